Source: an optimization exercise on an open RTL-to-GDS flow (aim: small area). Production flows keep margins and buffers that such runs may drop.
Only simulation tests tie the RTL to the original design; equivalence was not proved.
Order is by start time. A run may have started before the one above it ended, and the first run may already hold edits.
Some runs may be left out. An edit can pass the tests and still lose a function that they never use.

==> design.v <==
module rst_synch(RST_n,clk,rst_n);
input RST_n;
input clk;
output reg rst_n;
reg dff1;
always_ff @(negedge clk, negedge RST_n)begin
	if(!RST_n) begin
		dff1 <= 0;
		rst_n <= 0;
	end
	else begin
		dff1 <= 1;
		rst_n <= dff1;	
	end
end
endmodule	
module PWM11(duty, clk, rst_n, PWM_sig);
  input [10:0] duty;
  input clk, rst_n;
  output logic PWM_sig;
  logic PWM_sig_next;
  logic [10:0] cnt;
  always_ff @(posedge clk, negedge rst_n)
    if (!rst_n) begin
      PWM_sig <= 1'b0;
      cnt <= 11'h000;
    end
    else begin
      PWM_sig <= PWM_sig_next;
      cnt <= cnt+1;
    end
  assign PWM_sig_next = (cnt<duty) ? 1'b1: 1'b0;
endmodule
module mtr_drv(lft_duty, right_duty, clk, rst_n, PWML, PWMR, DIRL, DIRR);
  input [11:0] lft_duty, right_duty;
  input clk, rst_n;
  output PWML, PWMR;
  output DIRL, DIRR;
  logic [10:0] ABS_L, ABS_R;
  assign DIRL = lft_duty[11]  ? 1'b1: 1'b0;   
  assign DIRR = right_duty[11]? 1'b1: 1'b0;   
  assign ABS_L = lft_duty[11] ? ~lft_duty[10:0]: lft_duty[10:0];   
  assign ABS_R = right_duty[11] ? ~right_duty[10:0]: right_duty[10:0];   
  PWM11 PWM11_L (.duty(ABS_L), .clk(clk), .rst_n(rst_n), .PWM_sig(PWML));
  PWM11 PWM11_R (.duty(ABS_R), .clk(clk), .rst_n(rst_n), .PWM_sig(PWMR));
endmodule
module SPI_mstr16(clk,rst_n,SS_n,SCLK,MOSI,MISO,wrt,cmd,done,rd_data);
  input clk,rst_n;
  input wrt;
  input [15:0] cmd;
  input MISO;
  output reg done;		 
  output reg SS_n;		 
  output SCLK, MOSI;
  output [15:0] rd_data;
  typedef enum reg[1:0] {IDLE, FRNT_PRCH, MAIN, BCK_PRCH} state_t;
  state_t state, nxt_state;
  reg [15:0] shft_reg;
  reg [4:0] sclk_div;
  reg MISO_smpl;
  reg [3:0] bit_cnt;
  logic set_done,initialize,rst_sclk_div,shft,smpl;
  wire SCLK_rise_nxt, SCLK_fall_nxt;
  always @(posedge clk)
    if (initialize)
	  shft_reg <= cmd;
	else if (shft)
	  shft_reg <= {shft_reg[14:0],MISO_smpl};
  assign rd_data = shft_reg;
  assign MOSI = shft_reg[15];
  always @(posedge clk)
    if (smpl)
	  MISO_smpl <= MISO;
  always @(posedge clk)
    if (rst_sclk_div)
	  sclk_div <= 5'b10111;
	else
	  sclk_div <= sclk_div + 1;
  assign SCLK = sclk_div[4];
  assign SCLK_fall_nxt = &sclk_div;
  assign SCLK_rise_nxt = ~sclk_div[4] & &sclk_div[3:0];
  always @(posedge clk)
    if (initialize)
	  bit_cnt <= 4'b0000;
	else if (shft)
	  bit_cnt <= bit_cnt + 1;
  always @(posedge clk,negedge rst_n)
    if (!rst_n)
	  done <= 1'b0;			 
	else if (set_done)
	  done <= 1'b1;
	else if (initialize)
	  done <= 1'b0;
  always @(posedge clk,negedge rst_n)
    if (!rst_n)
	  SS_n <= 1'b1;			 
	else if (set_done)
	  SS_n <= 1'b1;
	else if (initialize)
	  SS_n <= 1'b0;
  always @(posedge clk, negedge	rst_n)
    if (!rst_n)
	  state <= IDLE;
	else
	  state <= nxt_state;
  always_comb begin
    nxt_state = IDLE;
	initialize = 0;
	rst_sclk_div = 0;
	set_done = 0;
	shft = 0;
	smpl = 0;
	case (state)
	  IDLE : begin
	    if (wrt) begin
		  initialize = 1;
		  nxt_state = FRNT_PRCH;
		end	 
        rst_sclk_div = 1;			 
	  end
	  FRNT_PRCH : begin
	    if (SCLK_rise_nxt) begin
		  smpl = 1;
		  nxt_state = MAIN;
		end else
		  nxt_state = FRNT_PRCH;
	  end
	  MAIN : begin
	    smpl = SCLK_rise_nxt;
		shft = SCLK_fall_nxt;
		if (&bit_cnt & SCLK_rise_nxt)
		  nxt_state = BCK_PRCH;
		else
		  nxt_state = MAIN;
	  end
	  BCK_PRCH : begin
	    if (SCLK_fall_nxt) begin
		  rst_sclk_div = 1;			 
		  set_done = 1;
		  shft = 1;
		  nxt_state = IDLE;
		end else
		  nxt_state = BCK_PRCH;  
	  end
	endcase
  end
endmodule
module A2D_intf(clk, rst_n, strt_cnv, chnnl, MISO, cnv_cmplt, res, SS_n, SCLK, MOSI);
  input clk, rst_n;
  input strt_cnv;     
  input [2:0] chnnl;   
  input MISO;      
  output logic cnv_cmplt;
  output logic [11:0] res;   
  output SS_n;   
  output SCLK;
  output MOSI;
  logic [15:0] rd_data;   
  logic wrt, done;
  logic [15:0] cmd;
  SPI_mstr16 SPI0(.clk(clk), .rst_n(rst_n), .SS_n(SS_n), .SCLK(SCLK), .MOSI(MOSI), .MISO(MISO), .wrt(wrt), .cmd(cmd), .done(done), .rd_data(rd_data));
  assign res = ~rd_data[11:0];
  assign cmd = {2'b00, chnnl, 11'h000};
  typedef enum logic [1:0] {IDLE, CONV, WAIT, READ} state_t;
  state_t state, nxt_state;
  always_ff @(posedge clk, negedge rst_n)
    if (!rst_n)
      state <= IDLE;
    else 
      state <= nxt_state;
  logic set_cmplt;   
  always_comb begin
    nxt_state = state;
    wrt = 1'b0;
    set_cmplt = 1'b0;
    case (state)
      IDLE: 
        if (strt_cnv) begin   
          wrt = 1'b1;
          set_cmplt = 1'b0;    
          nxt_state = CONV;
        end
      CONV: 
        if (done) begin   
          set_cmplt = 1'b0;
          nxt_state = WAIT;
        end
        else begin
          set_cmplt = 1'b0;
        end
      WAIT:  
        begin
          wrt = 1'b1;
          set_cmplt = 1'b0;
          nxt_state = READ;
        end
      READ:   
        if (done) begin
          nxt_state = IDLE;
          set_cmplt = 1'b1;   
        end
        else begin
          set_cmplt = 1'b0;
        end      
      default: nxt_state = IDLE;
    endcase
  end
  always_ff @(posedge clk, negedge rst_n)
    if (!rst_n)
      cnv_cmplt <= 1'b0;
    else if (strt_cnv)   
      cnv_cmplt <= 1'b0;
    else
      cnv_cmplt <= set_cmplt;   
endmodule
module IR_intf(clk,rst_n,SS_n,SCLK,MOSI,MISO,
				IR_L0,IR_L1,IR_L2,IR_L3,
				IR_R0,IR_R1,IR_R2,IR_R3,
				IR_en,IR_vld,line_present);
	parameter FAST_SIM = 0;
	localparam LINE_THRES = 12'h040;	 
	input clk,rst_n;	 
	output logic SS_n;	 
	output logic SCLK;	 
	output logic MOSI;	 
	input MISO;		 
	output logic [11:0] IR_L0,IR_L1,IR_L2,IR_L3;	 
	output logic [11:0] IR_R0,IR_R1,IR_R2,IR_R3;	 
	output logic IR_en;		 
	output logic IR_vld;		 
	output logic line_present;	 
	typedef enum reg[3:0]{IDLE,SETTLE,CONV,STRT_CONV} state_t;
	state_t state, nxt_state;
	logic [17:0] tmr;	 
	logic nxt_round;	 
	logic settled;		 
	logic inc_chnnl;	 
	logic strt_cnv;		 
	logic cnv_cmplt;	 
	logic clr_chnnl;	 
	logic clr;		 
	logic set_IR_en;	 
	logic clr_IR_en;	 
	logic [2:0] chnnl;	 
	logic [11:0] res;	 
	logic [11:0] IR_max;	 
	generate
		if(FAST_SIM) begin
			assign nxt_round = &tmr[13:0];
			assign settled = &tmr[10:0];
		end else begin
			assign nxt_round = &tmr;
			assign settled = &tmr[11:0];
		end
	endgenerate
	always_ff @(posedge clk, negedge rst_n) begin
		if(!rst_n)
			tmr <= 18'h3FFFF;
		else if(nxt_round)  
			tmr <= 0;
		else
			tmr <= tmr + 1;
	end
	always_ff @(posedge clk, negedge rst_n)begin
		if(!rst_n)
			IR_en <= 0;
		else if(clr_IR_en)
			IR_en <= 0;
		else if(set_IR_en)
			IR_en <= 1;
	end
	A2D_intf iA2D(.clk(clk),.rst_n(rst_n),.strt_cnv(strt_cnv),
				.cnv_cmplt(cnv_cmplt),.chnnl(chnnl),.res(res),
				.SS_n(SS_n),.SCLK(SCLK),.MOSI(MOSI),.MISO(MISO));
	always_ff @(posedge clk, negedge rst_n) begin
		if(!rst_n)
			state <= IDLE;
		else
			state <= nxt_state;
	end
	always_comb begin
		inc_chnnl = 0;
		clr_chnnl = 0;
		strt_cnv = 0;
		clr = 0;	
		IR_vld = 0;
		set_IR_en = 0;
		clr_IR_en = 0;
		nxt_state = state;
		case(state)
			IDLE:	 
				if(nxt_round) begin
					clr = 1;
					clr_chnnl = 1;
					set_IR_en = 1;
					nxt_state = SETTLE;
				end
			SETTLE: 	 
				if(settled) begin
					strt_cnv = 1;
					nxt_state = CONV;
				end
			CONV:	 
				if(cnv_cmplt) begin
					if(chnnl == 7) begin
						IR_vld = 1;
						clr_IR_en = 1;
						nxt_state = IDLE;
					end else begin
						inc_chnnl = 1;
						nxt_state = STRT_CONV;
					end
				end
			STRT_CONV: begin
				strt_cnv = 1;
				nxt_state = CONV;
				end
			default: 
				nxt_state = IDLE;
		endcase
	end
	always_ff @(posedge clk) begin
		if(clr)
			IR_max <= 0;
		else if(cnv_cmplt) begin
			if(res > IR_max)
				IR_max <= res;
		end
	end	
	always_ff @(posedge clk, negedge rst_n) begin
		if(!rst_n)
			line_present <= 0;
		else if(IR_vld) begin
			if(IR_max > LINE_THRES)
				line_present <= 1;
			else
				line_present <= 0;
		end 
	end
	always_ff @(posedge clk, negedge rst_n) begin
		if(!rst_n)
			chnnl <= 0;
		else if(clr_chnnl)
			chnnl <= 0;
		else if(inc_chnnl)
			chnnl <= chnnl + 1;
	end
	always_ff @(posedge clk) begin
		if(chnnl == 3'h0)
			IR_R0 <= res;
	end
	always_ff @(posedge clk) begin
		if(chnnl == 3'h1)
			IR_R1 <= res;
	end
	always_ff @(posedge clk) begin
		if(chnnl == 3'h2)
			IR_R2 <= res;
	end
	always_ff @(posedge clk) begin
		if(chnnl == 3'h3)
			IR_R3 <= res;
	end
	always_ff @(posedge clk) begin
		if(chnnl == 3'h4)
			IR_L0 <= res;
	end
	always_ff @(posedge clk) begin
		if(chnnl == 3'h5)
			IR_L1 <= res;
	end
	always_ff @(posedge clk) begin
		if(chnnl == 3'h6)
			IR_L2 <= res;
	end
	always_ff @(posedge clk) begin
		if(chnnl == 3'h7)
			IR_L3 <= res;
	end
endmodule
module err_compute_DP(clk,en_accum,clr_accum,sub,sel,IR_R0,IR_R1,IR_R2,IR_R3,
                    IR_L0,IR_L1,IR_L2,IR_L3,error);
  input clk;							 
  input en_accum,clr_accum;				 
  input sub;							 
  input [2:0] sel;						 
  input [11:0] IR_R0,IR_R1,IR_R2,IR_R3;  
  input [11:0] IR_L0,IR_L1,IR_L2,IR_L3;  
  output reg signed [15:0] error;	 
logic [15:0] next_error;
logic [15:0] IR;   
logic [15:0] IR_XOR_sub;
assign IR = (sel == 3'b000) ? {4'h0,IR_R0} :
	    (sel == 3'b001) ? {4'h0,IR_L0} :
	    (sel == 3'b010) ? {3'h0,IR_R1,1'b0} :
	    (sel == 3'b011) ? {3'h0,IR_L1,1'b0} :
	    (sel == 3'b100) ? {2'h0,IR_R2,2'h0} :
	    (sel == 3'b101) ? {2'h0,IR_L2,2'h0} : 
	    (sel == 3'b110) ? {1'b0,IR_R3,3'h0} : {1'b0,IR_L3,3'h0};
assign IR_XOR_sub = IR ^ {16{sub}};
assign next_error = error + IR_XOR_sub + sub;
  always_ff @(posedge clk)
    if (clr_accum)
	  error <= 16'h0000;
	else if (en_accum)
	  error <= next_error; 
endmodule
module err_compute_SM(
clk,
rst_n,
IR_vld,
sel,
clr_accum,
en_accum,
err_vld
);
input clk;
input rst_n;
input IR_vld;
output reg [2:0] sel;
output logic clr_accum;
output logic en_accum;
output logic err_vld;
logic inc_sel;   
always @(posedge clk, negedge rst_n)begin
	if(!rst_n)begin
		sel <= 3'b000;
	end
	else if(clr_accum)begin	 
		sel <= 3'b000;
	end
	else if(inc_sel)begin	 
		sel <= sel + 1;
	end
end
typedef enum reg [2:0] {IDLE,COMPUTE,VALID} state_t;
state_t state, nxt_state;
always_ff @(posedge clk, negedge rst_n)begin
	if(!rst_n)
		state <= IDLE;
	else
		state <= nxt_state;
end
always_comb begin
	clr_accum = 0;
	en_accum = 0;
	err_vld = 0;
	inc_sel = 0;
	nxt_state = state_t'(state);
	case(state)
		IDLE: begin
			if(IR_vld)begin		 
				clr_accum = 1;		 
				nxt_state = COMPUTE;
			end
		end
		COMPUTE: begin
			en_accum = 1;		 
			if(sel < 7)begin	 
				inc_sel = 1;
				nxt_state = COMPUTE;
			end
			else if(sel >= 7)begin	 
				inc_sel = 0;
				nxt_state = VALID;
			end	
		end
		VALID : begin
			err_vld = 1;		 
			nxt_state = IDLE;
		end
	endcase
end
endmodule
module err_compute(
clk,
rst_n,
IR_vld,
IR_R0,IR_R1,IR_R2,IR_R3,
IR_L0,IR_L1,IR_L2,IR_L3,
error,
err_vld
);
input clk;
input rst_n;
input IR_vld;
input [11:0] IR_R0,IR_R1,IR_R2,IR_R3;
input [11:0] IR_L0,IR_L1,IR_L2,IR_L3;
output reg signed [15:0] error;
output logic err_vld;
logic [15:0] error_raw;
logic err_vld_old;
logic  en_accum,clr_accum;
logic [2:0] sel;
err_compute_DP iDP(.clk(clk),.en_accum(en_accum),.clr_accum(clr_accum),.sub(sel[0]),
                     .sel(sel),.IR_R0(IR_R0),.IR_R1(IR_R1),.IR_R2(IR_R2),.IR_R3(IR_R3),
                     .IR_L0(IR_L0),.IR_L1(IR_L1),.IR_L2(IR_L2),.IR_L3(IR_L3),.error(error_raw));
err_compute_SM iSM(.clk(clk),.rst_n(rst_n),.IR_vld(IR_vld),.sel(sel),.clr_accum(clr_accum),
			.en_accum(en_accum),.err_vld(err_vld_old));	
always_ff @(posedge clk, negedge rst_n)begin
	if(!rst_n)
		error <= 16'h0000;
	else if(err_vld_old)
		error <= error_raw;
end
always_ff @(posedge clk, negedge rst_n)begin
	if(!rst_n)
		err_vld <= 0;
	else
		err_vld <= err_vld_old;
end 
endmodule
module UART_rcv(clk,rst_n,RX,rdy,rx_data,clr_rdy);
input clk,rst_n;			 
input RX;					 
input clr_rdy;				 
output rdy;					 
output [7:0] rx_data;		 
typedef enum reg {IDLE, RX_STATE} state_t;
state_t state, nxt_state;
reg [8:0] shift_reg;		 
reg [3:0] bit_cnt;			 
reg [12:0] baud_cnt;		 
reg rdy;					 
reg rx_ff1, rx_ff2;			 
logic start, set_rdy, receiving;		 
wire shift;
always_ff @(posedge clk or negedge rst_n)
  if (!rst_n)
    state <= IDLE;
  else
    state <= nxt_state;
always_ff @(posedge clk or negedge rst_n)
  if (!rst_n)
    bit_cnt <= 4'b0000;
  else if (start)
    bit_cnt <= 4'b0000;
  else if (shift)
    bit_cnt <= bit_cnt+1;
always_ff @(posedge clk or negedge rst_n)
  if (!rst_n)
    baud_cnt <= 2604;			 
  else if (start)
    baud_cnt <= 2604;			 
  else if (shift)
    baud_cnt <= 5208;			 
  else if (receiving)
    baud_cnt <= baud_cnt-1;		 
always_ff @(posedge clk)
  if (shift)
    shift_reg <= {rx_ff2,shift_reg[8:1]};    
always @(posedge clk or negedge rst_n)
  if (!rst_n)
    rdy <= 1'b0;
  else if (start || clr_rdy)
    rdy <= 1'b0;			 
  else if (set_rdy)
    rdy <= 1'b1;
always_ff @(posedge clk or negedge rst_n)
  if (!rst_n)
    begin
      rx_ff1 <= 1'b1;			 
      rx_ff2 <= 1'b1;
    end
  else
    begin
      rx_ff1 <= RX;
      rx_ff2 <= rx_ff1;
    end
always_comb
  begin
    start         = 0;
    set_rdy    = 0;
    receiving     = 0;
    nxt_state     = IDLE;	 
    case (state)
      IDLE : begin
        if (!rx_ff2)		 
          begin
            nxt_state = RX_STATE;
            start = 1;
          end
        else nxt_state = IDLE;
      end
      default : begin		 
        if (bit_cnt==4'b1010)
          begin
            set_rdy = 1;
            nxt_state = IDLE;
          end
        else
          nxt_state = RX_STATE;
        receiving = 1;
      end
    endcase
  end
assign shift = ~|baud_cnt; 						 
assign rx_data = shift_reg[7:0];				 
endmodule
module UART_wrapper(
clk,
rst_n,
clr_cmd_rdy,
RX,
cmd_rdy,
cmd
);
input clk;
input rst_n;
input clr_cmd_rdy;
input RX;
output reg cmd_rdy;
output reg [15:0] cmd;
reg [7:0] UPPER_BYTE; 	 
reg [7:0] rx_data;	 
logic store;		 
logic rdy;		 
logic set_cmd_rdy;	 
logic clr_rdy;		 
UART_rcv iRCV(.clk(clk),.rst_n(rst_n),.RX(RX),.clr_rdy(clr_rdy),.rx_data(rx_data),.rdy(rdy));
always_ff @(posedge clk) begin
	if(store)
		UPPER_BYTE <= rx_data;
end
assign cmd = {UPPER_BYTE,rx_data};   
typedef enum reg [1:0] {UPPER,LOWER} state_t;
state_t state, nxt_state;
always_ff @(posedge clk, negedge rst_n)begin
	if(!rst_n)
		state <= UPPER;
	else
		state <= nxt_state;
end
always_comb begin
	store = 0;
	clr_rdy = 0;
	set_cmd_rdy = 0;
	nxt_state = state_t'(state);
	case(state)
		UPPER: begin
			if(rdy)begin	 
				store = 1;
				clr_rdy = 1;	 
				nxt_state = LOWER;
			end
		end
		LOWER: begin
			if(rdy)begin
				set_cmd_rdy = 1;	 
				clr_rdy = 1;	 
				nxt_state = UPPER;
			end
		end
		default: begin
			nxt_state = UPPER;
		end
	endcase
end
always_ff @(posedge clk, negedge rst_n)begin
	if(!rst_n)begin
		cmd_rdy <= 0;
	end
	else if(set_cmd_rdy)begin
		cmd_rdy <= 1;
	end
	else if(clr_cmd_rdy)begin
		cmd_rdy <= 0;
	end
end
endmodule
module cmd_proc(clk, rst_n, line_present,BMPL_n,BMPR_n, RX, go, err_opn_lp,buzz);
input clk;
input rst_n;
input line_present;
input RX;
input BMPL_n;
input BMPR_n;
output reg go;
output reg [15:0] err_opn_lp;
output reg buzz;
parameter FAST_SIM = 0;
logic last_veer_rght;
logic nxt_cmd;
logic [15:0] cmd_reg;
logic [1:0] cmd_2bit;
logic cmd_rdy;
logic cap_cmd;
logic rev1;
logic rev2;
logic veer;
logic clr_err_opn_lp;
logic BMP_wait;	 
logic buzz_en;	 
logic [15:0]		cmd;			 
logic REV_tmr1;	 
logic REV_tmr2;	 
logic BMP_DBNC_tmr;	 
logic [25:0] tmr;	 
logic [14:0] buzz_cnt;	 
UART_wrapper iUART( 
		   .cmd_rdy		(cmd_rdy),
		   .cmd			(cmd[15:0]),
		   .clk			(clk),
		   .rst_n		(rst_n),
		   .clr_cmd_rdy		(cap_cmd),
		   .RX			(RX));
assign REV_tmr1 = (tmr[20:16] == 5'h0A && FAST_SIM)? 1 : (tmr[25:21] == 5'h16 && ~FAST_SIM)? 1 : 0;
assign REV_tmr2 =  (tmr[20:16] == 5'h10 && FAST_SIM)? 1 : (tmr[25:21] == 5'h1F && ~FAST_SIM)? 1 : 0;
assign BMP_DBNC_tmr = (FAST_SIM && &tmr[16:0])? 1 : (~FAST_SIM && &tmr[21:0])? 1:0;
always_ff @(posedge clk,negedge rst_n)begin
	if(!rst_n)
		tmr <= 26'h0000000;
	else if(~go && ~BMP_wait)
		tmr <= 26'h0000000;
	else
		tmr <= tmr + 1;
end
always_ff @(posedge clk,negedge rst_n)begin
	if(!rst_n)
		buzz_cnt <= 0;
	else if(!buzz_en)
		buzz_cnt <= 0;
	else if(buzz_en)
		buzz_cnt <= buzz_cnt + 1;
end
assign buzz = buzz_cnt[14];	 
always_ff @(posedge clk,negedge rst_n)begin
	if(!rst_n)
		cmd_reg <= 16'h0000;
	else if(cap_cmd)
		cmd_reg <= cmd;
	else if(nxt_cmd)
		cmd_reg <= {2'b00,cmd_reg[15:2]};
end
assign cmd_2bit = cmd_reg[1:0];
always_ff @(posedge clk,negedge rst_n)begin
	if(!rst_n)
		last_veer_rght <= 0;
	else if(nxt_cmd)
		last_veer_rght <= cmd_reg[0];
end
always @(posedge clk, negedge rst_n) begin
	if(!rst_n)
		err_opn_lp <= 16'h0000;
	else if(clr_err_opn_lp)
		err_opn_lp <= 16'h0000;
	else if(veer && cmd_2bit[0])
		err_opn_lp <= 16'h340;
	else if(veer && cmd_2bit[1])
		err_opn_lp <= -16'h340;
	else if(rev1 && last_veer_rght)
		err_opn_lp <= -16'h1E0;
	else if(rev1 && ~last_veer_rght)
		err_opn_lp <= 16'h1E0;
	else if(rev2 && last_veer_rght)
		err_opn_lp <= 16'h380;
	else if(rev2 && ~last_veer_rght)
		err_opn_lp <= -16'h380;
end
typedef enum reg [7:0] {IDLE,LINE_PRESENT,OBSTRUCT,WAIT,EDGE_DETECT,WAIT_SHORT,WAIT_LONG,WAIT_LINE_PRESENT} state_t;
state_t state, nxt_state;
always_ff @(posedge clk or negedge rst_n)begin
	  if (!rst_n)
		      state <= IDLE;
	  else
		      state <= nxt_state;
end
always_comb begin
	go = 1;
	buzz_en = 0;
	cap_cmd = 0;
	nxt_cmd = 0;
	rev1 = 0;
	rev2 = 0;
	veer = 0;
	clr_err_opn_lp = 0;
	BMP_wait = 0;
	nxt_state = state;
	case(state)
		IDLE: begin
			go = 0;
			if(cmd_rdy && line_present)begin
				nxt_state = LINE_PRESENT;
				go = 1;
				cap_cmd = 1;
			end
		end
		LINE_PRESENT: begin
			if(~line_present && cmd_2bit == 2'b11)begin
				nxt_state = WAIT_SHORT;
				go = 0;
				rev1 = 1;
			end
			else if(~line_present && |cmd_2bit[1:0])begin
				nxt_state = WAIT_LINE_PRESENT;
				veer = 1;
			end
			else if(~line_present && cmd_2bit == 2'b00)begin
				go = 0;
				nxt_state = IDLE;
			end
			else if(line_present)begin
				nxt_state = OBSTRUCT;
			end
		end
		OBSTRUCT: begin
			if(~BMPR_n || ~BMPL_n)begin
				nxt_state = WAIT;
				go = 0;
				buzz_en = 1;
			end
			else
				nxt_state = LINE_PRESENT;
		end
		WAIT: begin
			go = 0;
			BMP_wait = 1;
			buzz_en = 1;
			if(BMP_DBNC_tmr)begin
				nxt_state = EDGE_DETECT;
				go = 0;
				buzz_en = 1;
			end
		end
		EDGE_DETECT: begin
			go = 0;
			buzz_en = 1;
			if(~BMPR_n || ~BMPL_n)begin
				nxt_state = LINE_PRESENT;
				go = 1;
			end
		end
		WAIT_SHORT: begin
			if(REV_tmr1)begin
				nxt_state = WAIT_LONG;
				go = 0;
				rev2 = 1;
			end
		end
		WAIT_LONG: begin
			if(REV_tmr2)begin
				nxt_state = WAIT_LINE_PRESENT;
				clr_err_opn_lp = 1;
			end
		end
		WAIT_LINE_PRESENT: begin
			if(line_present)begin
				nxt_state = LINE_PRESENT;
				clr_err_opn_lp = 1;
				nxt_cmd = 1;
			end
		end
		default: begin
			nxt_state = IDLE;
		end
	endcase
end
endmodule
module P_term(
error,
err_sat,
P_term
);
input [15:0] error;
output logic signed [10:0] err_sat;  
output logic signed [14:0] P_term;
localparam P_COEFF = 4'h6;
logic signed [16:0] mult;
assign err_sat = (error[15] && ~&error[14:10]) ? 11'b10000000000 :			
			(~error[15] && |error[14:10]) ? 11'b01111111111 : error[10:0];
assign mult = $signed(P_COEFF) * err_sat;	 
assign P_term = (mult[16] && ~&mult[15:14]) ? 15'b100000000000000 :
			(~mult[16] && |mult[15:14]) ? 15'b011111111111111 : mult[14:0];
endmodule
module I_term(
clk,
rst_n,
err_sat,
line_present,
go,
moving,
err_vld,
I_term
);
input clk;
input rst_n;
input [10:0] err_sat;
input line_present;
input go;
input moving;
input err_vld;
output reg [9:0] I_term;
logic [15:0] err_sat_ext;  	 
logic [15:0] integrator;	
logic over;  			 
logic [15:0] add_result;	 
logic line_1;	 
logic line_2;	 
logic line_3;	 
logic line_present_edge;	 
assign err_sat_ext = {{6{err_sat[10]}}, err_sat[9:0]};
assign add_result = err_sat_ext + integrator;
assign over = ((err_sat_ext[15] == integrator[15]) && (add_result[15] != integrator[15]))? 1'b1 : 1'b0;
always_ff @(posedge clk, negedge rst_n)begin
	if(!rst_n)begin
		line_1 <= 0;
	end
	else begin
		line_1 <= line_present;
	end
end
assign line_present_edge = (~line_1 && line_present) ? 1'b1 : 1'b0; 
always_ff @(posedge clk, negedge rst_n)begin
	if(!rst_n)
		integrator <= 16'h0000;
	else if(~go || ~moving || line_present_edge)
		integrator <= 16'h0000;
	else if(~over && err_vld)
		integrator <= add_result;
end
assign I_term = integrator[15:6];
endmodule
module D_term(
clk,
rst_n,
err_sat,
err_vld,
D_term
);
input clk;
input rst_n;
input [10:0] err_sat;
input err_vld;
output signed [14:0] D_term;
localparam D_COEFF = 7'h38;
logic [10:0] err_current;
logic [10:0] err_prev;
logic [10:0] D_diff;
logic signed [7:0] D_diff_sat;
logic signed [7:0] D_diff_sat_piped;
always_ff @(posedge clk, negedge rst_n)begin
	if(!rst_n)begin
		err_current <= 15'h0000;
		err_prev <= 15'h0000;
	end
	else if(err_vld)begin
		err_current <= err_sat;
		err_prev <= err_current;
	end
end
assign D_diff = err_sat - err_prev;
assign D_diff_sat = (D_diff[10] && ~D_diff[9:7]) ? 8'b10000000 :
			(~D_diff[10] && |D_diff[9:7]) ? 8'b01111111 : D_diff[7:0];
always_ff @(posedge clk, negedge rst_n)begin
	if(!rst_n)
		D_diff_sat_piped <= 0;
	else
		D_diff_sat_piped <= D_diff_sat;
end
assign D_term = $signed(D_COEFF) * D_diff_sat_piped;
endmodule
module PID(
clk,
rst_n,
error,
err_vld,
go,
line_present,
rght_spd,
lft_spd
);
parameter FAST_SIM = 0;
input clk;
input rst_n;
input [15:0] error;
input err_vld;
input go;
input line_present;
output reg signed [11:0] rght_spd;
output reg signed [11:0] lft_spd;
logic [5:0] FRWRD;
logic [10:0] frwrd;
logic [10:0] err_sat;
logic [14:0] P_term;
logic [9:0] I_term;
logic signed [14:0] D_term;
logic moving;
logic [14:0] PID;
logic [10:0] err_sat_piped;	 
logic err_vld_piped;
generate
	if(FAST_SIM)
		assign FRWRD = 6'h20;
	else
		assign FRWRD = 6'h04;
endgenerate
always_ff @(posedge clk, negedge rst_n)begin
	if(!rst_n)
		err_sat_piped <= 0;
	else
		err_sat_piped <= err_sat;
end
always_ff @(posedge clk, negedge rst_n)begin
	if(!rst_n)
		err_vld_piped <= 0;
	else
		err_vld_piped <= err_vld;
end
P_term iP(.error(error),.err_sat(err_sat),.P_term(P_term));
I_term iI(.clk(clk),.rst_n(rst_n),.err_sat(err_sat_piped),.line_present(line_present),
		.go(go),.moving(moving),.err_vld(err_vld_piped),.I_term(I_term));
D_term iD(.clk(clk),.rst_n(rst_n),.err_sat(err_sat_piped),.err_vld(err_vld_piped),.D_term(D_term));
assign PID = P_term + I_term + D_term;
always_ff @(posedge clk, negedge rst_n)begin
	if(!rst_n)
		frwrd <= 0;
	else if(~go)
		frwrd <= 0;
	else if(err_vld && !(&frwrd[9:8]))
		frwrd <= frwrd + FRWRD;
end
assign moving = (frwrd > 11'h080) ? 1'b1 : 1'b0;
always_ff @(posedge clk, negedge rst_n)begin
	if(!rst_n)
		lft_spd <= 12'h000;
	else if(moving && go)
		lft_spd <= PID[14:3] + {1'b0,frwrd};
	else if(moving && ~go)
		lft_spd <= 12'h000 + {1'b0,frwrd};
	else if(~moving)
		lft_spd <= {1'b0,frwrd};
end
always_ff @(posedge clk, negedge rst_n)begin
	if(!rst_n)
		rght_spd <= 12'h000;
	else if(moving && go)
		rght_spd <=  {1'b0,frwrd} - PID[14:3];
	else if(moving && ~go)
		rght_spd <= {1'b0,frwrd} - 12'h000;
	else if(~moving)
		rght_spd <= {1'b0,frwrd};
end
endmodule
module MazeRunner(clk,RST_n,SS_n,MOSI,MISO,SCLK,PWMR,PWML,
                  DIRR,DIRL,IR_EN,BMPL_n,BMPR_n,buzz,
				  buzz_n,RX,LED);
  input clk;		 
  input RST_n;		 
  output SS_n;		 
  output MOSI;		 
  output SCLK;		 
  input MISO;		 
  output PWMR;		 
  output PWML;		 
  output DIRR;		 
  output DIRL;		 
  output IR_EN;		 
  input BMPL_n;		 
  input BMPR_n;		 
  output buzz;		 
  output buzz_n;
  input RX;			 
  output [7:0] LED;	 
  wire rst_n;		 
  wire send_resp;	 
  wire cmd_rdy;		 
  wire [7:0] cmd;	 
  wire clr_cmd_rdy;	 
  wire [11:0] IR_R0,IR_R1,IR_R2,IR_R3;
  wire [11:0] IR_L0,IR_L1,IR_L2,IR_L3;
  wire IR_vld;					 
  wire line_present;		 
  wire err_vld;				 
  wire go;
  wire [15:0] err_raw;		 
  wire [15:0] err_opn_lp;	 
  wire [15:0] error;		 
  wire signed [11:0] lft_spd,rght_spd;
  wire bmp_raw;				 
  localparam FAST_SIM = 1;		 
  rst_synch iRST(.clk(clk),.RST_n(RST_n),.rst_n(rst_n));
  mtr_drv imtr(.clk(clk),.rst_n(rst_n),.lft_duty(lft_spd),.right_duty(rght_spd),.DIRL(DIRL)
			,.DIRR(DIRR),.PWML(PWML),.PWMR(PWMR));
  IR_intf #(FAST_SIM) iIR(.clk(clk), .rst_n(rst_n), .MISO(MISO), .SS_n(SS_n), .SCLK(SCLK), .MOSI(MOSI), .line_present(line_present),
               .IR_en(IR_EN), .IR_vld(IR_vld), .IR_R0(IR_R0), .IR_R1(IR_R1), .IR_R2(IR_R2), .IR_R3(IR_R3), .IR_L0(IR_L0),
		 .IR_L1(IR_L1), .IR_L2(IR_L2), .IR_L3(IR_L3));
  err_compute ierr(.clk(clk),.rst_n(rst_n),.IR_vld(IR_vld), .IR_R0(IR_R0), .IR_R1(IR_R1), .IR_R2(IR_R2), .IR_R3(IR_R3), .IR_L0(IR_L0),
			 .IR_L1(IR_L1), .IR_L2(IR_L2), .IR_L3(IR_L3),.error(err_raw),.err_vld(err_vld));
  cmd_proc #(FAST_SIM) icmd(.clk(clk),.rst_n(rst_n),.line_present(line_present),.BMPL_n(BMPL_n),.BMPR_n(BMPR_n),.RX(RX),.go(go),.err_opn_lp(err_opn_lp),.buzz(buzz));
  assign buzz_n = ~buzz;
  assign error = (line_present) ? err_raw : err_opn_lp;	 
  PID #(FAST_SIM) iPID(.clk(clk),.rst_n(rst_n),.error(error),.err_vld(err_vld),.go(go),.line_present(line_present),.rght_spd(rght_spd),.lft_spd(lft_spd));
  assign LED = 8'h00;	 
endmodule
==> run.sh <==
#!/bin/bash
# synth_recipe.tcl (not shown) runs the flow's synth.tcl, then flattens the netlist and writes it again
# the make line also repeats each setting of config.mk as NAME=value (left out here)
make -C /OpenROAD-flow-scripts/flow DESIGN_CONFIG=/design/flow/config.mk WORK_HOME=/design/flow/orfs CLKGATE_MAP_FILE= SYNTH_SCRIPT=/design/flow/synth_recipe.tcl finish
==> config.mk <==
export PLATFORM = sky130hd
export DESIGN_NAME = MazeRunner
export DESIGN_NICKNAME = MazeRunner
export VERILOG_FILES = /design/flow/design.v
export SDC_FILE = /design/flow/constraint.sdc
export NUM_CORES = 4
export LEC_CHECK = 0
export CAP_MARGIN = 20
export CORE_MARGIN = 2
export CORE_UTILIZATION = 40
export PLACE_DENSITY = 0.6
export SLEW_MARGIN = 20
==> constraint.sdc <==
create_clock -name core_clock -period 10.0 [get_ports {clk}]
set_input_delay 2.0000 -clock core_clock [delete_from_list [all_inputs] [get_ports {clk}]]
set_output_delay 2.0000 -clock core_clock [all_outputs]
set_load 0.01 [all_outputs]
==> summary.md, run 1 <==
| Metric | Value |
|---|---|
| Status | no timing/DRC/antenna violations |
| Flops & latches, synth | roughly 420 |
| Ys async rst share | 60.3% |
| Number of enable flip-flop cells after synthesis | around 120 |
| Die area | approximately 60000 sq um |
| Die Y | between 200 and 250 um |
| Non-Filler Instances | 2999 |
| Postcts setup bufs | 0 |
| Vias in the first global route | 15.7k |
| Gr ovfl total | 0 |
| Fin util | 45.0% |
| # clock sinks | 421 |
| Detailed Route WL | about 44 mm |
| Post-route setup slack | 3.30 ns |
| Chip width | 243 um |
| Clk root buf | clkbuf_16 |
| Crit-path leading delay family | compound AO/OA/AOI/OAI gates |
| Biggest register | icmd.tmr |
| Top cell type by total area after synthesis | dfrtp_1 |
| Synthesized netlist cell count | 2192 |
| Number of placed instances, taps included | between 2k and 3k |
| Initial antenna violation count | 0 |
| Largest family of logic cells by synthesized area | simple AND/OR/NAND/NOR gates |
| Fin Clk Skew | 0.0206 ns |
| Clk Latency, worst-skew pair | 0.60 ns |
| Initial DRC Count | 833 |
| Mux contribution to synthesized area | roughly 3.7% |
| Distinct cells, synth | 92 |
| Dominant synthesized flop cell | dfrtp_1 |
| Total area of sequential cells | between 10000 and 15000 sq um |
| Clk buf depth | 3 |
| Min Tclk post-route | roughly 6.7 ns |
| Max Clk Rate | 149 MHz |
| CP peak stage delay | about 0.84 ns |
| TritonRoute pass-1 iters | 5 |
| Post-DRT Antenna Nets | 0 |
| Cell mode on critical path | inv_1 |
| Area growth from synthesis to layout | 11.1% |
| Part of the cycle the worst path needs | between 60% and 70% |
| Number of H-tree branching levels | 2 |
| DP Worst Slack | 2.78 ns |
| WP buf/inv | 4 |
| MaxCap Viol Count | 0 |
| Post-DR wirelength/cell | 14.8 um |
| Simple-gate area share of the yosys netlist | 14.2% |
| Ant diodes | 0 |
| Area contributors post-synth | dfrtp_1, edfxtp_1, ha_1 |
| Setup violators final | 0 |
| Worst setup SP type | flop |
| CP Max Fanout | 25 |
| Routability Congestion | just under 0.9 |
| CTS tree | built |
| CP Class | flop to flop |
| DR DRC count | 0 |
| Number of port buffers | 15 |
| Mapped cell area | 22800 sq um |
| NumNets Final | 2406 |
| Synth cell count leaders | dfrtp_1, nor2_1, nand2_1 |
| Pin count of the biggest net entering global routing | 149 |
| Filler cell count | 5332 |
| Min-Delay Path Class | flop to flop |
| Critical path arrival | approximately 7.1 ns |
| Final hold vios | 0 |
| Initial Util | 40.5% |
| Post-Synth Adder-Cell Area | 11.3% |
| R2r setup slk | 3.30 ns |
| Via count | 15.4k |
| Multi-input logic area | 11100 sq um |
| Yosys top cell area share | 25.2% |
| Gr usage total | approximately 15% |
| Syn Area/Cell | 10.4 sq um |
| Slowest-stage cell, CP | dfrtp_1 |
| PostCTS Resize Cnt | 0 |
| Worst setup EP type | flop |
| CP required | roughly 10 ns |
| Hpwl dp | 31.6 mm |
| Final Slew Violations | 0 |
| Core area | around 56000 sq um |
| Mean number of vias per cell | approximately 5.1 |
| Num rows | 87 |
| IO Count | 24 |
| Max reg flops | 26 |
| Compound-gate portion of the synthesized area | approximately 11% |
| First-pass GRT wire length | between 70 and 80 mm |
| Layout cells sized above 1 | 7.49% |
| XOR/XNOR Fraction of Synth Area | 7.94% |
| Slew margin rel. | 32.8% |
| Worst-path clk slew | 0.06 ns |
| Least-Margin Pin Slew | approximately 1.0 ns |
| Hold-fix buffers, CTS | 0 |
| Num CTS Buffers | between 40 and 50 |
| Sequential fraction of the synthesis area | 47.7% |
| RSZ-0062 raised after global routing | false |
| Warnings, synthesis | 17 |
| Most frequent cell after synthesis | dfrtp_1 |
worst paths after layout:
check                                         end  cells past startpoint             start
setup reg to reg                iPID.rght_spd[10]                     29  iIR.line_present
min in group asynchronous               iIR.IR_en                      0        iRST.rst_n
hold reg to reg                        iRST.rst_n                      0         iRST.dff1
hold / removal                         iRST.rst_n                      0         iRST.dff1
setup / recovery                iPID.rght_spd[10]                     29  iIR.line_present
max in group asynchronous  iPID.iD.err_current[5]                      1        iRST.rst_n
layer usage:
layer  routed length [um]  GRT usage (%)  up-vias
met2                20900           26.0      171
met1                21000           20.4     7461
met3                 1370           2.39       71
met5                    0              0        -
met4                  999           4.89        0
li1                     -              -     7654
cell usage in the layout (no fill, tap or decap), types with 79 or more instances in the layout:
master and count:
dfrtp_1 230, nor2_1 188, nand2_1 187, ha_1 177
inv_1 146, xnor2_1 128, edfxtp_1 117, o21ai_0 102
nand3_1 86, a21oi_1 82, xor2_1 79
through the flow:
| step | setup TNS (ns) | hold WS (ns) | instance area, sq um |
|---|---|---|---|
| after global placement | 0 | 0.301 | 23800 |
| after detailed placement | 0 | 0.304 | 23800 |
| after floorplan | -621.17 | 0.292 | 22900 |
| after global routing | 0 | 0.321 | 25400 |
| after CTS | 0 | 0.304 | 25400 |
| final | 0 | 0.306 | 25400 |
cell type report:
type                            count  area share (%)
Inverter                          148            2.19
Clock inverter                     20            1.01
Timing Repair Buffer               31            1.16
Tap cell                          756            3.73
Clock buffer                       66            5.20
Multi-Input combinational cell   1557            43.8
Sequential cell                   421            43.0
kinds of logic (layout without fill, tap and decap cells):
kind of cell,count (synthesis),in the layout
DFF,421,421
muxes,81,81
xor gates and xnor gates,207,207
adders and majority gates,195,195
buffers and inverters,222,265
AOI/OAI and AO/OA,386,386
other,2,10
and+or+nand+nor,678,678
Power of run 1 is not shown: the default activity estimate is doubtful for this run.
==> run 2: changes to the inputs <==
==> design.v (replaced) <==
module rst_synch(RST_n,clk,rst_n);
input RST_n;
input clk;
output reg rst_n;
reg dff1;
always_ff @(negedge clk, negedge RST_n)begin
	if(!RST_n) begin
		dff1 <= 0;
		rst_n <= 0;
	end
	else begin
		dff1 <= 1;
		rst_n <= dff1;	
	end
end
endmodule	
module MazeRunner(clk,RST_n,SS_n,MOSI,MISO,SCLK,PWMR,PWML,
                  DIRR,DIRL,IR_EN,BMPL_n,BMPR_n,buzz,
                  buzz_n,RX,LED);
  input clk;
  input RST_n;
  output SS_n;
  output MOSI;
  output SCLK;
  input MISO;
  output PWMR;
  output PWML;
  output DIRR;
  output DIRL;
  output IR_EN;
  input BMPL_n;
  input BMPR_n;
  output buzz;
  output buzz_n;
  input RX;
  output [7:0] LED;
  wire rst_n;
  rst_synch iRST(.clk(clk),.RST_n(RST_n),.rst_n(rst_n));
  logic [10:0] pcnt;
  always_ff @(posedge clk, negedge rst_n)
    if (!rst_n) pcnt <= 11'h000;
    else        pcnt <= pcnt + 11'h001;
  wire [3:0] m = pcnt[3:0];
  logic [9:0] fq;
  logic [4:0] fh;
  wire round_end = (fh == 5'd27) && (fq == 10'd223);
  wire frame_end = (fq == (10'd545 + {9'd0,fh[0]}));
  always_ff @(posedge clk, negedge rst_n)
    if (!rst_n) begin
      fq <= 10'd68;
      fh <= 5'd28;
    end else if (round_end) begin
      fq <= 10'd68;
      fh <= 5'd28;
    end else if (frame_end) begin
      fq <= 10'd23;
      fh <= fh + 5'd1;
    end else
      fq <= fq + 10'd1;
  wire conv   = ~fh[4];                   
  wire [2:0] chnnl = fh[3:1];
  wire [4:0] bitf = fq[9:5];              
  assign SS_n = ~(conv & (fq < 10'd544));
  assign SCLK = SS_n | fq[4];
  assign MOSI = ((bitf == 5'd3) & chnnl[2]) | ((bitf == 5'd4) & chnnl[1]) | ((bitf == 5'd5) & chnnl[0]);
  wire u_start  = (fh == 5'd28) && (fq == 10'd68);     
  wire ir_vld   = (fh == 5'd15) && (fq == 10'd545);
  wire err_cap  = (fh == 5'd16) && (fq == 10'd30);
  wire err_vld  = (fh == 5'd16) && (fq == 10'd31);
  wire err_vld2 = (fh == 5'd16) && (fq == 10'd32);
  logic IR_en;
  always_ff @(posedge clk, negedge rst_n)
    if (!rst_n)       IR_en <= 1'b0;
    else if (u_start) IR_en <= 1'b1;
    else if (ir_vld)  IR_en <= 1'b0;
  assign IR_EN = IR_en;
  wire smpl = (fq[4:0] == 5'd15);
  logic MISO_smpl;
  always_ff @(posedge clk)
    if (smpl) MISO_smpl <= MISO;
  wire data_frm = conv & fh[0];
  wire data_bit = (bitf >= 5'd5) && (bitf <= 5'd16);
  logic ln_over, ln_ge;
  wire ln_en  = data_frm & data_bit & smpl;
  wire ln_msb = (bitf == 5'd5);
  wire ln_c   = (bitf != 5'd10);           
  wire ln_eq  = ln_msb | ~ln_ge;
  always_ff @(posedge clk) begin
    if (fh[4])
      ln_over <= 1'b0;
    else if (ln_en & ln_eq & ~MISO & ln_c & (chnnl != 3'd7))
      ln_over <= 1'b1;
    if (ln_en & ln_eq)
      ln_ge <= MISO & ~ln_c;
  end
  logic line_present;
  always_ff @(posedge clk, negedge rst_n)
    if (!rst_n)      line_present <= 1'b0;
    else if (ir_vld) line_present <= ln_over;
  logic [15:0] acc;
  logic cy;
  wire [3:0] pos_sum = m + bitf[3:0];
  wire inj = data_frm & data_bit & fq[4] & (pos_sum == {2'b00, chnnl[1:0]}) & MISO_smpl;
  wire sub = fh[0] ? ~fh[3] : ~(fh[3] ^ (fh[2:1] == 2'b00));
  wire a   = acc[0];
  wire s   = a ^ inj ^ cy;
  wire ap  = a ^ sub;
  wire co  = (ap & inj) | (ap & cy) | (inj & cy);
  wire clr = fh[4] & fh[3];
  always_ff @(posedge clk) begin
    acc <= {s & ~clr, acc[15:1]};
    cy  <= co & ~clr & (m != 4'd15);
  end
  logic [10:0] err_raw;    
  always_ff @(posedge clk)
    if (err_cap)
      err_raw <= (acc[15] && ~&acc[14:10]) ? 11'h400 :
                 (~acc[15] && |acc[14:10]) ? 11'h3FF : acc[10:0];
  logic rx_ff1, rx_ff2;
  always_ff @(posedge clk, negedge rst_n)
    if (!rst_n) begin
      rx_ff1 <= 1'b1;
      rx_ff2 <= 1'b1;
    end else begin
      rx_ff1 <= RX;
      rx_ff2 <= rx_ff1;
    end
  logic [3:0] bit_cnt;
  logic [12:0] baud_cnt;
  logic [8:0] shift_reg;
  wire rx_idle = bit_cnt[3] & (bit_cnt[2] | (bit_cnt[1] & bit_cnt[0]));
  wire rdy     = (bit_cnt == 4'd11);
  wire start   = rx_idle & ~rx_ff2;
  wire shift   = (baud_cnt == 13'd0);
  always_ff @(posedge clk, negedge rst_n)
    if (!rst_n)       bit_cnt <= 4'd12;
    else if (rx_idle) bit_cnt <= start ? 4'd0 : 4'd12;
    else if (shift | (bit_cnt == 4'd10)) bit_cnt <= bit_cnt + 4'd1;
  always_ff @(posedge clk)
    if (start)        baud_cnt <= 13'd2604;
    else if (shift)   baud_cnt <= 13'd5208;
    else if (!rx_idle) baud_cnt <= baud_cnt - 13'd1;
  always_ff @(posedge clk)
    if (shift) shift_reg <= {rx_ff2, shift_reg[8:1]};
  logic upper_st, cmd_rdy;
  logic [7:0] upper_byte;
  always_ff @(posedge clk)
    if (rdy & ~upper_st) upper_byte <= shift_reg[7:0];
  always_ff @(posedge clk, negedge rst_n)
    if (!rst_n) upper_st <= 1'b0;
    else if (rdy) upper_st <= ~upper_st;
  localparam [2:0] IDLE = 3'd0, LINE_PRESENT = 3'd1, OBSTRUCT = 3'd2, WAIT = 3'd3,
                   EDGE_DETECT = 3'd4, WAIT_SHORT = 3'd5, WAIT_LONG = 3'd6, WAIT_LINE_PRESENT = 3'd7;
  logic [2:0] state, nxt_state;
  logic go, buzz_en, cap_cmd, nxt_cmd, rev1, rev2, veer, clr_opn, clr_tmr;
  logic [15:0] cmd_reg;
  logic last_veer_rght;
  logic [20:0] tmr;        
  logic buzz_q;            
  wire bump = ~BMPR_n | ~BMPL_n;
  wire [1:0] cmd_2bit = cmd_reg[1:0];
  always_ff @(posedge clk, negedge rst_n)
    if (!rst_n) cmd_rdy <= 1'b0;
    else if (rdy & upper_st) cmd_rdy <= 1'b1;
    else if (cap_cmd) cmd_rdy <= 1'b0;
  always_comb begin
    go = 1;
    buzz_en = 0;
    cap_cmd = 0;
    nxt_cmd = 0;
    rev1 = 0;
    rev2 = 0;
    veer = 0;
    clr_opn = 0;
    clr_tmr = 0;
    nxt_state = state;
    case (state)
      IDLE: begin
        go = 0;
        clr_tmr = 1;
        if (cmd_rdy && line_present) begin
          nxt_state = LINE_PRESENT;
          go = 1;
          cap_cmd = 1;
        end
      end
      LINE_PRESENT: begin
        clr_tmr = 1;
        if (~line_present && cmd_2bit == 2'b11) begin
          nxt_state = WAIT_SHORT;
          go = 0;
          rev1 = 1;
        end else if (~line_present && |cmd_2bit) begin
          nxt_state = WAIT_LINE_PRESENT;
          veer = 1;
        end else if (~line_present) begin
          go = 0;
          nxt_state = IDLE;
        end else
          nxt_state = OBSTRUCT;
      end
      OBSTRUCT: begin
        if (bump) begin
          nxt_state = WAIT;
          go = 0;
          buzz_en = 1;
        end else
          nxt_state = LINE_PRESENT;
      end
      WAIT: begin
        go = 0;
        buzz_en = 1;
        if (tmr[17]) nxt_state = EDGE_DETECT;
      end
      EDGE_DETECT: begin
        go = 0;
        buzz_en = 1;
        if (bump) begin
          nxt_state = LINE_PRESENT;
          go = 1;
        end
      end
      WAIT_SHORT: begin
        if (tmr[19] & tmr[17]) begin
          nxt_state = WAIT_LONG;
          go = 0;
          rev2 = 1;
          clr_tmr = 1;
        end
      end
      WAIT_LONG: begin
        if (tmr[20]) begin
          nxt_state = WAIT_LINE_PRESENT;
          clr_opn = 1;
        end
      end
      default: begin    
        if (line_present) begin
          nxt_state = LINE_PRESENT;
          clr_opn = 1;
          nxt_cmd = 1;
        end
      end
    endcase
  end
  always_ff @(posedge clk, negedge rst_n)
    if (!rst_n) state <= IDLE;
    else        state <= nxt_state;
  always_ff @(posedge clk)
    if (clr_tmr) tmr <= 21'h0;
    else         tmr <= tmr + 21'h1;
  always_ff @(posedge clk, negedge rst_n)
    if (!rst_n) buzz_q <= 1'b0;
    else        buzz_q <= buzz_en;
  assign buzz = buzz_q & tmr[14];
  assign buzz_n = ~buzz;
  always_ff @(posedge clk)
    if (cap_cmd)      cmd_reg <= {upper_byte, shift_reg[7:0]};
    else if (nxt_cmd) cmd_reg <= {2'b00, cmd_reg[15:2]};
  always_ff @(posedge clk, negedge rst_n)
    if (!rst_n)       last_veer_rght <= 1'b0;
    else if (nxt_cmd) last_veer_rght <= cmd_reg[0];
  logic opn_neg;
  logic [1:0] opn_mag;
  always_ff @(posedge clk, negedge rst_n)
    if (!rst_n) begin
      opn_neg <= 1'b0;
      opn_mag <= 2'd0;
    end else if (clr_opn) begin
      opn_neg <= 1'b0;
      opn_mag <= 2'd0;
    end else if (veer) begin
      opn_neg <= ~cmd_2bit[0];
      opn_mag <= 2'd1;
    end else if (rev1) begin
      opn_neg <= last_veer_rght;
      opn_mag <= 2'd2;
    end else if (rev2) begin
      opn_neg <= ~last_veer_rght;
      opn_mag <= 2'd3;
    end
  logic [5:0] opn_m;
  always_comb
    case (opn_mag)
      2'd0: opn_m = 6'd0;
      2'd1: opn_m = 6'd26;
      2'd2: opn_m = 6'd15;
      default: opn_m = 6'd28;
    endcase
  wire [5:0] opn_hi = opn_neg ? -opn_m : opn_m;
  wire [10:0] err_sat = line_present ? err_raw : {opn_hi, 5'b00000};
  logic [10:0] err_sat_piped, err_current, err_prev;
  logic [7:0]  D_diff_sat_piped;
  logic [15:0] integrator;
  logic line_1;
  logic [4:0] frwrd;         
  logic signed [11:0] lft_spd, rght_spd;
  wire moving = (frwrd > 5'd4);
  always_ff @(posedge clk) begin
    err_sat_piped <= err_sat;
    line_1 <= line_present;
  end
  always_ff @(posedge clk)
    if (err_vld2) begin
      err_current <= err_sat_piped;
      err_prev <= err_current;
    end
  wire [10:0] D_diff = err_sat_piped - err_prev;
  always_ff @(posedge clk)
    D_diff_sat_piped <= (D_diff[10] && (D_diff[9:7] != 3'b111)) ? 8'h80 :
                        (~D_diff[10] && |D_diff[9:7]) ? 8'h7F : D_diff[7:0];
  wire [15:0] err_ext = {{5{err_sat_piped[10]}}, err_sat_piped};
  wire [15:0] add_result = err_ext + integrator;
  wire over = (err_ext[15] == integrator[15]) && (add_result[15] != integrator[15]);
  always_ff @(posedge clk)
    if (~go || ~moving || (line_present & ~line_1))
      integrator <= 16'h0000;
    else if (~over && err_vld2)
      integrator <= add_result;
  wire [14:0] P_term = {{2{err_sat[10]}}, err_sat, 2'b00} + {{3{err_sat[10]}}, err_sat, 1'b0};
  wire [14:0] D_term = {{1{D_diff_sat_piped[7]}}, D_diff_sat_piped, 6'b0} - {{4{D_diff_sat_piped[7]}}, D_diff_sat_piped, 3'b0};
  wire [14:0] PID = P_term + {5'b0, integrator[15:6]} + D_term;
  always_ff @(posedge clk, negedge rst_n)
    if (!rst_n) frwrd <= 5'd0;
    else if (~go) frwrd <= 5'd0;
    else if (err_vld && !(frwrd[4] & frwrd[3])) frwrd <= frwrd + 5'd1;
  wire [11:0] fw = {2'b00, frwrd, 5'b00000};
  always_ff @(posedge clk, negedge rst_n)
    if (!rst_n) begin
      lft_spd <= 12'h000;
      rght_spd <= 12'h000;
    end else if (moving && go) begin
      lft_spd <= PID[14:3] + fw;
      rght_spd <= fw - PID[14:3];
    end else begin
      lft_spd <= fw;
      rght_spd <= fw;
    end
  assign DIRL = lft_spd[11];
  assign DIRR = rght_spd[11];
  wire [10:0] duty_l = lft_spd[11] ? ~lft_spd[10:0] : lft_spd[10:0];
  wire [10:0] duty_r = rght_spd[11] ? ~rght_spd[10:0] : rght_spd[10:0];
  logic PWML_q, PWMR_q;
  always_ff @(posedge clk, negedge rst_n)
    if (!rst_n) begin
      PWML_q <= 1'b0;
      PWMR_q <= 1'b0;
    end else begin
      PWML_q <= (pcnt < duty_l);
      PWMR_q <= (pcnt < duty_r);
    end
  assign PWML = PWML_q;
  assign PWMR = PWMR_q;
  assign LED = 8'h00;
endmodule
==> run 2 against run 1 <==
Worst hold slack got worse by 0.0066 ns. Die area down 43%. Final cell count is 43% lower. Global-route usage is 0.35 points lower. Via count shrank 43%. Routed wire length decreased by 44%. Highest routed layer unchanged. Synthesized cell count decreased by 42%. Critical endpoint is now iRST.rst_n. Still clean on timing, DRC and antenna. Clock skew down 0.0065 ns. Synthesized area fell by 43%. Setup slack gained 0.042 ns.
==> summary.md, run 2 <==
| Metric | Value |
|---|---|
| Setup violators final | 0 (unchanged) |
| Critical path arrival | 2.49 ns (was 7.14 ns) |
| Slew margin rel. | 33.8% (was 32.8%) |
| Mean number of vias per cell | 5.08 (was 5.12) |
| Final Slew Violations | 0 (unchanged) |
| Mapped cell area | 12900 sq um (was 22800 sq um) |
| Clk root buf | clkbuf_16 (unchanged) |
| Multi-input logic area | 6660 sq um (was 11100 sq um) |
| Post-DR wirelength/cell | 14.4 um (was 14.8 um) |
| DP Area | 13500 sq um (was 23800 sq um) |
| DR DRC count | 0 (unchanged) |
| Chip width | 184 um (was 243 um) |
| Gr ovfl total | 0 (unchanged) |
| Distinct cells, synth | 74 (was 92) |
| Core area | 31600 sq um (was 56400 sq um) |
| Initial DRC Count | 357 (was 833) |
| Least-Margin Pin Slew | 0.990 ns (was 1.01 ns) |
| Worst setup SP type | input port (was flop) |
| Vias in the first global route | 8445 (was 15.7k) |
| Clk buf depth | 3 (unchanged) |
| Initial Util | 40.8% (was 40.5%) |
| Number of enable flip-flop cells after synthesis | 68 (was 117) |
| Hpwl dp | 18.0 mm (was 31.6 mm) |
| Yosys top cell area share | 15.8% (was 25.2%) |
| Number of placed instances, taps included | 1670 (was 2913) |
| Via count | 8744 (was 15.4k) |
| CP Class | input port to asynchronous set/reset pin (was flop to flop) |
| Min-Delay Path Class | flop to flop (unchanged) |
| Flops & latches, synth | 232 (was 421) |
| Number of port buffers | 15 (unchanged) |
| Postcts setup bufs | 0 (unchanged) |
| Num rows | 65 (was 87) |
| Synth cell count leaders | nor2_1, ha_1, inv_1 (was dfrtp_1, nor2_1, nand2_1) |
| Die area | 33700 sq um (was 59000 sq um) |
| Warnings, synthesis | 2 (was 17) |
| Hold-fix buffers, CTS | 0 (unchanged) |
| Clk Latency, worst-skew pair | 0.54 ns (was 0.60 ns) |
| Top cell type by total area after synthesis | edfxtp_1 (was dfrtp_1) |
| Ant diodes | 0 (unchanged) |
| Most frequent cells in the layout | nor2_1, ha_1, inv_1 (was dfrtp_1, nor2_1, nand2_1) |
| IO Count | 24 (unchanged) |
| CP Max Fanout | 2 (was 25) |
| Die Y | 184 um (was 243 um) |
| Total area of sequential cells | 5720 sq um (was 10900 sq um) |
| Synthesized netlist cell count | 1280 (was 2192) |
| Final hold vios | 0 (unchanged) |
| Pin count of the biggest net entering global routing | 75 (was 149) |
| Number of H-tree branching levels | 1 (was 2) |
| Sequential fraction of the synthesis area | 44.3% (was 47.7%) |
| Area contributors post-synth | edfxtp_1, dfxtp_1, dfrtp_1 (was dfrtp_1, edfxtp_1, ha_1) |
| Num CTS Buffers | 27 (was 46) |
| Max reg flops | 21 (was 26) |
| Post-DRT Antenna Nets | 0 (unchanged) |
| Status | no timing/DRC/antenna violations (unchanged) |
| Worst-path clk slew | 0.04 ns (was 0.06 ns) |
| CP required | 5.83 ns (was 10.44 ns) |
| CP Cell Sequence | clkdlybuf4s50_1 |
| Layout cells sized above 1 | 6.53% (was 7.49%) |
| WP buf/inv | 1 (was 4) |
| Dominant synthesized flop cell | dfxtp_1 (was dfrtp_1) |
| Crit-path leading delay family | buffers and inverters (was compound AO/OA/AOI/OAI gates) |
| TritonRoute pass-1 iters | 4 (was 5) |
| Slowest-stage cell, CP | clkdlybuf4s50_1 (was dfrtp_1) |
| CTS tree | built (unchanged) |
| Worst setup EP type | asynchronous set/reset pin (was flop) |
| Area growth from synthesis to layout | 11.0% (was 11.1%) |
| Gr usage total | 15.1% (was 15.4%) |
| NumNets Final | 1429 (was 2406) |
| Final setup TNS | 0 ns (unchanged) |
| Detailed Route WL | 24.8 mm (was 44.3 mm) |
| Ys async rst share | 32.8% (was 60.3%) |
| Initial antenna violation count | 0 (unchanged) |
| Non-Filler Instances | 1720 (was 2999) |
| Biggest register | tmr (was icmd.tmr) |
| Routability Congestion | 0.833 (was 0.868) |
| Filler cell count | 2974 (was 5332) |
| CP peak stage delay | 0.49 ns (was 0.84 ns) |
| # clock sinks | 232 (was 421) |
| Most frequent cell after synthesis | nor2_1 (was dfrtp_1) |
| RSZ-0062 raised after global routing | false (unchanged) |
| First-pass GRT wire length | 42.0 mm (was 76.5 mm) |
| Most common cell after layout, fill and taps aside | nor2_1 (was dfrtp_1) |
| Fin Clk Skew | 0.0140 ns (was 0.0206 ns) |
| PostCTS Resize Cnt | 0 (unchanged) |
| Cell area after layout | 14300 sq um (was 25400 sq um) |
| Syn Area/Cell | 10.1 sq um (was 10.4 sq um) |
| MaxCap Viol Count | 0 (unchanged) |
==> run 2: changes by cell type after synthesis, sizes merged, moves of 43 or more <==
cell	change
dfrtp	-165
edfxtp	-49
ha	-72
inv	-43
nand2	-95
nand3	-49
nor2	-75
o21ai	-51
xnor2	-43
==> run 2: worst paths after layout <==
path | cells after the start | to | slack (ns) | start
max | 1 | iRST.rst_n | 3.34 | RST_n
max reg2reg | 1 | lft_spd[1] | 3.85 | iRST.rst_n
max in group core_clock | 21 | rght_spd[11] | 4.54 | opn_mag[0]
min | 0 | iRST.rst_n | 0.30 | iRST.dff1
min reg2reg | 0 | iRST.rst_n | 0.30 | iRST.dff1
min in group asynchronous | 1 | fq[8] | 5.54 | iRST.rst_n
==> run 2: cells by family (layout without fill, tap and decap cells) <==
kind of cell	Yosys count	in the layout	synth area share [%]
simple gates	373	373	13.8
other cells	2	9	0.0582
compound gates	232	232	11.9
buf+inv	143	174	4.46
mux	29	29	2.40
fa+ha+maj	130	130	13.7
flops	232	232	44.3
xor+xnor	139	139	9.43
==> run 2: metal layers <==
| layer | vias up | wire (um) | global-route usage (%) |
|---|---|---|---|
| met5 | - | 0 | 0 |
| met4 | 0 | 533 | 3.49 |
| met3 | 36 | 712 | 2.20 |
| met2 | 84 | 11500 | 24.8 |
| met1 | 4182 | 12000 | 21.0 |
| li1 | 4442 | - | - |
==> run 2: cell type report <==
cell class / instances / share of cell area [%]
Clock buffer: 35 / 5.07
Clock inverter: 15 / 0.987
Inverter: 104 / 2.73
Multi-Input combinational cell: 912 / 46.5
Sequential cell: 232 / 39.9
Tap cell: 402 / 3.51
Timing Repair Buffer: 20 / 1.31
==> run 2: per-stage QoR <==
| stage | utilization [%] | worst slack, ns | hold slack, ns |
|---|---|---|---|
| floorplan | - | 2.67 | 0.292 |
| global placement | 42.5 | 2.78 | 0.301 |
| detailed placement | 42.5 | 2.78 | 0.300 |
| CTS | 45.3 | 3.35 | 0.300 |
| global route | 45.3 | 3.33 | 0.315 |
| finish | 45.3 | 3.34 | 0.299 |
Power of run 2 is not shown: the default activity estimate is doubtful for this run.
==> run 3: changes to the inputs <==
--- a/design.v
+++ b/design.v
@@ -16,28 +16,33 @@
 endmodule	
-module MazeRunner(clk,RST_n,SS_n,MOSI,MISO,SCLK,PWMR,PWML,
-                  DIRR,DIRL,IR_EN,BMPL_n,BMPR_n,buzz,
-                  buzz_n,RX,LED);
-  input clk;
-  input RST_n;
-  output SS_n;
-  output MOSI;
-  output SCLK;
-  input MISO;
-  output PWMR;
-  output PWML;
-  output DIRR;
-  output DIRL;
-  output IR_EN;
-  input BMPL_n;
-  input BMPR_n;
-  output buzz;
-  output buzz_n;
-  input RX;
-  output [7:0] LED;
-  wire rst_n;
-  rst_synch iRST(.clk(clk),.RST_n(RST_n),.rst_n(rst_n));
-  logic [10:0] pcnt;
+module mtr_drv(clk,rst_n,cnt,lft_duty,right_duty,PWML,PWMR,DIRL,DIRR);
+  input clk, rst_n;
+  input [10:0] cnt;              
+  input [11:0] lft_duty, right_duty;
+  output logic PWML, PWMR;
+  output DIRL, DIRR;
+  assign DIRL = lft_duty[11];
+  assign DIRR = right_duty[11];
+  wire [10:0] abs_l = lft_duty[11] ? ~lft_duty[10:0] : lft_duty[10:0];
+  wire [10:0] abs_r = right_duty[11] ? ~right_duty[10:0] : right_duty[10:0];
+  wire ge_l, ge_r;
+  rca #(11) iCL(.a(cnt),.b(~abs_l),.ci(1'b1),.s(),.co(ge_l));
+  rca #(11) iCR(.a(cnt),.b(~abs_r),.ci(1'b1),.s(),.co(ge_r));
   always_ff @(posedge clk, negedge rst_n)
-    if (!rst_n) pcnt <= 11'h000;
-    else        pcnt <= pcnt + 11'h001;
+    if (!rst_n) begin
+      PWML <= 1'b0;
+      PWMR <= 1'b0;
+    end else begin
+      PWML <= ~ge_l;
+      PWMR <= ~ge_r;
+    end
+endmodule
+module IR_intf(clk,rst_n,pcnt,MISO,SS_n,SCLK,MOSI,IR_en,line_present,err_raw,err_vld,err_vld2);
+  input clk, rst_n;
+  input [10:0] pcnt;             
+  input MISO;
+  output SS_n, SCLK, MOSI;
+  output logic IR_en;
+  output logic line_present;
+  output logic [10:0] err_raw;   
+  output err_vld, err_vld2;      
   wire [3:0] m = pcnt[3:0];
@@ -45,4 +50,9 @@
   logic [4:0] fh;
+  wire [9:0] fq_inc;
+  wire [4:0] fh_inc;
+  rca #(10) iFQ(.a(fq),.b(10'h000),.ci(1'b1),.s(fq_inc),.co());
+  rca #(5) iFH(.a(fh),.b(5'h00),.ci(1'b1),.s(fh_inc),.co());
   wire round_end = (fh == 5'd27) && (fq == 10'd223);
-  wire frame_end = (fq == (10'd545 + {9'd0,fh[0]}));
+  wire fq_hi = fq[9] & fq[5];             
+  wire frame_end = fq_hi & (fh[0] ? fq[1] : fq[0]);
   always_ff @(posedge clk, negedge rst_n)
@@ -56,5 +66,5 @@
       fq <= 10'd23;
-      fh <= fh + 5'd1;
+      fh <= fh_inc;
     end else
-      fq <= fq + 10'd1;
+      fq <= fq_inc;
   wire conv   = ~fh[4];                   
@@ -62,3 +72,3 @@
   wire [4:0] bitf = fq[9:5];              
-  assign SS_n = ~(conv & (fq < 10'd544));
+  assign SS_n = ~(conv & ~fq_hi);
   assign SCLK = SS_n | fq[4];
@@ -66,7 +76,6 @@
   wire u_start  = (fh == 5'd28) && (fq == 10'd68);     
-  wire ir_vld   = (fh == 5'd15) && (fq == 10'd545);
+  wire ir_vld   = (fh == 5'd15) && fq_hi && fq[0];        
   wire err_cap  = (fh == 5'd16) && (fq == 10'd30);
-  wire err_vld  = (fh == 5'd16) && (fq == 10'd31);
-  wire err_vld2 = (fh == 5'd16) && (fq == 10'd32);
-  logic IR_en;
+  assign err_vld  = (fh == 5'd16) && (fq == 10'd31);
+  assign err_vld2 = (fh == 5'd16) && (fq == 10'd32);
   always_ff @(posedge clk, negedge rst_n)
@@ -75,3 +84,2 @@
     else if (ir_vld)  IR_en <= 1'b0;
-  assign IR_EN = IR_en;
   wire smpl = (fq[4:0] == 5'd15);
@@ -95,3 +103,2 @@
   end
-  logic line_present;
   always_ff @(posedge clk, negedge rst_n)
@@ -101,3 +108,4 @@
   logic cy;
-  wire [3:0] pos_sum = m + bitf[3:0];
+  wire [3:0] pos_sum;
+  rca #(4) iPS(.a(m),.b(bitf[3:0]),.ci(1'b0),.s(pos_sum),.co());
   wire inj = data_frm & data_bit & fq[4] & (pos_sum == {2'b00, chnnl[1:0]}) & MISO_smpl;
@@ -113,3 +121,2 @@
   end
-  logic [10:0] err_raw;    
   always_ff @(posedge clk)
@@ -118,2 +125,25 @@
                  (~acc[15] && |acc[14:10]) ? 11'h3FF : acc[10:0];
+endmodule
+module rca #(parameter W = 8) (a, b, ci, s, co);
+  input [W-1:0] a, b;
+  input ci;
+  output [W-1:0] s;
+  output co;
+  wire [W:0] c;
+  assign c[0] = ci;
+  genvar i;
+  generate
+    for (i = 0; i < W; i = i + 1) begin : bitn
+      assign s[i] = a[i] ^ b[i] ^ c[i];
+      assign c[i+1] = (a[i] & b[i]) | (a[i] & c[i]) | (b[i] & c[i]);
+    end
+  endgenerate
+  assign co = c[W];
+endmodule
+module UART_wrapper(clk,rst_n,clr_cmd_rdy,RX,cmd_rdy,cmd);
+  input clk, rst_n;
+  input clr_cmd_rdy;
+  input RX;
+  output logic cmd_rdy;
+  output [15:0] cmd;
   logic rx_ff1, rx_ff2;
@@ -134,2 +164,6 @@
   wire shift   = (baud_cnt == 13'd0);
+  wire [3:0] bit_inc;
+  wire [12:0] baud_dec;
+  rca #(4) iBI(.a(bit_cnt),.b(4'h0),.ci(1'b1),.s(bit_inc),.co());
+  rca #(13) iBD(.a(baud_cnt),.b(13'h1FFF),.ci(1'b0),.s(baud_dec),.co());
   always_ff @(posedge clk, negedge rst_n)
@@ -137,10 +171,10 @@
     else if (rx_idle) bit_cnt <= start ? 4'd0 : 4'd12;
-    else if (shift | (bit_cnt == 4'd10)) bit_cnt <= bit_cnt + 4'd1;
+    else if (shift | (bit_cnt == 4'd10)) bit_cnt <= bit_inc;
   always_ff @(posedge clk)
-    if (start)        baud_cnt <= 13'd2604;
-    else if (shift)   baud_cnt <= 13'd5208;
-    else if (!rx_idle) baud_cnt <= baud_cnt - 13'd1;
+    if (start)         baud_cnt <= 13'd2604;
+    else if (shift)    baud_cnt <= 13'd5208;
+    else if (!rx_idle) baud_cnt <= baud_dec;
   always_ff @(posedge clk)
     if (shift) shift_reg <= {rx_ff2, shift_reg[8:1]};
-  logic upper_st, cmd_rdy;
+  logic upper_st;
   logic [7:0] upper_byte;
@@ -149,4 +183,22 @@
   always_ff @(posedge clk, negedge rst_n)
-    if (!rst_n) upper_st <= 1'b0;
+    if (!rst_n)   upper_st <= 1'b0;
     else if (rdy) upper_st <= ~upper_st;
+  always_ff @(posedge clk, negedge rst_n)
+    if (!rst_n) cmd_rdy <= 1'b0;
+    else if (rdy & upper_st) cmd_rdy <= 1'b1;
+    else if (clr_cmd_rdy) cmd_rdy <= 1'b0;
+  assign cmd = {upper_byte, shift_reg[7:0]};
+endmodule
+module cmd_proc(clk,rst_n,line_present,BMPL_n,BMPR_n,RX,go,err_opn,buzz);
+  input clk, rst_n;
+  input line_present;
+  input BMPL_n, BMPR_n;
+  input RX;
+  output logic go;
+  output [10:0] err_opn;         
+  output buzz;
+  logic cmd_rdy;
+  logic [15:0] cmd;
+  logic cap_cmd;
+  UART_wrapper iUART(.clk(clk),.rst_n(rst_n),.clr_cmd_rdy(cap_cmd),.RX(RX),.cmd_rdy(cmd_rdy),.cmd(cmd));
   localparam [2:0] IDLE = 3'd0, LINE_PRESENT = 3'd1, OBSTRUCT = 3'd2, WAIT = 3'd3,
@@ -154,13 +206,9 @@
   logic [2:0] state, nxt_state;
-  logic go, buzz_en, cap_cmd, nxt_cmd, rev1, rev2, veer, clr_opn, clr_tmr;
+  logic buzz_en, nxt_cmd, rev1, rev2, veer, clr_opn, clr_tmr;
   logic [15:0] cmd_reg;
   logic last_veer_rght;
-  logic [20:0] tmr;        
-  logic buzz_q;            
+  logic [20:0] tmr;
+  logic buzz_q;                  
   wire bump = ~BMPR_n | ~BMPL_n;
   wire [1:0] cmd_2bit = cmd_reg[1:0];
-  always_ff @(posedge clk, negedge rst_n)
-    if (!rst_n) cmd_rdy <= 1'b0;
-    else if (rdy & upper_st) cmd_rdy <= 1'b1;
-    else if (cap_cmd) cmd_rdy <= 1'b0;
   always_comb begin
@@ -209,3 +257,3 @@
       end
-      WAIT: begin
+      WAIT: begin                
         go = 0;
@@ -222,3 +270,3 @@
       end
-      WAIT_SHORT: begin
+      WAIT_SHORT: begin          
         if (tmr[19] & tmr[17]) begin
@@ -230,3 +278,3 @@
       end
-      WAIT_LONG: begin
+      WAIT_LONG: begin           
         if (tmr[20]) begin
@@ -236,3 +284,3 @@
       end
-      default: begin    
+      default: begin             
         if (line_present) begin
@@ -248,5 +296,7 @@
     else        state <= nxt_state;
+  wire [20:0] tmr_inc;
+  rca #(21) iTI(.a(tmr),.b(21'h0),.ci(1'b1),.s(tmr_inc),.co());
   always_ff @(posedge clk)
     if (clr_tmr) tmr <= 21'h0;
-    else         tmr <= tmr + 21'h1;
+    else         tmr <= tmr_inc;
   always_ff @(posedge clk, negedge rst_n)
@@ -255,5 +305,4 @@
   assign buzz = buzz_q & tmr[14];
-  assign buzz_n = ~buzz;
   always_ff @(posedge clk)
-    if (cap_cmd)      cmd_reg <= {upper_byte, shift_reg[7:0]};
+    if (cap_cmd)      cmd_reg <= cmd;
     else if (nxt_cmd) cmd_reg <= {2'b00, cmd_reg[15:2]};
@@ -281,12 +330,23 @@
     end
-  logic [5:0] opn_m;
+  logic [5:0] opn_hi;
   always_comb
-    case (opn_mag)
-      2'd0: opn_m = 6'd0;
-      2'd1: opn_m = 6'd26;
-      2'd2: opn_m = 6'd15;
-      default: opn_m = 6'd28;
+    case ({opn_neg, opn_mag})
+      3'b0_01: opn_hi = 6'd26;           
+      3'b1_01: opn_hi = 6'd38;           
+      3'b0_10: opn_hi = 6'd15;           
+      3'b1_10: opn_hi = 6'd49;           
+      3'b0_11: opn_hi = 6'd28;           
+      3'b1_11: opn_hi = 6'd36;           
+      default: opn_hi = 6'd0;
     endcase
-  wire [5:0] opn_hi = opn_neg ? -opn_m : opn_m;
-  wire [10:0] err_sat = line_present ? err_raw : {opn_hi, 5'b00000};
+  assign err_opn = {opn_hi, 5'b00000};
+endmodule
+module PID(clk,rst_n,err_sat,err_vld,err_vld2,go,line_present,lft_spd,rght_spd);
+  input clk, rst_n;
+  input [10:0] err_sat;          
+  input err_vld;
+  input err_vld2;                
+  input go;
+  input line_present;
+  output [11:0] lft_spd, rght_spd;
   logic [10:0] err_sat_piped, err_current, err_prev;
@@ -295,5 +355,18 @@
   logic line_1;
-  logic [4:0] frwrd;         
-  logic signed [11:0] lft_spd, rght_spd;
-  wire moving = (frwrd > 5'd4);
+  logic [4:0] frwrd_q;           
+  logic go_q;
+  logic [11:0] pid_q;
+  wire [4:0] frwrd_inc;
+  rca #(5) iFI(.a(frwrd_q),.b(5'h00),.ci(1'b1),.s(frwrd_inc),.co());
+  wire [4:0] frwrd = ~go_q ? 5'd0 :
+                     (err_vld2 && !(frwrd_q[4] & frwrd_q[3])) ? frwrd_inc : frwrd_q;
+  wire moving = frwrd[4] | frwrd[3] | (frwrd[2] & (frwrd[1] | frwrd[0]));    
+  always_ff @(posedge clk, negedge rst_n)
+    if (!rst_n) begin
+      frwrd_q <= 5'd0;
+      go_q <= 1'b0;
+    end else begin
+      frwrd_q <= frwrd;
+      go_q <= go;
+    end
   always_ff @(posedge clk) begin
@@ -307,3 +380,4 @@
     end
-  wire [10:0] D_diff = err_sat_piped - err_prev;
+  wire [10:0] D_diff;
+  rca #(11) iDD(.a(err_sat_piped),.b(~err_prev),.ci(1'b1),.s(D_diff),.co());
   always_ff @(posedge clk)
@@ -312,3 +386,4 @@
   wire [15:0] err_ext = {{5{err_sat_piped[10]}}, err_sat_piped};
-  wire [15:0] add_result = err_ext + integrator;
+  wire [15:0] add_result;
+  rca #(16) iIA(.a(err_ext),.b(integrator),.ci(1'b0),.s(add_result),.co());
   wire over = (err_ext[15] == integrator[15]) && (add_result[15] != integrator[15]);
@@ -319,36 +394,56 @@
       integrator <= add_result;
-  wire [14:0] P_term = {{2{err_sat[10]}}, err_sat, 2'b00} + {{3{err_sat[10]}}, err_sat, 1'b0};
-  wire [14:0] D_term = {{1{D_diff_sat_piped[7]}}, D_diff_sat_piped, 6'b0} - {{4{D_diff_sat_piped[7]}}, D_diff_sat_piped, 3'b0};
-  wire [14:0] PID = P_term + {5'b0, integrator[15:6]} + D_term;
-  always_ff @(posedge clk, negedge rst_n)
-    if (!rst_n) frwrd <= 5'd0;
-    else if (~go) frwrd <= 5'd0;
-    else if (err_vld && !(frwrd[4] & frwrd[3])) frwrd <= frwrd + 5'd1;
-  wire [11:0] fw = {2'b00, frwrd, 5'b00000};
-  always_ff @(posedge clk, negedge rst_n)
-    if (!rst_n) begin
-      lft_spd <= 12'h000;
-      rght_spd <= 12'h000;
-    end else if (moving && go) begin
-      lft_spd <= PID[14:3] + fw;
-      rght_spd <= fw - PID[14:3];
-    end else begin
-      lft_spd <= fw;
-      rght_spd <= fw;
-    end
-  assign DIRL = lft_spd[11];
-  assign DIRR = rght_spd[11];
-  wire [10:0] duty_l = lft_spd[11] ? ~lft_spd[10:0] : lft_spd[10:0];
-  wire [10:0] duty_r = rght_spd[11] ? ~rght_spd[10:0] : rght_spd[10:0];
-  logic PWML_q, PWMR_q;
+  wire [14:0] P_term, PI_term, D_term, PID;
+  rca #(15) iP(.a({{2{err_sat[10]}}, err_sat, 2'b00}),.b({{3{err_sat[10]}}, err_sat, 1'b0}),.ci(1'b0),.s(P_term),.co());
+  rca #(15) iPI(.a(P_term),.b({5'b0, integrator[15:6]}),.ci(1'b0),.s(PI_term),.co());
+  rca #(15) iD(.a({D_diff_sat_piped[7], D_diff_sat_piped, 6'b0}),.b(~{{4{D_diff_sat_piped[7]}}, D_diff_sat_piped, 3'b0}),.ci(1'b1),.s(D_term),.co());
+  rca #(15) iPID(.a(PI_term),.b(D_term),.ci(1'b0),.s(PID),.co());
+  always_ff @(posedge clk, negedge rst_n)
+    if (!rst_n)              pid_q <= 12'h000;
+    else if (moving && go)   pid_q <= PID[14:3];
+    else                     pid_q <= 12'h000;
+  wire [11:0] fw = {2'b00, frwrd_q, 5'b00000};
+  rca #(12) iL(.a(fw),.b(pid_q),.ci(1'b0),.s(lft_spd),.co());
+  rca #(12) iR(.a(fw),.b(~pid_q),.ci(1'b1),.s(rght_spd),.co());
+endmodule
+module MazeRunner(clk,RST_n,SS_n,MOSI,MISO,SCLK,PWMR,PWML,
+                  DIRR,DIRL,IR_EN,BMPL_n,BMPR_n,buzz,
+                  buzz_n,RX,LED);
+  input clk;             
+  input RST_n;           
+  output SS_n;           
+  output MOSI;           
+  output SCLK;           
+  input MISO;            
+  output PWMR;           
+  output PWML;           
+  output DIRR;           
+  output DIRL;           
+  output IR_EN;          
+  input BMPL_n;          
+  input BMPR_n;          
+  output buzz;           
+  output buzz_n;
+  input RX;              
+  output [7:0] LED;      
+  wire rst_n;
+  wire line_present, err_vld, err_vld2, go;
+  wire [10:0] err_raw, err_opn, err_sat;
+  wire [11:0] lft_spd, rght_spd;
+  rst_synch iRST(.clk(clk),.RST_n(RST_n),.rst_n(rst_n));
+  logic [10:0] pcnt;
+  wire [10:0] pcnt_inc;
+  rca #(11) iPC(.a(pcnt),.b(11'h000),.ci(1'b1),.s(pcnt_inc),.co());
   always_ff @(posedge clk, negedge rst_n)
-    if (!rst_n) begin
-      PWML_q <= 1'b0;
-      PWMR_q <= 1'b0;
-    end else begin
-      PWML_q <= (pcnt < duty_l);
-      PWMR_q <= (pcnt < duty_r);
-    end
-  assign PWML = PWML_q;
-  assign PWMR = PWMR_q;
+    if (!rst_n) pcnt <= 11'h000;
+    else        pcnt <= pcnt_inc;
+  IR_intf iIR(.clk(clk),.rst_n(rst_n),.pcnt(pcnt),.MISO(MISO),.SS_n(SS_n),.SCLK(SCLK),.MOSI(MOSI),
+              .IR_en(IR_EN),.line_present(line_present),.err_raw(err_raw),.err_vld(err_vld),.err_vld2(err_vld2));
+  cmd_proc icmd(.clk(clk),.rst_n(rst_n),.line_present(line_present),.BMPL_n(BMPL_n),.BMPR_n(BMPR_n),
+                .RX(RX),.go(go),.err_opn(err_opn),.buzz(buzz));
+  assign buzz_n = ~buzz;
+  assign err_sat = line_present ? err_raw : err_opn;
+  PID iPID(.clk(clk),.rst_n(rst_n),.err_sat(err_sat),.err_vld(err_vld),.err_vld2(err_vld2),.go(go),
+           .line_present(line_present),.lft_spd(lft_spd),.rght_spd(rght_spd));
+  mtr_drv imtr(.clk(clk),.rst_n(rst_n),.cnt(pcnt),.lft_duty(lft_spd),.right_duty(rght_spd),
+               .PWML(PWML),.PWMR(PWMR),.DIRL(DIRL),.DIRR(DIRR));
   assign LED = 8'h00;
==> run 3 against run 2 <==
Still clean on timing, DRC and antenna. Via count shrank 19%. Critical path depth increased by 18. Core utilization down 0.29 points. Die area decreased by 9.4%. Synthesized area is 9.6% lower. Worst hold slack better by 0.0074 ns. Global-route usage shrank 0.88 points. Design area is 9.9% lower. Critical endpoint is now iPID.integrator[3]. Largest cell class unchanged. Highest routed layer unchanged.
==> summary.md, run 3 <==
| Metric | Value |
|---|---|
| Status | no timing/DRC/antenna violations (unchanged) |
| CP required | 10.38 ns (was 5.83 ns) |
| NumNets Final | 1198 (was 1429) |
| Initial Util | 40.7% (was 40.8%) |
| Top cell type by total area after synthesis | edfxtp_1 (unchanged) |
| MaxCap Viol Count | 0 (unchanged) |
| Dominant synthesized flop cell | dfxtp_1 (unchanged) |
| R2r setup slk | 1.76 ns (was 3.85 ns) |
| Clk root buf | clkbuf_16 (unchanged) |
| Sequential fraction of the synthesis area | 46.8% (was 44.3%) |
| Mux contribution to synthesized area | 3.55% (was 2.40%) |
| Clk buf depth | 3 (unchanged) |
| Most common cell after layout, fill and taps aside | inv_1 (was nor2_1) |
| CP Class | flop to flop (was input port to asynchronous set/reset pin) |
| Final hold vios | 0 (unchanged) |
| Post-DR wirelength/cell | 14.4 um (about the same) |
| Hold Crit Start | iRST.dff1 (unchanged) |
| Vias in the first global route | 7176 (was 8445) |
| Area contributors post-synth | edfxtp_1, dfxtp_1, dfrtp_1 (unchanged) |
| Number of enable flip-flop cells after synthesis | 68 (unchanged) |
| Total area of sequential cells | 5470 sq um (was 5720 sq um) |
| GR Util met1 | 19.4% (was 21.0%) |
| Post-DRT Antenna Nets | 0 (unchanged) |
| Chip width | 175 um (was 184 um) |
| Area growth from synthesis to layout | 10.6% (was 11.0%) |
| Mapped cell area | 11700 sq um (was 12900 sq um) |
| Met3 global-route usage | 2.20% (about the same) |
| Worst setup SP type | flop (was input port) |
| Biggest register | icmd.tmr (was tmr) |
| Pin count of the biggest net entering global routing | 65 (was 75) |
| Yosys top cell area share | 17.5% (was 15.8%) |
| # clock sinks | 222 (was 232) |
| Warnings, synthesis | 7 (was 2) |
| Worst setup EP type | flop (was asynchronous set/reset pin) |
| Least-Margin Pin Slew | 0.874 ns (was 0.990 ns) |
| TritonRoute pass-1 iters | 4 (unchanged) |
| Gr ovfl total | 0 (unchanged) |
| Core area | 28700 sq um (was 31600 sq um) |
| Hpwl dp | 15.1 mm (was 18.0 mm) |
| Critical path arrival | 8.62 ns (was 2.49 ns) |
| IO Count | 24 (unchanged) |
| Min-Delay Path Class | flop to flop (unchanged) |
| Detailed Route WL | 20.9 mm (was 24.8 mm) |
| Syn Area/Cell | 11.3 sq um (was 10.1 sq um) |
| Ant diodes | 0 (unchanged) |
| Num CTS Buffers | 25 (was 27) |
| Most frequent cell after synthesis | inv_1 (was nor2_1) |
| Simple-gate area share of the yosys netlist | 10.5% (was 13.8%) |
| Max Clk Rate | 121 MHz |
| CTS tree | built (unchanged) |
| Initial DRC Count | 408 (was 357) |
| Postcts setup bufs | 0 (unchanged) |
| Clk Latency, worst-skew pair | 0.52 ns (was 0.54 ns) |
| Max reg flops | 21 (unchanged) |
| Met2 usage | 23.6% (was 24.8%) |
| R2R cell count | 19 (was 1) |
| Layout cells sized above 1 | 7.89% (was 6.53%) |
| Multi-input logic area | 5520 sq um (was 6660 sq um) |
| Crit Reg-Reg Endpoint | iPID.integrator[3] (was lft_spd[1]) |
| Num rows | 62 (was 65) |
| Largest family of logic cells by synthesized area | adder cells (was simple AND/OR/NAND/NOR gates) |
| Synth cell count leaders | inv_1, dfxtp_1, nor2_1 (was nor2_1, ha_1, inv_1) |
| Setup violators final | 0 (unchanged) |
| Reg2reg start | iPID.err_sat_piped[0] (was iRST.rst_n) |
| Slew margin rel. | 41.4% (was 33.8%) |
| Min Tclk post-route | 8.24 ns |
| Via count | 7059 (was 8744) |
| Die Y | 175 um (was 184 um) |
| Compound-gate portion of the synthesized area | 10.0% (was 11.9%) |
| WHS Endpoint | iRST.rst_n (unchanged) |
| Distinct cells, synth | 75 (was 74) |
| Routability Congestion | 0.783 (was 0.833) |
| Number of port buffers | 15 (unchanged) |
| Flops & latches, synth | 222 (was 232) |
| Initial antenna violation count | 0 (unchanged) |
| DR DRC count | 0 (unchanged) |
| Ys async rst share | 29.7% (was 32.8%) |
| Part of the cycle the worst path needs | 82.4% |
| Hold-fix buffers, CTS | 0 (unchanged) |
| Final setup TNS | 0 ns (unchanged) |
| Die area | 30600 sq um (was 33700 sq um) |
| Worst Hold Depth | 0 (unchanged) |
| Filler cell count | 2695 (was 2974) |
| Most frequent cells in the layout | inv_1, dfxtp_1, nor2_1 (was nor2_1, ha_1, inv_1) |
| First-pass GRT wire length | 35.7 mm (was 42.0 mm) |
| Fin Clk Skew | 0.0145 ns (was 0.0140 ns) |
| Synthesized netlist cell count | 1030 (was 1280) |
| Final Slew Violations | 0 (unchanged) |
| Post-Synth Adder-Cell Area | 20.1% (was 13.7%) |
| XOR/XNOR Fraction of Synth Area | 2.77% (was 9.43%) |
| PostCTS Resize Cnt | 0 (unchanged) |
| Mean number of vias per cell | 4.87 (was 5.08) |
| CP Max Fanout | 15 (was 2) |
| Worst-path clk slew | 0.06 ns (was 0.04 ns) |
| Global route hottest layer | met2 (unchanged) |
| RSZ-0062 raised after global routing | false (unchanged) |
| Number of H-tree branching levels | 1 (unchanged) |
| Gr usage total | 14.2% (was 15.1%) |
==> run 3: cell type report <==
class,count,area share (%)
Sequential cell,222,42.3
Multi-Input combinational cell,654,42.8
Inverter,121,3.52
Tap cell,384,3.72
Timing Repair Buffer,22,1.57
Clock buffer,32,5.29
Clock inverter,14,0.785
==> run 3: through the flow <==
step | instances | hold slack [ns] | cell area [sq um] | setup WS [ns] | util (%)
CTS | 1449 | 0.311 | 12900 | 1.65 | 45.0
floorplan | 1037 | 0.292 | 11700 | 2.00 | -
finish | 1449 | 0.306 | 12900 | 1.76 | 45.0
global route | 1449 | 0.318 | 12900 | 1.41 | 45.0
global placement | 1403 | 0.301 | 12100 | 1.81 | 42.2
detailed placement | 1403 | 0.311 | 12100 | 1.67 | 42.2
==> run 3: how the worst max path moves through the flow <==
stage | from | end | slack, ns | depth (start not counted)
after CTS | iPID.err_sat_piped[0] | iPID.integrator[3] | 1.65 | 19
after detailed placement | iPID.err_sat_piped[0] | iPID.integrator[3] | 1.67 | 19
after global placement | iPID.integrator[0] | iPID.integrator[1] | 1.81 | 19
after floorplan | iPID.integrator[0] | iPID.integrator[5] | 2.00 | 20
after global routing | iPID.err_sat_piped[0] | iPID.integrator[11] | 1.41 | 19
final | iPID.err_sat_piped[0] | iPID.integrator[3] | 1.76 | 19
==> run 3: critical path: stages (launching register included) <==
cell     delay [ns]
dfxtp_1        0.33
ha_1           0.21
fa_1           0.46
fa_1           0.47
fa_1           0.47
fa_1           0.47
fa_1           0.46
fa_1           0.46
fa_1           0.46
fa_1           0.46
fa_1           0.46
fa_1           0.47
fa_1           0.46
fa_1           0.46
fa_1           0.46
fa_1           0.47
or3_1          0.37
nand3_2        0.39
mux2i_1        0.24
nor2_1         0.06
==> run 3: layer usage <==
layer	wire length, um	vias up
met4	475	0
met2	9840	72
li1	-	3550
met1	10000	3404
met3	589	33
met5	0	-
==> run 3: logic make-up (layout without fill, tap and decap cells) <==
group | after synthesis | count (layout)
AND/OR/NAND/NOR | 245 | 245
flip-flops | 222 | 222
AO/OA/AOI/OAI | 176 | 176
buffers and inverters | 161 | 189
adder cells (fa/ha/maj) | 149 | 149
multiplexers | 39 | 39
XOR/XNOR | 36 | 36
other | 2 | 9
Power of run 3 is not shown: the default activity estimate is doubtful for this run.
==> run 4: changes to the inputs <==
--- a/config.mk
+++ b/config.mk
@@ -10,2 +10,5 @@
 export CORE_UTILIZATION = 40
+export CTS_BUF_LIST = sky130_fd_sc_hd__clkbuf_8
+export CTS_CLUSTER_DIAMETER = 60
+export CTS_CLUSTER_SIZE = 16
 export PLACE_DENSITY = 0.6
==> run 4 against run 3 <==
First-iteration DRC count down 17%. Core utilization shrank 1.0 points. Design area is 2.3% lower. Setup slack got worse by 0.0069 ns. Critical path type unchanged.
==> summary.md, run 4 <==
| Metric | Value |
|---|---|
| Mapped cell area | 11700 sq um (unchanged) |
| Die area | 30600 sq um (unchanged) |
| Filler cell count | 2726 (was 2695) |
| Final setup TNS | 0 ns (unchanged) |
| First-pass GRT wire length | 35.3 mm (was 35.7 mm) |
| Final Slew Violations | 0 (unchanged) |
| Number of H-tree branching levels | 1 (unchanged) |
| Post-DRT Antenna Nets | 0 (unchanged) |
| Number of enable flip-flop cells after synthesis | 68 (unchanged) |
| Initial antenna violation count | 0 (unchanged) |
| Post-DR wirelength/cell | 14.4 um (about the same) |
| Syn Area/Cell | 11.3 sq um (unchanged) |
| Uppermost layer routed | met4 (unchanged) |
| R2R cell count | 19 (unchanged) |
| Initial DRC Count | 339 (was 408) |
| Num CTS Buffers | 21 (was 25) |
| Mean number of vias per cell | 4.88 (was 4.87) |
| Crit Reg-Reg Endpoint | iPID.integrator[3] (unchanged) |
| Biggest register | icmd.tmr (unchanged) |
| Top cell type by total area after synthesis | edfxtp_1 (unchanged) |
| Max Clk Rate | 121 MHz (about the same) |
| Most frequent cells in the layout | inv_1, dfxtp_1, nor2_1 (unchanged) |
| Slew margin rel. | 43.4% (was 41.4%) |
| Fin Clk Skew | 0.0321 ns (was 0.0145 ns) |
| Final hold vios | 0 (unchanged) |
| Gr ovfl total | 0 (unchanged) |
| Dominant synthesized flop cell | dfxtp_1 (unchanged) |
| Non-Filler Instances | 1441 (was 1449) |
| Multi-input logic area | 5520 sq um (unchanged) |
| Total area of sequential cells | 5470 sq um (unchanged) |
| PostCTS Resize Cnt | 0 (unchanged) |
| Postcts setup bufs | 0 (unchanged) |
| Number of placed instances, taps included | 1403 (unchanged) |
| CP Max Fanout | 15 (unchanged) |
| Most frequent cell after synthesis | inv_1 (unchanged) |
| Pin count of the biggest net entering global routing | 65 (unchanged) |
| IO Count | 24 (unchanged) |
| Distinct cells, synth | 75 (unchanged) |
| WHS Endpoint | iRST.rst_n (unchanged) |
| Critical path arrival | 8.66 ns (was 8.62 ns) |
| Initial Util | 40.7% (unchanged) |
| Met2 wire len | 9.89 mm (was 9.84 mm) |
| Most common cell after layout, fill and taps aside | inv_1 (unchanged) |
| Yosys top cell area share | 17.5% (unchanged) |
| Worst setup EP type | flop (unchanged) |
| Min-Delay Path Class | flop to flop (unchanged) |
| Core area | 28700 sq um (unchanged) |
| Warnings, synthesis | 7 (unchanged) |
| Area growth from synthesis to layout | 8.06% (was 10.6%) |
| Via count | 7032 (was 7059) |
| CP required | 10.42 ns (was 10.38 ns) |
| Max reg flops | 21 (unchanged) |
| Reg2reg start | iPID.err_sat_piped[0] (unchanged) |
| TritonRoute pass-1 iters | 5 (was 4) |
| Chip width | 175 um (unchanged) |
| CP Class | flop to flop (unchanged) |
| Die Y | 175 um (unchanged) |
| Status | no timing/DRC/antenna violations (unchanged) |
| Metal3 WL | 441 um (was 589 um) |
| Part of the cycle the worst path needs | 82.5% (was 82.4%) |
| DR DRC count | 0 (unchanged) |
| # clock sinks | 222 (unchanged) |
| Clk root buf | clkbuf_8 (was clkbuf_16) |
| R2r setup slk | 1.75 ns (was 1.76 ns) |
| Hold-fix buffers, CTS | 0 (unchanged) |
| Least-Margin Pin Slew | 0.844 ns (was 0.874 ns) |
| Setup violators final | 0 (unchanged) |
| NumNets Final | 1194 (was 1198) |
| Hpwl dp | 15.1 mm (unchanged) |
| CTS tree | built (unchanged) |
| Post-route setup slack | 1.75 ns (was 1.76 ns) |
| Hold Crit Start | iRST.dff1 (unchanged) |
| Flops & latches, synth | 222 (unchanged) |
| Worst Hold Depth | 0 (unchanged) |
| Worst-path clk slew | 0.10 ns (was 0.06 ns) |
| Routability Congestion | 0.783 (unchanged) |
| Clk buf depth | 3 (unchanged) |
| Area contributors post-synth | edfxtp_1, dfxtp_1, dfrtp_1 (unchanged) |
| Synthesized netlist cell count | 1030 (unchanged) |
| MaxCap Viol Count | 0 (unchanged) |
| Layout cells sized above 1 | 7.66% (was 7.89%) |
| Ys async rst share | 29.7% (unchanged) |
| Min Tclk post-route | 8.25 ns (was 8.24 ns) |
| Post-Route M1 WL | 9.94 mm (was 10.0 mm) |
| Num rows | 62 (unchanged) |
| Worst setup SP type | flop (unchanged) |
| Number of port buffers | 15 (unchanged) |
| Detailed Route WL | 20.7 mm (was 20.9 mm) |
| Ant diodes | 0 (unchanged) |
| Vias in the first global route | 7115 (was 7176) |
| Hold slack final | 0.307 ns (was 0.306 ns) |
| Synth cell count leaders | inv_1, dfxtp_1, nor2_1 (unchanged) |
| RSZ-0062 raised after global routing | false (unchanged) |
| Clk Latency, worst-skew pair | 0.54 ns (was 0.52 ns) |
| DP Worst Slack | 1.67 ns (unchanged) |
| Sequential fraction of the synthesis area | 46.8% (unchanged) |
| Gr usage total | 14.1% (was 14.2%) |
run 4: cell count changes in the layout (fill, tap and decap cells not counted):
cell and delta:
clkbuf_16 -26, clkbuf_8 +21, clkbuf_1 -5, clkinv_2 -5
clkinv_1 -4, inv_1 +4, bufinv_16 +2, clkinvlp_4 +2
clkinv_4 +1, clkinv_8 +1, inv_4 +1
run 4: critical path, stage by stage (launching register included):
cell	delay, ns
dfxtp_1	0.34
ha_1	0.21
fa_1	0.46
fa_1	0.47
fa_1	0.47
fa_1	0.47
fa_1	0.46
fa_1	0.46
fa_1	0.46
fa_1	0.46
fa_1	0.46
fa_1	0.47
fa_1	0.46
fa_1	0.46
fa_1	0.46
fa_1	0.47
or3_1	0.37
nand3_2	0.39
mux2i_1	0.24
nor2_1	0.06
run 4: layout make-up:
class	count	area share, %
inverters	121	3.60
flip-flops and latches	222	43.3
repair buffers	22	1.61
clock buffers	22	2.40
clock inverters	16	1.45
multi-input cells	654	43.8
well taps	384	3.81
run 4: kinds of logic (layout without fill, tap and decap cells):
group	after synthesis	in the layout	synth area share, %
AO/OA/AOI/OAI	176	176	10.0
XOR/XNOR	36	36	2.77
adder cells (fa/ha/maj)	149	149	20.1
buffers and inverters	161	181	6.11
flip-flops	222	222	46.8
multiplexers	39	39	3.55
other	2	9	0.0643
AND/OR/NAND/NOR	245	245	10.5
run 4: through the flow:
step	util (%)	cell area [sq um]
detailed placement	42.2	12100
CTS	43.9	12600
global route	43.9	12600
floorplan	-	11700
global placement	42.2	12100
finish	43.9	12600
run 4: how the worst max path moves through the flow:
| stage | startpoint | end | slack (ns) |
|---|---|---|---|
| final | iPID.err_sat_piped[0] | iPID.integrator[3] | 1.75 |
| after global routing | iPID.err_sat_piped[0] | iPID.integrator[7] | 1.41 |
| after CTS | iPID.err_sat_piped[0] | iPID.integrator[3] | 1.64 |
| after detailed placement | iPID.err_sat_piped[0] | iPID.integrator[3] | 1.67 |
| after global placement | iPID.integrator[0] | iPID.integrator[1] | 1.81 |
| after floorplan | iPID.integrator[0] | iPID.integrator[5] | 2.00 |
run 4: metal layers:
| layer | up-vias | GRT usage [%] |
|---|---|---|
| li1 | 3534 | - |
| met1 | 3414 | 19.3 |
| met2 | 58 | 23.6 |
| met3 | 26 | 1.76 |
| met4 | 0 | 3.58 |
| met5 | - | 0 |
Power of run 4 is not shown: the default activity estimate is doubtful for this run.
==> run 5: changes to the inputs <==
--- a/config.mk
+++ b/config.mk
@@ -10,5 +10,5 @@
 export CORE_UTILIZATION = 40
-export CTS_BUF_LIST = sky130_fd_sc_hd__clkbuf_8
-export CTS_CLUSTER_DIAMETER = 60
-export CTS_CLUSTER_SIZE = 16
+export CTS_BUF_LIST = sky130_fd_sc_hd__clkbuf_4
+export CTS_CLUSTER_DIAMETER = 40
+export CTS_CLUSTER_SIZE = 10
 export PLACE_DENSITY = 0.6
==> run 5 against run 4 <==
Still clean. Final cell count increased by 2.1%. Worst hold slack improved by 0.00056 ns. Die area unchanged. Synthesized cell count unchanged. Routed wire length increased by 1.0%. Register-to-register slack about the same. Non-clock buffer count unchanged. Design area increased by 0.91%. Sequential share of layout area decreased by 0.39 points. Maximum frequency about the same.
==> summary.md, run 5 <==
| Metric | Value |
|---|---|
| Final hold vios | 0 (unchanged) |
| Max Clk Rate | 121 MHz (about the same) |
| Detailed Route WL | 20.9 mm (was 20.7 mm) |
| Final Slew Violations | 0 (unchanged) |
| CTS tree | built (unchanged) |
| CP Max Fanout | 15 (unchanged) |
| Initial Util | 40.7% (unchanged) |
| Clk root buf | clkbuf_4 (was clkbuf_8) |
| Worst setup SP type | flop (unchanged) |
| DR DRC count | 0 (unchanged) |
| Dominant synthesized flop cell | dfxtp_1 (unchanged) |
| Cell mode on critical path | fa_1 (unchanged) |
| Distinct cells, synth | 75 (unchanged) |
| Max reg flops | 21 (unchanged) |
| # clock sinks | 222 (unchanged) |
| NumNets Final | 1210 (was 1194) |
| CP Cell Sequence | ha_1, fa_1, fa_1, fa_1, fa_1, fa_1, fa_1, fa_1, fa_1, fa_1, fa_1, fa_1, fa_1, fa_1, fa_1, or3_1, nand3_2, mux2i_1, nor2_1 (unchanged) |
| Num CTS Buffers | 37 (was 21) |
| Gr ovfl total | 0 (unchanged) |
| Worst setup EP type | flop (unchanged) |
| Flops & latches, synth | 222 (unchanged) |
| Routability Congestion | 0.783 (unchanged) |
| Die area | 30600 sq um (unchanged) |
| Hpwl dp | 15.1 mm (unchanged) |
| Biggest register | icmd.tmr (unchanged) |
| Status | no timing/DRC/antenna violations (unchanged) |
| Layout cells sized above 1 | 10.3% (was 7.66%) |
| Vias in the first global route | 7229 (was 7115) |
| Fin Clk Skew | 0.0605 ns (was 0.0321 ns) |
| RSZ-0062 raised after global routing | false (unchanged) |
| Min-Delay Path Class | flop to flop (unchanged) |
| Ys async rst share | 29.7% (unchanged) |
| Synthesized netlist cell count | 1030 (unchanged) |
| Mean number of vias per cell | 4.86 (was 4.88) |
| Final setup TNS | 0 ns (unchanged) |
| Area contributors post-synth | edfxtp_1, dfxtp_1, dfrtp_1 (unchanged) |
| Warnings, synthesis | 7 (unchanged) |
| Fin util | 44.3% (was 43.9%) |
| Sequential fraction of the synthesis area | 46.8% (unchanged) |
| CP Class | flop to flop (unchanged) |
| Clk Latency, worst-skew pair | 0.63 ns (was 0.54 ns) |
| Top cell type by total area after synthesis | edfxtp_1 (unchanged) |
| Area growth from synthesis to layout | 9.05% (was 8.06%) |
| Num rows | 62 (unchanged) |
| Worst-path clk slew | 0.10 ns (about the same) |
| Min Tclk post-route | 8.24 ns (was 8.25 ns) |
| TritonRoute pass-1 iters | 4 (was 5) |
| Least-Margin Pin Slew | 0.879 ns (was 0.844 ns) |
| Core area | 28700 sq um (unchanged) |
| Via count | 7152 (was 7032) |
| Number of H-tree branching levels | 2 (was 1) |
| Number of port buffers | 15 (unchanged) |
| Post-DRT Antenna Nets | 0 (unchanged) |
| Most common cell after layout, fill and taps aside | inv_1 (unchanged) |
| Most frequent cell after synthesis | inv_1 (unchanged) |
| Yosys top cell area share | 17.5% (unchanged) |
| Chip width | 175 um (unchanged) |
| Crit-path leading delay family | adder cells (unchanged) |
| Filler cell count | 2745 (was 2726) |
| First-pass GRT wire length | 35.7 mm (was 35.3 mm) |
| CP peak stage delay | 0.47 ns (about the same) |
| MaxCap Viol Count | 0 (unchanged) |
| WP buf/inv | 0 (unchanged) |
| Postcts setup bufs | 0 (unchanged) |
| Part of the cycle the worst path needs | 82.4% (was 82.5%) |
| Most frequent cells in the layout | inv_1, dfxtp_1, nor2_1 (unchanged) |
| Critical path arrival | 8.72 ns (was 8.66 ns) |
| Slew margin rel. | 41.1% (was 43.4%) |
| PostCTS Resize Cnt | 0 (unchanged) |
| Gr usage total | 14.3% (was 14.1%) |
| CP required | 10.48 ns (was 10.42 ns) |
| Post-DR wirelength/cell | 14.2 um (was 14.4 um) |
| Pin count of the biggest net entering global routing | 65 (unchanged) |
| Number of enable flip-flop cells after synthesis | 68 (unchanged) |
| Slowest-stage cell, CP | fa_1 (unchanged) |
| IO Count | 24 (unchanged) |
| Clk buf depth | 3 (unchanged) |
| Initial DRC Count | 349 (was 339) |
| Synth cell count leaders | inv_1, dfxtp_1, nor2_1 (unchanged) |
| Setup violators final | 0 (unchanged) |
| Initial antenna violation count | 1 (was 0) |
| Die Y | 175 um (unchanged) |
| Hold-fix buffers, CTS | 0 (unchanged) |
| Syn Area/Cell | 11.3 sq um (unchanged) |
| Mapped cell area | 11700 sq um (unchanged) |
[run 5: cell counts after synthesis]
No cell type changed its count.
[run 5: area by class of cell]
type	instances	area, sq um	share of cell area [%]
multi-input cells	654	5520	43.4
repair buffers	22	203	1.59
inverters	121	454	3.57
well taps	384	480	3.78
diodes	1	2.50	0.0197
flip-flops and latches	222	5470	43.0
clock buffers	45	338	2.65
clock inverters	22	260	2.04
[run 5: path summary, 6_finish.rpt]
kind	start	endpoint	slack [ns]	cells after the start
max	iPID.err_sat_piped[0]	iPID.integrator[3]	1.76	19
min	iRST.dff1	iRST.rst_n	0.31	0
max reg2reg	iPID.err_sat_piped[0]	iPID.integrator[3]	1.76	19
min reg2reg	iRST.dff1	iRST.rst_n	0.31	0
max in group asynchronous	RST_n	iRST.rst_n	3.39	1
min in group asynchronous	iRST.rst_n	icmd.buzz_q	5.43	1
[run 5: logic make-up after synthesis]
kind of cell | count (synthesis) | synth area share [%]
simple gates | 245 | 10.5
flops | 222 | 46.8
compound gates | 176 | 10.0
buf+inv | 161 | 6.11
fa+ha+maj | 149 | 20.1
mux | 39 | 3.55
xor+xnor | 36 | 2.77
other cells | 2 | 0.0643
[run 5: layer usage]
layer	vias up	global-route usage (%)	share of wire, %	routed length [um]
li1	3587	-	-	-
met1	3451	19.2	47	9920
met2	88	23.6	47	9930
met3	26	2.76	3.7	772
met4	0	4.27	1.5	318
met5	-	0	0	0
[run 5: metrics by stage]
stage	instances	instance area, sq um	hold WS (ns)	setup WS, ns
after global placement	1403	12100	0.301	1.81
after CTS	1470	12700	0.307	1.65
after global routing	1471	12700	0.321	1.41
final	1471	12700	0.307	1.76
after detailed placement	1403	12100	0.311	1.67
after floorplan	1037	11700	0.292	2.00
Power of run 5 is not shown: the default activity estimate is doubtful for this run.
==> run 6: changes to the inputs <==
--- a/design.v
+++ b/design.v
@@ -158,3 +158,3 @@
   logic [3:0] bit_cnt;
-  logic [12:0] baud_cnt;
+  logic [12:0] baud_lfsr;    
   logic [8:0] shift_reg;
@@ -163,7 +163,6 @@
   wire start   = rx_idle & ~rx_ff2;
-  wire shift   = (baud_cnt == 13'd0);
+  wire shift   = &baud_lfsr;
   wire [3:0] bit_inc;
-  wire [12:0] baud_dec;
   rca #(4) iBI(.a(bit_cnt),.b(4'h0),.ci(1'b1),.s(bit_inc),.co());
-  rca #(13) iBD(.a(baud_cnt),.b(13'h1FFF),.ci(1'b0),.s(baud_dec),.co());
+  wire baud_fb = baud_lfsr[12] ^ baud_lfsr[4] ^ baud_lfsr[1] ^ baud_lfsr[0];
   always_ff @(posedge clk, negedge rst_n)
@@ -173,5 +172,5 @@
   always_ff @(posedge clk)
-    if (start)         baud_cnt <= 13'd2604;
-    else if (shift)    baud_cnt <= 13'd5208;
-    else if (!rx_idle) baud_cnt <= baud_dec;
+    if (start)         baud_lfsr <= 13'h1535;
+    else if (shift)    baud_lfsr <= 13'h0A87;
+    else if (!rx_idle) baud_lfsr <= {baud_lfsr[11:0], baud_fb};
   always_ff @(posedge clk)
@@ -209,3 +208,4 @@
   logic last_veer_rght;
-  logic [20:0] tmr;
+  logic [13:0] tmr_lo;
+  logic [6:0] tmr_hi;
   logic buzz_q;                  
@@ -260,3 +260,3 @@
         buzz_en = 1;
-        if (tmr[17]) nxt_state = EDGE_DETECT;
+        if (tmr_hi[3]) nxt_state = EDGE_DETECT;
       end
@@ -271,3 +271,3 @@
       WAIT_SHORT: begin          
-        if (tmr[19] & tmr[17]) begin
+        if (tmr_hi[5] & tmr_hi[3]) begin
           nxt_state = WAIT_LONG;
@@ -279,3 +279,3 @@
       WAIT_LONG: begin           
-        if (tmr[20]) begin
+        if (tmr_hi[6]) begin
           nxt_state = WAIT_LINE_PRESENT;
@@ -296,7 +296,14 @@
     else        state <= nxt_state;
-  wire [20:0] tmr_inc;
-  rca #(21) iTI(.a(tmr),.b(21'h0),.ci(1'b1),.s(tmr_inc),.co());
+  wire [6:0] tmr_hi_inc;
+  wire tmr_wrap = (tmr_lo == 14'h2000);
+  wire tmr_fb = tmr_lo[13] ^ tmr_lo[11] ^ tmr_lo[1] ^ tmr_lo[0] ^ ~|tmr_lo[12:0];
+  rca #(7) iTI(.a(tmr_hi),.b(7'h00),.ci(tmr_wrap),.s(tmr_hi_inc),.co());
   always_ff @(posedge clk)
-    if (clr_tmr) tmr <= 21'h0;
-    else         tmr <= tmr_inc;
+    if (clr_tmr) begin
+      tmr_lo <= 14'h0000;
+      tmr_hi <= 7'h00;
+    end else begin
+      tmr_lo <= {tmr_lo[12:0], tmr_fb};
+      tmr_hi <= tmr_hi_inc;
+    end
   always_ff @(posedge clk, negedge rst_n)
@@ -304,3 +311,3 @@
     else        buzz_q <= buzz_en;
-  assign buzz = buzz_q & tmr[14];
+  assign buzz = buzz_q & tmr_hi[0];
   always_ff @(posedge clk)
--- a/config.mk
+++ b/config.mk
@@ -10,5 +10,5 @@
 export CORE_UTILIZATION = 40
-export CTS_BUF_LIST = sky130_fd_sc_hd__clkbuf_4
-export CTS_CLUSTER_DIAMETER = 40
-export CTS_CLUSTER_SIZE = 10
+export CTS_BUF_LIST = sky130_fd_sc_hd__clkbuf_8
+export CTS_CLUSTER_DIAMETER = 60
+export CTS_CLUSTER_SIZE = 16
 export PLACE_DENSITY = 0.6
==> run 6 against run 5 <==
Register-to-register slack worse by 0.02 ns. Sequential share of layout area grew 2.0 points. Critical path type unchanged. Critical endpoint is now iPID.integrator[10]. Largest cell class is now flip-flops and latches. Clock-buffer cell count is 22 lower. Still clean. Synthesized cell count shrank 6.9%. Flip-flop and latch count stayed put.
==> summary.md, run 6 <==
| Metric | Value |
|---|---|
| Vias in the first global route | 6678 (was 7229) |
| R2R cell count | 19 (unchanged) |
| Mean number of vias per cell | 4.89 (was 4.86) |
| Setup violators final | 0 (unchanged) |
| Synthesized netlist cell count | 959 (was 1030) |
| Most frequent cell after synthesis | inv_1 (unchanged) |
| Ys async rst share | 29.7% (unchanged) |
| CP Max Fanout | 15 (unchanged) |
| Pin count of the biggest net entering global routing | 49 (was 65) |
| Simple-gate area share of the yosys netlist | 11.2% (was 10.5%) |
| Critical path arrival | 8.69 ns (was 8.72 ns) |
| Filler cell count | 2613 (was 2745) |
| Distinct cells, synth | 78 (was 75) |
| IO Count | 24 (unchanged) |
| CP Class | flop to flop (unchanged) |
| Via count | 6692 (was 7152) |
| Min Tclk post-route | 8.26 ns (was 8.24 ns) |
| Multi-input logic area | 5190 sq um (was 5520 sq um) |
| Num CTS Buffers | 23 (was 37) |
| Non-Filler Instances | 1369 (was 1471) |
| Ant diodes | 0 (was 1) |
| Postcts setup bufs | 0 (unchanged) |
| TritonRoute pass-1 iters | 4 (unchanged) |
| Yosys top cell area share | 18.3% (was 17.5%) |
| Worst setup EP type | flop (unchanged) |
| Syn Area/Cell | 11.7 sq um (was 11.3 sq um) |
| Setup crit end | iPID.integrator[10] (was iPID.integrator[3]) |
| Most common cell after layout, fill and taps aside | inv_1 (unchanged) |
| Crit Reg-Reg Endpoint | iPID.integrator[10] (was iPID.integrator[3]) |
| Initial DRC Count | 289 (was 349) |
| Gr ovfl total | 0 (unchanged) |
| Post-DRT Antenna Nets | 0 (unchanged) |
| Num rows | 61 (was 62) |
| Area growth from synthesis to layout | 8.84% (was 9.05%) |
| Final setup TNS | 0 ns (unchanged) |
| Die Y | 171 um (was 175 um) |
| Slew margin rel. | 41.4% (was 41.1%) |
| Status | no timing/DRC/antenna violations (unchanged) |
| RSZ-0062 raised after global routing | false (unchanged) |
| Number of H-tree branching levels | 1 (was 2) |
| Fin Clk Skew | 0.0341 ns (was 0.0605 ns) |
| Synth cell count leaders | inv_1, dfxtp_1, edfxtp_1 (was inv_1, dfxtp_1, nor2_1) |
| Final hold vios | 0 (unchanged) |
| Max Clk Rate | 121 MHz (about the same) |
| Reg2reg start | iPID.integrator[0] (was iPID.err_sat_piped[0]) |
| Number of enable flip-flop cells after synthesis | 68 (unchanged) |
| Routability Congestion | 0.791 (was 0.783) |
| Compound-gate portion of the synthesized area | 8.17% (was 10.0%) |
| Chip width | 171 um (was 175 um) |
| Most frequent cells in the layout | inv_1, dfxtp_1, edfxtp_1 (was inv_1, dfxtp_1, nor2_1) |
| Least-Margin Pin Slew | 0.875 ns (was 0.879 ns) |
| Layout cells sized above 1 | 8.68% (was 10.3%) |
| Mapped cell area | 11200 sq um (was 11700 sq um) |
| First-pass GRT wire length | 33.2 mm (was 35.7 mm) |
| Clk Latency, worst-skew pair | 0.56 ns (was 0.63 ns) |
| XOR/XNOR Fraction of Synth Area | 4.23% (was 2.77%) |
| Worst-path clk slew | 0.09 ns (was 0.10 ns) |
| Dominant synthesized flop cell | dfxtp_1 (unchanged) |
| Total area of sequential cells | 5470 sq um (unchanged) |
| Core area | 27600 sq um (was 28700 sq um) |
| PostCTS Resize Cnt | 0 (unchanged) |
| Area contributors post-synth | edfxtp_1, dfxtp_1, dfrtp_1 (unchanged) |
| Number of port buffers | 15 (unchanged) |
| Top cell type by total area after synthesis | edfxtp_1 (unchanged) |
| Warnings, synthesis | 7 (unchanged) |
| DR DRC count | 0 (unchanged) |
| Final Slew Violations | 0 (unchanged) |
| Detailed Route WL | 19.5 mm (was 20.9 mm) |
| Gr usage total | 14.0% (was 14.3%) |
| CTS tree | built (unchanged) |
| Hold-fix buffers, CTS | 0 (unchanged) |
| Post-route setup slack | 1.74 ns (was 1.76 ns) |
| # clock sinks | 222 (unchanged) |
| Post-Synth Adder-Cell Area | 18.1% (was 20.1%) |
| Clk root buf | clkbuf_8 (was clkbuf_4) |
| Initial Util | 40.5% (was 40.7%) |
| Mux contribution to synthesized area | 4.33% (was 3.55%) |
| Part of the cycle the worst path needs | 82.6% (was 82.4%) |
| Die area | 29300 sq um (was 30600 sq um) |
| MaxCap Viol Count | 0 (unchanged) |
| Initial antenna violation count | 0 (was 1) |
| Worst setup path start | iPID.integrator[0] (was iPID.err_sat_piped[0]) |
| CP required | 10.43 ns (was 10.48 ns) |
| Largest family of logic cells by synthesized area | adder cells (unchanged) |
| DP Worst Slack | 1.71 ns (was 1.67 ns) |
| Min-Delay Path Class | flop to flop (unchanged) |
| Sequential fraction of the synthesis area | 48.9% (was 46.8%) |
| Flops & latches, synth | 222 (unchanged) |
| Worst setup SP type | flop (unchanged) |
| NumNets Final | 1102 (was 1210) |
| Hpwl dp | 14.1 mm (was 15.1 mm) |
| Number of placed instances, taps included | 1327 (was 1403) |
| Clk buf depth | 3 (unchanged) |
| R2r setup slk | 1.74 ns (was 1.76 ns) |
| Post-DR wirelength/cell | 14.2 um (about the same) |
==> run 6: worst min path at each step <==
stage,from,to,slack [ns],cells past startpoint
final,iRST.dff1,iRST.rst_n,0.31,0
after detailed placement,iRST.dff1,iRST.rst_n,0.30,0
after floorplan,iRST.dff1,iRST.rst_n,0.29,0
after CTS,iRST.dff1,iRST.rst_n,0.31,0
after global routing,iRST.dff1,iRST.rst_n,0.32,0
after global placement,iRST.dff1,iRST.rst_n,0.30,0
==> run 6: layout make-up <==
cell class	count	area share, %
Multi-Input combinational cell	607	42.7
Inverter	99	3.05
Tap cell	378	3.88
Sequential cell	222	44.9
Timing Repair Buffer	21	1.60
Clock inverter	19	1.29
Clock buffer	23	2.60
==> run 6: logic make-up (layout without fill, tap and decap cells) <==
family	count (synthesis)	in the layout
compound gates	139	139
xor+xnor	45	45
fa+ha+maj	123	123
buf+inv	137	162
flops	222	222
mux	46	46
other cells	2	9
simple gates	245	245
==> run 6: metrics by stage <==
stage / area, sq um / utilization, % / hold WS [ns]
6_report: 12200 / 44.1 / 0.306
3_3_place_gp: 11700 / 42.3 / 0.304
3_5_place_dp: 11700 / 42.3 / 0.297
5_1_grt: 12200 / 44.1 / 0.322
2_1_floorplan: 11200 / - / 0.292
4_1_cts: 12200 / 44.1 / 0.307
==> run 6: layer usage <==
layer | global-route usage, % | routed length, um | up-vias
li1 | - | - | 3292
met1 | 20.1 | 9550 | 3270
met2 | 22.4 | 8880 | 97
met3 | 2.07 | 599 | 33
met4 | 3.76 | 454 | 0
met5 | 0 | 0 | -
==> run 6: worst max-delay path: stages (launching register included) <==
cell     delay [ns]
dfxtp_1        0.33
ha_1           0.21
fa_1           0.45
fa_1           0.46
fa_1           0.46
fa_1           0.47
fa_1           0.46
fa_1           0.47
fa_1           0.46
fa_1           0.48
fa_1           0.46
fa_1           0.46
fa_1           0.46
fa_1           0.46
fa_1           0.46
fa_1           0.50
nand2_1        0.08
o211a_1        0.66
mux2i_1        0.29
nor2_1         0.06
Power of run 6 is not shown: the default activity estimate is doubtful for this run.
==> run 7: changes to the inputs <==
==> flow/run.sh (new file) <==
#!/bin/bash
# Own flow: the standard layout, with synthesis mapped for area by ABC.
# Synthesis runs first with flow/synth_area.tcl (the standard flow's synthesis script
# with a different ABC script); standard.sh then runs the remaining steps
# from the synthesized netlist.  Each tool's output goes to its own log.
set -euo pipefail
W=$(pwd)
make -C "$FLOW_HOME" DESIGN_CONFIG="$W/config.mk" WORK_HOME="$W/orfs" CLKGATE_MAP_FILE= \
  SYNTH_SCRIPT="$W/flow/synth_area.tcl" synth > "$W/synth.log" 2>&1
bash "$W/standard.sh" finish > "$W/layout.log" 2>&1
test -s "$W/out/final.def"
==> flow/abc_area.script (new file) <==
strash
balance
rewrite
refactor
balance
rewrite
rewrite -z
balance
refactor -z
rewrite -z
balance
balance
rewrite
refactor
balance
rewrite
rewrite -z
balance
refactor -z
rewrite -z
balance
dch -f
amap
topo
dnsize -c
==> flow/synth_area.tcl (new file) <==
# The standard synthesis script (synth_recipe.tcl), with the ABC step
# mapping for area: same passes, same registers; only the combinational
# mapping script differs.
set area_script [file join [file dirname [file normalize [info script]]] abc_area.script]
proc synth {args} { yosys synth -nofsm -noshare {*}$args }
proc abc {args} {
  global area_script
  set i [lsearch $args -script]
  if {$i >= 0} {
    set args [lreplace $args $i [expr {$i + 1}] -script $area_script]
  }
  yosys abc {*}$args
}
source $::env(SCRIPTS_DIR)/synth.tcl
# left out here: clear keep_hierarchy, flatten, clean up, hide names made inside functions, write 1_2_yosys.v
==> standard.sh (new file) <==
#!/bin/bash
# synth_recipe.tcl (not shown) runs the flow's synth.tcl, then flattens the netlist and writes it again
# the make line also repeats each setting of config.mk as NAME=value (left out here)
make -C /OpenROAD-flow-scripts/flow DESIGN_CONFIG=/design/flow/config.mk WORK_HOME=/design/flow/orfs CLKGATE_MAP_FILE= SYNTH_SCRIPT=/design/flow/synth_recipe.tcl "${@:-finish}"
removed: run.sh
==> run 7 against run 6 <==
First-iteration DRC count increased by 20%. Via count fell by 0.13%. Still clean on timing, DRC and antenna. Maximum frequency shrank 1.6%. Flip-flop and latch count is the same. Critical path type unchanged. Routed wire length down 3.8%. Final cell count is 2.0% lower. Design area down 3.7%. Clock-buffer cell count increased by 1.
==> summary.md, run 7 <==
| Metric | Value |
|---|---|
| Warnings, synthesis | 7 (unchanged) |
| Final Slew Violations | 0 (unchanged) |
| Vias in the first global route | 6625 (was 6678) |
| Cell area after layout | 11700 sq um (was 12200 sq um) |
| Num CTS Buffers | 23 (unchanged) |
| Max Clk Rate | 119 MHz (was 121 MHz) |
| Top cell type by total area after synthesis | edfxtp_1 (unchanged) |
| PostCTS Resize Cnt | 0 (unchanged) |
| Final hold vios | 0 (unchanged) |
| NumNets Final | 1116 (was 1102) |
| Distinct cells, synth | 50 (was 78) |
| IO Count | 24 (unchanged) |
| Dominant synthesized flop cell | dfxtp_1 (unchanged) |
| Gr usage total | 14.1% (was 14.0%) |
| Initial antenna violation count | 0 (unchanged) |
| Compound-gate portion of the synthesized area | 13.1% (was 8.17%) |
| Non-Filler Instances | 1341 (was 1369) |
| CP Max Fanout | 16 (was 15) |
| Min-Delay Path Class | flop to flop (unchanged) |
| # clock sinks | 222 (unchanged) |
| CP Class | flop to flop (unchanged) |
| Least-Margin Pin Slew | 0.959 ns (was 0.875 ns) |
| Worst-path clk slew | 0.10 ns (was 0.09 ns) |
| Hpwl dp | 13.8 mm (was 14.1 mm) |
| Die Y | 167 um (was 171 um) |
| DR DRC count | 0 (unchanged) |
| XOR/XNOR Fraction of Synth Area | 0% (was 4.23%) |
| Post-Synth Adder-Cell Area | 19.1% (was 18.1%) |
| Worst setup EP type | flop (unchanged) |
| Routability Congestion | 0.847 (was 0.791) |
| Clk root buf | clkbuf_8 (unchanged) |
| Status | no timing/DRC/antenna violations (unchanged) |
| TritonRoute pass-1 iters | 5 (was 4) |
| Most common cell after layout, fill and taps aside | clkinv_1 (was inv_1) |
| Chip width | 167 um (was 171 um) |
| Sequential fraction of the synthesis area | 51.7% (was 48.9%) |
| Fin Clk Skew | 0.0294 ns (was 0.0341 ns) |
| Simple-gate area share of the yosys netlist | 9.84% (was 11.2%) |
| Pin count of the biggest net entering global routing | 59 (was 49) |
| Synthesized netlist cell count | 941 (was 959) |
| Flops & latches, synth | 222 (unchanged) |
| Detailed Route WL | 18.7 mm (was 19.5 mm) |
| Syn Area/Cell | 11.2 sq um (was 11.7 sq um) |
| Initial Util | 40.7% (was 40.5%) |
| Initial DRC Count | 348 (was 289) |
| Critical path arrival | 8.84 ns (was 8.69 ns) |
| Area contributors post-synth | edfxtp_1, dfxtp_1, dfrtp_1 (unchanged) |
| Hold-fix buffers, CTS | 0 (unchanged) |
| Number of port buffers | 15 (unchanged) |
| Gr ovfl total | 0 (unchanged) |
| Slew margin rel. | 35.4% (was 41.4%) |
| Synth cell count leaders | clkinv_1, nor2_1, dfxtp_1 (was inv_1, dfxtp_1, edfxtp_1) |
| Number of enable flip-flop cells after synthesis | 68 (unchanged) |
| Via count | 6683 (was 6692) |
| Mean number of vias per cell | 4.98 (was 4.89) |
| Clk Latency, worst-skew pair | 0.56 ns (about the same) |
| Die area | 27700 sq um (was 29300 sq um) |
| Post-DR wirelength/cell | 14.0 um (was 14.2 um) |
| CTS tree | built (unchanged) |
| DP Area | 11200 sq um (was 11700 sq um) |
| Mux contribution to synthesized area | 0% (was 4.33%) |
| Most frequent cells in the layout | clkinv_1, nor2_1, dfxtp_1 (was inv_1, dfxtp_1, edfxtp_1) |
| RSZ-0062 raised after global routing | false (unchanged) |
| Yosys top cell area share | 19.3% (was 18.3%) |
| Area growth from synthesis to layout | 10.9% (was 8.84%) |
| Most frequent cell after synthesis | clkinv_1 (was inv_1) |
| Number of placed instances, taps included | 1298 (was 1327) |
| Largest family of logic cells by synthesized area | adder cells (unchanged) |
| Part of the cycle the worst path needs | 83.9% (was 82.6%) |
| Postcts setup bufs | 0 (unchanged) |
| Clk buf depth | 3 (unchanged) |
| CP required | 10.44 ns (was 10.43 ns) |
| First-pass GRT wire length | 32.6 mm (was 33.2 mm) |
| Fin util | 45.1% (was 44.1%) |
| Ys async rst share | 29.7% (unchanged) |
| Min Tclk post-route | 8.39 ns (was 8.26 ns) |
| Core area | 26000 sq um (was 27600 sq um) |
| Layout cells sized above 1 | 6.07% (was 8.68%) |
| MaxCap Viol Count | 0 (unchanged) |
| Worst setup SP type | flop (unchanged) |
| Setup violators final | 0 (unchanged) |
| Final setup TNS | 0 ns (unchanged) |
| Mapped cell area | 10600 sq um (was 11200 sq um) |
| Post-DRT Antenna Nets | 0 (unchanged) |
| Number of H-tree branching levels | 1 (unchanged) |
| Num rows | 59 (was 61) |
[run 7: worst paths after layout]
kind                       slack [ns]                    end  cells past startpoint             startpoint
max                              1.61     iPID.integrator[7]                     19  iPID.err_sat_piped[0]
min                              0.31             iRST.rst_n                      0              iRST.dff1
max reg2reg                      1.61     iPID.integrator[7]                     19  iPID.err_sat_piped[0]
min reg2reg                      0.31             iRST.rst_n                      0              iRST.dff1
max in group asynchronous        3.35              iRST.dff1                      1                  RST_n
min in group asynchronous        5.15  icmd.iUART.bit_cnt[0]                      0             iRST.rst_n
[run 7: cell families (layout without fill, tap and decap cells)]
kind of cell | Yosys count | count (layout)
compound gates | 202 | 202
fa+ha+maj | 122 | 122
buf+inv | 167 | 224
flops | 222 | 222
other cells | 2 | 10
simple gates | 226 | 226
[run 7: critical path, cell delays in order, from the launching register on]
cell,delay [ns]
dfxtp_1,0.35
ha_1,0.21
fa_1,0.46
fa_1,0.46
fa_1,0.46
fa_1,0.46
fa_1,0.46
fa_1,0.48
fa_1,0.46
fa_1,0.46
fa_1,0.46
fa_1,0.46
fa_1,0.46
fa_1,0.46
fa_1,0.46
fa_1,0.49
o311ai_2,0.22
buf_4,0.25
clkinv_1,0.39
o221a_1,0.39
[run 7: metal layers]
layer	up-vias	GRT usage, %	part of all wire [%]
li1	3357	-	-
met5	-	0	0
met2	91	23.0	47
met1	3210	19.9	48
met4	0	3.37	2.0
met3	25	2.14	3.1
[run 7: area by class of cell]
| cell class | instances | area (sq um) |
|---|---|---|
| Sequential cell | 222 | 5470 |
| Multi-Input combinational cell | 559 | 4490 |
| Tap cell | 335 | 419 |
| Clock buffer | 24 | 330 |
| Fill cell | 2453 | 14300 |
| Inverter | 158 | 593 |
| Timing Repair Buffer | 24 | 218 |
| Antenna cell | 1 | 2.50 |
| Clock inverter | 18 | 199 |
[run 7: stage by stage]
| step | hold WS, ns | worst slack (ns) |
|---|---|---|
| after floorplan | 0.292 | 0.282 |
| after global placement | 0.302 | 1.68 |
| after detailed placement | 0.298 | 1.56 |
| after CTS | 0.309 | 1.56 |
| after global routing | 0.312 | 1.21 |
| final | 0.308 | 1.61 |
Power of run 7 is not shown: the default activity estimate is doubtful for this run.
==> run 8: changes to the inputs <==
--- a/flow/run.sh
+++ b/flow/run.sh
@@ -9,2 +9,5 @@
   SYNTH_SCRIPT="$W/flow/synth_area.tcl" synth > "$W/synth.log" 2>&1
+# clock tree: clkbuf_8 leaves over clusters of up to 16 registers, no
+# dummy loads
+export CTS_ARGS="-sink_clustering_enable -repair_clock_nets -sink_clustering_size 16 -sink_clustering_max_diameter 60 -buf_list sky130_fd_sc_hd__clkbuf_8 -dont_use_dummy_load"
 bash "$W/standard.sh" finish > "$W/layout.log" 2>&1
==> run 8 against run 7 <==
Design area fell by 1.8%. Clock skew rose by 0.030 ns. Register-to-register slack barely moved. Setup slack improved by 0.0039 ns. Routed wire length fell by 0.72%. Die area did not move. Clock-buffer cell count fell by 1. Largest cell class unchanged.
==> summary.md, run 8 <==
| Metric | Value |
|---|---|
| Critical path arrival | 8.80 ns (was 8.84 ns) |
| DR DRC count | 0 (unchanged) |
| Postcts setup bufs | 0 (unchanged) |
| Hold-fix buffers, CTS | 0 (unchanged) |
| Area contributors post-synth | edfxtp_1, dfxtp_1, dfrtp_1 (unchanged) |
| Synth cell count leaders | clkinv_1, nor2_1, dfxtp_1 (unchanged) |
| IO Count | 24 (unchanged) |
| TritonRoute pass-1 iters | 5 (unchanged) |
| Core area | 26000 sq um (unchanged) |
| Final setup TNS | 0 ns (unchanged) |
| Sequential fraction of the synthesis area | 51.7% (unchanged) |
| CTS tree | built (unchanged) |
| CP Max Fanout | 16 (unchanged) |
| Detailed Route WL | 18.6 mm (was 18.7 mm) |
| Min-Delay Path Class | flop to flop (unchanged) |
| Most common cell after layout, fill and taps aside | clkinv_1 (unchanged) |
| Post-DR wirelength/cell | 14.1 um (was 14.0 um) |
| Yosys top cell area share | 19.3% (unchanged) |
| Setup violators final | 0 (unchanged) |
| Post-DRT Antenna Nets | 0 (unchanged) |
| Clk Latency, worst-skew pair | 0.56 ns (about the same) |
| Clk buf depth | 3 (unchanged) |
| First-pass GRT wire length | 32.3 mm (was 32.6 mm) |
| Die area | 27700 sq um (unchanged) |
| NumNets Final | 1116 (unchanged) |
| Final Slew Violations | 0 (unchanged) |
| Warnings, synthesis | 7 (unchanged) |
| # clock sinks | 222 (unchanged) |
| Worst setup EP type | flop (unchanged) |
| Number of H-tree branching levels | 1 (unchanged) |
| Slew margin rel. | 36.3% (was 35.4%) |
| Gr usage total | 14.0% (was 14.1%) |
| Gr ovfl total | 0 (unchanged) |
| Part of the cycle the worst path needs | 83.9% (about the same) |
| Top cell type by total area after synthesis | edfxtp_1 (unchanged) |
| Layout cells sized above 1 | 4.56% (was 6.07%) |
| Via count | 6659 (was 6683) |
| Most frequent cells in the layout | clkinv_1, nor2_1, dfxtp_1 (unchanged) |
| RSZ-0062 raised after global routing | false (unchanged) |
| Num rows | 59 (unchanged) |
| Number of enable flip-flop cells after synthesis | 68 (unchanged) |
| Fin util | 44.3% (was 45.1%) |
| Syn Area/Cell | 11.2 sq um (unchanged) |
| Dominant synthesized flop cell | dfxtp_1 (unchanged) |
| Ys async rst share | 29.7% (unchanged) |
| Hold slack final | 0.308 ns (about the same) |
| Least-Margin Pin Slew | 0.946 ns (was 0.959 ns) |
| Worst-path clk slew | 0.10 ns (about the same) |
| Hpwl dp | 13.8 mm (unchanged) |
| PostCTS Resize Cnt | 0 (unchanged) |
| Most frequent cell after synthesis | clkinv_1 (unchanged) |
| Area growth from synthesis to layout | 8.86% (was 10.9%) |
| Mapped cell area | 10600 sq um (unchanged) |
| Status | no timing/DRC/antenna violations (unchanged) |
| Distinct cells, synth | 50 (unchanged) |
| Number of port buffers | 15 (unchanged) |
| Clk root buf | clkbuf_8 (unchanged) |
| Worst setup SP type | flop (unchanged) |
| Vias in the first global route | 6595 (was 6625) |
| Initial antenna violation count | 0 (unchanged) |
| Flops & latches, synth | 222 (unchanged) |
| Initial Util | 40.7% (unchanged) |
| Min Tclk post-route | 8.39 ns (about the same) |
| MaxCap Viol Count | 0 (unchanged) |
| Routability Congestion | 0.847 (unchanged) |
| CP Class | flop to flop (unchanged) |
| Pin count of the biggest net entering global routing | 59 (unchanged) |
| Chip width | 167 um (unchanged) |
| Num CTS Buffers | 23 (unchanged) |
| Ant diodes | 0 (was 1) |
| Max Clk Rate | 119 MHz (about the same) |
| Final hold vios | 0 (unchanged) |
| Mean number of vias per cell | 5.04 (was 4.98) |
| Synthesized netlist cell count | 941 (unchanged) |
| CP required | 10.41 ns (was 10.44 ns) |
| Fin Clk Skew | 0.0591 ns (was 0.0294 ns) |
| Die Y | 167 um (unchanged) |
| Initial DRC Count | 351 (was 348) |
-- run 8: cell types whose count changed in the layout (fill, tap and decap cells not counted), sizes merged --
cell	previous run	this run
clkinv	162	158
diode	1	0
clkbuf	24	23
bufinv	2	0
inv	11	0
clkinvlp	1	0
-- run 8: worst paths after layout --
kind | startpoint | to | slack, ns | cells after the start
min | iRST.dff1 | iRST.rst_n | 0.31 | 0
min in group asynchronous | iRST.rst_n | icmd.iUART.bit_cnt[0] | 5.17 | 0
max reg2reg | iPID.err_sat_piped[0] | iPID.integrator[7] | 1.61 | 19
max | iPID.err_sat_piped[0] | iPID.integrator[7] | 1.61 | 19
max in group asynchronous | RST_n | iRST.dff1 | 3.35 | 1
min reg2reg | iRST.dff1 | iRST.rst_n | 0.31 | 0
-- run 8: layout make-up --
class                      count  area (sq um)
fill                        2471         14500
timing repair buffer          24           218
sequential                   222          5470
multi-input combinational    559          4490
clock buffer                  23           317
tap                          335           419
inverter                     158           593
-- run 8: cells by family (layout without fill, tap and decap cells) --
group	after synthesis	in the layout	share of synthesized area, %
AND/OR/NAND/NOR	226	226	9.84
flip-flops	222	222	51.7
AO/OA/AOI/OAI	202	202	13.1
buffers and inverters	167	205	6.22
adder cells (fa/ha/maj)	122	122	19.1
other	2	9	0.0711
-- run 8: worst max-delay path: stages, from the launching register on --
cell and delay [ns]:
dfxtp_1 0.35, ha_1 0.21, fa_1 0.45, fa_1 0.46
fa_1 0.46, fa_1 0.46, fa_1 0.46, fa_1 0.48
fa_1 0.46, fa_1 0.46, fa_1 0.46, fa_1 0.46
fa_1 0.46, fa_1 0.46, fa_1 0.46, fa_1 0.49
o311ai_2 0.22, buf_4 0.25, clkinv_1 0.38, o221a_1 0.38
-- run 8: per-layer routing --
metal / global-route usage [%] / up-vias / share of wire (%)
met5: 0 / - / 0
met2: 22.7 / 80 / 47
met1: 19.9 / 3215 / 48
met3: 2.14 / 28 / 2.9
li1: - / 3336 / -
met4: 3.52 / 0 / 2.3
-- run 8: per-stage QoR --
stage	setup WS [ns]	cell area, sq um	instances
3_3_place_gp	1.68	11200	1298
4_1_cts	1.55	11500	1321
5_1_grt	1.20	11500	1321
6_report	1.61	11500	1321
2_1_floorplan	0.282	10600	948
3_5_place_dp	1.56	11200	1298
Power of run 8 is not shown: the default activity estimate is doubtful for this run.
==> run 9: changes to the inputs <==
--- a/design.v
+++ b/design.v
@@ -358,4 +358,4 @@
   output [11:0] lft_spd, rght_spd;
-  logic [10:0] err_sat_piped, err_current, err_prev;
-  logic [7:0]  D_diff_sat_piped;
+  logic [10:0] err_current, err_prev;
+  logic [7:0]  D_diff_sat, D_diff_sat_piped;
   logic [15:0] integrator;
@@ -378,9 +378,7 @@
     end
-  always_ff @(posedge clk) begin
-    err_sat_piped <= err_sat;
+  always_ff @(posedge clk)
     line_1 <= line_present;
-  end
   always_ff @(posedge clk)
-    if (err_vld2) begin
-      err_current <= err_sat_piped;
+    if (err_vld) begin
+      err_current <= err_sat;
       err_prev <= err_current;
@@ -388,7 +386,9 @@
   wire [10:0] D_diff;
-  rca #(11) iDD(.a(err_sat_piped),.b(~err_prev),.ci(1'b1),.s(D_diff),.co());
-  always_ff @(posedge clk)
-    D_diff_sat_piped <= (D_diff[10] && (D_diff[9:7] != 3'b111)) ? 8'h80 :
-                        (~D_diff[10] && |D_diff[9:7]) ? 8'h7F : D_diff[7:0];
-  wire [15:0] err_ext = {{5{err_sat_piped[10]}}, err_sat_piped};
+  rca #(11) iDD(.a(err_sat),.b(~err_prev),.ci(1'b1),.s(D_diff),.co());
+  always_ff @(posedge clk) begin
+    D_diff_sat <= (D_diff[10] && (D_diff[9:7] != 3'b111)) ? 8'h80 :
+                  (~D_diff[10] && |D_diff[9:7]) ? 8'h7F : D_diff[7:0];
+    D_diff_sat_piped <= D_diff_sat;
+  end
+  wire [15:0] err_ext = {{5{err_current[10]}}, err_current};
   wire [15:0] add_result;
--- a/flow/run.sh
+++ b/flow/run.sh
@@ -12,2 +12,4 @@
 export CTS_ARGS="-sink_clustering_enable -repair_clock_nets -sink_clustering_size 16 -sink_clustering_max_diameter 60 -buf_list sky130_fd_sc_hd__clkbuf_8 -dont_use_dummy_load"
+# every port still gets a buffer, the smallest one
+export BUFFER_PORTS_ARGS="-buffer_cell sky130_fd_sc_hd__buf_1"
 bash "$W/standard.sh" finish > "$W/layout.log" 2>&1
==> run 9 against run 8 <==
Maximum frequency fell by 0.63%. Still clean. Synthesized area fell by 0.15%. Final cell count rose by 0.38%. Non-clock buffer count did not move. Critical endpoint is now iPID.integrator[4]. Die area fell by 0.15%. Routed wire length rose by 5.0%. Worst hold slack got worse by 0.0042 ns. Largest cell class unchanged.
==> summary.md, run 9 <==
| Metric | Value |
|---|---|
| Max Clk Rate | 118 MHz (was 119 MHz) |
| Fin util | 43.9% (was 44.3%) |
| # clock sinks | 219 (was 222) |
| Initial Util | 40.6% (was 40.7%) |
| TritonRoute pass-1 iters | 5 (unchanged) |
| Gr ovfl total | 0 (unchanged) |
| Synth cell count leaders | clkinv_1, nor2_1, dfxtp_1 (unchanged) |
| Hpwl dp | 14.3 mm (was 13.8 mm) |
| WP buf/inv | 0 (was 2) |
| Min Tclk post-route | 8.44 ns (was 8.39 ns) |
| Dominant synthesized flop cell | dfxtp_1 (unchanged) |
| DR DRC count | 0 (unchanged) |
| MaxCap Viol Count | 0 (unchanged) |
| Sequential fraction of the synthesis area | 51.2% (was 51.7%) |
| Number of port buffers | 15 (unchanged) |
| Worst setup path start | iPID.err_current[0] (was iPID.err_sat_piped[0]) |
| Part of the cycle the worst path needs | 84.4% (was 83.9%) |
| R2R cell count | 18 (was 19) |
| Crit Reg-Reg Endpoint | iPID.integrator[4] (was iPID.integrator[7]) |
| Setup crit end | iPID.integrator[4] (was iPID.integrator[7]) |
| Most frequent cell after synthesis | clkinv_1 (unchanged) |
| Status | no timing/DRC/antenna violations (unchanged) |
| Crit-path leading delay family | adder cells (unchanged) |
| Critical path arrival | 8.91 ns (was 8.80 ns) |
| Num CTS Buffers | 25 (was 23) |
| RSZ-0062 raised after global routing | false (unchanged) |
| Setup violators final | 0 (unchanged) |
| CP required | 10.47 ns (was 10.41 ns) |
| Ant diodes | 0 (unchanged) |
| Number of H-tree branching levels | 1 (unchanged) |
| Worst setup EP type | flop (unchanged) |
| Area contributors post-synth | edfxtp_1, dfxtp_1, dfrtp_1 (unchanged) |
| Die Y | 166 um (was 167 um) |
| Chip width | 166 um (was 167 um) |
| Final setup TNS | 0 ns (unchanged) |
| Worst-path clk slew | 0.07 ns (was 0.10 ns) |
| Top cell type by total area after synthesis | edfxtp_1 (unchanged) |
| R2r setup slk | 1.56 ns (was 1.61 ns) |
| Post-route setup slack | 1.56 ns (was 1.61 ns) |
| Fin Clk Skew | 0.0630 ns (was 0.0591 ns) |
| Mapped cell area | 10600 sq um (about the same) |
| Gr usage total | 14.7% (was 14.0%) |
| Num rows | 59 (unchanged) |
| Layout cells sized above 1 | 4.54% (was 4.56%) |
| Clk root buf | clkbuf_8 (unchanged) |
| Die area | 27700 sq um (about the same) |
| DP Worst Slack | 1.52 ns (was 1.56 ns) |
| Min-Delay Path Class | flop to flop (unchanged) |
| Area growth from synthesis to layout | 8.16% (was 8.86%) |
| Vias in the first global route | 6795 (was 6595) |
| First-pass GRT wire length | 33.7 mm (was 32.3 mm) |
| Hold-fix buffers, CTS | 0 (unchanged) |
| Final Slew Violations | 0 (unchanged) |
| Cell mode on critical path | fa_1 (unchanged) |
| Clk Latency, worst-skew pair | 0.57 ns (was 0.56 ns) |
| Yosys top cell area share | 19.4% (was 19.3%) |
| CP Max Fanout | 15 (was 16) |
| Syn Area/Cell | 11.2 sq um (about the same) |
| IO Count | 24 (unchanged) |
| Most common cell after layout, fill and taps aside | clkinv_1 (unchanged) |
| PostCTS Resize Cnt | 0 (unchanged) |
| Distinct cells, synth | 49 (was 50) |
| Via count | 6634 (was 6659) |
| Warnings, synthesis | 7 (unchanged) |
| Final hold vios | 0 (unchanged) |
| Worst path depth | 18 (was 19) |
| CTS tree | built (unchanged) |
| DP Area | 11100 sq um (was 11200 sq um) |
| Synthesized netlist cell count | 944 (was 941) |
| Least-Margin Pin Slew | 1.04 ns (was 0.946 ns) |
| Clk buf depth | 3 (unchanged) |
| Most frequent cells in the layout | clkinv_1, nor2_1, dfxtp_1 (unchanged) |
| Pin count of the biggest net entering global routing | 65 (was 59) |
| CP Cell Sequence | ha_1, fa_1, fa_1, fa_1, fa_1, fa_1, fa_1, fa_1, fa_1, fa_1, fa_1, fa_1, fa_1, fa_1, fa_1, o21ai_0, or2_0, o221a_1 (was ha_1, fa_1, fa_1, fa_1, fa_1, fa_1, fa_1, fa_1, fa_1, fa_1, fa_1, fa_1, fa_1, fa_1, fa_1, o311ai_2, buf_4, clkinv_1, o221a_1) |
| Postcts setup bufs | 0 (unchanged) |
| Ys async rst share | 30.1% (was 29.7%) |
| Initial DRC Count | 288 (was 351) |
| Reg2reg start | iPID.err_current[0] (was iPID.err_sat_piped[0]) |
| Slowest-stage cell, CP | or2_0 (was fa_1) |
| Post-DRT Antenna Nets | 0 (unchanged) |
| Flops & latches, synth | 219 (was 222) |
| Number of enable flip-flop cells after synthesis | 68 (unchanged) |
| Slew margin rel. | 30.1% (was 36.3%) |
| NumNets Final | 1121 (was 1116) |
| Core area | 26000 sq um (unchanged) |
| Detailed Route WL | 19.5 mm (was 18.6 mm) |
| Initial antenna violation count | 0 (unchanged) |
| Cell area after layout | 11400 sq um (was 11500 sq um) |
| Routability Congestion | 0.819 (was 0.847) |
| Worst setup SP type | flop (unchanged) |
| CP peak stage delay | 0.68 ns (was 0.49 ns) |
| Mean number of vias per cell | 5.00 (was 5.04) |
| Post-DR wirelength/cell | 14.7 um (was 14.1 um) |
| CP Class | flop to flop (unchanged) |
==> run 9: changes by cell type after synthesis, sizes merged, moves of 4 or more <==
cell and change:
nand2 +9, o21a +5, a21oi -8, o21ai -6, nor4 +5, nand4 -4
==> run 9: worst min-delay path by stage <==
stage	startpoint	end	slack (ns)	cells past startpoint
2_1_floorplan	iRST.dff1	iRST.rst_n	0.29	0
3_3_place_gp	iRST.dff1	iRST.rst_n	0.30	0
3_5_place_dp	iRST.dff1	iRST.rst_n	0.31	0
4_1_cts	iRST.dff1	iRST.rst_n	0.31	0
5_1_grt	iRST.dff1	iRST.rst_n	0.31	0
6_report	iRST.dff1	iRST.rst_n	0.30	0
==> run 9: worst register-to-register path, cell delays in order, from the launching register on <==
cell and delay (ns):
edfxtp_1 0.40, ha_1 0.21, fa_1 0.40, fa_1 0.46
fa_1 0.46, fa_1 0.46, fa_1 0.46, fa_1 0.47
fa_1 0.47, fa_1 0.47, fa_1 0.46, fa_1 0.49
fa_1 0.47, fa_1 0.46, fa_1 0.46, fa_1 0.47
o21ai_0 0.30, or2_0 0.68, o221a_1 0.32
==> run 9: layer usage <==
metal,GRT usage (%),wire length [um]
met1,19.8,9120
met2,25.2,9290
met3,2.38,679
met4,3.45,445
met5,0,0
==> run 9: cells by family after synthesis <==
logic type / after synthesis / share of synthesized area (%)
buffers and inverters: 168 / 6.26
DFF: 219 / 51.2
other: 2 / 0.0712
xor gates and xnor gates: 1 / 0.0830
and+or+nand+nor: 237 / 10.3
adders and majority gates: 122 / 19.1
AOI/OAI and AO/OA: 195 / 12.9
==> run 9: layout make-up <==
cell class	count	area, sq um
Multi-Input combinational cell	564	4530
Timing Repair Buffer	24	120
Fill cell	2461	14600
Sequential cell	219	5410
Tap cell	335	419
Inverter	159	597
Clock buffer	25	344
==> run 9: through the flow <==
stage               instances  hold WS [ns]
floorplan                 951         0.292
global placement         1300         0.301
detailed placement       1300         0.305
CTS                      1325         0.305
global route             1326         0.312
finish                   1326         0.304
Power of run 9 is not shown: the default activity estimate is doubtful for this run.
==> run 10: changes to the inputs <==
--- a/design.v
+++ b/design.v
@@ -385,4 +385,5 @@
     end
-  wire [10:0] D_diff;
-  rca #(11) iDD(.a(err_sat),.b(~err_prev),.ci(1'b1),.s(D_diff),.co());
+  wire [10:0] D_diff_n, D_diff;
+  rca #(11) iDD(.a(~err_sat),.b(err_prev),.ci(1'b0),.s(D_diff_n),.co());
+  assign D_diff = ~D_diff_n;
   always_ff @(posedge clk) begin
@@ -412,3 +413,5 @@
   rca #(12) iL(.a(fw),.b(pid_q),.ci(1'b0),.s(lft_spd),.co());
-  rca #(12) iR(.a(fw),.b(~pid_q),.ci(1'b1),.s(rght_spd),.co());
+  wire [11:0] rght_n;
+  rca #(12) iR(.a(~fw),.b(pid_q),.ci(1'b0),.s(rght_n),.co());
+  assign rght_spd = ~rght_n;
 endmodule
==> flow/run.sh (replaced) <==
#!/bin/bash
# Own flow: the standard layout, with synthesis mapped for area by ABC
# (no full-adder cell extraction: ABC maps the adders too).
# Synthesis runs first with flow/synth_area.tcl (the standard flow's synthesis script
# with a different ABC script); standard.sh then runs the remaining steps
# from the synthesized netlist.  Each tool's output goes to its own log.
set -euo pipefail
W=$(pwd)
make -C "$FLOW_HOME" DESIGN_CONFIG="$W/config.mk" WORK_HOME="$W/orfs" CLKGATE_MAP_FILE= \
  SYNTH_SCRIPT="$W/flow/synth_area.tcl" ADDER_MAP_FILE= synth > "$W/synth.log" 2>&1
# clock tree: clkbuf_8 leaves over clusters of up to 16 registers, no
# dummy loads
export CTS_ARGS="-sink_clustering_enable -repair_clock_nets -sink_clustering_size 20 -sink_clustering_max_diameter 60 -buf_list sky130_fd_sc_hd__clkbuf_8 -dont_use_dummy_load"
# every port still gets a buffer, the smallest one
export BUFFER_PORTS_ARGS="-buffer_cell sky130_fd_sc_hd__buf_1"
bash "$W/standard.sh" finish > "$W/layout.log" 2>&1
test -s "$W/out/final.def"
==> flow/abc_area.script (replaced) <==
strash
dc2
dc2
balance
rewrite
refactor
balance
rewrite
rewrite -z
balance
refactor -z
rewrite -z
balance
dch -f
amap
topo
dnsize -c
==> run 10 against run 9 <==
Final cell count grew 22%. Setup slack better by 2.2 ns. Non-clock buffer count down 2. Via count is 26% higher. Core utilization decreased by 0.39 points. Synthesized area fell by 1.4%. Die area shrank 1.4%. Clock-buffer cell count fell by 3. Flip-flop and latch count did not move. Routed wire length rose by 9.3%. Critical path depth decreased by 17. Global-route usage is 1.2 points higher. Highest routed layer unchanged.
==> summary.md, run 10 <==
| Metric | Value |
|---|---|
| Status | no timing/DRC/antenna violations (unchanged) |
| Pin count of the biggest net entering global routing | 65 (unchanged) |
| Synth cell count leaders | nor2_1, a21oi_1, clkinv_1 (was clkinv_1, nor2_1, dfxtp_1) |
| Cell area after layout | 11200 sq um (was 11400 sq um) |
| Final setup TNS | 0 ns (unchanged) |
| Worst setup path start | RST_n (was iPID.err_current[0]) |
| Routability Congestion | 0.897 (was 0.819) |
| CP Class | input port to asynchronous set/reset pin (was flop to flop) |
| Ys async rst share | 30.1% (unchanged) |
| Ant diodes | 0 (unchanged) |
| Setup violators final | 0 (unchanged) |
| Clk buf depth | 3 (unchanged) |
| Reg2reg start | iRST.rst_n (was iPID.err_current[0]) |
| Via count | 8392 (was 6634) |
| Chip width | 165 um (was 166 um) |
| Number of enable flip-flop cells after synthesis | 68 (unchanged) |
| TritonRoute pass-1 iters | 5 (unchanged) |
| Mean number of vias per cell | 5.19 (was 5.00) |
| Num CTS Buffers | 22 (was 25) |
| Yosys top cell area share | 19.6% (was 19.4%) |
| Initial DRC Count | 491 (was 288) |
| Warnings, synthesis | 7 (unchanged) |
| Most frequent cells in the layout | nor2_1, a21oi_1, clkinv_1 (was clkinv_1, nor2_1, dfxtp_1) |
| Die area | 27300 sq um (was 27700 sq um) |
| Vias in the first global route | 7497 (was 6795) |
| CP peak stage delay | 0.12 ns (was 0.68 ns) |
| Fin util | 43.5% (was 43.9%) |
| CP Cell Sequence | buf_1 (was ha_1, fa_1, fa_1, fa_1, fa_1, fa_1, fa_1, fa_1, fa_1, fa_1, fa_1, fa_1, fa_1, fa_1, fa_1, o21ai_0, or2_0, o221a_1) |
| CTS tree | built (unchanged) |
| Gr ovfl total | 0 (unchanged) |
| Most frequent cell after synthesis | nor2_1 (was clkinv_1) |
| Worst setup EP type | asynchronous set/reset pin (was flop) |
| Syn Area/Cell | 8.39 sq um (was 11.2 sq um) |
| Die Y | 165 um (was 166 um) |
| Synthesized netlist cell count | 1240 (was 944) |
| Uppermost layer routed | met4 (unchanged) |
| WP buf/inv | 1 (was 0) |
| Gr usage total | 15.9% (was 14.7%) |
| Post-Route M1 WL | 10.2 mm (was 9.12 mm) |
| Final hold vios | 0 (unchanged) |
| Num rows | 59 (unchanged) |
| Layout cells sized above 1 | 3.20% (was 4.54%) |
| Most common cell after layout, fill and taps aside | nor2_1 (was clkinv_1) |
| DP Area | 10900 sq um (was 11100 sq um) |
| Final Slew Violations | 0 (unchanged) |
| Top cell type by total area after synthesis | edfxtp_1 (unchanged) |
| Filler cell count | 2526 (was 2461) |
| Worst setup SP type | input port (was flop) |
| Clk root buf | clkbuf_8 (unchanged) |
| Area growth from synthesis to layout | 7.77% (was 8.16%) |
| Dominant synthesized flop cell | dfxtp_1 (unchanged) |
| DR DRC count | 0 (unchanged) |
| Core area | 25800 sq um (was 26000 sq um) |
| RSZ-0062 raised after global routing | false (unchanged) |
| # clock sinks | 219 (unchanged) |
| Worst-path clk slew | 0.07 ns (about the same) |
| Post-DRT Antenna Nets | 0 (unchanged) |
| NumNets Final | 1290 (was 1121) |
| First-pass GRT wire length | 35.7 mm (was 33.7 mm) |
| PostCTS Resize Cnt | 0 (unchanged) |
| Metal3 WL | 678 um (was 679 um) |
| CP required | 5.83 ns (was 10.47 ns) |
| CP Max Fanout | 2 (was 15) |
| Met2 wire len | 10.1 mm (was 9.29 mm) |
| IO Count | 24 (unchanged) |
| Slowest-stage cell, CP | buf_1 (was or2_0) |
| Crit-path leading delay family | buffers and inverters (was adder cells) |
| Number of H-tree branching levels | 1 (unchanged) |
| Critical path arrival | 2.12 ns (was 8.91 ns) |
| Hpwl dp | 15.7 mm (was 14.3 mm) |
| Slew margin rel. | 40.2% (was 30.1%) |
| Fin Clk Skew | 0.0767 ns (was 0.0630 ns) |
| Hold Crit Start | iRST.dff1 (unchanged) |
| Postcts setup bufs | 0 (unchanged) |
| Sequential fraction of the synthesis area | 52.0% (was 51.2%) |
| Number of port buffers | 15 (unchanged) |
| Mapped cell area | 10400 sq um (was 10600 sq um) |
| Initial Util | 40.4% (was 40.6%) |
| Hold-fix buffers, CTS | 0 (unchanged) |
| Distinct cells, synth | 52 (was 49) |
| Detailed Route WL | 21.3 mm (was 19.5 mm) |
| Initial antenna violation count | 0 (unchanged) |
| Clk Latency, worst-skew pair | 0.56 ns (was 0.57 ns) |
| Flops & latches, synth | 219 (unchanged) |
| Post-DR wirelength/cell | 13.2 um (was 14.7 um) |
| Area contributors post-synth | edfxtp_1, dfxtp_1, dfrtp_1 (unchanged) |
| Least-Margin Pin Slew | 0.897 ns (was 1.04 ns) |
| Min-Delay Path Class | flop to flop (unchanged) |
| MaxCap Viol Count | 0 (unchanged) |
[run 10: changes by cell type in the layout (fill, tap and decap cells not counted), sizes merged, moves of 8 or more]
cell	delta
nor2	+198
a211oi	+8
clkinv	-19
o21ai	+57
nand2	+30
o22ai	+31
o221a	-12
a21oi	+102
fa	-65
ha	-57
[run 10: per-layer routing]
layer | up-vias | GRT usage, %
li1 | 4460 | -
met1 | 3804 | 21.6
met4 | 0 | 3.64
met3 | 30 | 2.32
met5 | - | 0
met2 | 98 | 26.9
[run 10: final timing paths]
path,end,slack [ns],cells past startpoint
min reg2reg,iRST.rst_n,0.30,0
min in group asynchronous,icmd.buzz_q,5.46,1
max in group core_clock,DIRR,3.89,19
min,iRST.rst_n,0.30,0
max reg2reg,imtr.PWMR,3.90,1
max,iRST.dff1,3.71,1
[run 10: cell families after synthesis]
| group | count (synthesis) | share of synthesized area, % |
|---|---|---|
| buf+inv | 149 | 5.66 |
| other cells | 2 | 0.0722 |
| compound gates | 391 | 22.7 |
| flops | 219 | 52.0 |
| simple gates | 475 | 19.3 |
| xor+xnor | 4 | 0.337 |
[run 10: cell type report]
cell class	instances	area (sq um)	share of cell area, %
Sequential cell	219	5410	48.2
Multi-Input combinational cell	879	4450	39.7
Inverter	140	526	4.69
Tap cell	335	419	3.74
Clock buffer	22	303	2.70
Timing Repair Buffer	22	109	0.971
[run 10: through the flow]
stage / cells / worst slack, ns / hold WS, ns
after floorplan: 1247 / 2.97 / 0.292
after global placement: 1595 / 3.16 / 0.302
after detailed placement: 1595 / 3.14 / 0.309
after CTS: 1617 / 3.73 / 0.310
after global routing: 1617 / 3.06 / 0.325
final: 1617 / 3.71 / 0.299
Power of run 10 is not shown: the default activity estimate is doubtful for this run.
==> run 11: changes to the inputs <==
--- a/flow/run.sh
+++ b/flow/run.sh
@@ -12,3 +12,3 @@
 # dummy loads
-export CTS_ARGS="-sink_clustering_enable -repair_clock_nets -sink_clustering_size 20 -sink_clustering_max_diameter 60 -buf_list sky130_fd_sc_hd__clkbuf_8 -dont_use_dummy_load"
+export CTS_ARGS="-sink_clustering_enable -repair_clock_nets -sink_clustering_size 16 -sink_clustering_max_diameter 60 -buf_list sky130_fd_sc_hd__clkbuf_8 -dont_use_dummy_load"
 # every port still gets a buffer, the smallest one
==> run 11 against run 10 <==
Still clean on timing, DRC and antenna. Global-route usage about the same. Design area increased by 0.12%. Core utilization increased by 0.053 points.
==> summary.md, run 11 <==
| Metric | Value |
|---|---|
| WP buf/inv | 1 (unchanged) |
| Gr ovfl total | 0 (unchanged) |
| MaxCap Viol Count | 0 (unchanged) |
| Status | no timing/DRC/antenna violations (unchanged) |
| Worst setup path start | RST_n (unchanged) |
| Hpwl dp | 15.7 mm (unchanged) |
| CTS tree | built (unchanged) |
| XOR/XNOR Fraction of Synth Area | 0.337% (unchanged) |
| Mean number of vias per cell | 5.17 (was 5.19) |
| Core area | 25800 sq um (unchanged) |
| Routability Congestion | 0.897 (unchanged) |
| First-pass GRT wire length | 35.6 mm (was 35.7 mm) |
| Num rows | 59 (unchanged) |
| Final hold vios | 0 (unchanged) |
| Via count | 8371 (was 8392) |
| Initial antenna violation count | 0 (unchanged) |
| # clock sinks | 219 (unchanged) |
| Most common cell after layout, fill and taps aside | nor2_1 (unchanged) |
| Post-DR wirelength/cell | 13.2 um (about the same) |
| Die area | 27300 sq um (unchanged) |
| Hold Crit Start | iRST.dff1 (unchanged) |
| Final Slew Violations | 0 (unchanged) |
| Number of H-tree branching levels | 1 (unchanged) |
| Worst-path clk slew | 0.06 ns (was 0.07 ns) |
| Synth cell count leaders | nor2_1, a21oi_1, clkinv_1 (unchanged) |
| Crit-path leading delay family | buffers and inverters (unchanged) |
| Distinct cells, synth | 52 (unchanged) |
| Initial Util | 40.4% (unchanged) |
| Number of port buffers | 15 (unchanged) |
| CP required | 5.82 ns (was 5.83 ns) |
| Worst setup EP type | asynchronous set/reset pin (unchanged) |
| Hold-fix buffers, CTS | 0 (unchanged) |
| Largest family of logic cells by synthesized area | compound AO/OA/AOI/OAI gates (unchanged) |
| Synthesized netlist cell count | 1240 (unchanged) |
| Clk Latency, worst-skew pair | 0.55 ns (was 0.56 ns) |
| Postcts setup bufs | 0 (unchanged) |
| Mapped cell area | 10400 sq um (unchanged) |
| Least-Margin Pin Slew | 0.895 ns (was 0.897 ns) |
| Setup violators final | 0 (unchanged) |
| NumNets Final | 1291 (was 1290) |
| Die Y | 165 um (unchanged) |
| Compound-gate portion of the synthesized area | 22.7% (unchanged) |
| Vias in the first global route | 7498 (was 7497) |
| Pin count of the biggest net entering global routing | 65 (unchanged) |
| Top cell type by total area after synthesis | edfxtp_1 (unchanged) |
| Fin Clk Skew | 0.0797 ns (was 0.0767 ns) |
| Dominant synthesized flop cell | dfxtp_1 (unchanged) |
| Syn Area/Cell | 8.39 sq um (unchanged) |
| Ant diodes | 0 (unchanged) |
| Post-Synth Adder-Cell Area | 0% (unchanged) |
| IO Count | 24 (unchanged) |
| Clk root buf | clkbuf_8 (unchanged) |
| Critical path arrival | 2.12 ns (about the same) |
| Warnings, synthesis | 7 (unchanged) |
| R2r setup slk | 3.91 ns (was 3.90 ns) |
| Slowest-stage cell, CP | buf_1 (unchanged) |
| Mux contribution to synthesized area | 0% (unchanged) |
| PostCTS Resize Cnt | 0 (unchanged) |
| RSZ-0062 raised after global routing | false (unchanged) |
| Reg2reg start | iRST.rst_n (unchanged) |
| Final setup TNS | 0 ns (unchanged) |
| CP Max Fanout | 2 (unchanged) |
| Flops & latches, synth | 219 (unchanged) |
| Ys async rst share | 30.1% (unchanged) |
| TritonRoute pass-1 iters | 5 (unchanged) |
| CP Cell Sequence | buf_1 (unchanged) |
| Detailed Route WL | 21.4 mm (was 21.3 mm) |
| Num CTS Buffers | 23 (was 22) |
| Post-DRT Antenna Nets | 0 (unchanged) |
| Min-Delay Path Class | flop to flop (unchanged) |
| Initial DRC Count | 476 (was 491) |
| Sequential fraction of the synthesis area | 52.0% (unchanged) |
| Worst setup SP type | input port (unchanged) |
| Number of enable flip-flop cells after synthesis | 68 (unchanged) |
| Most frequent cell after synthesis | nor2_1 (unchanged) |
| CP Class | input port to asynchronous set/reset pin (unchanged) |
| Chip width | 165 um (unchanged) |
| Clk buf depth | 3 (unchanged) |
| Area growth from synthesis to layout | 7.90% (was 7.77%) |
| Layout cells sized above 1 | 3.27% (was 3.20%) |
| DR DRC count | 0 (unchanged) |
| Area contributors post-synth | edfxtp_1, dfxtp_1, dfrtp_1 (unchanged) |
| CP peak stage delay | 0.12 ns (about the same) |
| Gr usage total | 15.9% (about the same) |
| Yosys top cell area share | 19.6% (unchanged) |
| Simple-gate area share of the yosys netlist | 19.3% (unchanged) |
| Most frequent cells in the layout | nor2_1, a21oi_1, clkinv_1 (unchanged) |
| Slew margin rel. | 40.3% (was 40.2%) |
==> run 11: cell counts after synthesis <==
No cell type changed its count.
==> run 11: layer usage <==
layer | GRT usage, % | vias up | wire length (um)
met3 | 2.32 | 29 | 650
met2 | 26.9 | 100 | 10100
met5 | 0 | - | 0
met4 | 3.68 | 0 | 427
met1 | 21.5 | 3785 | 10200
li1 | - | 4457 | -
==> run 11: final cells by class <==
| cell class | instances | area (sq um) |
|---|---|---|
| Multi-Input combinational cell | 879 | 4450 |
| Sequential cell | 219 | 5410 |
| Fill cell | 2527 | 14500 |
| Tap cell | 335 | 419 |
| Clock buffer | 23 | 317 |
| Inverter | 140 | 526 |
| Timing Repair Buffer | 22 | 109 |
==> run 11: path summary, 6_finish.rpt <==
path                                to  depth (start not counted)
min in group asynchronous  icmd.buzz_q                          1
hold / removal              iRST.rst_n                          0
max in group core_clock           DIRR                         19
setup / recovery             iRST.dff1                          1
setup reg to reg             imtr.PWMR                          1
hold reg to reg             iRST.rst_n                          0
==> run 11: through the flow <==
stage	util [%]	cell area, sq um	setup slack [ns]	instances	hold slack (ns)
6_report	43.6	11200	3.70	1618	0.306
5_1_grt	43.6	11200	3.04	1618	0.325
4_1_cts	43.6	11200	3.73	1618	0.310
3_5_place_dp	42.3	10900	3.14	1595	0.309
3_3_place_gp	42.3	10900	3.16	1595	0.302
2_1_floorplan	-	10400	2.97	1247	0.292
==> run 11: cells by family after synthesis <==
family	after synthesis
AO/OA/AOI/OAI	391
XOR/XNOR	4
buffers and inverters	149
flip-flops	219
other	2
AND/OR/NAND/NOR	475
Power of run 11 is not shown: the default activity estimate is doubtful for this run.
==> run 12: changes to the inputs <==
--- a/config.mk
+++ b/config.mk
@@ -7,3 +7,3 @@
 export LEC_CHECK = 0
-export CAP_MARGIN = 20
+export CAP_MARGIN = 0
 export CORE_MARGIN = 2
@@ -14,2 +14,2 @@
 export PLACE_DENSITY = 0.6
-export SLEW_MARGIN = 20
+export SLEW_MARGIN = 0
==> run 12 against run 11 <==
Worst hold slack stayed put. Clock-buffer cell count did not move. Setup slack hardly changed. Register-to-register slack hardly changed. Sequential share of layout area unchanged.
==> summary.md, run 12 <==
| Metric | Value |
|---|---|
| Status | no timing/DRC/antenna violations (unchanged) |
| Layout cells sized above 1 | 3.27% (unchanged) |
| Crit Reg-Reg Endpoint | imtr.PWMR (unchanged) |
| Final setup TNS | 0 ns (unchanged) |
| Sequential fraction of the synthesis area | 52.0% (unchanged) |
| First-pass GRT wire length | 35.6 mm (unchanged) |
| Hpwl dp | 15.7 mm (unchanged) |
| Least-Margin Pin Slew | 1.08 ns (was 0.895 ns) |
| Warnings, synthesis | 7 (unchanged) |
| Min-Delay Path Class | flop to flop (unchanged) |
| Hold-fix buffers, CTS | 0 (unchanged) |
| Slew margin rel. | 27.7% (was 40.3%) |
| Routability Congestion | 0.897 (unchanged) |
| CP peak stage delay | 0.12 ns (about the same) |
| Synthesized netlist cell count | 1240 (unchanged) |
| CP Cell Sequence | buf_1 (unchanged) |
| Die Y | 165 um (unchanged) |
| Distinct cells, synth | 52 (unchanged) |
| Reg2reg start | iRST.rst_n (unchanged) |
| Number of H-tree branching levels | 1 (unchanged) |
| Final hold vios | 0 (unchanged) |
| Post-DR wirelength/cell | 13.2 um (about the same) |
| CTS tree | built (unchanged) |
| Clk Latency, worst-skew pair | 0.55 ns (about the same) |
| Detailed Route WL | 21.4 mm (about the same) |
| Critical path arrival | 2.12 ns (about the same) |
| Worst setup SP type | input port (unchanged) |
| Clk buf depth | 3 (unchanged) |
| CP required | 5.82 ns (about the same) |
| Top cell type by total area after synthesis | edfxtp_1 (unchanged) |
| Gr usage total | 15.9% (unchanged) |
| Setup violators final | 0 (unchanged) |
| Gr ovfl total | 0 (unchanged) |
| WP buf/inv | 1 (unchanged) |
| Mean number of vias per cell | 5.17 (about the same) |
| Worst setup path start | RST_n (unchanged) |
| DR DRC count | 0 (unchanged) |
| Ys async rst share | 30.1% (unchanged) |
| Postcts setup bufs | 0 (unchanged) |
| IO Count | 24 (unchanged) |
| Final Slew Violations | 0 (unchanged) |
| Die area | 27300 sq um (unchanged) |
| Number of port buffers | 15 (unchanged) |
| TritonRoute pass-1 iters | 4 (was 5) |
| Crit-path leading delay family | buffers and inverters (unchanged) |
| Area contributors post-synth | edfxtp_1, dfxtp_1, dfrtp_1 (unchanged) |
| Most frequent cell after synthesis | nor2_1 (unchanged) |
| Setup crit end | iRST.dff1 (unchanged) |
| Worst-path clk slew | 0.06 ns (about the same) |
| Via count | 8368 (was 8371) |
| Num rows | 59 (unchanged) |
| R2r setup slk | 3.91 ns (about the same) |
| CP Class | input port to asynchronous set/reset pin (unchanged) |
| Fin Clk Skew | 0.0801 ns (was 0.0797 ns) |
| Flops & latches, synth | 219 (unchanged) |
| NumNets Final | 1291 (unchanged) |
| Dominant synthesized flop cell | dfxtp_1 (unchanged) |
| Most frequent cells in the layout | nor2_1, a21oi_1, clkinv_1 (unchanged) |
| Mapped cell area | 10400 sq um (unchanged) |
| Area growth from synthesis to layout | 7.90% (unchanged) |
| Chip width | 165 um (unchanged) |
| Number of enable flip-flop cells after synthesis | 68 (unchanged) |
| Core area | 25800 sq um (unchanged) |
| Vias in the first global route | 7498 (unchanged) |
| Pin count of the biggest net entering global routing | 65 (unchanged) |
| Worst path depth | 1 (unchanged) |
| Post-DRT Antenna Nets | 0 (unchanged) |
| MaxCap Viol Count | 0 (unchanged) |
| Synth cell count leaders | nor2_1, a21oi_1, clkinv_1 (unchanged) |
| CP Max Fanout | 2 (unchanged) |
| R2R cell count | 1 (unchanged) |
| RSZ-0062 raised after global routing | false (unchanged) |
| Clk root buf | clkbuf_8 (unchanged) |
| Initial Util | 40.4% (unchanged) |
| Initial antenna violation count | 0 (unchanged) |
| Num CTS Buffers | 23 (unchanged) |
| Ant diodes | 0 (unchanged) |
| Syn Area/Cell | 8.39 sq um (unchanged) |
| Most common cell after layout, fill and taps aside | nor2_1 (unchanged) |
| Yosys top cell area share | 19.6% (unchanged) |
| Initial DRC Count | 476 (unchanged) |
| Slowest-stage cell, CP | buf_1 (unchanged) |
| PostCTS Resize Cnt | 0 (unchanged) |
| Worst setup EP type | asynchronous set/reset pin (unchanged) |
| # clock sinks | 219 (unchanged) |
-- run 12: cell counts after synthesis --
No cell type changed its count.
-- run 12: final cells by class --
class                   instances  area (sq um)
clock buffers                  23           317
flip-flops and latches        219          5410
inverters                     140           526
multi-input cells             879          4450
well taps                     335           419
repair buffers                 22           109
fillers                      2527         14500
-- run 12: logic make-up (layout without fill, tap and decap cells) --
group / count (synthesis) / in the layout / share of synthesized area (%)
flip-flops: 219 / 219 / 52.0
XOR/XNOR: 4 / 4 / 0.337
buffers and inverters: 149 / 185 / 5.66
AO/OA/AOI/OAI: 391 / 391 / 22.7
AND/OR/NAND/NOR: 475 / 475 / 19.3
other: 2 / 9 / 0.0722
-- run 12: how the worst min path moves through the flow --
| stage | end | depth (start not counted) | start |
|---|---|---|---|
| after global routing | iRST.rst_n | 0 | iRST.dff1 |
| after floorplan | iRST.rst_n | 0 | iRST.dff1 |
| after CTS | iRST.rst_n | 0 | iRST.dff1 |
| after global placement | iRST.rst_n | 0 | iRST.dff1 |
| after detailed placement | iRST.rst_n | 0 | iRST.dff1 |
| final | iRST.rst_n | 0 | iRST.dff1 |
-- run 12: routing by layer --
layer	global-route usage, %	routed length [um]
met5	0	0
met4	3.68	425
met3	2.32	635
met2	26.9	10100
met1	21.5	10200
-- run 12: stage by stage --
step / cell area [sq um] / hold WS, ns / setup slack [ns] / utilization [%] / instances
after floorplan: 10400 / 0.292 / 2.97 / - / 1247
after CTS: 11200 / 0.310 / 3.73 / 43.6 / 1618
final: 11200 / 0.306 / 3.70 / 43.6 / 1618
after global placement: 10900 / 0.302 / 3.16 / 42.3 / 1595
after detailed placement: 10900 / 0.309 / 3.14 / 42.3 / 1595
after global routing: 11200 / 0.325 / 3.04 / 43.6 / 1618
Power of run 12 is not shown: the default activity estimate is doubtful for this run.
==> run 13: changes to the inputs <==
--- a/config.mk
+++ b/config.mk
@@ -7,5 +7,5 @@
 export LEC_CHECK = 0
-export CAP_MARGIN = 0
+export CAP_MARGIN = 20
 export CORE_MARGIN = 2
-export CORE_UTILIZATION = 40
+export CORE_UTILIZATION = 65
 export CTS_BUF_LIST = sky130_fd_sc_hd__clkbuf_8
@@ -13,3 +13,3 @@
 export CTS_CLUSTER_SIZE = 16
-export PLACE_DENSITY = 0.6
-export SLEW_MARGIN = 0
+export PLACE_DENSITY = 0.75
+export SLEW_MARGIN = 20
==> run 13 against run 12 <==
Still clean on timing, DRC and antenna. Synthesized cell count unchanged. Sequential share of layout area increased by 0.84 points. Flip-flop and latch count unchanged. First-iteration DRC count increased by 26%. Routed wire length decreased by 4.5%.
==> summary.md, run 13 <==
| Metric | Value |
|---|---|
| Clk Latency, worst-skew pair | 0.51 ns (was 0.55 ns) |
| Slowest-stage cell, CP | buf_1 (unchanged) |
| Gr ovfl total | 0 (unchanged) |
| PostCTS Resize Cnt | 0 (unchanged) |
| Clk buf depth | 3 (unchanged) |
| Post-DRT Antenna Nets | 0 (unchanged) |
| Worst-path clk slew | 0.07 ns (was 0.06 ns) |
| Post-route setup slack | 3.67 ns (was 3.70 ns) |
| Crit-path leading delay family | buffers and inverters (unchanged) |
| Post-DR wirelength/cell | 13.6 um (was 13.2 um) |
| Status | no timing/DRC/antenna violations (unchanged) |
| Synthesized netlist cell count | 1240 (unchanged) |
| Worst setup SP type | input port (unchanged) |
| Postcts setup bufs | 0 (unchanged) |
| Fin Clk Skew | 0.0425 ns (was 0.0801 ns) |
| TritonRoute pass-1 iters | 5 (was 4) |
| Ant diodes | 0 (unchanged) |
| Distinct cells, synth | 52 (unchanged) |
| Num rows | 46 (was 59) |
| Slew margin rel. | 38.7% (was 27.7%) |
| Most frequent cells in the layout | nor2_1, a21oi_1, clkinv_1 (unchanged) |
| Die area | 17000 sq um (was 27300 sq um) |
| Simple-gate area share of the yosys netlist | 19.3% (unchanged) |
| Final Slew Violations | 0 (unchanged) |
| Number of enable flip-flop cells after synthesis | 68 (unchanged) |
| Setup violators final | 0 (unchanged) |
| Least-Margin Pin Slew | 0.911 ns (was 1.08 ns) |
| Hold-fix buffers, CTS | 0 (unchanged) |
| Flops & latches, synth | 219 (unchanged) |
| Initial antenna violation count | 0 (unchanged) |
| Compound-gate portion of the synthesized area | 22.7% (unchanged) |
| Mapped cell area | 10400 sq um (unchanged) |
| Gr usage total | 24.4% (was 15.9%) |
| Area contributors post-synth | edfxtp_1, dfxtp_1, dfrtp_1 (unchanged) |
| CP required | 5.78 ns (was 5.82 ns) |
| Initial DRC Count | 599 (was 476) |
| Die Y | 131 um (was 165 um) |
| Vias in the first global route | 7430 (was 7498) |
| Mean number of vias per cell | 5.64 (was 5.17) |
| CP peak stage delay | 0.11 ns (was 0.12 ns) |
| First-pass GRT wire length | 34.1 mm (was 35.6 mm) |
| Most common cell after layout, fill and taps aside | nor2_1 (unchanged) |
| Non-Filler Instances | 1496 (was 1618) |
| IO Count | 24 (unchanged) |
| MaxCap Viol Count | 0 (unchanged) |
| Clk root buf | clkbuf_8 (unchanged) |
| Cell area after layout | 11000 sq um (was 11200 sq um) |
| Worst setup EP type | asynchronous set/reset pin (unchanged) |
| Number of placed instances, taps included | 1477 (was 1595) |
| Routability Congestion | 0.917 (was 0.897) |
| Final setup TNS | 0 ns (unchanged) |
| Final hold vios | 0 (unchanged) |
| XOR/XNOR Fraction of Synth Area | 0.337% (unchanged) |
| Critical path arrival | 2.11 ns (was 2.12 ns) |
| Sequential fraction of the synthesis area | 52.0% (unchanged) |
| Min-Delay Path Class | flop to flop (unchanged) |
| RSZ-0062 raised after global routing | false (unchanged) |
| Post-Synth Adder-Cell Area | 0% (unchanged) |
| CTS tree | built (unchanged) |
| Num CTS Buffers | 18 (was 23) |
| DR DRC count | 0 (unchanged) |
| Mux contribution to synthesized area | 0% (unchanged) |
| Via count | 8439 (was 8368) |
| CP Cell Sequence | buf_1 (unchanged) |
| Core area | 15800 sq um (was 25800 sq um) |
| Number of H-tree branching levels | 1 (unchanged) |
| Dominant synthesized flop cell | dfxtp_1 (unchanged) |
| Detailed Route WL | 20.4 mm (was 21.4 mm) |
| Chip width | 131 um (was 165 um) |
| Top cell type by total area after synthesis | edfxtp_1 (unchanged) |
| Yosys top cell area share | 19.6% (unchanged) |
| Pin count of the biggest net entering global routing | 38 (was 65) |
| Warnings, synthesis | 7 (unchanged) |
| WP buf/inv | 1 (unchanged) |
| Number of port buffers | 15 (unchanged) |
| Ys async rst share | 30.1% (unchanged) |
| Layout cells sized above 1 | 3.05% (was 3.27%) |
| CP Class | input port to asynchronous set/reset pin (unchanged) |
| CP Max Fanout | 2 (unchanged) |
| Hpwl dp | 15.0 mm (was 15.7 mm) |
| NumNets Final | 1288 (was 1291) |
| Initial Util | 66.0% (was 40.4%) |
| Largest family of logic cells by synthesized area | compound AO/OA/AOI/OAI gates (unchanged) |
| DP Worst Slack | 3.15 ns (was 3.14 ns) |
| # clock sinks | 219 (unchanged) |
| Area growth from synthesis to layout | 6.06% (was 7.90%) |
| DP Area | 10800 sq um (was 10900 sq um) |
| Syn Area/Cell | 8.39 sq um (unchanged) |
| Most frequent cell after synthesis | nor2_1 (unchanged) |
| Synth cell count leaders | nor2_1, a21oi_1, clkinv_1 (unchanged) |
run 13: cell counts after synthesis:
No cell type changed its count.
run 13: final timing paths:
check,from,end,slack (ns),cells past startpoint
max in group core_clock,iPID.pid_q[1],DIRR,3.87,19
min in group asynchronous,iRST.rst_n,iIR.fq[1],5.29,0
max,RST_n,iRST.dff1,3.67,1
min reg2reg,iRST.dff1,iRST.rst_n,0.29,0
min,iRST.dff1,iRST.rst_n,0.29,0
max reg2reg,iRST.rst_n,pcnt[8],3.78,1
run 13: per-stage QoR:
stage / hold WS, ns / utilization [%]
floorplan: 0.292 / -
global placement: 0.303 / 68.2
detailed placement: 0.295 / 68.3
CTS: 0.289 / 69.9
global route: 0.303 / 70.0
finish: 0.288 / 70.0
run 13: area by class of cell:
type | instances | area, sq um
Timing Repair Buffer | 24 | 135
Clock buffer | 18 | 248
Sequential cell | 219 | 5410
Multi-Input combinational cell | 879 | 4450
Inverter | 140 | 526
Tap cell | 216 | 270
Fill cell | 1269 | 4730
run 13: per-layer routing:
layer / routed length [um] / share of wire, % / track usage [%] / vias to the layer above
met4: 225 / 1.1 / 4.76 / 0
li1: - / - / - / 4447
met5: 0 / 0 / 0 / -
met2: 9750 / 48 / 42.2 / 145
met1: 9690 / 48 / 33.6 / 3828
met3: 725 / 3.6 / 3.01 / 19
run 13: cell families after synthesis:
kind of cell	after synthesis
AO/OA/AOI/OAI	391
AND/OR/NAND/NOR	475
flip-flops	219
buffers and inverters	149
other	2
XOR/XNOR	4
Power of run 13 is not shown: the default activity estimate is doubtful for this run.
==> run 14: changes to the inputs <==
--- a/design.v
+++ b/design.v
@@ -69,2 +69,5 @@
       fq <= fq_inc;
+  logic sclk_q;
+  always_ff @(posedge clk)
+    sclk_q <= round_end | frame_end | fh[4] | (fq_inc[9] & fq_inc[5]) | fq_inc[4];
   wire conv   = ~fh[4];                   
@@ -73,3 +76,3 @@
   assign SS_n = ~(conv & ~fq_hi);
-  assign SCLK = SS_n | fq[4];
+  assign SCLK = sclk_q;
   assign MOSI = ((bitf == 5'd3) & chnnl[2]) | ((bitf == 5'd4) & chnnl[1]) | ((bitf == 5'd5) & chnnl[0]);
@@ -371,9 +374,6 @@
   always_ff @(posedge clk, negedge rst_n)
-    if (!rst_n) begin
-      frwrd_q <= 5'd0;
-      go_q <= 1'b0;
-    end else begin
-      frwrd_q <= frwrd;
-      go_q <= go;
-    end
+    if (!rst_n) frwrd_q <= 5'd0;
+    else        frwrd_q <= frwrd;
+  always_ff @(posedge clk)
+    go_q <= go;
   always_ff @(posedge clk)
--- a/config.mk
+++ b/config.mk
@@ -9,3 +9,3 @@
 export CORE_MARGIN = 2
-export CORE_UTILIZATION = 65
+export CORE_UTILIZATION = 80
 export CTS_BUF_LIST = sky130_fd_sc_hd__clkbuf_8
@@ -13,3 +13,3 @@
 export CTS_CLUSTER_SIZE = 16
-export PLACE_DENSITY = 0.75
+export PLACE_DENSITY = 0.85
 export SLEW_MARGIN = 20
==> run 14 against run 13 <==
Die area shrank 18%. Critical path depth grew 29. First-iteration DRC count increased by 73%. Register-to-register slack worse by 0.42 ns. Sequential share of layout area rose by 0.12 points. Synthesized cell count increased by 1.7%. Still clean. Non-clock buffer count is 3 lower.
==> summary.md, run 14 <==
| Metric | Value |
|---|---|
| Initial Util | 82.4% (was 66.0%) |
| Clk buf depth | 3 (unchanged) |
| Hold-fix buffers, CTS | 0 (unchanged) |
| DR DRC count | 0 (unchanged) |
| Status | no timing/DRC/antenna violations (unchanged) |
| Max Clk Rate | 151 MHz |
| Via count | 9436 (was 8439) |
| Synth cell count leaders | nor2_1, clkinv_1, a21oi_1 (was nor2_1, a21oi_1, clkinv_1) |
| WHS Endpoint | iRST.rst_n (unchanged) |
| Critical path arrival | 7.08 ns (was 2.11 ns) |
| Postcts setup bufs | 0 (unchanged) |
| Worst Hold Depth | 0 (unchanged) |
| Hpwl dp | 17.4 mm (was 15.0 mm) |
| Number of enable flip-flop cells after synthesis | 68 (unchanged) |
| Post-DRT Antenna Nets | 0 (unchanged) |
| Worst setup SP type | flop (was input port) |
| Worst-path clk slew | 0.12 ns (was 0.07 ns) |
| Clk Latency, worst-skew pair | 0.52 ns (was 0.51 ns) |
| Dominant synthesized flop cell | dfxtp_1 (unchanged) |
| Top cell type by total area after synthesis | edfxtp_1 (unchanged) |
| R2R cell count | 30 (was 1) |
| WP buf/inv | 2 (was 1) |
| IO Count | 24 (unchanged) |
| CP Max Fanout | 14 (was 2) |
| Ant diodes | 0 (unchanged) |
| Number of placed instances, taps included | 1452 (was 1477) |
| Reg2reg start | iIR.line_present (was iRST.rst_n) |
| Yosys top cell area share | 19.5% (was 19.6%) |
| MaxCap Viol Count | 0 (unchanged) |
| Mapped cell area | 10500 sq um (was 10400 sq um) |
| Initial DRC Count | 1035 (was 599) |
| Post-DR wirelength/cell | 17.1 um (was 13.6 um) |
| Number of port buffers | 15 (unchanged) |
| Fin Clk Skew | 0.0406 ns (was 0.0425 ns) |
| CTS tree | built (unchanged) |
| Die area | 14000 sq um (was 17000 sq um) |
| Final Slew Violations | 0 (unchanged) |
| TritonRoute pass-1 iters | 8 (was 5) |
| Cell mode on critical path | nor2_1 |
| First-pass GRT wire length | 42.1 mm (was 34.1 mm) |
| Most common cell after layout, fill and taps aside | nor2_1 (unchanged) |
| Die Y | 118 um (was 131 um) |
| Crit Reg-Reg Endpoint | iPID.pid_q[11] (was pcnt[8]) |
| Flops & latches, synth | 220 (was 219) |
| CP required | 10.43 ns (was 5.78 ns) |
| Slew margin rel. | 43.2% (was 38.7%) |
| Worst setup EP type | flop (was asynchronous set/reset pin) |
| CP peak stage delay | 0.68 ns (was 0.11 ns) |
| Cell area after layout | 11000 sq um (about the same) |
| Routability Congestion | 0.946 (was 0.917) |
| Area contributors post-synth | edfxtp_1, dfxtp_1, dfrtp_1 (unchanged) |
| Final hold vios | 0 (unchanged) |
| Gr usage total | 36.4% (was 24.4%) |
| Chip width | 118 um (was 131 um) |
| PostCTS Resize Cnt | 0 (unchanged) |
| Initial antenna violation count | 0 (unchanged) |
| Least-Margin Pin Slew | 0.844 ns (was 0.911 ns) |
| Crit-path leading delay family | compound AO/OA/AOI/OAI gates (was buffers and inverters) |
| Setup violators final | 0 (unchanged) |
| Min-Delay Path Class | flop to flop (unchanged) |
| RSZ-0062 raised after global routing | false (unchanged) |
| Layout cells sized above 1 | 2.77% (was 3.05%) |
| Number of H-tree branching levels | 1 (unchanged) |
| CP Class | flop to flop (was input port to asynchronous set/reset pin) |
| Core area | 12700 sq um (was 15800 sq um) |
| Mean number of vias per cell | 6.42 (was 5.64) |
| Ys async rst share | 29.5% (was 30.1%) |
| Synthesized netlist cell count | 1261 (was 1240) |
| DP Area | 10800 sq um (about the same) |
| Vias in the first global route | 9125 (was 7430) |
| Hold Crit Start | iRST.dff1 (unchanged) |
| Num CTS Buffers | 18 (unchanged) |
| NumNets Final | 1306 (was 1288) |
| Filler cell count | 723 (was 1269) |
| Area growth from synthesis to layout | 5.29% (was 6.06%) |
| Gr ovfl total | 0 (unchanged) |
| Warnings, synthesis | 7 (unchanged) |
| Pin count of the biggest net entering global routing | 64 (was 38) |
| Final setup TNS | 0 ns (unchanged) |
| Distinct cells, synth | 52 (unchanged) |
| Clk root buf | clkbuf_8 (unchanged) |
| Non-Filler Instances | 1470 (was 1496) |
| Slowest-stage cell, CP | dfrtp_1 (was buf_1) |
| Detailed Route WL | 25.1 mm (was 20.4 mm) |
| Syn Area/Cell | 8.31 sq um (was 8.39 sq um) |
| Part of the cycle the worst path needs | 66.4% |
| Most frequent cell after synthesis | nor2_1 (unchanged) |
| Num rows | 41 (was 46) |
| R2r setup slk | 3.36 ns (was 3.78 ns) |
| # clock sinks | 220 (was 219) |
| Min Tclk post-route | between 6 and 7 ns |
| Most frequent cells in the layout | nor2_1, clkinv_1, a21oi_1 (was nor2_1, a21oi_1, clkinv_1) |
| Sequential fraction of the synthesis area | 51.7% (was 52.0%) |
run 14: cell count changes after synthesis, moves of 3 or more:
cell	change
nor4_1	-9
clkinv_1	+17
nor2b_1	-5
nor3_1	-4
o2111ai_1	+4
o21ai_0	+11
nor2_1	+3
nand3_1	-3
o21a_1	-4
a21oi_1	+4
run 14: layout make-up:
cell class,instances,area (sq um),area share [%]
sequential,220,5420,49.1
tap,172,215,1.95
clock buffer,18,248,2.24
inverter,157,589,5.34
timing repair buffer,21,101,0.918
multi-input combinational,882,4460,40.4
run 14: stage by stage:
stage | utilization, % | setup WS [ns] | hold WS, ns
after floorplan | - | 3.00 | 0.292
after global placement | 84.7 | 3.17 | 0.303
after detailed placement | 84.7 | 3.16 | 0.307
after CTS | 86.7 | 3.61 | 0.308
after global routing | 86.8 | 2.50 | 0.321
final | 86.8 | 3.36 | 0.303
run 14: cells by family (layout without fill, tap and decap cells):
kind of cell | count (synthesis) | in the layout | share of synthesized area [%]
AOI/OAI and AO/OA | 410 | 410 | 23.6
buffers and inverters | 166 | 196 | 6.23
and+or+nand+nor | 461 | 461 | 18.2
other | 2 | 9 | 0.0716
DFF | 220 | 220 | 51.7
xor gates and xnor gates | 2 | 2 | 0.167
run 14: how the worst max path moves through the flow:
stage                                 from             end  slack (ns)  depth (start not counted)
after global placement               RST_n       iRST.dff1        3.17                          1
after CTS                 iIR.line_present  iPID.pid_q[11]        3.61                         30
final                     iIR.line_present  iPID.pid_q[11]        3.36                         30
after detailed placement             RST_n      iRST.rst_n        3.16                          1
after floorplan                 iRST.rst_n       iIR.IR_en        3.00                          0
after global routing      iIR.line_present  iPID.pid_q[11]        2.50                         30
run 14: layer usage:
layer	GRT usage, %	vias up	wire [um]
li1	-	4496	-
met1	47.0	4334	9930
met2	62.3	502	12000
met3	4.92	104	2080
met4	15.1	0	1080
met5	0	-	0
run 14: worst register-to-register path: cells and delay by family (launching register included):
kind	cells	cell delay (ns)
compound gates	13	2.83
simple gates	15	2.32
buf+inv	2	0.73
flops	1	0.68
Power of run 14 is not shown: the default activity estimate is doubtful for this run.
==> run 15: changes to the inputs <==
--- a/config.mk
+++ b/config.mk
@@ -9,3 +9,3 @@
 export CORE_MARGIN = 2
-export CORE_UTILIZATION = 80
+export CORE_UTILIZATION = 65
 export CTS_BUF_LIST = sky130_fd_sc_hd__clkbuf_8
@@ -13,3 +13,3 @@
 export CTS_CLUSTER_SIZE = 16
-export PLACE_DENSITY = 0.85
+export PLACE_DENSITY = 0.75
 export SLEW_MARGIN = 20
==> run 15 against run 14 <==
Still clean on timing, DRC and antenna. Critical path depth is 29 lower. Clock-buffer cell count stayed put. Non-clock buffer count is 1 higher. Clock skew is 0.0062 ns lower. Final cell count is 3.1% higher. Design area is 0.52% higher. Critical path type is now input port to asynchronous set/reset pin. Highest routed layer unchanged.
==> summary.md, run 15 <==
| Metric | Value |
|---|---|
| Status | no timing/DRC/antenna violations (unchanged) |
| Post-DRT Antenna Nets | 0 (unchanged) |
| Clk buf depth | 3 (unchanged) |
| Yosys top cell area share | 19.5% (unchanged) |
| Num rows | 46 (was 41) |
| Vias in the first global route | 7416 (was 9125) |
| Hold slack final | 0.301 ns (was 0.303 ns) |
| Worst-path clk slew | 0.07 ns (was 0.12 ns) |
| Compound-gate portion of the synthesized area | 23.6% (unchanged) |
| Number of H-tree branching levels | 1 (unchanged) |
| Sequential fraction of the synthesis area | 51.7% (unchanged) |
| CTS tree | built (unchanged) |
| # clock sinks | 220 (unchanged) |
| PostCTS Resize Cnt | 0 (unchanged) |
| DR DRC count | 0 (unchanged) |
| Dominant synthesized flop cell | dfxtp_1 (unchanged) |
| Clk Latency, worst-skew pair | 0.53 ns (was 0.52 ns) |
| Pin count of the biggest net entering global routing | 64 (unchanged) |
| Initial antenna violation count | 0 (unchanged) |
| Hpwl dp | 15.3 mm (was 17.4 mm) |
| NumNets Final | 1307 (was 1306) |
| Gr ovfl total | 0 (unchanged) |
| Top cell type by total area after synthesis | edfxtp_1 (unchanged) |
| Part of the cycle the worst path needs | 63.1% (was 66.4%) |
| Mux contribution to synthesized area | 0% (unchanged) |
| Number of port buffers | 15 (unchanged) |
| CP Class | input port to asynchronous set/reset pin (was flop to flop) |
| Core area | 15800 sq um (was 12700 sq um) |
| Critical path arrival | 2.12 ns (was 7.08 ns) |
| First-pass GRT wire length | 34.3 mm (was 42.1 mm) |
| Postcts setup bufs | 0 (unchanged) |
| Warnings, synthesis | 7 (unchanged) |
| Most frequent cell after synthesis | nor2_1 (unchanged) |
| Mapped cell area | 10500 sq um (unchanged) |
| Setup violators final | 0 (unchanged) |
| RSZ-0062 raised after global routing | false (unchanged) |
| WP buf/inv | 1 (was 2) |
| Number of enable flip-flop cells after synthesis | 68 (unchanged) |
| Synth cell count leaders | nor2_1, clkinv_1, a21oi_1 (unchanged) |
| Die Y | 131 um (was 118 um) |
| Distinct cells, synth | 52 (unchanged) |
| Largest family of logic cells by synthesized area | compound AO/OA/AOI/OAI gates (unchanged) |
| Synthesized netlist cell count | 1261 (unchanged) |
| Routability Congestion | 0.916 (was 0.946) |
| Slew margin rel. | 33.5% (was 43.2%) |
| Post-Synth Adder-Cell Area | 0% (unchanged) |
| Chip width | 131 um (was 118 um) |
| TritonRoute pass-1 iters | 8 (unchanged) |
| Detailed Route WL | 21.0 mm (was 25.1 mm) |
| Final hold vios | 0 (unchanged) |
| Initial Util | 66.2% (was 82.4%) |
| Flops & latches, synth | 220 (unchanged) |
| Worst setup SP type | input port (was flop) |
| Final setup TNS | 0 ns (unchanged) |
| Area contributors post-synth | edfxtp_1, dfxtp_1, dfrtp_1 (unchanged) |
| Mean number of vias per cell | 5.70 (was 6.42) |
| Slowest-stage cell, CP | buf_1 (was dfrtp_1) |
| Post-DR wirelength/cell | 13.9 um (was 17.1 um) |
| Most common cell after layout, fill and taps aside | nor2_1 (unchanged) |
| Ant diodes | 0 (unchanged) |
| Gr usage total | 24.7% (was 36.4%) |
| Simple-gate area share of the yosys netlist | 18.2% (unchanged) |
| DP Worst Slack | 3.15 ns (was 3.16 ns) |
| CP Cell Sequence | buf_1 |
| Ys async rst share | 29.5% (unchanged) |
| Most frequent cells in the layout | nor2_1, clkinv_1, a21oi_1 (unchanged) |
| Initial DRC Count | 529 (was 1035) |
| Crit-path leading delay family | buffers and inverters (was compound AO/OA/AOI/OAI gates) |
| XOR/XNOR Fraction of Synth Area | 0.167% (unchanged) |
| Area growth from synthesis to layout | 5.84% (was 5.29%) |
| Num CTS Buffers | 18 (unchanged) |
| Syn Area/Cell | 8.31 sq um (unchanged) |
| Min-Delay Path Class | flop to flop (unchanged) |
| Max Clk Rate | 159 MHz (was 151 MHz) |
| Min Tclk post-route | 6.31 ns (was 6.64 ns) |
| Worst setup EP type | asynchronous set/reset pin (was flop) |
| Final Slew Violations | 0 (unchanged) |
| Clk root buf | clkbuf_8 (unchanged) |
| CP Max Fanout | 2 (was 14) |
| IO Count | 24 (unchanged) |
| Post-route setup slack | 3.69 ns (was 3.36 ns) |
| Via count | 8642 (was 9436) |
| Fin Clk Skew | 0.0343 ns (was 0.0406 ns) |
| CP required | 5.81 ns (was 10.43 ns) |
| MaxCap Viol Count | 0 (unchanged) |
| CP peak stage delay | 0.12 ns (was 0.68 ns) |
| Die area | 17200 sq um (was 14000 sq um) |
| Least-Margin Pin Slew | 0.988 ns (was 0.844 ns) |
| Layout cells sized above 1 | 2.85% (was 2.77%) |
| Hold-fix buffers, CTS | 0 (unchanged) |
run 15: cell count changes in the layout (fill, tap and decap cells not counted), sizes merged:
cell  delta
buf      +1
run 15: path summary, 6_finish.rpt:
check	slack, ns	to	cells after the start	from
max in group core_clock	3.73	iPID.pid_q[11]	30	iIR.line_present
hold reg to reg	0.30	iRST.rst_n	0	iRST.dff1
min in group asynchronous	5.45	iIR.fh[1]	1	iRST.rst_n
hold / removal	0.30	iRST.rst_n	0	iRST.dff1
setup / recovery	3.69	iRST.rst_n	1	RST_n
setup reg to reg	3.73	iPID.pid_q[11]	30	iIR.line_present
run 15: cells by family after synthesis:
kind of cell / after synthesis
xor gates and xnor gates: 2
DFF: 220
other: 2
AOI/OAI and AO/OA: 410
and+or+nand+nor: 461
buffers and inverters: 166
run 15: cell type report:
class                      count  area, sq um
multi-input combinational    882         4460
fill                        1289         4730
clock buffer                  18          248
timing repair buffer          22          109
sequential                   220         5420
tap                          216          270
inverter                     157          589
run 15: stage by stage:
step / util [%] / area [sq um] / instances
6_report: 70.1 / 11100 / 1515
5_1_grt: 70.1 / 11100 / 1515
4_1_cts: 70.0 / 11100 / 1515
3_5_place_dp: 68.5 / 10800 / 1497
3_3_place_gp: 68.5 / 10800 / 1497
2_1_floorplan: - / 10500 / 1268
run 15: worst register-to-register path: cells and delay by family (launching register included):
family                 cells  cell delay (ns)
AND/OR/NAND/NOR           15             2.18
buffers and inverters      2             0.72
AO/OA/AOI/OAI             13             2.59
flip-flops                 1             0.69
run 15: layer usage:
metal	global-route usage [%]	up-vias	share of wire [%]
met5	0	-	0
met3	4.23	23	4.9
met1	36.4	3936	49
met4	4.76	0	1.3
met2	39.2	174	45
li1	-	4509	-
Power of run 15 is not shown: the default activity estimate is doubtful for this run.
==> run 16: changes to the inputs <==
--- a/flow/run.sh
+++ b/flow/run.sh
@@ -12,3 +12,3 @@
 # dummy loads
-export CTS_ARGS="-sink_clustering_enable -repair_clock_nets -sink_clustering_size 16 -sink_clustering_max_diameter 60 -buf_list sky130_fd_sc_hd__clkbuf_8 -dont_use_dummy_load"
+export CTS_ARGS="-sink_clustering_enable -repair_clock_nets -sink_clustering_size 10 -sink_clustering_max_diameter 40 -buf_list sky130_fd_sc_hd__clkbuf_4 -dont_use_dummy_load"
 # every port still gets a buffer, the smallest one
==> run 16 against run 15 <==
Worst hold slack hardly changed. Highest routed layer unchanged. Largest cell class unchanged. Via count is 1.1% higher. Core utilization is 0.063 points higher.
==> summary.md, run 16 <==
| Metric | Value |
|---|---|
| Layout cells sized above 1 | 4.03% (was 2.85%) |
| Fin Clk Skew | 0.0801 ns (was 0.0343 ns) |
| IO Count | 24 (unchanged) |
| Worst setup path start | iIR.line_present (was RST_n) |
| Mean number of vias per cell | 5.70 (about the same) |
| PostCTS Resize Cnt | 0 (unchanged) |
| CP peak stage delay | 0.67 ns (was 0.12 ns) |
| Detailed Route WL | 21.3 mm (was 21.0 mm) |
| Number of placed instances, taps included | 1497 (unchanged) |
| Clk buf depth | 3 (unchanged) |
| Slew margin rel. | 35.7% (was 33.5%) |
| Gr usage total | 25.3% (was 24.7%) |
| Top cell type by total area after synthesis | edfxtp_1 (unchanged) |
| Final Slew Violations | 0 (unchanged) |
| Part of the cycle the worst path needs | 63.7% (was 63.1%) |
| Ys async rst share | 29.5% (unchanged) |
| Final setup TNS | 0 ns (unchanged) |
| Flops & latches, synth | 220 (unchanged) |
| Fin util | 70.2% (was 70.1%) |
| Final hold vios | 0 (unchanged) |
| Synth cell count leaders | nor2_1, clkinv_1, a21oi_1 (unchanged) |
| Sequential fraction of the synthesis area | 51.7% (unchanged) |
| Syn Area/Cell | 8.31 sq um (unchanged) |
| Warnings, synthesis | 7 (unchanged) |
| Dominant synthesized flop cell | dfxtp_1 (unchanged) |
| Most frequent cell after synthesis | nor2_1 (unchanged) |
| MaxCap Viol Count | 0 (unchanged) |
| Distinct cells, synth | 52 (unchanged) |
| Synthesized netlist cell count | 1261 (unchanged) |
| Hpwl dp | 15.3 mm (unchanged) |
| # clock sinks | 220 (unchanged) |
| First-pass GRT wire length | 34.8 mm (was 34.3 mm) |
| NumNets Final | 1323 (was 1307) |
| Num rows | 46 (unchanged) |
| Num CTS Buffers | 34 (was 18) |
| Mapped cell area | 10500 sq um (unchanged) |
| CP Max Fanout | 14 (was 2) |
| Clk Latency, worst-skew pair | 0.62 ns (was 0.53 ns) |
| DR DRC count | 0 (unchanged) |
| Max Clk Rate | 157 MHz (was 159 MHz) |
| WP buf/inv | 2 (was 1) |
| Filler cell count | 1286 (was 1289) |
| Cell mode on critical path | nor2_1 |
| R2R cell count | 30 (unchanged) |
| Initial DRC Count | 627 (was 529) |
| R2r setup slk | 3.63 ns (was 3.73 ns) |
| Initial antenna violation count | 1 (was 0) |
| CP required | 10.51 ns (was 5.81 ns) |
| Die area | 17200 sq um (unchanged) |
| Crit Reg-Reg Endpoint | iPID.pid_q[11] (unchanged) |
| Via count | 8735 (was 8642) |
| Number of enable flip-flop cells after synthesis | 68 (unchanged) |
| CP Class | flop to flop (was input port to asynchronous set/reset pin) |
| Least-Margin Pin Slew | 0.955 ns (was 0.988 ns) |
| Reg2reg start | iIR.line_present (unchanged) |
| Hold-fix buffers, CTS | 0 (unchanged) |
| Non-Filler Instances | 1532 (was 1515) |
| Status | no timing/DRC/antenna violations (unchanged) |
| Number of H-tree branching levels | 2 (was 1) |
| Worst-path clk slew | 0.08 ns (was 0.07 ns) |
| Post-DRT Antenna Nets | 0 (unchanged) |
| Chip width | 131 um (unchanged) |
| Vias in the first global route | 7564 (was 7416) |
| TritonRoute pass-1 iters | 5 (was 8) |
| Min Tclk post-route | 6.37 ns (was 6.31 ns) |
| Slowest-stage cell, CP | dfrtp_1 (was buf_1) |
| Total area of sequential cells | 5420 sq um (unchanged) |
| Most common cell after layout, fill and taps aside | nor2_1 (unchanged) |
| Post-DR wirelength/cell | 13.9 um (about the same) |
| Multi-input logic area | 4460 sq um (unchanged) |
| Initial Util | 66.2% (unchanged) |
| Postcts setup bufs | 0 (unchanged) |
| Worst setup SP type | flop (was input port) |
| Area growth from synthesis to layout | 5.93% (was 5.84%) |
| CTS tree | built (unchanged) |
| Worst path depth | 30 (was 1) |
| Critical path arrival | 6.88 ns (was 2.12 ns) |
| Gr ovfl total | 0 (unchanged) |
| Setup crit end | iPID.pid_q[11] (was iRST.rst_n) |
| Crit-path leading delay family | compound AO/OA/AOI/OAI gates (was buffers and inverters) |
| Setup violators final | 0 (unchanged) |
| Pin count of the biggest net entering global routing | 64 (unchanged) |
| Die Y | 131 um (unchanged) |
| RSZ-0062 raised after global routing | false (unchanged) |
| Worst setup EP type | flop (was asynchronous set/reset pin) |
| Clk root buf | clkbuf_4 (was clkbuf_8) |
| Area contributors post-synth | edfxtp_1, dfxtp_1, dfrtp_1 (unchanged) |
| Number of port buffers | 15 (unchanged) |
| Core area | 15800 sq um (unchanged) |
| Routability Congestion | 0.916 (unchanged) |
| Most frequent cells in the layout | nor2_1, clkinv_1, a21oi_1 (unchanged) |
| Min-Delay Path Class | flop to flop (unchanged) |
| Yosys top cell area share | 19.5% (unchanged) |
run 16: worst min-delay path by stage:
stage	startpoint	endpoint	slack, ns	cells after the start
after detailed placement	iRST.dff1	iRST.rst_n	0.31	0
after global routing	iRST.dff1	iRST.rst_n	0.32	0
after CTS	iRST.dff1	iRST.rst_n	0.31	0
after floorplan	iRST.dff1	iRST.rst_n	0.29	0
final	iRST.dff1	iRST.rst_n	0.30	0
after global placement	iRST.dff1	iRST.rst_n	0.30	0
run 16: per-layer routing:
metal / global-route usage (%) / vias up / wire (um)
met3: 4.76 / 35 / 1180
met4: 7.20 / 0 / 357
li1: - / 4563 / -
met2: 39.2 / 205 / 9460
met5: 0 / - / 0
met1: 36.6 / 3932 / 10300
run 16: worst reg2reg max path: cells and delay by family (launching register included):
family,cells,cell delay [ns]
compound gates,13,2.65
simple gates,15,2.27
flops,1,0.67
buf+inv,2,0.76
run 16: logic make-up (layout without fill, tap and decap cells):
| family | count (synthesis) | after routing | share of synthesized area [%] |
|---|---|---|---|
| AO/OA/AOI/OAI | 410 | 410 | 23.6 |
| XOR/XNOR | 2 | 2 | 0.167 |
| buffers and inverters | 166 | 213 | 6.23 |
| flip-flops | 220 | 220 | 51.7 |
| other | 2 | 10 | 0.0716 |
| AND/OR/NAND/NOR | 461 | 461 | 18.2 |
run 16: per-stage QoR:
stage                     setup slack, ns  hold slack, ns  cell area [sq um]
after floorplan                      3.00           0.292              10500
after global placement               3.17           0.303              10800
after detailed placement             3.15           0.306              10800
after CTS                            3.75           0.306              11100
after global routing                 2.79           0.319              11100
final                                3.63           0.300              11100
run 16: layout make-up:
type,count,share of cell area (%)
Clock buffer,34,2.30
Antenna cell,1,0.0225
Tap cell,216,2.43
Multi-Input combinational cell,882,40.1
Sequential cell,220,48.8
Inverter,157,5.31
Timing Repair Buffer,22,0.980
Power of run 16 is not shown: the default activity estimate is doubtful for this run.
==> run 17: changes to the inputs <==
--- a/flow/run.sh
+++ b/flow/run.sh
@@ -12,3 +12,3 @@
 # dummy loads
-export CTS_ARGS="-sink_clustering_enable -repair_clock_nets -sink_clustering_size 10 -sink_clustering_max_diameter 40 -buf_list sky130_fd_sc_hd__clkbuf_4 -dont_use_dummy_load"
+export CTS_ARGS="-sink_clustering_enable -repair_clock_nets -sink_clustering_size 30 -sink_clustering_max_diameter 60 -buf_list sky130_fd_sc_hd__clkbuf_16 -dont_use_dummy_load"
 # every port still gets a buffer, the smallest one
==> run 17 against run 16 <==
Clock-buffer cell count shrank 19. Routed wire length down 2.0%. Non-clock buffer count is the same. Still clean. Die area stayed put. Synthesized area stayed put. Final cell count is 1.3% lower. Maximum frequency grew 0.34%. Highest routed layer unchanged. Via count is 2.1% lower. Register-to-register slack improved by 0.02 ns. Core utilization is 0.74 points higher.
==> summary.md, run 17 <==
| Metric | Value |
|---|---|
| Status | no timing/DRC/antenna violations (unchanged) |
| Hold-fix buffers, CTS | 0 (unchanged) |
| CP Class | flop to flop (unchanged) |
| Warnings, synthesis | 7 (unchanged) |
| Most frequent cell after synthesis | nor2_1 (unchanged) |
| Detailed Route WL | 20.9 mm (was 21.3 mm) |
| Worst setup EP type | flop (unchanged) |
| Die area | 17200 sq um (unchanged) |
| Area contributors post-synth | edfxtp_1, dfxtp_1, dfrtp_1 (unchanged) |
| Via count | 8552 (was 8735) |
| Die Y | 131 um (unchanged) |
| Cell mode on critical path | nor2_1 (unchanged) |
| Most frequent cells in the layout | nor2_1, clkinv_1, a21oi_1 (unchanged) |
| TritonRoute pass-1 iters | 5 (unchanged) |
| Part of the cycle the worst path needs | 63.4% (was 63.7%) |
| Min Tclk post-route | 6.34 ns (was 6.37 ns) |
| WP buf/inv | 2 (unchanged) |
| Number of port buffers | 15 (unchanged) |
| Ant diodes | 0 (was 1) |
| Dominant synthesized flop cell | dfxtp_1 (unchanged) |
| Slowest-stage cell, CP | dfrtp_1 (unchanged) |
| Gr ovfl total | 0 (unchanged) |
| Post-DRT Antenna Nets | 0 (unchanged) |
| Initial antenna violation count | 0 (was 1) |
| Gr usage total | 24.6% (was 25.3%) |
| CP required | 10.36 ns (was 10.51 ns) |
| Vias in the first global route | 7435 (was 7564) |
| Fin Clk Skew | 0.0491 ns (was 0.0801 ns) |
| Chip width | 131 um (unchanged) |
| Mean number of vias per cell | 5.66 (was 5.70) |
| Max Clk Rate | 158 MHz (was 157 MHz) |
| Hpwl dp | 15.3 mm (unchanged) |
| Routability Congestion | 0.916 (unchanged) |
| PostCTS Resize Cnt | 0 (unchanged) |
| Least-Margin Pin Slew | 0.988 ns (was 0.955 ns) |
| CP peak stage delay | 0.67 ns (about the same) |
| Area growth from synthesis to layout | 7.05% (was 5.93%) |
| Worst setup SP type | flop (unchanged) |
| Mapped cell area | 10500 sq um (unchanged) |
| CTS tree | built (unchanged) |
| Flops & latches, synth | 220 (unchanged) |
| RSZ-0062 raised after global routing | false (unchanged) |
| MaxCap Viol Count | 0 (unchanged) |
| Clk root buf | clkbuf_16 (was clkbuf_4) |
| Num rows | 46 (unchanged) |
| Synthesized netlist cell count | 1261 (unchanged) |
| Most common cell after layout, fill and taps aside | nor2_1 (unchanged) |
| CP Max Fanout | 14 (unchanged) |
| Post-DR wirelength/cell | 13.8 um (was 13.9 um) |
| Syn Area/Cell | 8.31 sq um (unchanged) |
| First-pass GRT wire length | 34.3 mm (was 34.8 mm) |
| DR DRC count | 0 (unchanged) |
| Top cell type by total area after synthesis | edfxtp_1 (unchanged) |
| Pin count of the biggest net entering global routing | 64 (unchanged) |
| Final hold vios | 0 (unchanged) |
| Final Slew Violations | 0 (unchanged) |
| Clk buf depth | 3 (unchanged) |
| # clock sinks | 220 (unchanged) |
| Distinct cells, synth | 52 (unchanged) |
| Number of H-tree branching levels | 1 (was 2) |
| Final setup TNS | 0 ns (unchanged) |
| NumNets Final | 1304 (was 1323) |
| IO Count | 24 (unchanged) |
| Sequential fraction of the synthesis area | 51.7% (unchanged) |
| Clk Latency, worst-skew pair | 0.49 ns (was 0.62 ns) |
| Num CTS Buffers | 15 (was 34) |
| Initial Util | 66.2% (unchanged) |
| Ys async rst share | 29.5% (unchanged) |
| Postcts setup bufs | 0 (unchanged) |
| Slew margin rel. | 33.6% (was 35.7%) |
| Core area | 15800 sq um (unchanged) |
| Min-Delay Path Class | flop to flop (unchanged) |
| Yosys top cell area share | 19.5% (unchanged) |
| Initial DRC Count | 586 (was 627) |
| Worst-path clk slew | 0.08 ns (about the same) |
| Crit-path leading delay family | compound AO/OA/AOI/OAI gates (unchanged) |
| Layout cells sized above 1 | 2.62% (was 4.03%) |
| Synth cell count leaders | nor2_1, clkinv_1, a21oi_1 (unchanged) |
| Setup violators final | 0 (unchanged) |
| Critical path arrival | 6.71 ns (was 6.88 ns) |
| Number of enable flip-flop cells after synthesis | 68 (unchanged) |
## run 17: layout make-up
class | instances | area, sq um
well taps | 216 | 270
flip-flops and latches | 220 | 5420
inverters | 157 | 589
repair buffers | 22 | 109
fillers | 1269 | 4600
clock buffers | 15 | 375
multi-input cells | 882 | 4460
## run 17: path summary, 6_finish.rpt
path / start / to / slack, ns / cells after the start
max in group asynchronous: RST_n / iRST.rst_n / 3.67 / 1
hold / removal: iRST.dff1 / iRST.rst_n / 0.30 / 0
setup / recovery: iIR.line_present / iPID.pid_q[10] / 3.66 / 30
min in group asynchronous: iRST.rst_n / iIR.fh[1] / 5.49 / 1
hold reg to reg: iRST.dff1 / iRST.rst_n / 0.30 / 0
setup reg to reg: iIR.line_present / iPID.pid_q[10] / 3.66 / 30
## run 17: through the flow
stage	utilization (%)	setup slack, ns	std cells	hold WS [ns]	area, sq um
after global placement	68.5	3.17	1497	0.303	10800
final	70.9	3.66	1512	0.300	11200
after CTS	70.9	3.67	1512	0.306	11200
after global routing	70.9	2.78	1512	0.318	11200
after detailed placement	68.5	3.15	1497	0.306	10800
after floorplan	-	3.00	1268	0.292	10500
## run 17: logic make-up after synthesis
logic type                count (synthesis)  synth area share (%)
and+or+nand+nor                         461                  18.2
DFF                                     220                  51.7
xor gates and xnor gates                  2                 0.167
buffers and inverters                   166                  6.23
AOI/OAI and AO/OA                       410                  23.6
other                                     2                0.0716
## run 17: layer usage
| layer | track usage, % | vias up | part of all wire [%] | wire length [um] |
|---|---|---|---|---|
| met4 | 4.51 | 0 | 1.3 | 271 |
| li1 | - | 4502 | - | - |
| met5 | 0 | - | 0 | 0 |
| met3 | 3.58 | 21 | 4.6 | 971 |
| met1 | 36.4 | 3848 | 50 | 10400 |
| met2 | 39.4 | 181 | 44 | 9270 |
Power of run 17 is not shown: the default activity estimate is doubtful for this run.
